Background: an optimization exercise with open tools, aiming at small area and a short achievable clock period. Do not read the settings as production practice. At most, simulation tests tie the RTL to the original design; equivalence was not proved. The runs stand in the order in which they began. Some may have run side by side, so a run need not build on the results above it, and the first need not be the original design. The series may have gaps, and a smaller design here may also do less where the tests do not look. Only the layout flow was run in runs 2 to 12, 26 and 27; the RTL was not checked for function there. Power figures rest on the tool's default switching activity, not on a simulated workload.

<file path="flow/run.sh">
#!/bin/bash
# synth_recipe.tcl (not shown) runs the flow's synth.tcl, then flattens the netlist and writes it again
# the make line also repeats each setting of config.mk as NAME=value (left out here)
make -C /OpenROAD-flow-scripts/flow DESIGN_CONFIG=/design/flow/config.mk WORK_HOME=/design/flow/orfs CLKGATE_MAP_FILE= SYNTH_SCRIPT=/design/flow/synth_recipe.tcl finish
</file>
<file path="flow/config.mk">
export PLATFORM = sky130hd
export DESIGN_NAME = matriscarpici
export DESIGN_NICKNAME = matriscarpici
export VERILOG_FILES = /design/flow/design.v
export SDC_FILE = /design/flow/constraint.sdc
export NUM_CORES = 4
export LEC_CHECK = 0
export CAP_MARGIN = 20
export CORE_MARGIN = 2
export CORE_UTILIZATION = 40
export SLEW_MARGIN = 20
</file>
<file path="flow/constraint.sdc">
create_clock -name core_clock -period 9.5 [get_ports {clk}]
set_input_delay 1.9000 -clock core_clock [delete_from_list [all_inputs] [get_ports {clk}]]
set_output_delay 1.9000 -clock core_clock [all_outputs]
set_load 0.01 [all_outputs]
</file>
<file path="flow/design.v">
`timescale 1ns / 1ps
module matriscarpici #(parameter M=8)(
    input clk,
    input rst,
    input [M-1:0] matris_veri,
    input matris_gecerli,
    output reg [2*M+1:0] carpim_veri,  
    output reg carpim_gecerli
    );
    reg [M-1:0] A_matrisi [7:0];
    reg [M-1:0] B_matrisi [7:0];
    reg [2*M+1:0] carpim_veri_sonraki;
    reg carpim_gecerli_sonraki;
    reg [4:0] sayac;
    reg [4:0] sayac_sonraki;
    reg [1:0] sayac2;
    reg [1:0] sayac2_sonraki;
    always @* begin
        sayac_sonraki = sayac;
        sayac2_sonraki = sayac2;
        carpim_veri_sonraki = 0;
        carpim_gecerli_sonraki = 0;
        if(matris_gecerli && sayac < 16) begin
            sayac_sonraki = sayac + 1;
        end
        if(sayac == 16) begin  
            sayac2_sonraki = sayac2 + 1;
            case(sayac2)
                2'b00: begin
                    carpim_veri_sonraki = A_matrisi[0]*B_matrisi[0] + A_matrisi[1]*B_matrisi[2] 
                                        + A_matrisi[2]*B_matrisi[4] + A_matrisi[3]*B_matrisi[6];
                    carpim_gecerli_sonraki = 1;
                end
                2'b01: begin
                    carpim_veri_sonraki = A_matrisi[0]*B_matrisi[1] + A_matrisi[1]*B_matrisi[3] 
                                        + A_matrisi[2]*B_matrisi[5] + A_matrisi[3]*B_matrisi[7];
                    carpim_gecerli_sonraki = 1;
                end
                2'b10: begin
                    carpim_veri_sonraki = A_matrisi[4]*B_matrisi[0] + A_matrisi[5]*B_matrisi[2] 
                                        + A_matrisi[6]*B_matrisi[4] + A_matrisi[7]*B_matrisi[6];
                    carpim_gecerli_sonraki = 1;
                end
                2'b11: begin
                    carpim_veri_sonraki = A_matrisi[4]*B_matrisi[1] + A_matrisi[5]*B_matrisi[3] 
                                        + A_matrisi[6]*B_matrisi[5] + A_matrisi[7]*B_matrisi[7];
                    carpim_gecerli_sonraki = 1;
                    sayac_sonraki = 0;
                    sayac2_sonraki = 0;
                end
            endcase
        end
    end
    always @(posedge clk) begin
        if(rst) begin
            sayac <= 0;
            sayac2 <= 0;
            carpim_veri <= 0;
            carpim_gecerli <= 0;
        end
        else begin
            if(matris_gecerli && sayac < 16) begin  
                if(sayac[3] == 0) begin
                    A_matrisi[sayac[2:0]] = matris_veri;
                end
                else begin
                    B_matrisi[sayac[2:0]] = matris_veri;
                end
            end
            sayac <= sayac_sonraki;
            sayac2 <= sayac2_sonraki;
            carpim_veri <= carpim_veri_sonraki;
            carpim_gecerli <= carpim_gecerli_sonraki;
        end
    end
endmodule
</file>
==> impl_metrics.env, run 1 <==
export IMPL_synthTopCellsByArea="fa_1, ha_1, inv_1"
export IMPL_p_leak_uw=0.02233
export IMPL_synth_nets=5752
export IMPL_drt_iter0_markers=1581
export IMPL_finalSetupViolations=0
export IMPL_htreeDepth=4
export IMPL_start_util=0.4036
export IMPL_fillers=10245
export IMPL_whs_ns=0.5088
export IMPL_path_buf_inv=7
export IMPL_yosysUniqueCellTypes=61
export IMPL_slew_violations=0
export IMPL_start_kind="flip-flop"
export IMPL_synth_area_per_cell_um2=9.662
export IMPL_wl_um=120700
export IMPL_cts_setup_buffers=0
export IMPL_finalHoldViolations=0
export IMPL_die_y_um=327.1
export IMPL_drtAntennaViolNets=0
export IMPL_most_common_layout_cells="inv_1, fa_1, and2_1"
export IMPL_grt_pass1_vias=30706
export IMPL_max_stage_delay_ns=0.79
export IMPL_cp_end_kind="flip-flop"
export IMPL_grt_ovfl_total=0
export IMPL_status="complete, no violations"
export IMPL_relSlewSlack=0.2761
export IMPL_nNetsFinal=5676
export IMPL_dp_hpwl_um=101100
export IMPL_hold_class="flip-flop to flip-flop"
export IMPL_fmax_mhz=128.1
export IMPL_die_w_um=327.1
export IMPL_tightest_slew_ns=1.082
export IMPL_track_usage=0.2329
export IMPL_multiInputGateArea_um2=32270
export IMPL_drive_gt1_frac=0.01409
export IMPL_ctsResizeCount=0
export IMPL_syn_area_um2=41770
export IMPL_powerDensity_nw_per_um2=103.8
export IMPL_cts_tree="built"
export IMPL_drc=0
export IMPL_antenna_found_initial=9
export IMPL_grt_max_degree=37
export IMPL_synth_cells=4323
export IMPL_root_buffer="clkbuf_16"
export IMPL_place_gp_congestion=0.9375
export IMPL_cap_viol_max_count=0
export IMPL_vias_per_cell=5.007
export IMPL_fin_skew_ns=0.01866
export IMPL_clock_latency_ns=0.52
export IMPL_cp_arrival_ns=8.16
export IMPL_synth_top_flop_cell="edfxtp_1"
export IMPL_synth_seq_area_share=0.1045
export IMPL_setup_tns_ns=0
export IMPL_num_vias=28274
export IMPL_ios=30
export IMPL_dr_pass1_iters=6
export IMPL_cp_max_fo=16
export IMPL_die_area_um2=107000
export IMPL_clkSinkCount=154
export IMPL_regArea_um2=4364
export IMPL_final_common_cell="inv_1"
export IMPL_criticalPathCategory="flip-flop to flip-flop"
export IMPL_timing_final_crit_share=0.8217
export IMPL_grt_pass1_wl_um=182700
export IMPL_cts_inserted_buffers=17
export IMPL_port_buffers=29
export IMPL_yosys_warnings=1
export IMPL_critPathSlowestCell="edfxtp_1"
export IMPL_cts_hold_buf=0
export IMPL_yosys_register_bits=154
export IMPL_async_flop_share=0
export IMPL_place_inst=5608
export IMPL_critPathTopFamily="adder cells"
export IMPL_cp_cell_sequence="nand2_1 -> fa_1 -> inv_1 -> fa_1 -> inv_1 -> fa_1 -> inv_1 -> fa_1 -> fa_1 -> inv_1 -> fa_1 -> inv_1 -> fa_1 -> inv_1 -> fa_1 -> inv_1 -> ha_1 -> a21o_1 -> a2111oi_1 -> o31ai_1 -> a21o_1 -> a21oi_1 -> xor2_1 -> a221oi_1"
export IMPL_rows=118
export IMPL_synth_top_area_frac=0.4295
export IMPL_yosysTopAreaCell="fa_1"
export IMPL_syn2layout_area_growth_pct=5.284
export IMPL_rsz0062_at_grt="false"
export IMPL_peakVddDrop_uv=222.0
export IMPL_core_area_um2=103500
export IMPL_cp_common_cell="fa_1"
export IMPL_fin_crit_ns=7.807
export IMPL_path_clk_slew_ns=0.07
export IMPL_wl_per_cell_um=21.37
export IMPL_cts_buffer_depth=2
export IMPL_stdcell_count=5647
export IMPL_worstPathRequired_ns=9.85
export IMPL_synth_edf_count=128
## routing by layer
metal | GRT usage | wire, um | vias up
met3 | 0.02253 | 5397 | 228
li1 | - | - | 12433
met2 | 0.4207 | 63530 | 724
met5 | 0 | 0 | -
met1 | 0.2758 | 45080 | 14889
met4 | 0.1170 | 6677 | 0
## synth_stat cells (all sizes together), types with 2 or more instances
cell / count
dfxtp: 26
xnor2: 46
o21a: 6
o41ai: 4
fa: 896
a211o: 2
nor3b: 2
o31ai: 2
o21bai: 5
o22ai: 2
a222oi: 7
a31oi: 5
or3: 2
a211oi: 11
o21ai: 13
or2: 3
a21oi: 43
nand2: 413
a221oi: 10
nor2: 57
a2111oi: 3
o2111ai: 2
a31o: 2
xor2: 18
nor2b: 10
nand2b: 6
a221o: 3
ha: 522
and2: 638
and3: 2
nand3: 10
a22oi: 4
inv: 1227
clkbuf: 141
a21o: 18
nor3: 14
edfxtp: 128
a41oi: 3
or4: 2
## through the flow
step	area (um2)	worst slack, ns	total power [uW]	util
finish	43970	1.693	4566	0.4249
global route	43950	1.351	4882	0.4247
detailed placement	43380	1.804	3836	0.4192
floorplan	41770	2.564	2851	-
CTS	43950	1.778	4579	0.4247
global placement	43380	1.857	3821	0.4192
## cell type report
cell class                      count  area share
Multi-Input combinational cell   2800      0.7338
Inverter                         1227      0.1047
Sequential cell                   154     0.09924
Tap cell                         1380     0.03926
Clock buffer                       18    0.009759
Timing Repair Buffer               47    0.009446
Clock inverter                     13    0.003272
Antenna cell                        8   0.0004552
## tightest hold or removal path, stage by stage (launching register included)
cell and delay (ns):
dfxtp_1 0.34, nand2_1 0.07, a21oi_1 0.06
## kinds of logic after synthesis
logic type               synth area share
adder cells (fa/ha/maj)            0.5858
buffers and inverters              0.1230
AND/OR/NAND/NOR                    0.1464
flip-flops                         0.1045
AO/OA/AOI/OAI                     0.02660
XOR/XNOR                          0.01342
multiplexers                    0.0002397
## final timing paths
kind / startpoint / end / slack, ns / depth (start not counted)
worst min-delay path: sayac[1] / sayac[1] / 0.51 / 2
worst max register to register: B_matrisi[6][0] / carpim_veri[16] / 1.69 / 24
worst max-delay path: B_matrisi[6][0] / carpim_veri[16] / 1.69 / 24
worst min register to register: sayac[1] / sayac[1] / 0.51 / 2
## report_power, final
group	internal, uW	leakage (uW)	switching [uW]
clock	387	0.000278	338
sequential	735	0.00136	18.9
combinational	1240	0.0207	1840
total	2370	0.0223	2200
## flip-flops by register name, summed over array words and instances, names as in the netlist
name,flops
A_matrisi,64
B_matrisi,64
carpim_veri,18
sayac,5
sayac2,2
carpim_gecerli,1
==> run 2, diff against run 1 <==
==> flow/design.v (replaced) <==
`timescale 1ns / 1ps
module matriscarpici #(parameter M=8)(
    input clk,
    input rst,
    input [M-1:0] matris_veri,
    input matris_gecerli,
    output reg [2*M+1:0] carpim_veri,
    output reg carpim_gecerli
    );
    reg [4:0] n;           
    reg [1:0] k;           
    reg [M-1:0] d_r;       
    reg [3:0] i_r;         
    reg t_r;               
    reg [M-1:0] s [0:7];   
    reg [2*M+1:0] f0, g0, f1, g1;  
    wire take = matris_gecerli && !n[4];
    wire shift_a = t_r && (!i_r[3] || i_r[0]);
    wire acc_en = t_r && i_r[3];
    wire first = (i_r[2:1] == 2'd0);
    wire [2*M+1:0] p0 = (first ? {(2*M+2){1'b0}} : f0) + s[0] * d_r;
    wire [2*M+1:0] p1 = (first ? {(2*M+2){1'b0}} : f1) + s[4] * d_r;
    integer j;
    always @(posedge clk) begin
        d_r <= matris_veri;
        i_r <= n[3:0];
        t_r <= take && !rst;
        if (shift_a) begin
            for (j = 0; j < 7; j = j + 1)
                s[j] <= s[j+1];
            s[7] <= d_r;
        end
        if (acc_en) begin
            f0 <= g0;
            g0 <= p0;
            f1 <= g1;
            g1 <= p1;
        end
        if (rst) begin
            n <= 0;
            k <= 0;
            carpim_veri <= 0;
            carpim_gecerli <= 0;
        end else if (n[4]) begin
            k <= k + 1;
            if (k == 2'd3)
                n <= 0;
            carpim_gecerli <= 1;
            carpim_veri <= k[1] ? (k[0] ? g1 : f1) : g0;
        end else begin
            if (take)
                n <= n + 1;
            carpim_veri <= 0;
            carpim_gecerli <= 0;
        end
    end
endmodule
==> run 2 against run 1 <==
- register-to-register slack better by 2.7 ns
- still clean
- sequential cell count increased by 21
- worst hold slack got worse by 0.10 ns
- area after synthesis fell by 74%
- first-iteration DRC count is 70% lower
- core utilization up 2.7 points
- largest cell class unchanged
- critical path type unchanged
- sequential share of layout area increased by 30 points
- synthesized cell count down 78%
- count of clock-buffer cells in the layout increased by 3
- non-clock buffer count fell by 15
- combinational power fell by 74%
- cell area down 72%
==> impl_metrics.env, run 2 <==
export IMPL_synth_top_flop_cell="edfxtp_1"
export IMPL_clock_latency_ns=0.44
export IMPL_yosys_warnings=2
export IMPL_synth_area_per_cell_um2=11.65
export IMPL_worstPathRequired_ns=9.68
export IMPL_yosysTopAreaCell="edfxtp_1"
export IMPL_root_buffer="clkbuf_16"
export IMPL_synth_edf_count=136
export IMPL_cap_viol_max_count=0
export IMPL_cts_buffer_depth=2
export IMPL_synth_cells=942
export IMPL_path_clk_slew_ns=0.08
export IMPL_drc=0
export IMPL_dp_hpwl_um=14930
export IMPL_tightest_slew_ns=1.057
export IMPL_criticalPathCategory="flip-flop to flip-flop"
export IMPL_place_gp_congestion=0.8143
export IMPL_relSlewSlack=0.2950
export IMPL_ctsResizeCount=0
export IMPL_fin_crit_ns=5.093
export IMPL_cp_max_fo=35
export IMPL_nNetsFinal=1161
export IMPL_grt_pass1_vias=6644
export IMPL_start_util=0.4073
export IMPL_yosysUniqueCellTypes=50
export IMPL_setup_tns_ns=0
export IMPL_synthTopCellsByArea="edfxtp_1, fa_1, ha_1"
export IMPL_final_common_cell="inv_1"
export IMPL_wl_um=21640
export IMPL_synth_most_common_cell="inv_1"
export IMPL_most_common_layout_cells="inv_1, edfxtp_1, fa_1"
export IMPL_critPathSlowestCell="or2_2"
export IMPL_grt_max_degree=73
export IMPL_ios=30
export IMPL_cts_setup_buffers=0
export IMPL_cts_tree="built"
export IMPL_vias_per_cell=5.005
export IMPL_antenna_cells=0
export IMPL_wl_per_cell_um=16.37
export IMPL_synth_nets=1135
export IMPL_multiInputGateArea_um2=5408
export IMPL_grt_ovfl_total=0
export IMPL_core_area_um2=26950
export IMPL_finalSetupViolations=0
export IMPL_syn_area_um2=10980
export IMPL_track_usage=0.1616
export IMPL_top_register="s"
export IMPL_num_vias=6616
export IMPL_path_buf_inv=3
export IMPL_drt_iter0_markers=481
export IMPL_async_flop_share=0
export IMPL_status="complete, no violations"
export IMPL_antenna_found_initial=0
export IMPL_largest_register_ffs=64
export IMPL_cp_arrival_ns=5.28
export IMPL_cp_cell_sequence="or2_2 -> nand2_1 -> fa_1 -> inv_1 -> ha_1 -> ha_1 -> inv_1 -> fa_1 -> inv_1 -> ha_1 -> fa_1 -> a211oi_1 -> o21ai_0 -> a2111oi_0 -> nor3_1 -> xor2_1"
export IMPL_fin_skew_ns=0.01657
export IMPL_p_leak_uw=0.005274
export IMPL_port_buffers=29
export IMPL_start_kind="flip-flop"
export IMPL_cts_inserted_buffers=17
export IMPL_cts_hold_buf=0
export IMPL_drtAntennaViolNets=0
export IMPL_yosys_register_bits=175
export IMPL_die_y_um=169.7
export IMPL_synth_common_cells="inv_1, edfxtp_1, fa_1"
export IMPL_dr_pass1_iters=5
export IMPL_regArea_um2=4865
export IMPL_critPathTopFamily="adder cells"
export IMPL_synth_top_area_frac=0.3721
export IMPL_grt_pass1_wl_um=35600
export IMPL_slew_violations=0
export IMPL_die_area_um2=28780
export IMPL_htreeDepth=4
export IMPL_die_w_um=169.7
export IMPL_fmax_mhz=196.4
export IMPL_rows=60
export IMPL_timing_final_crit_share=0.5361
export IMPL_rsz0062_at_grt="false"
export IMPL_hold_class="flip-flop to flip-flop"
export IMPL_fillers=2503
export IMPL_syn2layout_area_growth_pct=10.89
export IMPL_finalHoldViolations=0
export IMPL_cp_end_kind="flip-flop"
export IMPL_max_stage_delay_ns=0.61
export IMPL_whs_ns=0.4092
export IMPL_drive_gt1_frac=0.03568
export IMPL_powerDensity_nw_per_um2=194.8
export IMPL_clkSinkCount=175
export IMPL_peakVddDrop_uv=126.5
export IMPL_synth_seq_area_share=0.4432
-- run 2: cell count changes after synthesis, sizes merged, moves of 10 or more --
| cell | before | now |
|---|---|---|
| a211oi | 11 | 21 |
| ha | 522 | 82 |
| nor2 | 57 | 41 |
| clkbuf | 141 | 19 |
| inv | 1227 | 165 |
| xnor2 | 46 | 16 |
| fa | 896 | 100 |
| a21oi | 43 | 16 |
| mux2i | 1 | 21 |
| and2 | 638 | 93 |
| dfxtp | 26 | 39 |
| xor2 | 18 | 7 |
| nand2 | 413 | 88 |
-- run 2: area by class of cell --
cell class | instances | share of cell area
clock inverter | 11 | 0.007401
tap | 341 | 0.03505
timing repair buffer | 32 | 0.02570
multi-input combinational | 577 | 0.4443
sequential | 175 | 0.3997
inverter | 165 | 0.05088
clock buffer | 21 | 0.03701
-- run 2: final timing paths --
kind               start      to  slack [ns]  cells past startpoint
setup / recovery  i_r[1]  g1[15]        4.41                     16
hold reg to reg     n[1]  i_r[1]        0.41                      0
setup reg to reg  i_r[1]  g1[15]        4.41                     16
hold / removal      n[1]  i_r[1]        0.41                      0
-- run 2: power breakdown --
group	leakage, uW	internal, uW	switching (uW)
clock	0.000256	365	301
combinational	0.00345	337	464
sequential	0.00157	882	22.2
-- run 2: cell families (layout without fill, tap and decap cells) --
| kind of cell | after synthesis | count (layout) | synth area share |
|---|---|---|---|
| simple gates | 262 | 262 | 0.1198 |
| mux | 21 | 21 | 0.01915 |
| compound gates | 89 | 89 | 0.05825 |
| xor+xnor | 23 | 23 | 0.01835 |
| flops | 175 | 175 | 0.4432 |
| fa+ha+maj | 182 | 182 | 0.2758 |
| buf+inv | 190 | 229 | 0.06543 |
-- run 2: worst reg2reg max path, cell delays in order, from the launching register on --
cell and delay, ns:
dfxtp_1 0.33, or2_2 0.61, nand2_1 0.20, fa_1 0.56, inv_1 0.04, ha_1 0.27
ha_1 0.28, inv_1 0.05, fa_1 0.47, inv_1 0.04, ha_1 0.20, fa_1 0.49
a211oi_1 0.34, o21ai_0 0.24, a2111oi_0 0.43, nor3_1 0.13, xor2_1 0.15
-- run 2: routing by layer --
layer  GRT usage  vias up  part of all wire
met5           0        -                 0
met1      0.2295     3344              0.48
met2      0.2525      103              0.47
met3     0.03102       24             0.036
li1            -     3145                 -
met4     0.04794        0             0.015
-- run 2: metrics by stage --
step | utilization | setup slack, ns | std cells | power, uW | instance area (um2)
floorplan | - | 3.935 | 942 | 1556 | 10980
global placement | 0.4316 | 4.542 | 1290 | 1707 | 11630
detailed placement | 0.4316 | 4.446 | 1290 | 1719 | 11630
CTS | 0.4516 | 4.401 | 1322 | 2394 | 12170
global route | 0.4516 | 4.082 | 1322 | 2546 | 12170
finish | 0.4516 | 4.407 | 1322 | 2371 | 12170
==> run 3, diff against run 2 <==
--- a/flow/config.mk
+++ b/flow/config.mk
@@ -8,4 +8,5 @@
 export CAP_MARGIN = 20
 export CORE_MARGIN = 2
 export CORE_UTILIZATION = 40
+export SETUP_SLACK_MARGIN = 5
 export SLEW_MARGIN = 20
==> run 3 against run 2 <==
- still clean
- non-clock buffer count grew 31
- worst hold slack lost 0.0014 ns
- global-route usage grew 0.90 points
- sequential cell count is the same
- wire length grew 5.4%
- die area is the same
- synthesized cell count is the same
- largest power group is now combinational cells
==> impl_metrics.env, run 3 <==
export IMPL_antenna_cells=0
export IMPL_comb_power_share=0.380
export IMPL_grt_pass1_wl_um=37140
export IMPL_worstPathRequired_ns=9.80
export IMPL_drt_iter0_markers=503
export IMPL_final_util=0.4717
export IMPL_syn2layout_area_growth_pct=15.81
export IMPL_synth_top_flop_cell="edfxtp_1"
export IMPL_setup_tns_ns=0
export IMPL_grt_pass1_vias=6749
export IMPL_finalSetupViolations=0
export IMPL_final_common_cell="inv_1"
export IMPL_ios=30
export IMPL_cts_hold_buf=0
export IMPL_synth_compound_area_share=0.05825
export IMPL_seqPwrFrac=0.351
export IMPL_yosys_register_bits=175
export IMPL_core_area_um2=26950
export IMPL_root_buffer="clkbuf_16"
export IMPL_max_stage_delay_ns=0.58
export IMPL_powerDensity_nw_per_um2=201.8
export IMPL_synth_top_family_by_area="adder cells"
export IMPL_worstRegToRegCells=14
export IMPL_yosys_mux_area_fraction=0.01915
export IMPL_tightest_slew_ns=1.011
export IMPL_dr_pass1_iters=5
export IMPL_vias_per_cell=5.003
export IMPL_antenna_found_initial=0
export IMPL_synthTopCellsByArea="edfxtp_1, fa_1, ha_1"
export IMPL_synth_most_common_cell="inv_1"
export IMPL_timing_final_crit_share=0.4664
export IMPL_rsz0062_at_grt="true"
export IMPL_yosysTopAreaCell="edfxtp_1"
export IMPL_start_util=0.4073
export IMPL_grt_max_degree=73
export IMPL_power_switching_uw=891.9
export IMPL_relSlewSlack=0.3262
export IMPL_synth_cells=942
export IMPL_syn_area_um2=10980
export IMPL_critPathSlowestCell="edfxtp_1"
export IMPL_cap_viol_max_count=0
export IMPL_htreeDepth=4
export IMPL_path_clk_slew_ns=0.07
export IMPL_whs_path_depth=0
export IMPL_synth_edf_count=136
export IMPL_cp_max_fo=8
export IMPL_drc=0
export IMPL_synthXorXnorAreaFrac=0.01835
export IMPL_port_buffers=29
export IMPL_cts_buffer_depth=2
export IMPL_yosys_warnings=2
export IMPL_clock_latency_ns=0.45
export IMPL_cp_end_kind="flip-flop"
export IMPL_cp_common_cell="fa_1"
export IMPL_die_area_um2=28780
export IMPL_criticalPathCategory="flip-flop to flip-flop"
export IMPL_slew_violations=0
export IMPL_rows=60
export IMPL_nNetsFinal=1194
export IMPL_drtAntennaViolNets=0
export IMPL_cp_arrival_ns=4.73
export IMPL_cp_cell_sequence="nand2_1 -> fa_1 -> fa_1 -> inv_1 -> fa_1 -> inv_1 -> fa_1 -> inv_1 -> ha_4 -> a21oi_2 -> o211ai_1 -> and3_4 -> or4b_1 -> nand3_1"
export IMPL_drive_gt1_frac=0.1203
export IMPL_most_common_layout_cells="inv_1, edfxtp_1, fa_1"
export IMPL_p_leak_uw=0.005481
export IMPL_yosysUniqueCellTypes=50
export IMPL_cts_inserted_buffers=17
export IMPL_cts_tree="built"
export IMPL_die_y_um=169.7
export IMPL_dpl_worst_slack_ns=4.379
export IMPL_synth_nets=1135
export IMPL_synth_common_cells="inv_1, edfxtp_1, fa_1"
export IMPL_async_flop_share=0
export IMPL_fin_skew_ns=0.01185
export IMPL_fin_ws_ns=5.069
export IMPL_grt_ovfl_total=0
export IMPL_track_usage=0.1706
export IMPL_synth_seq_area_share=0.4432
export IMPL_wl_per_cell_um=16.84
export IMPL_p_sw_frac=0.3477
export IMPL_synth_area_per_cell_um2=11.65
export IMPL_p_int_uw=1673
export IMPL_die_w_um=169.7
export IMPL_wl_um=22820
export IMPL_hold_class="flip-flop to flip-flop"
export IMPL_synth_top_area_frac=0.3721
export IMPL_fmax_mhz=225.7
export IMPL_largest_register_ffs=64
export IMPL_status="complete, no violations"
export IMPL_pwr_share_clk=0.269
export IMPL_synth_fa_ha_area_frac=0.2758
export IMPL_top_register="s"
export IMPL_peakVddDrop_uv=124.1
export IMPL_clkSinkCount=175
export IMPL_place_gp_congestion=0.8089
export IMPL_dp_hpwl_um=15020
export IMPL_finalHoldViolations=0
export IMPL_start_kind="flip-flop"
export IMPL_fin_crit_ns=4.431
export IMPL_synthSimpleGateAreaFrac=0.1198
export IMPL_num_vias=6779
-- run 3: final cells by class --
type,count,area [um2]
timing repair buffer,63,549.3
inverter,165,619.3
multi-input combinational,579,5657
fill,2458,14240
sequential,175,4897
tap,341,426.7
clock inverter,12,95.09
clock buffer,20,467.9
-- run 3: cell families after synthesis --
group	after synthesis
AO/OA/AOI/OAI	89
XOR/XNOR	23
adder cells (fa/ha/maj)	182
buffers and inverters	190
flip-flops	175
multiplexers	21
AND/OR/NAND/NOR	262
-- run 3: final timing paths --
path / start / end / slack, ns
setup / recovery: s[0][3] / g0[16] / 5.07
hold / removal: n[1] / i_r[1] / 0.41
setup reg to reg: s[0][3] / g0[16] / 5.07
hold reg to reg: n[1] / i_r[1] / 0.41
-- run 3: worst max-delay path: cells and delay by family, from the launching register on --
family	cells	cell delay (ns)
fa+ha+maj	5	2.23
flops	1	0.58
compound gates	2	0.33
simple gates	4	1.00
buf+inv	3	0.17
-- run 3: through the flow --
step	instance area, um2	hold slack (ns)	instances	power (uW)
after CTS	12450	0.4097	1345	2482
after floorplan	10980	0.3749	942	1556
final	12710	0.4078	1355	2565
after global placement	11630	0.3892	1290	1706
after global routing	12710	0.4238	1355	2752
after detailed placement	11630	0.3988	1290	1721
-- run 3: power by group through the flow --
stage / clock network [uW] / logic, uW / registers, uW
CTS: 714 / 866 / 902
floorplan: 0 / 649 / 907
detailed placement: 0 / 800 / 921
global route: 741 / 1110 / 902
global placement: 0 / 786 / 920
finish: 691 / 975 / 900
-- run 3: routing by layer --
metal  vias up  global-route usage  wire [um]
met1      3444              0.2441      10850
met5         -                   0          0
met4         0             0.04608        319
met3        23             0.03405        874
li1       3210                   -          -
met2       102              0.2658      10770
-- run 3: what timing repair did --
action,CTS,global route
pin swaps,3,19
gates resized for setup,29,45
setup endpoints to repair,20,16
buffers inserted,21,10
cloned,2,0
==> run 4, diff against run 3 <==
--- a/flow/design.v
+++ b/flow/design.v
@@ -12,14 +12,16 @@
     reg [M-1:0] d_r;       
     reg [3:0] i_r;         
     reg t_r;               
+    reg [2*M-1:0] p0, p1;  
+    reg pv;                
+    reg pf;                
     reg [M-1:0] s [0:7];   
     reg [2*M+1:0] f0, g0, f1, g1;  
     wire take = matris_gecerli && !n[4];
     wire shift_a = t_r && (!i_r[3] || i_r[0]);
-    wire acc_en = t_r && i_r[3];
-    wire first = (i_r[2:1] == 2'd0);
-    wire [2*M+1:0] p0 = (first ? {(2*M+2){1'b0}} : f0) + s[0] * d_r;
-    wire [2*M+1:0] p1 = (first ? {(2*M+2){1'b0}} : f1) + s[4] * d_r;
+    wire [2*M+1:0] sum0 = (pf ? {(2*M+2){1'b0}} : f0) + p0;
+    wire [2*M+1:0] sum1 = (pf ? {(2*M+2){1'b0}} : f1) + p1;
+    wire [2*M+1:0] g0_d = pv ? sum0 : g0;
     integer j;
     always @(posedge clk) begin
         d_r <= matris_veri;
@@ -30,12 +32,16 @@
                 s[j] <= s[j+1];
             s[7] <= d_r;
         end
-        if (acc_en) begin
+        p0 <= s[0] * d_r;
+        p1 <= s[4] * d_r;
+        pv <= t_r && i_r[3];
+        pf <= (i_r[2:1] == 2'd0);
+        if (pv) begin
             f0 <= g0;
-            g0 <= p0;
             f1 <= g1;
-            g1 <= p1;
+            g1 <= sum1;
         end
+        g0 <= g0_d;
         if (rst) begin
             n <= 0;
             k <= 0;
@@ -46,7 +52,7 @@
             if (k == 2'd3)
                 n <= 0;
             carpim_gecerli <= 1;
-            carpim_veri <= k[1] ? (k[0] ? g1 : f1) : g0;
+            carpim_veri <= k[1] ? (k[0] ? g1 : f1) : g0_d;
         end else begin
             if (take)
                 n <= n + 1;
==> run 4 against run 3 <==
- still clean on timing, DRC and antenna
- clock power increased by 33%
- via count rose by 14%
- sequential power increased by 22%
- count of clock-buffer cells in the layout rose by 8
- critical path type unchanged
==> impl_metrics.env, run 4 <==
export IMPL_stdcell_count=1551
export IMPL_grt_pass1_vias=7729
export IMPL_regArea_um2=5389
export IMPL_cts_buffer_depth=3
export IMPL_synth_seq_area_share=0.4415
export IMPL_synth_cells=1074
export IMPL_clock_latency_ns=0.52
export IMPL_cts_tree="built"
export IMPL_final_common_cell="edfxtp_1"
export IMPL_critPathSlowestCell="fa_1"
export IMPL_min_from="i_r[1]"
export IMPL_power_switching_uw=910.8
export IMPL_vias_per_cell=4.962
export IMPL_synth_most_common_cell="edfxtp_1"
export IMPL_place_gp_congestion=0.8130
export IMPL_synth_common_cells="edfxtp_1, inv_1, ha_1"
export IMPL_pwr_share_clk=0.314
export IMPL_start_util=0.4078
export IMPL_finalHoldViolations=0
export IMPL_yosysTopAreaCell="edfxtp_1"
export IMPL_tightest_slew_ns=0.7985
export IMPL_die_w_um=178.3
export IMPL_grt_ovfl_total=0
export IMPL_cap_viol_max_count=0
export IMPL_die_y_um=178.3
export IMPL_die_area_um2=31790
export IMPL_drt_iter0_markers=416
export IMPL_status="complete, no violations"
export IMPL_p_leak_uw=0.005906
export IMPL_cp_end_kind="flip-flop"
export IMPL_synth_edf_count=118
export IMPL_whs_ns=0.3803
export IMPL_p_sw_frac=0.3116
export IMPL_rsz0062_at_grt="true"
export IMPL_relSlewSlack=0.4677
export IMPL_dr_pass1_iters=5
export IMPL_synth_nets=1265
export IMPL_p_int_uw=2012
export IMPL_critPathTopFamily="adder cells"
export IMPL_largest_register_ffs=64
export IMPL_wl_per_cell_um=15.19
export IMPL_hold_class="flip-flop to flip-flop"
export IMPL_drive_gt1_frac=0.1102
export IMPL_nNetsFinal=1335
export IMPL_root_buffer="clkbuf_16"
export IMPL_htreeDepth=1
export IMPL_dpl_worst_slack_ns=4.628
export IMPL_core_area_um2=29800
export IMPL_setup_tns_ns=0
export IMPL_worstPathRequired_ns=9.90
export IMPL_cp_cell_sequence="and2_4 -> fa_2 -> fa_1 -> inv_1 -> fa_1 -> fa_1 -> inv_1 -> ha_4 -> o21a_1 -> o31a_1 -> o211ai_1 -> a21oi_2 -> a2111oi_4 -> a21oi_2 -> xnor2_1"
export IMPL_num_vias=7696
export IMPL_multiInputGateArea_um2=6436
export IMPL_cts_hold_buf=0
export IMPL_peakVddDrop_uv=145.3
export IMPL_port_buffers=29
export IMPL_timing_final_crit_share=0.4566
export IMPL_track_usage=0.1525
export IMPL_ios=30
export IMPL_comb_power_share=0.310
export IMPL_top_register="s"
export IMPL_r2r_start="s[0][1]"
export IMPL_grt_max_degree=65
export IMPL_most_common_layout_cells="edfxtp_1, inv_1, ha_1"
export IMPL_rows=63
export IMPL_cp_max_fo=6
export IMPL_syn_area_um2=12150
export IMPL_synth_area_per_cell_um2=11.31
export IMPL_cp_common_cell="fa_1"
export IMPL_criticalPathCategory="flip-flop to flip-flop"
export IMPL_powerDensity_nw_per_um2=206.8
export IMPL_fin_crit_ns=4.338
export IMPL_cp_arrival_ns=4.74
export IMPL_place_inst=1474
export IMPL_yosys_warnings=2
export IMPL_synth_top_area_frac=0.2916
export IMPL_wl_um=23560
export IMPL_drtAntennaViolNets=0
export IMPL_path_clk_slew_ns=0.06
export IMPL_fmax_mhz=230.5
export IMPL_finalSetupViolations=0
export IMPL_syn2layout_area_growth_pct=16.33
export IMPL_fillers=2712
export IMPL_fin_skew_ns=0.01524
export IMPL_yosysUniqueCellTypes=54
export IMPL_slew_violations=0
export IMPL_start_kind="flip-flop"
export IMPL_antenna_found_initial=0
export IMPL_fin_ws_ns=5.162
export IMPL_dp_hpwl_um=16790
export IMPL_grt_pass1_wl_um=38410
export IMPL_cp_startpoint="s[0][1]"
export IMPL_max_stage_delay_ns=0.54
export IMPL_clkSinkCount=209
export IMPL_async_flop_share=0
export IMPL_cts_inserted_buffers=24
export IMPL_seqPwrFrac=0.376
export IMPL_antenna_cells=0
export IMPL_path_buf_inv=2
export IMPL_yosys_register_bits=209
export IMPL_synth_top_flop_cell="edfxtp_1"
export IMPL_drc=0
export IMPL_synthTopCellsByArea="edfxtp_1, dfxtp_1, fa_1"
==> run 4: cell types whose count changed after synthesis, sizes merged, moves of 10 or more <==
cell,delta
a21oi,+32
and2,+10
dfxtp,+52
edfxtp,-18
fa,-26
ha,+24
inv,-50
mux2,+10
nand2,-33
nand2b,+11
nor2b,+34
o21a,+15
o21ai,+19
xnor2,+20
==> run 4: power by group through the flow <==
stage	clock network, uW	registers [uW]	logic (uW)
after floorplan	0	1100	667
after global placement	0	1130	826
after detailed placement	0	1130	831
after CTS	947	1110	848
after global routing	981	1110	1040
final	917	1100	906
==> run 4: path summary, 6_finish.rpt <==
path,end,slack [ns],depth (start not counted)
worst max-delay path,p0[15],5.16,15
worst min-delay path,pf,0.38,1
worst max register to register,p0[15],5.16,15
worst min register to register,pf,0.38,1
==> run 4: cell families (layout without fill, tap and decap cells) <==
family                     Yosys count  count (layout)  synth area share
and+or+nand+nor                    301             301            0.1327
xor gates and xnor gates            49              49           0.03532
buffers and inverters              139             226           0.04294
muxes                               29              29           0.02492
AOI/OAI and AO/OA                  167             167           0.09154
DFF                                209             209            0.4415
adders and majority gates          180             180            0.2311
==> run 4: repair_timing <==
action,in CTS,in global routing
gates resized for setup,12,26
pin swaps,1,20
endpoints found under the setup margin,6,8
setup buffers,6,28
==> run 4: metrics by stage <==
stage,instance area [um2],util,total power (uW)
6_report,14140,0.4744,2923
4_1_cts,13770,0.4620,2901
2_1_floorplan,12160,-,1763
5_1_grt,14140,0.4744,3128
3_3_place_gp,12900,0.4329,1952
3_5_place_dp,12900,0.4329,1957
==> run 4: final cells by class <==
type | instances | area share
Clock buffer | 28 | 0.04567
Multi-Input combinational cell | 726 | 0.4553
Inverter | 115 | 0.03054
Clock inverter | 15 | 0.01080
Tap cell | 390 | 0.03452
Sequential cell | 209 | 0.3812
Timing Repair Buffer | 68 | 0.04195
==> run 4: per-layer routing <==
layer  share of wire  up-vias  GRT usage
met5               0        -          0
met4           0.029        0    0.05047
met3           0.032       51    0.02003
met2            0.47      103     0.2620
met1            0.47     3722     0.1993
li1                -     3820          -
==> run 4: worst register-to-register path: stages (launching register included) <==
cell	delay, ns
edfxtp_1	0.47
and2_4	0.19
fa_2	0.39
fa_1	0.54
inv_1	0.05
fa_1	0.46
fa_1	0.49
inv_1	0.06
ha_4	0.25
o21a_1	0.17
o31a_1	0.12
o211ai_1	0.30
a21oi_2	0.12
a2111oi_4	0.37
a21oi_2	0.10
xnor2_1	0.13
==> run 5, diff against run 4 <==
--- a/flow/design.v
+++ b/flow/design.v
@@ -12,15 +12,15 @@
     reg [M-1:0] d_r;       
     reg [3:0] i_r;         
     reg t_r;               
-    reg [2*M-1:0] p0, p1;  
+    reg [M+3:0] p0l, p0h, p1l, p1h;  
     reg pv;                
     reg pf;                
     reg [M-1:0] s [0:7];   
     reg [2*M+1:0] f0, g0, f1, g1;  
     wire take = matris_gecerli && !n[4];
     wire shift_a = t_r && (!i_r[3] || i_r[0]);
-    wire [2*M+1:0] sum0 = (pf ? {(2*M+2){1'b0}} : f0) + p0;
-    wire [2*M+1:0] sum1 = (pf ? {(2*M+2){1'b0}} : f1) + p1;
+    wire [2*M+1:0] sum0 = (pf ? {(2*M+2){1'b0}} : f0) + p0l + {p0h, 4'd0};
+    wire [2*M+1:0] sum1 = (pf ? {(2*M+2){1'b0}} : f1) + p1l + {p1h, 4'd0};
     wire [2*M+1:0] g0_d = pv ? sum0 : g0;
     integer j;
     always @(posedge clk) begin
@@ -32,8 +32,10 @@
                 s[j] <= s[j+1];
             s[7] <= d_r;
         end
-        p0 <= s[0] * d_r;
-        p1 <= s[4] * d_r;
+        p0l <= s[0] * d_r[3:0];
+        p0h <= s[0] * d_r[7:4];
+        p1l <= s[4] * d_r[3:0];
+        p1h <= s[4] * d_r[7:4];
         pv <= t_r && i_r[3];
         pf <= (i_r[2:1] == 2'd0);
         if (pv) begin
==> run 5 against run 4 <==
- wire length decreased by 2.5%
- final cell count is 1.8% lower
- highest routed layer unchanged
- synthesized cell count shrank 0.28%
- first-iteration DRC count decreased by 6.3%
- cell area fell by 1.3%
- non-clock buffer count shrank 34
- clock skew rose by 0.0060 ns
==> impl_metrics.env, run 5 <==
export IMPL_dr_pass1_iters=5
export IMPL_root_buffer="clkbuf_16"
export IMPL_rsz0062_at_grt="false"
export IMPL_core_area_um2=30590
export IMPL_p_leak_uw=0.005930
export IMPL_grt_pass1_wl_um=37400
export IMPL_synth_top_area_frac=0.2858
export IMPL_criticalPathCategory="flip-flop to flip-flop"
export IMPL_clock_latency_ns=0.54
export IMPL_power_uw=3040
export IMPL_synth_seq_area_share=0.4585
export IMPL_syn2layout_area_growth_pct=12.48
export IMPL_placed_cell_area_um2=13090
export IMPL_wl_per_cell_um=15.09
export IMPL_antenna_cells=0
export IMPL_setup_tns_ns=0
export IMPL_dpl_worst_slack_ns=5.696
export IMPL_timing_final_crit_share=0.3994
export IMPL_clkSinkCount=225
export IMPL_die_y_um=180.1
export IMPL_critPathSlowestCell="dfxtp_1"
export IMPL_final_util=0.4559
export IMPL_cts_tree="built"
export IMPL_cts_inserted_buffers=26
export IMPL_fillers=2857
export IMPL_track_usage=0.1415
export IMPL_htreeDepth=1
export IMPL_die_w_um=180.1
export IMPL_synth_edf_count=118
export IMPL_fin_ws_ns=5.705
export IMPL_slew_violations=0
export IMPL_synth_nets=1262
export IMPL_status="complete, no violations"
export IMPL_grt_max_degree=75
export IMPL_finalHoldViolations=0
export IMPL_synthXorXnorAreaFrac=0.04379
export IMPL_drtAntennaViolNets=0
export IMPL_dp_hpwl_um=17050
export IMPL_drt_iter0_markers=390
export IMPL_die_area_um2=32420
export IMPL_cts_buffer_depth=3
export IMPL_relSlewSlack=0.3876
export IMPL_synthSimpleGateAreaFrac=0.1285
export IMPL_most_common_layout_cells="edfxtp_1, ha_1, dfxtp_1"
export IMPL_synth_most_common_cell="edfxtp_1"
export IMPL_yosys_warnings=2
export IMPL_place_gp_congestion=0.8271
export IMPL_port_buffers=29
export IMPL_vias_per_cell=4.818
export IMPL_finalSetupViolations=0
export IMPL_final_common_cell="edfxtp_1"
export IMPL_rows=64
export IMPL_grt_pass1_vias=7304
export IMPL_top_register="s"
export IMPL_synth_cells=1071
export IMPL_cp_arrival_ns=4.25
export IMPL_ios=30
export IMPL_syn_area_um2=12400
export IMPL_worstPathRequired_ns=9.95
export IMPL_stdcell_area_um2=13950
export IMPL_path_clk_slew_ns=0.06
export IMPL_cts_setup_buffers=0
export IMPL_drc=0
export IMPL_drive_gt1_frac=0.06477
export IMPL_synth_common_cells="edfxtp_1, ha_1, dfxtp_1"
export IMPL_synth_top_flop_cell="edfxtp_1"
export IMPL_start_util=0.4054
export IMPL_num_vias=7338
export IMPL_cp_end_kind="flip-flop"
export IMPL_cap_viol_max_count=0
export IMPL_hold_class="flip-flop to flip-flop"
export IMPL_cp_cell_sequence="nand2_1 -> fa_1 -> inv_1 -> fa_1 -> ha_1 -> a21o_1 -> a21oi_1 -> o21ai_0 -> or4_1 -> a31o_2 -> a21oi_1 -> xnor2_1"
export IMPL_antenna_found_initial=0
export IMPL_yosys_register_bits=225
export IMPL_fmax_mhz=263.5
export IMPL_yosysUniqueCellTypes=54
export IMPL_cp_max_fo=17
export IMPL_min_from="i_r[1]"
export IMPL_tightest_slew_ns=0.9185
export IMPL_cp_startpoint="d_r[6]"
export IMPL_cts_hold_buf=0
export IMPL_grt_ovfl_total=0
export IMPL_max_stage_delay_ns=0.67
export IMPL_r2r_start="d_r[6]"
export IMPL_ctsResizeCount=0
export IMPL_yosys_mux_area_fraction=0.02714
export IMPL_synth_fa_ha_area_frac=0.2216
export IMPL_yosysTopAreaCell="edfxtp_1"
export IMPL_largest_register_ffs=64
export IMPL_synth_area_per_cell_um2=11.58
export IMPL_start_kind="flip-flop"
export IMPL_powerDensity_nw_per_um2=218.0
export IMPL_nNetsFinal=1298
export IMPL_async_flop_share=0
export IMPL_peakVddDrop_uv=135.4
export IMPL_fin_crit_ns=3.795
export IMPL_synth_compound_area_share=0.07820
export IMPL_synth_top_family_by_area="adder cells"
export IMPL_wl_um=22980
export IMPL_fin_skew_ns=0.02123
export IMPL_synthTopCellsByArea="edfxtp_1, dfxtp_1, ha_1"
run 5: cell types whose count changed in the layout (fill, tap and decap cells not counted), sizes merged, moves of 10 or more:
cell,before,now
buf,37,5
dfxtp,91,107
inv,118,101
xnor2,36,46
o21a,16,6
a21o,9,20
run 5: area by class of cell:
class                           instances  area (um2)  share of cell area
Tap cell                              396       495.5             0.03553
Sequential cell                       225        5689              0.4079
Timing Repair Buffer                   34       327.8             0.02350
Clock inverter                         14       126.4            0.009061
Multi-Input combinational cell        720        6201              0.4446
Inverter                              100       375.4             0.02691
Clock buffer                           34       732.0             0.05248
run 5: metal layers:
| metal | vias up | track usage | wire length, um | share of wire |
|---|---|---|---|---|
| met5 | - | 0 | 0 | 0 |
| met4 | 0 | 0.04129 | 553 | 0.024 |
| met3 | 31 | 0.02082 | 661 | 0.029 |
| met2 | 87 | 0.2354 | 11020 | 0.48 |
| met1 | 3510 | 0.1926 | 10750 | 0.47 |
| li1 | 3710 | - | - | - |
run 5: critical path: cells and delay by family (launching register included):
kind | cells | cell delay (ns)
buf+inv | 1 | 0.06
simple gates | 2 | 0.58
flops | 1 | 0.67
fa+ha+maj | 3 | 1.34
xor+xnor | 1 | 0.13
compound gates | 5 | 0.93
run 5: logic make-up after synthesis:
family / count (synthesis)
and+or+nand+nor: 297
xor gates and xnor gates: 62
DFF: 225
muxes: 32
AOI/OAI and AO/OA: 149
adders and majority gates: 180
buffers and inverters: 126
run 5: report_power, final:
group | leakage, uW | internal, uW | switching, uW
sequential | 0.00198 | 1150 | 62.9
combinational | 0.00353 | 387 | 476
clock | 0.000423 | 574 | 395
total | 0.00593 | 2110 | 934
run 5: stage by stage:
step	hold WS, ns	cells
after global placement	0.3735	1475
after CTS	0.3802	1523
final	0.3752	1523
after global routing	0.3929	1523
after detailed placement	0.3735	1475
after floorplan	0.3627	1071
run 5: final timing paths:
path / slack, ns / endpoint / depth (start not counted)
setup / recovery: 5.71 / p0h[11] / 12
hold / removal: 0.38 / pf / 1
setup reg to reg: 5.71 / p0h[11] / 12
hold reg to reg: 0.38 / pf / 1
==> run 6, diff against run 5 <==
==> flow/flow/run.sh (new file) <==
#!/bin/bash
# Standard layout, unchanged; logs kept in this folder.
bash standard.sh > standard.log 2>&1
==> flow/standard.sh (new file) <==
#!/bin/bash
# synth_recipe.tcl (not shown) runs the flow's synth.tcl, then flattens the netlist and writes it again
# the make line also repeats each setting of config.mk as NAME=value (left out here)
make -C /OpenROAD-flow-scripts/flow DESIGN_CONFIG=/design/flow/config.mk WORK_HOME=/design/flow/orfs CLKGATE_MAP_FILE= SYNTH_SCRIPT=/design/flow/synth_recipe.tcl "${@:-finish}"
removed: flow/run.sh
==> run 6 against run 5 <==
- sequential share of layout area is the same
- critical path depth unchanged
- non-clock buffer count unchanged
- worst hold slack is the same
- core utilization unchanged
- via count unchanged
- register-to-register slack about the same
- largest cell class unchanged
==> impl_metrics.env, run 6 <==
export IMPL_rows=64
export IMPL_most_common_layout_cells="edfxtp_1, ha_1, dfxtp_1"
export IMPL_wl_per_cell_um=15.09
export IMPL_top_register="s"
export IMPL_die_y_um=180.1
export IMPL_setup_tns_ns=0
export IMPL_final_util=0.4559
export IMPL_cp_max_fo=17
export IMPL_die_area_um2=32420
export IMPL_yosysTopAreaCell="edfxtp_1"
export IMPL_synth_cells=1071
export IMPL_stdcell_count=1523
export IMPL_final_common_cell="edfxtp_1"
export IMPL_antenna_cells=0
export IMPL_synthSimpleGateAreaFrac=0.1285
export IMPL_nNetsFinal=1298
export IMPL_drc=0
export IMPL_drtAntennaViolNets=0
export IMPL_num_vias=7338
export IMPL_worstPathRequired_ns=9.95
export IMPL_htreeDepth=1
export IMPL_place_inst=1475
export IMPL_cts_setup_buffers=0
export IMPL_stdcell_area_um2=13950
export IMPL_cp_arrival_ns=4.25
export IMPL_timing_final_crit_share=0.3994
export IMPL_cts_buffer_depth=3
export IMPL_grt_ovfl_total=0
export IMPL_fin_crit_ns=3.795
export IMPL_r2r_start="d_r[6]"
export IMPL_path_buf_inv=1
export IMPL_clock_latency_ns=0.54
export IMPL_async_flop_share=0
export IMPL_port_buffers=29
export IMPL_track_usage=0.1415
export IMPL_synth_common_cells="edfxtp_1, ha_1, dfxtp_1"
export IMPL_synthTopCellsByArea="edfxtp_1, dfxtp_1, ha_1"
export IMPL_powerDensity_nw_per_um2=218.0
export IMPL_synth_most_common_cell="edfxtp_1"
export IMPL_clkSinkCount=225
export IMPL_rrSetupSlack_ns=5.71
export IMPL_largest_register_ffs=64
export IMPL_grt_max_degree=75
export IMPL_worstRegToRegCells=12
export IMPL_path_clk_slew_ns=0.06
export IMPL_root_buffer="clkbuf_16"
export IMPL_synth_area_per_cell_um2=11.58
export IMPL_ctsResizeCount=0
export IMPL_drive_gt1_frac=0.06477
export IMPL_synth_seq_area_share=0.4585
export IMPL_critPathTopFamily="adder cells"
export IMPL_vias_per_cell=4.818
export IMPL_finalSetupViolations=0
export IMPL_fin_ws_ns=5.705
export IMPL_core_area_um2=30590
export IMPL_worst_path_stages=12
export IMPL_yosys_mux_area_fraction=0.02714
export IMPL_finalHoldViolations=0
export IMPL_antenna_found_initial=0
export IMPL_start_util=0.4054
export IMPL_yosysUniqueCellTypes=54
export IMPL_max_stage_delay_ns=0.67
export IMPL_drt_iter0_markers=390
export IMPL_dr_pass1_iters=5
export IMPL_cp_startpoint="d_r[6]"
export IMPL_syn2layout_area_growth_pct=12.48
export IMPL_r2r_end="p0h[11]"
export IMPL_synth_edf_count=118
export IMPL_place_gp_congestion=0.8271
export IMPL_hold_class="flip-flop to flip-flop"
export IMPL_placed_cell_area_um2=13090
export IMPL_yosys_warnings=2
export IMPL_wl_um=22980
export IMPL_grt_pass1_vias=7304
export IMPL_synth_fa_ha_area_frac=0.2216
export IMPL_grt_pass1_wl_um=37400
export IMPL_yosys_register_bits=225
export IMPL_cts_tree="built"
export IMPL_synth_top_flop_cell="edfxtp_1"
export IMPL_synth_top_area_frac=0.2858
export IMPL_tightest_slew_ns=0.9185
export IMPL_status="complete, no violations"
export IMPL_rsz0062_at_grt="false"
export IMPL_critPathSlowestCell="dfxtp_1"
export IMPL_cap_viol_max_count=0
export IMPL_fmax_mhz=263.5
export IMPL_slew_violations=0
export IMPL_synth_nets=1262
export IMPL_syn_area_um2=12400
export IMPL_dp_hpwl_um=17050
export IMPL_cts_inserted_buffers=26
export IMPL_cts_hold_buf=0
export IMPL_ios=30
export IMPL_die_w_um=180.1
export IMPL_relSlewSlack=0.3876
export IMPL_start_kind="flip-flop"
export IMPL_synth_compound_area_share=0.07820
export IMPL_crit_end="p0h[11]"
export IMPL_cp_cell_sequence="nand2_1 -> fa_1 -> inv_1 -> fa_1 -> ha_1 -> a21o_1 -> a21oi_1 -> o21ai_0 -> or4_1 -> a31o_2 -> a21oi_1 -> xnor2_1"
export IMPL_criticalPathCategory="flip-flop to flip-flop"
export IMPL_cp_end_kind="flip-flop"
export IMPL_synthXorXnorAreaFrac=0.04379
export IMPL_p_leak_uw=0.005930
export IMPL_dpl_worst_slack_ns=5.696
export IMPL_synth_top_family_by_area="adder cells"
export IMPL_fin_skew_ns=0.02123
export IMPL_peakVddDrop_uv=135.4
## run 6: cell counts in the layout (fill, tap and decap cells not counted)
No cell type changed its count.
## run 6: worst min-delay path by stage
stage,from,end,slack (ns),cells after the start
finish,i_r[1],pf,0.38,1
global route,i_r[2],pf,0.39,1
CTS,i_r[1],pf,0.38,1
detailed placement,i_r[1],pf,0.37,1
global placement,i_r[1],pf,0.37,1
floorplan,i_r[1],pf,0.36,1
## run 6: cells by family (layout without fill, tap and decap cells)
group | after synthesis | after routing
buffers and inverters | 126 | 182
XOR/XNOR | 62 | 62
flip-flops | 225 | 225
adder cells (fa/ha/maj) | 180 | 180
AO/OA/AOI/OAI | 149 | 149
AND/OR/NAND/NOR | 297 | 297
multiplexers | 32 | 32
## run 6: metal layers
metal	vias to the layer above	part of all wire	track usage
met5	-	0	0
met4	0	0.024	0.04129
met3	31	0.029	0.02082
met2	87	0.48	0.2354
met1	3510	0.47	0.1926
li1	3710	-	-
## run 6: per-stage QoR
step           hold slack, ns  total power [uW]
2_1_floorplan          0.3627              1892
3_3_place_gp           0.3735              2097
3_5_place_dp           0.3735              2105
4_1_cts                0.3802              3087
5_1_grt                0.3929              3243
6_report               0.3752              3040
## run 6: cell type report
| type | count | area, um2 |
|---|---|---|
| clock buffer | 34 | 732.0 |
| clock inverter | 14 | 126.4 |
| fill | 2857 | 16640 |
| inverter | 100 | 375.4 |
| multi-input combinational | 720 | 6201 |
| sequential | 225 | 5689 |
| tap | 396 | 495.5 |
| timing repair buffer | 34 | 327.8 |
## run 6: power by group
group | internal [uW] | switching (uW) | leakage, uW
sequential | 1150 | 62.9 | 0.00198
combinational | 387 | 476 | 0.00353
clock | 574 | 395 | 0.000423
total | 2110 | 934 | 0.00593
==> run 7, diff against run 6 <==
==> flow/flow/run.sh (replaced) <==
#!/bin/bash
# Standard layout with extra ORFS make settings from flow/make_args.txt
# (repair-timing margin and similar); the full make output goes to standard.log.
args=$(cat flow/make_args.txt)
bash standard.sh $args finish > standard.log 2>&1
==> flow/flow/make_args.txt (new file) <==
SETUP_SLACK_MARGIN=6.0
==> run 7 against run 6 <==
- still clean
- synthesized cell count unchanged
- setup slack better by 0.32 ns
- cell area up 3.0%
- sequential power about the same
- first-iteration DRC count down 3.1%
- die area unchanged
- clock skew up 0.0049 ns
- final cell count up 1.8%
- non-clock buffer count up 30
- critical path depth up 1
- critical endpoint is now p1l[11]
- largest cell class unchanged
- largest power group unchanged
==> impl_metrics.env, run 7 <==
export IMPL_status="complete, no violations"
export IMPL_most_common_layout_cells="edfxtp_1, ha_1, dfxtp_1"
export IMPL_clkSinkCount=225
export IMPL_synth_cells=1071
export IMPL_relSlewSlack=0.3773
export IMPL_synthTopCellsByArea="edfxtp_1, dfxtp_1, ha_1"
export IMPL_cp_max_fo=6
export IMPL_synth_common_cells="edfxtp_1, ha_1, dfxtp_1"
export IMPL_cts_tree="built"
export IMPL_drive_gt1_frac=0.1177
export IMPL_setup_tns_ns=0
export IMPL_path_buf_inv=2
export IMPL_num_vias=7543
export IMPL_critPathSlowestCell="edfxtp_1"
export IMPL_synth_compound_area_share=0.07820
export IMPL_powerDensity_nw_per_um2=215.0
export IMPL_ios=30
export IMPL_finalSetupViolations=0
export IMPL_multiInputGateArea_um2=6372
export IMPL_p_leak_uw=0.006098
export IMPL_regArea_um2=5709
export IMPL_synth_top_flop_cell="edfxtp_1"
export IMPL_worstPathRequired_ns=9.95
export IMPL_syn2layout_area_growth_pct=15.90
export IMPL_fillers=2809
export IMPL_synth_top_family_by_area="adder cells"
export IMPL_grt_pass1_vias=7400
export IMPL_cap_viol_max_count=0
export IMPL_drtAntennaViolNets=0
export IMPL_die_w_um=180.1
export IMPL_largest_register_ffs=64
export IMPL_nNetsFinal=1327
export IMPL_final_common_cell="edfxtp_1"
export IMPL_yosys_mux_area_fraction=0.02714
export IMPL_port_buffers=29
export IMPL_place_gp_congestion=0.8322
export IMPL_dp_hpwl_um=17250
export IMPL_grt_pass1_wl_um=38470
export IMPL_wl_um=24090
export IMPL_yosys_warnings=2
export IMPL_whs_ns=0.3786
export IMPL_synth_seq_area_share=0.4585
export IMPL_synth_most_common_cell="edfxtp_1"
export IMPL_top_register="s"
export IMPL_synth_top_area_frac=0.2858
export IMPL_p_int_uw=2144
export IMPL_start_util=0.4054
export IMPL_dr_pass1_iters=4
export IMPL_track_usage=0.1461
export IMPL_slew_violations=0
export IMPL_grt_ovfl_total=0
export IMPL_criticalPathCategory="flip-flop to flip-flop"
export IMPL_synth_nets=1262
export IMPL_core_area_um2=30590
export IMPL_hold_class="flip-flop to flip-flop"
export IMPL_cts_inserted_buffers=25
export IMPL_seqPwrFrac=0.390
export IMPL_vias_per_cell=4.863
export IMPL_root_buffer="clkbuf_16"
export IMPL_critPathTopFamily="adder cells"
export IMPL_max_stage_delay_ns=0.54
export IMPL_async_flop_share=0
export IMPL_pwr_share_clk=0.315
export IMPL_fmax_mhz=287.8
export IMPL_fin_crit_ns=3.475
export IMPL_timing_final_crit_share=0.3658
export IMPL_finalHoldViolations=0
export IMPL_yosysUniqueCellTypes=54
export IMPL_fin_skew_ns=0.02613
export IMPL_antenna_found_initial=0
export IMPL_cp_cell_sequence="buf_6 -> nand2_4 -> fa_1 -> inv_1 -> fa_1 -> ha_1 -> a21o_1 -> a21oi_2 -> o21ai_2 -> or4_4 -> a41o_1 -> a21oi_2 -> xnor2_1"
export IMPL_cts_hold_buf=0
export IMPL_cp_end_kind="flip-flop"
export IMPL_wl_per_cell_um=15.53
export IMPL_cts_buffer_depth=3
export IMPL_power_switching_uw=946.8
export IMPL_drt_iter0_markers=378
export IMPL_comb_power_share=0.295
export IMPL_syn_area_um2=12400
export IMPL_path_clk_slew_ns=0.06
export IMPL_synth_fa_ha_area_frac=0.2216
export IMPL_synthSimpleGateAreaFrac=0.1285
export IMPL_die_y_um=180.1
export IMPL_rows=64
export IMPL_htreeDepth=1
export IMPL_synthXorXnorAreaFrac=0.04379
export IMPL_rsz0062_at_grt="true"
export IMPL_yosys_register_bits=225
export IMPL_antenna_cells=0
export IMPL_drc=0
export IMPL_synth_edf_count=118
export IMPL_grt_max_degree=65
export IMPL_tightest_slew_ns=0.9340
export IMPL_yosysTopAreaCell="edfxtp_1"
export IMPL_cp_arrival_ns=3.92
export IMPL_clock_latency_ns=0.54
export IMPL_die_area_um2=32420
export IMPL_start_kind="flip-flop"
export IMPL_synth_area_per_cell_um2=11.58
export IMPL_peakVddDrop_uv=113.8
export IMPL_p_sw_frac=0.3063
==> run 7: cell counts after synthesis <==
No cell type changed its count.
==> run 7: per-stage QoR <==
| stage | power (uW) | worst slack, ns | instances | cell area (um2) | utilization |
|---|---|---|---|---|---|
| final | 3090 | 6.025 | 1551 | 14370 | 0.4698 |
| after global routing | 3291 | 5.863 | 1551 | 14370 | 0.4698 |
| after CTS | 3109 | 5.881 | 1538 | 14110 | 0.4614 |
| after detailed placement | 2104 | 5.706 | 1475 | 13090 | 0.4279 |
| after global placement | 2096 | 5.773 | 1475 | 13090 | 0.4279 |
| after floorplan | 1892 | 6.018 | 1071 | 12410 | - |
==> run 7: layer usage <==
layer,part of all wire,vias to the layer above,wire (um),global-route usage
met5,0,-,0,0
met4,0.021,0,503,0.03548
met2,0.49,93,11800,0.2472
met1,0.46,3639,11000,0.1997
met3,0.033,38,784,0.01940
li1,-,3773,-,-
==> run 7: layout make-up <==
| cell class | instances | share of cell area |
|---|---|---|
| flip-flops and latches | 225 | 0.3973 |
| clock inverters | 13 | 0.01106 |
| clock buffers | 33 | 0.04701 |
| repair buffers | 64 | 0.04066 |
| inverters | 100 | 0.02612 |
| well taps | 396 | 0.03448 |
| multi-input cells | 720 | 0.4434 |
==> run 7: cells by family (layout without fill, tap and decap cells) <==
family	after synthesis	after routing
xor gates and xnor gates	62	62
DFF	225	225
and+or+nand+nor	297	297
muxes	32	32
buffers and inverters	126	210
adders and majority gates	180	180
AOI/OAI and AO/OA	149	149
==> run 7: timing repair <==
item	CTS	global route
pin swaps	3	25
resized for setup	18	42
cloned	0	0
endpoints found under the setup margin	11	11
setup buffers	17	13
==> run 7: power by group through the flow <==
stage | sequential [uW] | combinational [uW] | clock [uW]
3_5_place_dp | 1230 | 870 | 0
3_3_place_gp | 1230 | 865 | 0
5_1_grt | 1220 | 1030 | 1040
2_1_floorplan | 1200 | 687 | 0
4_1_cts | 1210 | 895 | 1000
6_report | 1210 | 911 | 973
==> run 7: worst paths after layout <==
check	start	to	slack, ns	cells past startpoint
worst min-delay path	i_r[1]	pf	0.38	1
worst max-delay path	s[4][2]	p1l[11]	6.03	13
worst max register to register	s[4][2]	p1l[11]	6.03	13
worst min register to register	i_r[1]	pf	0.38	1
==> run 8, diff against run 7 <==
==> flow/flow/make_args.txt (replaced) <==
SETUP_SLACK_MARGIN=6.5
==> run 8 against run 7 <==
- final cell count rose by 3.4%
- sequential power hardly changed
- largest power group unchanged
- critical path depth stayed put
- non-clock buffer count grew 50
- critical path type unchanged
- fmax is 3.3% higher
- clock skew fell by 0.0085 ns
- via count up 4.1%
- cell area is 7.1% higher
- setup slack better by 0.11 ns
- critical endpoint unchanged
- synthesized cell count is the same
- clock power shrank 1%
==> impl_metrics.env, run 8 <==
export IMPL_drc=0
export IMPL_drtAntennaViolNets=0
export IMPL_path_clk_slew_ns=0.06
export IMPL_status="complete, no violations"
export IMPL_rows=64
export IMPL_die_y_um=180.1
export IMPL_clock_latency_ns=0.54
export IMPL_yosysTopAreaCell="edfxtp_1"
export IMPL_cp_startpoint="s[4][1]"
export IMPL_hold_class="flip-flop to flip-flop"
export IMPL_drive_gt1_frac=0.2626
export IMPL_ios=30
export IMPL_synth_most_common_cell="edfxtp_1"
export IMPL_synth_area_per_cell_um2=11.58
export IMPL_r2r_start="s[4][1]"
export IMPL_fin_skew_ns=0.01758
export IMPL_syn_area_um2=12400
export IMPL_synth_top_area_frac=0.2858
export IMPL_htreeDepth=1
export IMPL_core_area_um2=30590
export IMPL_drt_iter0_markers=298
export IMPL_synthTopCellsByArea="edfxtp_1, dfxtp_1, ha_1"
export IMPL_wl_per_cell_um=15.75
export IMPL_nNetsFinal=1378
export IMPL_fin_crit_ns=3.365
export IMPL_grt_max_degree=65
export IMPL_cap_viol_max_count=0
export IMPL_num_vias=7853
export IMPL_wl_um=25250
export IMPL_fillers=2738
export IMPL_powerDensity_nw_per_um2=218.1
export IMPL_vias_per_cell=4.899
export IMPL_antenna_cells=0
export IMPL_yosys_register_bits=225
export IMPL_final_common_cell="edfxtp_1"
export IMPL_start_kind="flip-flop"
export IMPL_grt_ovfl_total=0
export IMPL_start_util=0.4054
export IMPL_timing_final_crit_share=0.3542
export IMPL_cts_tree="built"
export IMPL_cp_arrival_ns=3.83
export IMPL_peakVddDrop_uv=166.0
export IMPL_grt_pass1_vias=7844
export IMPL_antenna_found_initial=0
export IMPL_dr_pass1_iters=4
export IMPL_slew_violations=0
export IMPL_synth_top_flop_cell="edfxtp_1"
export IMPL_track_usage=0.1526
export IMPL_synth_seq_area_share=0.4585
export IMPL_cp_end_kind="flip-flop"
export IMPL_cts_inserted_buffers=26
export IMPL_yosys_warnings=2
export IMPL_cp_max_fo=6
export IMPL_worstPathRequired_ns=9.96
export IMPL_synth_nets=1262
export IMPL_min_from="i_r[1]"
export IMPL_most_common_layout_cells="edfxtp_1, dfxtp_1, and2_1, inv_1, ha_1"
export IMPL_top_register="s"
export IMPL_tightest_slew_ns=0.8331
export IMPL_relSlewSlack=0.4446
export IMPL_cts_hold_buf=0
export IMPL_whs_ns=0.3691
export IMPL_finalSetupViolations=0
export IMPL_grt_pass1_wl_um=40230
export IMPL_criticalPathCategory="flip-flop to flip-flop"
export IMPL_dp_hpwl_um=17020
export IMPL_root_buffer="clkbuf_16"
export IMPL_syn2layout_area_growth_pct=24.15
export IMPL_fmax_mhz=297.2
export IMPL_synth_common_cells="edfxtp_1, ha_1, dfxtp_1"
export IMPL_async_flop_share=0
export IMPL_p_leak_uw=0.006568
export IMPL_yosysUniqueCellTypes=54
export IMPL_finalHoldViolations=0
export IMPL_place_gp_congestion=0.7979
export IMPL_die_area_um2=32420
export IMPL_port_buffers=29
export IMPL_synth_cells=1071
export IMPL_setup_tns_ns=0
export IMPL_synth_edf_count=118
export IMPL_die_w_um=180.1
export IMPL_rsz0062_at_grt="true"
export IMPL_largest_register_ffs=64
export IMPL_cts_buffer_depth=3
export IMPL_clkSinkCount=225
[run 8: cell families (layout without fill, tap and decap cells)]
kind of cell               count (synthesis)  after routing  synth area share
adders and majority gates                180            180            0.2216
muxes                                     32             32           0.02714
DFF                                      225            225            0.4585
xor gates and xnor gates                  62             62           0.04379
AOI/OAI and AO/OA                        149            149           0.07820
buffers and inverters                    126            262           0.04228
and+or+nand+nor                          297            297            0.1285
[run 8: per-stage QoR]
step | std cells | cell area (um2) | total power (uW) | setup WS, ns | utilization
6_report | 1603 | 15390 | 3357 | 6.135 | 0.5032
5_1_grt | 1603 | 15390 | 3564 | 5.997 | 0.5032
4_1_cts | 1578 | 14930 | 3249 | 6.163 | 0.4880
3_5_place_dp | 1475 | 13230 | 2114 | 5.893 | 0.4326
3_3_place_gp | 1475 | 13230 | 2104 | 5.922 | 0.4326
2_1_floorplan | 1071 | 12600 | 1913 | 6.267 | -
[run 8: final timing paths]
kind              to  slack [ns]  cells after the start
max          p1l[11]        6.14                     13
min               pf        0.37                      1
max reg2reg  p1l[11]        6.14                     13
min reg2reg       pf        0.37                      1
[run 8: what timing repair did]
item | CTS | global route
pin swaps | 51 | 71
buffers inserted | 54 | 25
endpoints found under the setup margin | 61 | 54
resized for setup | 166 | 87
gates cloned | 1 | 0
[run 8: final cells by class]
cell class                 instances  area, um2  area share
clock inverter                    12      108.9    0.007071
tap                              396      495.5     0.03219
clock buffer                      36      729.5     0.04739
multi-input combinational        720       7034      0.4570
timing repair buffer             114      937.1     0.06088
sequential                       225       5713      0.3711
inverter                         100      375.4     0.02438
[run 8: layer usage]
layer,track usage,vias up,share of wire
met4,0.04710,0,0.026
met1,0.2020,3842,0.45
met2,0.2604,105,0.49
li1,-,3866,-
met5,0,-,0
met3,0.02102,40,0.034
[run 8: power by group]
group	internal (uW)	total, uW	switching, uW
logic	590	1190	598
registers	1150	1200	59.5
clock network	568	963	396
[run 8: critical path, stage by stage, from the launching register on]
cell	delay (ns)
edfxtp_1	0.39
buf_6	0.15
nand2_1	0.07
fa_1	0.51
inv_1	0.05
fa_1	0.48
ha_1	0.34
a21o_1	0.19
a21oi_4	0.15
o21ai_2	0.09
or4_4	0.42
a41o_1	0.22
a21oi_2	0.13
xnor2_1	0.11
==> run 9, diff against run 8 <==
==> flow/flow/make_args.txt (replaced) <==
SETUP_SLACK_MARGIN=6.0
--- a/flow/config.mk
+++ b/flow/config.mk
@@ -5,6 +5,7 @@
 export SDC_FILE = /design/flow/constraint.sdc
 export NUM_CORES = 4
 export LEC_CHECK = 0
+export ABC_CLOCK_PERIOD_IN_PS = 2500
 export CAP_MARGIN = 20
 export CORE_MARGIN = 2
 export CORE_UTILIZATION = 40
==> run 9 against run 8 <==
- global-route usage is 0.65 points lower
- wire length is 4.6% lower
- critical path type unchanged
- setup slack worse by 0.11 ns
- non-clock buffer count is 50 lower
- largest cell class unchanged
- die area stayed put
- still clean
- final cell count is 3.2% lower
- clock skew is 0.0085 ns higher
- largest power group unchanged
- combinational power is 23% lower
- area after synthesis stayed put
==> impl_metrics.env, run 9 <==
export IMPL_num_vias=7543
export IMPL_synth_top_area_frac=0.2858
export IMPL_cp_arrival_ns=3.92
export IMPL_cts_inserted_buffers=25
export IMPL_yosys_register_bits=225
export IMPL_cap_viol_max_count=0
export IMPL_root_buffer="clkbuf_16"
export IMPL_dpl_worst_slack_ns=5.706
export IMPL_timing_final_crit_share=0.3658
export IMPL_nNetsFinal=1327
export IMPL_setup_tns_ns=0
export IMPL_synth_most_common_cell="edfxtp_1"
export IMPL_wl_per_cell_um=15.53
export IMPL_start_util=0.4054
export IMPL_peakVddDrop_uv=113.8
export IMPL_cp_end_kind="flip-flop"
export IMPL_dp_hpwl_um=17250
export IMPL_die_w_um=180.1
export IMPL_rsz0062_at_grt="true"
export IMPL_yosysTopAreaCell="edfxtp_1"
export IMPL_final_common_cell="edfxtp_1"
export IMPL_die_y_um=180.1
export IMPL_synth_nets=1262
export IMPL_relSlewSlack=0.3773
export IMPL_cp_max_fo=6
export IMPL_multiInputGateArea_um2=6372
export IMPL_async_flop_share=0
export IMPL_p_leak_uw=0.006098
export IMPL_powerDensity_nw_per_um2=215.0
export IMPL_place_gp_congestion=0.8322
export IMPL_drive_gt1_frac=0.1177
export IMPL_cts_hold_buf=0
export IMPL_drtAntennaViolNets=0
export IMPL_fin_skew_ns=0.02613
export IMPL_synth_area_per_cell_um2=11.58
export IMPL_yosysUniqueCellTypes=54
export IMPL_cts_buffer_depth=3
export IMPL_vias_per_cell=4.863
export IMPL_tightest_slew_ns=0.9340
export IMPL_power_uw=3090
export IMPL_drc=0
export IMPL_path_clk_slew_ns=0.06
export IMPL_synth_cells=1071
export IMPL_grt_pass1_vias=7400
export IMPL_grt_ovfl_total=0
export IMPL_clkSinkCount=225
export IMPL_core_area_um2=30590
export IMPL_place_inst=1475
export IMPL_hold_class="flip-flop to flip-flop"
export IMPL_fillers=2809
export IMPL_fmax_mhz=287.8
export IMPL_synth_seq_area_share=0.4585
export IMPL_synth_edf_count=118
export IMPL_yosys_warnings=2
export IMPL_grt_max_degree=65
export IMPL_finalSetupViolations=0
export IMPL_antenna_found_initial=0
export IMPL_track_usage=0.1461
export IMPL_htreeDepth=1
export IMPL_stdcell_count=1551
export IMPL_start_kind="flip-flop"
export IMPL_syn2layout_area_growth_pct=15.90
export IMPL_largest_register_ffs=64
export IMPL_top_register="s"
export IMPL_wl_um=24090
export IMPL_ios=30
export IMPL_regArea_um2=5709
export IMPL_criticalPathCategory="flip-flop to flip-flop"
export IMPL_fin_crit_ns=3.475
export IMPL_most_common_layout_cells="edfxtp_1, ha_1, dfxtp_1"
export IMPL_slew_violations=0
export IMPL_drt_iter0_markers=378
export IMPL_synthTopCellsByArea="edfxtp_1, dfxtp_1, ha_1"
export IMPL_synth_common_cells="edfxtp_1, ha_1, dfxtp_1"
export IMPL_fin_ws_ns=6.025
export IMPL_worstPathRequired_ns=9.95
export IMPL_port_buffers=29
export IMPL_whs_ns=0.3786
export IMPL_antenna_cells=0
export IMPL_dr_pass1_iters=4
export IMPL_finalHoldViolations=0
export IMPL_clock_latency_ns=0.54
export IMPL_syn_area_um2=12400
export IMPL_cts_tree="built"
export IMPL_die_area_um2=32420
export IMPL_rows=64
export IMPL_grt_pass1_wl_um=38470
export IMPL_status="complete, no violations"
export IMPL_synth_top_flop_cell="edfxtp_1"
## run 9: power by group
part / total, uW / switching (uW) / internal, uW / leakage, uW
registers: 1210 / 60.8 / 1150 / 0.00198
clock network: 973 / 388 / 585 / 0.000405
logic: 911 / 498 / 413 / 0.00372
## run 9: path summary, 6_finish.rpt
check	from	to	slack [ns]	cells past startpoint
setup / recovery	s[4][2]	p1l[11]	6.03	13
hold / removal	i_r[1]	pf	0.38	1
setup reg to reg	s[4][2]	p1l[11]	6.03	13
hold reg to reg	i_r[1]	pf	0.38	1
## run 9: final cells by class
cell class                 count  share of cell area
sequential                   225              0.3973
timing repair buffer          64             0.04066
multi-input combinational    720              0.4434
inverter                     100             0.02612
tap                          396             0.03448
clock buffer                  33             0.04701
clock inverter                13             0.01106
## run 9: kinds of logic (layout without fill, tap and decap cells)
kind of cell | after synthesis | after routing | synth area share
adders and majority gates | 180 | 180 | 0.2216
muxes | 32 | 32 | 0.02714
and+or+nand+nor | 297 | 297 | 0.1285
AOI/OAI and AO/OA | 149 | 149 | 0.07820
xor gates and xnor gates | 62 | 62 | 0.04379
buffers and inverters | 126 | 210 | 0.04228
DFF | 225 | 225 | 0.4585
## run 9: worst max-delay path, cell delays in order (launching register included)
cell and delay (ns):
edfxtp_1 0.54, buf_6 0.16, nand2_4 0.04, fa_1 0.48, inv_1 0.05, fa_1 0.47
ha_1 0.30, a21o_1 0.17, a21oi_2 0.17, o21ai_2 0.09, or4_4 0.48, a41o_1 0.21
a21oi_2 0.13, xnor2_1 0.12
## run 9: timing repair
| item | 4_1_cts | 5_1_grt |
|---|---|---|
| endpoints found under the setup margin | 11 | 11 |
| pin swaps | 3 | 25 |
| resized for setup | 18 | 42 |
| buffers inserted | 17 | 13 |
## run 9: layer usage
metal	up-vias	track usage	part of all wire
met1	3639	0.1997	0.46
met2	93	0.2472	0.49
li1	3773	-	-
met3	38	0.01940	0.033
met4	0	0.03548	0.021
met5	-	0	0
## run 9: stage by stage
step	area, um2	util
after floorplan	12410	-
after global placement	13090	0.4279
final	14370	0.4698
after global routing	14370	0.4698
after CTS	14110	0.4614
after detailed placement	13090	0.4279
==> run 10, diff against run 9 <==
==> flow/flow/make_args.txt (replaced) <==
SETUP_SLACK_MARGIN=6.5
==> run 10 against run 9 <==
- still clean
- total power increased by 8.6%
- core utilization is 3.3 points higher
- sequential cell count unchanged
- combinational power is 31% higher
- first-iteration DRC count down 21%
- sequential share of layout area fell by 2.6 points
- critical path type unchanged
- highest routed layer unchanged
==> impl_metrics.env, run 10 <==
export IMPL_status="complete, no violations"
export IMPL_rsz0062_at_grt="true"
export IMPL_antenna_found_initial=0
export IMPL_syn2layout_area_growth_pct=24.15
export IMPL_grt_pass1_wl_um=40230
export IMPL_hold_class="flip-flop to flip-flop"
export IMPL_p_int_uw=2303
export IMPL_grt_ovfl_total=0
export IMPL_start_kind="flip-flop"
export IMPL_synth_cells=1071
export IMPL_wl_per_cell_um=15.75
export IMPL_p_sw_frac=0.3139
export IMPL_dr_pass1_iters=4
export IMPL_die_area_um2=32420
export IMPL_vias_per_cell=4.899
export IMPL_wl_um=25250
export IMPL_rrSetupSlack_ns=6.14
export IMPL_holdPathEnd="pf"
export IMPL_start_util=0.4054
export IMPL_power_switching_uw=1053
export IMPL_top_register="s"
export IMPL_fmax_mhz=297.2
export IMPL_grt_pass1_vias=7844
export IMPL_place_inst=1475
export IMPL_grt_max_degree=65
export IMPL_ios=30
export IMPL_num_vias=7853
export IMPL_finalHoldViolations=0
export IMPL_slew_violations=0
export IMPL_fillers=2738
export IMPL_seqPwrFrac=0.359
export IMPL_synth_top_area_frac=0.2858
export IMPL_placed_cell_area_um2=13230
export IMPL_die_w_um=180.1
export IMPL_cp_max_fo=6
export IMPL_yosysUniqueCellTypes=54
export IMPL_finalSetupViolations=0
export IMPL_power_uw=3357
export IMPL_criticalPathCategory="flip-flop to flip-flop"
export IMPL_cts_buffer_depth=3
export IMPL_async_flop_share=0
export IMPL_stdcell_area_um2=15390
export IMPL_synth_nets=1262
export IMPL_die_y_um=180.1
export IMPL_drc=0
export IMPL_cts_tree="built"
export IMPL_clock_latency_ns=0.54
export IMPL_most_common_layout_cells="edfxtp_1, dfxtp_1, and2_1, inv_1, ha_1"
export IMPL_track_usage=0.1526
export IMPL_synthTopCellsByArea="edfxtp_1, dfxtp_1, ha_1"
export IMPL_place_gp_congestion=0.7979
export IMPL_worstRegToRegCells=13
export IMPL_fin_crit_ns=3.365
export IMPL_clkSinkCount=225
export IMPL_rows=64
export IMPL_synth_area_per_cell_um2=11.58
export IMPL_root_buffer="clkbuf_16"
export IMPL_powerDensity_nw_per_um2=218.1
export IMPL_r2r_end="p1l[11]"
export IMPL_synth_edf_count=118
export IMPL_r2r_start="s[4][1]"
export IMPL_htreeDepth=1
export IMPL_core_area_um2=30590
export IMPL_setup_tns_ns=0
export IMPL_yosys_register_bits=225
export IMPL_cp_arrival_ns=3.83
export IMPL_syn_area_um2=12400
export IMPL_cts_inserted_buffers=26
export IMPL_final_common_cell="edfxtp_1"
export IMPL_largest_register_ffs=64
export IMPL_comb_power_share=0.354
export IMPL_yosys_warnings=2
export IMPL_drt_iter0_markers=298
export IMPL_synth_common_cells="edfxtp_1, ha_1, dfxtp_1"
export IMPL_peakVddDrop_uv=166.0
export IMPL_pwr_share_clk=0.287
export IMPL_min_from="i_r[1]"
export IMPL_cp_end_kind="flip-flop"
export IMPL_synth_seq_area_share=0.4585
export IMPL_yosysTopAreaCell="edfxtp_1"
export IMPL_drive_gt1_frac=0.2626
export IMPL_drtAntennaViolNets=0
export IMPL_port_buffers=29
export IMPL_p_leak_uw=0.006568
export IMPL_antenna_cells=0
export IMPL_path_clk_slew_ns=0.06
export IMPL_worstPathRequired_ns=9.96
export IMPL_fin_skew_ns=0.01758
export IMPL_stdcell_count=1603
export IMPL_synth_top_flop_cell="edfxtp_1"
export IMPL_whs_path_depth=1
export IMPL_nNetsFinal=1378
export IMPL_synth_most_common_cell="edfxtp_1"
export IMPL_tightest_slew_ns=0.8331
export IMPL_timing_final_crit_share=0.3542
export IMPL_relSlewSlack=0.4446
export IMPL_cap_viol_max_count=0
export IMPL_dp_hpwl_um=17020
==> run 10: cell counts after synthesis <==
No cell type changed its count.
==> run 10: layout make-up <==
| type | instances | area [um2] | area share |
|---|---|---|---|
| Inverter | 100 | 375.4 | 0.02438 |
| Tap cell | 396 | 495.5 | 0.03219 |
| Clock inverter | 12 | 108.9 | 0.007071 |
| Timing Repair Buffer | 114 | 937.1 | 0.06088 |
| Clock buffer | 36 | 729.5 | 0.04739 |
| Multi-Input combinational cell | 720 | 7034 | 0.4570 |
| Sequential cell | 225 | 5713 | 0.3711 |
==> run 10: worst max-delay path, stage by stage (launching register included) <==
cell      delay (ns)
edfxtp_1        0.39
buf_6           0.15
nand2_1         0.07
fa_1            0.51
inv_1           0.05
fa_1            0.48
ha_1            0.34
a21o_1          0.19
a21oi_4         0.15
o21ai_2         0.09
or4_4           0.42
a41o_1          0.22
a21oi_2         0.13
xnor2_1         0.11
==> run 10: worst max-delay path by stage <==
stage | from | end | cells past startpoint
2_1_floorplan | s[0][2] | p0h[11] | 12
3_3_place_gp | rst | carpim_veri[14] | 5
3_5_place_dp | rst | carpim_veri[16] | 4
4_1_cts | s[0][4] | p0h[11] | 12
5_1_grt | s[4][2] | p1l[11] | 13
6_report | s[4][1] | p1l[11] | 13
==> run 10: power groups by stage <==
stage	Combinational [uW]	Sequential [uW]	Clock, uW
2_1_floorplan	708	1210	0
3_3_place_gp	872	1230	0
3_5_place_dp	879	1230	0
4_1_cts	1060	1210	984
5_1_grt	1320	1220	1030
6_report	1190	1200	963
==> run 10: kinds of logic after synthesis <==
| family | count (synthesis) | share of synthesized area |
|---|---|---|
| adder cells (fa/ha/maj) | 180 | 0.2216 |
| AND/OR/NAND/NOR | 297 | 0.1285 |
| flip-flops | 225 | 0.4585 |
| multiplexers | 32 | 0.02714 |
| XOR/XNOR | 62 | 0.04379 |
| buffers and inverters | 126 | 0.04228 |
| AO/OA/AOI/OAI | 149 | 0.07820 |
==> run 10: what timing repair did <==
action | 4_1_cts | 5_1_grt
buffers inserted | 54 | 25
gates cloned | 1 | 0
hold buffers | 0 | 0
resized for setup | 166 | 87
pin swaps | 51 | 71
setup endpoints to repair | 61 | 54
hold endpoints to repair | 0 | 0
==> run 10: stage by stage <==
stage	hold WS (ns)	util	setup slack (ns)
6_report	0.3691	0.5032	6.135
5_1_grt	0.3899	0.5032	5.997
4_1_cts	0.3716	0.4880	6.163
3_5_place_dp	0.3653	0.4326	5.893
3_3_place_gp	0.3578	0.4326	5.922
2_1_floorplan	0.3553	-	6.267
==> run 10: layer usage <==
| metal | up-vias | track usage | part of all wire |
|---|---|---|---|
| met5 | - | 0 | 0 |
| met4 | 0 | 0.04710 | 0.026 |
| met2 | 105 | 0.2604 | 0.49 |
| met3 | 40 | 0.02102 | 0.034 |
| met1 | 3842 | 0.2020 | 0.45 |
| li1 | 3866 | - | - |
==> run 11, diff against run 10 <==
==> flow/design.v (replaced) <==
`timescale 1ns / 1ps
module matriscarpici #(parameter M=8)(
    input clk,
    input rst,
    input [M-1:0] matris_veri,
    input matris_gecerli,
    output reg [2*M+1:0] carpim_veri,
    output reg carpim_gecerli
    );
    reg [4:0] n;           
    reg [1:0] k;           
    reg [M-1:0] d0_r, d1_r;  
    reg [3:0] i_r;         
    reg t_r;               
    reg [M+3:0] p0l, p0h, p1l, p1h;  
    reg pv;                
    reg [M-1:0] s [0:7];   
    reg [2*M+1:0] f0, g0, f1, g1;  
    wire take = matris_gecerli && !n[4];
    wire shift_a = t_r && (!i_r[3] || i_r[0]);
    wire clr = !n[4] && !n[3];
    wire [2*M+1:0] sum0 = f0 + p0l + {p0h, 4'd0};
    wire [2*M+1:0] sum1 = f1 + p1l + {p1h, 4'd0};
    wire out_sum = !rst && n[4] && !k[1] && pv;
    wire [2*M+1:0] out_held = (rst || !n[4]) ? {(2*M+2){1'b0}} :
                              k[1] ? (k[0] ? g1 : f1) : g0;
    integer j;
    always @(posedge clk) begin
        d0_r <= matris_veri;
        d1_r <= matris_veri;
        i_r <= n[3:0];
        t_r <= take && !rst;
        if (shift_a) begin
            for (j = 0; j < 7; j = j + 1)
                s[j] <= s[j+1];
            s[7] <= d0_r;
        end
        p0l <= s[0] * d0_r[3:0];
        p0h <= s[0] * d0_r[7:4];
        p1l <= s[4] * d1_r[3:0];
        p1h <= s[4] * d1_r[7:4];
        pv <= t_r && i_r[3];
        if (clr) begin
            f0 <= 0;
            g0 <= 0;
            f1 <= 0;
            g1 <= 0;
        end else if (pv) begin
            f0 <= g0;
            g0 <= sum0;
            f1 <= g1;
            g1 <= sum1;
        end
        carpim_veri <= out_sum ? sum0 : out_held;
        carpim_gecerli <= !rst && n[4];
        if (rst) begin
            n <= 0;
            k <= 0;
        end else if (n[4]) begin
            k <= k + 1;
            if (k == 2'd3)
                n <= 0;
        end else if (take) begin
            n <= n + 1;
        end
    end
endmodule
==> flow/flow/make_args.txt (replaced) <==
SETUP_SLACK_MARGIN=6.8
--- a/flow/config.mk
+++ b/flow/config.mk
@@ -5,7 +5,6 @@
 export SDC_FILE = /design/flow/constraint.sdc
 export NUM_CORES = 4
 export LEC_CHECK = 0
-export ABC_CLOCK_PERIOD_IN_PS = 2500
 export CAP_MARGIN = 20
 export CORE_MARGIN = 2
 export CORE_UTILIZATION = 40
==> run 11 against run 10 <==
- final cell count up 5.8%
- clock skew shrank 0.0022 ns
- cell area increased by 1.5%
- sequential cell count fell by 3
- count of clock-buffer cells in the layout down 3
- non-clock buffer count shrank 14
- sequential power down 7%
- critical path type unchanged
- area after synthesis grew 0.93%
- still clean on timing, DRC and antenna
==> impl_metrics.env, run 11 <==
export IMPL_final_common_cell="dfxtp_1"
export IMPL_drt_iter0_markers=461
export IMPL_drc=0
export IMPL_port_buffers=29
export IMPL_die_y_um=180.9
export IMPL_cts_hold_buf=0
export IMPL_p_leak_uw=0.006463
export IMPL_status="complete, no violations"
export IMPL_r2r_start="s[4][2]"
export IMPL_place_gp_congestion=0.7976
export IMPL_powerDensity_nw_per_um2=207.9
export IMPL_timing_final_crit_share=0.3522
export IMPL_synth_seq_area_share=0.4063
export IMPL_synth_top_flop_cell="dfxtp_1"
export IMPL_cts_tree="built"
export IMPL_antenna_found_initial=0
export IMPL_rows=64
export IMPL_fin_crit_ns=3.345
export IMPL_yosysTopAreaCell="dfxtp_1"
export IMPL_setup_tns_ns=0
export IMPL_place_inst=1583
export IMPL_cp_max_fo=4
export IMPL_ios=30
export IMPL_antenna_cells=0
export IMPL_wl_um=27520
export IMPL_async_flop_share=0
export IMPL_syn_area_um2=12510
export IMPL_grt_pass1_wl_um=44220
export IMPL_worstPathRequired_ns=9.93
export IMPL_cp_startpoint="s[4][2]"
export IMPL_dr_pass1_iters=5
export IMPL_most_common_layout_cells="dfxtp_1, nor2_1, inv_1"
export IMPL_criticalPathCategory="flip-flop to flip-flop"
export IMPL_synth_top_area_frac=0.2527
export IMPL_num_vias=8479
export IMPL_synth_nets=1380
export IMPL_top_register="s"
export IMPL_dp_hpwl_um=18370
export IMPL_min_from="s[6][3]"
export IMPL_tightest_slew_ns=0.9170
export IMPL_start_kind="flip-flop"
export IMPL_path_clk_slew_ns=0.06
export IMPL_stdcell_count=1696
export IMPL_die_w_um=180.9
export IMPL_drive_gt1_frac=0.2315
export IMPL_clock_latency_ns=0.54
export IMPL_grt_max_degree=65
export IMPL_synthTopCellsByArea="dfxtp_1, edfxtp_1, ha_1"
export IMPL_die_area_um2=32720
export IMPL_yosys_warnings=2
export IMPL_grt_pass1_vias=8349
export IMPL_synth_common_cells="dfxtp_1, ha_1, inv_1"
export IMPL_core_area_um2=30670
export IMPL_track_usage=0.1672
export IMPL_finalHoldViolations=0
export IMPL_synth_area_per_cell_um2=10.53
export IMPL_root_buffer="clkbuf_16"
export IMPL_slew_violations=0
export IMPL_synth_most_common_cell="dfxtp_1"
export IMPL_wl_per_cell_um=16.23
export IMPL_htreeDepth=1
export IMPL_peakVddDrop_uv=135.0
export IMPL_start_util=0.4080
export IMPL_hold_class="flip-flop to flip-flop"
export IMPL_synth_edf_count=64
export IMPL_largest_register_ffs=64
export IMPL_clkSinkCount=222
export IMPL_fin_skew_ns=0.01538
export IMPL_syn2layout_area_growth_pct=24.82
export IMPL_relSlewSlack=0.3887
export IMPL_nNetsFinal=1472
export IMPL_cap_viol_max_count=0
export IMPL_vias_per_cell=4.999
export IMPL_yosysUniqueCellTypes=59
export IMPL_cp_arrival_ns=3.78
export IMPL_cts_inserted_buffers=25
export IMPL_finalSetupViolations=0
export IMPL_rsz0062_at_grt="true"
export IMPL_yosys_register_bits=222
export IMPL_cp_end_kind="flip-flop"
export IMPL_grt_ovfl_total=0
export IMPL_fmax_mhz=298.9
export IMPL_drtAntennaViolNets=0
export IMPL_synth_cells=1189
export IMPL_cts_buffer_depth=3
==> run 11: cell count changes after synthesis, moves of 7 or more <==
cell / change
nor2_1: +53
nor2b_1: -28
mux2_2: -7
a21oi_1: +10
xnor2_1: -12
clkbuf_1: +9
o21ai_0: +12
mux2i_1: +44
edfxtp_1: -54
xor2_1: +8
dfxtp_1: +51
==> run 11: final cells by class <==
type	instances	area, um2
Tap cell	396	495.5
Timing Repair Buffer	100	892.1
Multi-Input combinational cell	826	7744
Clock inverter	13	240.2
Sequential cell	222	5134
Inverter	106	400.4
Fill cell	2741	15050
Clock buffer	33	715.7
==> run 11: critical path, cell delays in order (launching register included) <==
cell	delay (ns)
edfxtp_1	0.38
buf_6	0.13
nand2_4	0.04
fa_1	0.50
inv_1	0.05
fa_1	0.47
ha_1	0.30
a21o_1	0.18
a21oi_4	0.15
nor2b_1	0.06
o21a_1	0.20
o41ai_4	0.23
or4b_1	0.46
o311ai_1	0.09
==> run 11: report_power, final <==
group	internal (uW)	leakage, uW	switching (uW)
Combinational	503	0.00410	541
Sequential	1050	0.00190	54.1
Clock	696	0.000457	403
Total	2250	0.00646	998
==> run 11: layer usage <==
| metal | track usage | up-vias | wire [um] |
|---|---|---|---|
| met5 | 0 | - | 0 |
| met4 | 0.04097 | 0 | 652 |
| met3 | 0.02117 | 41 | 743 |
| met2 | 0.2695 | 124 | 12530 |
| met1 | 0.2385 | 4076 | 13600 |
| li1 | - | 4238 | - |
==> run 11: kinds of logic (layout without fill, tap and decap cells) <==
group / after synthesis / after routing / share of synthesized area
mux: 69 / 69 / 0.05579
compound gates: 195 / 195 / 0.1034
flops: 222 / 222 / 0.4063
fa+ha+maj: 180 / 180 / 0.2196
buf+inv: 141 / 252 / 0.04249
simple gates: 324 / 324 / 0.1319
xor+xnor: 58 / 58 / 0.04059
==> run 11: final timing paths <==
check	to	depth (start not counted)	slack, ns
max reg2reg	p1h[11]	13	6.15
min	s[5][3]	0	0.41
max	p1h[11]	13	6.15
min reg2reg	s[5][3]	0	0.41
==> run 11: repair_timing <==
| action | CTS | global route |
|---|---|---|
| setup endpoints to repair | 72 | 68 |
| gates cloned | 1 | 0 |
| setup buffers | 52 | 14 |
| pin swaps | 56 | 54 |
| resized for setup | 159 | 77 |
==> run 11: through the flow <==
stage / power (uW) / area (um2) / worst slack [ns] / util / hold WS, ns
after floorplan: 1751 / 12830 / 6.127 / - / 0.3909
after global placement: 1915 / 13470 / 5.973 / 0.4391 / 0.4017
after detailed placement: 1919 / 13470 / 5.852 / 0.4391 / 0.4045
after CTS: 3145 / 15120 / 6.179 / 0.4930 / 0.4125
after global routing: 3430 / 15620 / 6.031 / 0.5093 / 0.4202
final: 3248 / 15620 / 6.155 / 0.5093 / 0.4134
==> run 12, diff against run 11 <==
==> flow/flow/make_args.txt (replaced) <==
SETUP_SLACK_MARGIN=6.5
==> run 12 against run 11 <==
- area after synthesis unchanged
- die area unchanged
- fmax about the same
- global-route usage down 0.49 points
- setup slack worse by 0.0012 ns
- critical endpoint unchanged
- largest cell class unchanged
- highest routed layer is now met5
==> impl_metrics.env, run 12 <==
export IMPL_status="complete, no violations"
export IMPL_worstRegToRegCells=12
export IMPL_finalSetupViolations=0
export IMPL_start_kind="flip-flop"
export IMPL_slew_violations=0
export IMPL_yosys_warnings=2
export IMPL_drt_iter0_markers=301
export IMPL_tightest_slew_ns=0.8636
export IMPL_die_y_um=180.9
export IMPL_cp_max_fo=3
export IMPL_holdPathEnd="s[4][6]"
export IMPL_antenna_cells=0
export IMPL_die_area_um2=32720
export IMPL_fmax_mhz=298.8
export IMPL_cts_buffer_depth=3
export IMPL_antenna_found_initial=1
export IMPL_rsz0062_at_grt="true"
export IMPL_drtAntennaViolNets=0
export IMPL_criticalPathCategory="flip-flop to flip-flop"
export IMPL_root_buffer="clkbuf_16"
export IMPL_track_usage=0.1623
export IMPL_wl_um=27050
export IMPL_fillers=2823
export IMPL_whs_ns=0.4178
export IMPL_cts_inserted_buffers=25
export IMPL_rrSetupSlack_ns=6.15
export IMPL_grt_max_degree=65
export IMPL_port_buffers=29
export IMPL_relSlewSlack=0.4243
export IMPL_cp_arrival_ns=3.77
export IMPL_synth_nets=1380
export IMPL_syn_area_um2=12510
export IMPL_top_register="s"
export IMPL_synth_most_common_cell="dfxtp_1"
export IMPL_regArea_um2=5117
export IMPL_grt_pass1_wl_um=43170
export IMPL_synth_common_cells="dfxtp_1, ha_1, inv_1"
export IMPL_cts_tree="built"
export IMPL_clkSinkCount=222
export IMPL_synth_seq_area_share=0.4063
export IMPL_synth_cells=1189
export IMPL_fin_skew_ns=0.01808
export IMPL_cp_end_kind="flip-flop"
export IMPL_fin_crit_ns=3.347
export IMPL_nNetsFinal=1467
export IMPL_core_area_um2=30670
export IMPL_drc=0
export IMPL_yosys_register_bits=222
export IMPL_synth_area_per_cell_um2=10.53
export IMPL_cap_viol_max_count=0
export IMPL_largest_register_ffs=64
export IMPL_start_util=0.4080
export IMPL_ios=30
export IMPL_die_w_um=180.9
export IMPL_r2r_end="p1h[11]"
export IMPL_synthTopCellsByArea="dfxtp_1, edfxtp_1, ha_1"
export IMPL_place_gp_congestion=0.8055
export IMPL_stdcell_area_um2=14890
export IMPL_multiInputGateArea_um2=7343
export IMPL_wl_per_cell_um=16.00
export IMPL_htreeDepth=1
export IMPL_dp_hpwl_um=18530
export IMPL_hold_class="flip-flop to flip-flop"
export IMPL_r2r_start="s[4][2]"
export IMPL_vias_per_cell=4.988
export IMPL_drive_gt1_frac=0.1807
export IMPL_synth_edf_count=64
export IMPL_grt_pass1_vias=8212
export IMPL_grt_ovfl_total=0
export IMPL_timing_final_crit_share=0.3523
export IMPL_async_flop_share=0
export IMPL_most_common_layout_cells="dfxtp_1, ha_1, and2_1"
export IMPL_yosysUniqueCellTypes=59
export IMPL_placed_cell_area_um2=13400
export IMPL_rows=64
export IMPL_synth_top_area_frac=0.2527
export IMPL_peakVddDrop_uv=159.3
export IMPL_yosysTopAreaCell="dfxtp_1"
export IMPL_syn2layout_area_growth_pct=18.95
export IMPL_num_vias=8434
export IMPL_cts_hold_buf=0
export IMPL_path_clk_slew_ns=0.06
export IMPL_p_leak_uw=0.006251
export IMPL_final_common_cell="dfxtp_1"
export IMPL_dr_pass1_iters=5
export IMPL_whs_path_depth=0
export IMPL_finalHoldViolations=0
export IMPL_worstPathRequired_ns=9.92
export IMPL_synth_top_flop_cell="dfxtp_1"
export IMPL_cp_startpoint="s[4][2]"
export IMPL_final_util=0.4854
export IMPL_clock_latency_ns=0.53
export IMPL_setup_tns_ns=0
export IMPL_min_from="s[5][6]"
export IMPL_powerDensity_nw_per_um2=195.9
==> run 12: changes by cell type in the layout (fill, tap and decap cells not counted), moves of 7 or more <==
cell	before	now
buf_6	26	9
ha_4	20	10
ha_1	87	101
dfxtp_1	133	146
a21oi_1	43	50
dfxtp_2	18	5
==> run 12: what timing repair did <==
action	4_1_cts	5_1_grt
endpoints found under the hold margin	0	0
endpoints found under the setup margin	42	45
resized for setup	93	56
pin swaps	39	30
buffers inserted	48	14
==> run 12: critical path, stage by stage (launching register included) <==
cell	delay [ns]
edfxtp_1	0.45
nand2_2	0.09
fa_1	0.51
inv_1	0.05
fa_1	0.47
ha_1	0.30
a21o_1	0.19
a21oi_4	0.15
nor2b_1	0.06
o21a_1	0.22
o41ai_4	0.23
or4b_1	0.46
o311ai_1	0.09
==> run 12: cell type report <==
class                      count  share of cell area
tap                          396             0.03329
timing repair buffer          95             0.05026
multi-input combinational    826              0.4933
clock buffer                  31             0.04631
inverter                     106             0.02673
sequential                   222              0.3438
clock inverter                15            0.006304
==> run 12: cell families (layout without fill, tap and decap cells) <==
kind of cell,after synthesis,count (layout),synth area share
AOI/OAI and AO/OA,195,195,0.1034
xor gates and xnor gates,58,58,0.04059
adders and majority gates,180,180,0.2196
buffers and inverters,141,247,0.04249
DFF,222,222,0.4063
muxes,69,69,0.05579
and+or+nand+nor,324,324,0.1319
==> run 12: power breakdown <==
part	leakage [uW]	internal [uW]	switching, uW	total, uW
combinational	0.00397	425	477	901
sequential	0.00190	1050	57.0	1110
clock	0.000378	517	389	907
==> run 12: through the flow <==
step                total power [uW]  std cells  worst slack (ns)
finish                          2916       1691             6.153
detailed placement              1917       1583             5.869
CTS                             2880       1677             6.177
global route                    3092       1691             6.029
global placement                1908       1583             5.967
floorplan                       1741       1189             6.109
==> run 12: worst max path at each step <==
stage | slack [ns] | cells past startpoint | to
global placement | 5.97 | 12 | p1h[11]
detailed placement | 5.87 | 12 | p1h[11]
CTS | 6.18 | 12 | p1h[11]
floorplan | 6.11 | 13 | p1h[11]
global route | 6.03 | 12 | p1h[11]
finish | 6.15 | 12 | p1h[11]
==> run 12: metal layers <==
metal  wire [um]  global-route usage  vias up
met5          13                   0        -
met4         561             0.04774        2
met3         744             0.02298       40
met2       12030              0.2484      109
met1       13700              0.2382     4048
li1            -                   -     4235
==> run 13, diff against run 12 <==
--- a/flow/design.v
+++ b/flow/design.v
@@ -10,6 +10,7 @@
     reg [4:0] n;           
     reg [1:0] k;           
     reg [M-1:0] d0_r, d1_r;  
+    reg [M+1:0] t_r3;      
     reg [3:0] i_r;         
     reg t_r;               
     reg [M+3:0] p0l, p0h, p1l, p1h;  
@@ -19,6 +20,17 @@
     wire take = matris_gecerli && !n[4];
     wire shift_a = t_r && (!i_r[3] || i_r[0]);
     wire clr = !n[4] && !n[3];
+    wire [M+1:0] r0 [0:3];
+    wire [M+1:0] r1 [0:3];
+    genvar q;
+    generate
+        for (q = 0; q < 4; q = q + 1) begin : rows
+            wire [1:0] a0 = s[0][2*q+1:2*q];
+            wire [1:0] a1 = s[4][2*q+1:2*q];
+            assign r0[q] = a0[1] ? (a0[0] ? t_r3 : {1'b0, d0_r, 1'b0}) : (a0[0] ? {2'b00, d0_r} : {(M+2){1'b0}});
+            assign r1[q] = a1[1] ? (a1[0] ? t_r3 : {1'b0, d1_r, 1'b0}) : (a1[0] ? {2'b00, d1_r} : {(M+2){1'b0}});
+        end
+    endgenerate
     wire [2*M+1:0] sum0 = f0 + p0l + {p0h, 4'd0};
     wire [2*M+1:0] sum1 = f1 + p1l + {p1h, 4'd0};
     wire out_sum = !rst && n[4] && !k[1] && pv;
@@ -28,6 +40,7 @@
     always @(posedge clk) begin
         d0_r <= matris_veri;
         d1_r <= matris_veri;
+        t_r3 <= {2'b00, matris_veri} + {1'b0, matris_veri, 1'b0};
         i_r <= n[3:0];
         t_r <= take && !rst;
         if (shift_a) begin
@@ -35,10 +48,10 @@
                 s[j] <= s[j+1];
             s[7] <= d0_r;
         end
-        p0l <= s[0] * d0_r[3:0];
-        p0h <= s[0] * d0_r[7:4];
-        p1l <= s[4] * d1_r[3:0];
-        p1h <= s[4] * d1_r[7:4];
+        p0l <= r0[0] + {r0[1], 2'b00};
+        p0h <= r0[2] + {r0[3], 2'b00};
+        p1l <= r1[0] + {r1[1], 2'b00};
+        p1h <= r1[2] + {r1[3], 2'b00};
         pv <= t_r && i_r[3];
         if (clr) begin
             f0 <= 0;
==> flow/flow/make_args.txt (replaced) <==
SETUP_SLACK_MARGIN=7.0
==> run 13 against run 12 <==
- largest cell class unchanged
- final cell count decreased by 4.3%
- non-clock buffer count decreased by 2
- core utilization increased by 1.1 points
- cell area increased by 2.0%
- total power increased by 3.0%
- synthesized cell count decreased by 3.2%
- wire length increased by 7.4%
- first-iteration DRC count increased by 39%
==> impl_metrics.env, run 13 <==
export IMPL_fmax_mhz=350.5
export IMPL_num_vias=8653
export IMPL_dr_pass1_iters=4
export IMPL_peakVddDrop_uv=133.0
export IMPL_cp_max_fo=1
export IMPL_htreeDepth=1
export IMPL_drtAntennaViolNets=0
export IMPL_grt_pass1_wl_um=45660
export IMPL_placed_cell_area_um2=13100
export IMPL_final_util=0.4965
export IMPL_whs_ns=0.4168
export IMPL_stdcell_area_um2=15190
export IMPL_wl_um=29060
export IMPL_synth_most_common_cell="dfxtp_1"
export IMPL_fin_crit_ns=2.853
export IMPL_cts_buffer_depth=3
export IMPL_async_flop_share=0
export IMPL_antenna_found_initial=0
export IMPL_yosys_register_bits=231
export IMPL_place_gp_congestion=0.7866
export IMPL_drive_gt1_frac=0.3017
export IMPL_synth_nets=1276
export IMPL_rows=64
export IMPL_synth_common_cells="dfxtp_1, ha_1, nor2_1"
export IMPL_die_y_um=180.1
export IMPL_cp_arrival_ns=0.95
export IMPL_most_common_layout_cells="dfxtp_1, nor2_1, mux2i_1"
export IMPL_yosysUniqueCellTypes=76
export IMPL_stdcell_count=1619
export IMPL_top_register="s"
export IMPL_root_buffer="clkbuf_16"
export IMPL_r2r_start="s[0][0]"
export IMPL_synth_seq_area_share=0.4242
export IMPL_wl_per_cell_um=17.95
export IMPL_grt_max_degree=65
export IMPL_powerDensity_nw_per_um2=197.7
export IMPL_drt_iter0_markers=417
export IMPL_start_util=0.4057
export IMPL_cp_cell_sequence="buf_2"
export IMPL_dp_hpwl_um=19000
export IMPL_setup_tns_ns=0
export IMPL_antenna_cells=0
export IMPL_cts_tree="built"
export IMPL_core_area_um2=30590
export IMPL_p_leak_uw=0.005868
export IMPL_tightest_slew_ns=0.9713
export IMPL_cap_viol_max_count=0
export IMPL_nNetsFinal=1330
export IMPL_synth_top_area_frac=0.2694
export IMPL_grt_pass1_vias=8482
export IMPL_clkSinkCount=231
export IMPL_whs_path_depth=0
export IMPL_cp_end_kind="output port"
export IMPL_rrSetupSlack_ns=6.69
export IMPL_finalSetupViolations=0
export IMPL_timing_final_crit_share=0.3003
export IMPL_worstPathRequired_ns=7.60
export IMPL_critPathSlowestCell="dfxtp_1"
export IMPL_yosys_warnings=2
export IMPL_r2r_end="p0l[10]"
export IMPL_max_stage_delay_ns=0.30
export IMPL_track_usage=0.1728
export IMPL_status="complete, no violations"
export IMPL_final_common_cell="dfxtp_1"
export IMPL_rsz0062_at_grt="true"
export IMPL_largest_register_ffs=64
export IMPL_criticalPathCategory="flip-flop to output port"
export IMPL_min_from="n[0]"
export IMPL_vias_per_cell=5.345
export IMPL_cts_inserted_buffers=24
export IMPL_syn_area_um2=12410
export IMPL_fin_skew_ns=0.02204
export IMPL_grt_ovfl_total=0
export IMPL_ios=30
export IMPL_die_area_um2=32450
export IMPL_worst_path_stages=1
export IMPL_synth_edf_count=64
export IMPL_synth_area_per_cell_um2=10.78
export IMPL_syn2layout_area_growth_pct=22.37
export IMPL_relSlewSlack=0.3518
export IMPL_start_kind="flip-flop"
export IMPL_worstRegToRegCells=10
export IMPL_synth_top_flop_cell="dfxtp_1"
export IMPL_slew_violations=0
export IMPL_hold_class="flip-flop to flip-flop"
export IMPL_path_clk_slew_ns=0.06
export IMPL_port_buffers=29
export IMPL_finalHoldViolations=0
export IMPL_path_buf_inv=1
export IMPL_synthTopCellsByArea="dfxtp_1, edfxtp_1, ha_1"
export IMPL_drc=0
export IMPL_yosysTopAreaCell="dfxtp_1"
export IMPL_die_w_um=180.1
export IMPL_clock_latency_ns=0.53
export IMPL_holdPathEnd="i_r[0]"
export IMPL_place_inst=1515
export IMPL_synth_cells=1151
export IMPL_critPathTopFamily="flip-flops"
## run 13: report_power, final
part	switching [uW]	internal [uW]	total [uW]
combinational	417	409	825
sequential	74.7	1080	1160
clock	399	621	1020
## run 13: worst max-delay path by stage
stage	start	slack (ns)	end
detailed placement	matris_veri[1]	5.64	t_r3[7]
CTS	carpim_veri[0]	6.62	carpim_veri[0]
floorplan	matris_veri[1]	6.40	t_r3[8]
global placement	matris_veri[1]	5.68	t_r3[7]
global route	s[0][0]	6.59	p0l[10]
finish	carpim_veri[0]	6.65	carpim_veri[0]
## run 13: metal layers
metal	global-route usage	vias to the layer above	part of all wire
met2	0.2880	152	0.46
met5	0	-	0
met1	0.2361	4166	0.48
li1	-	4290	-
met4	0.04839	0	0.028
met3	0.02264	45	0.034
## run 13: repair_timing
| action | 4_1_cts | 5_1_grt |
|---|---|---|
| gates resized for setup | 178 | 104 |
| setup buffers | 43 | 17 |
| pin swaps | 47 | 62 |
| endpoints found under the setup margin | 83 | 70 |
| hold buffers | 0 | 0 |
## run 13: area by class of cell
cell class                      instances  area (um2)
Multi-Input combinational cell        823        7617
Fill cell                            2773       15400
Tap cell                              396       495.5
Clock inverter                         12       153.9
Sequential cell                       231        5300
Timing Repair Buffer                   93       770.7
Clock buffer                           32       724.4
Inverter                               32       125.1
## run 13: worst reg2reg max path, cell delays in order (launching register included)
cell and delay (ns):
edfxtp_1 0.53, mux2_4 0.35, a22o_1 0.18, ha_2 0.19
fa_2 0.40, a21o_1 0.17, a21oi_2 0.18, o21bai_1 0.13
a2111oi_2 0.30, nor3_1 0.09, xor2_1 0.16
## run 13: cell families after synthesis
| kind of cell | count (synthesis) | synth area share |
|---|---|---|
| compound gates | 259 | 0.1549 |
| fa+ha+maj | 114 | 0.1288 |
| buf+inv | 97 | 0.03166 |
| simple gates | 254 | 0.1017 |
| xor+xnor | 60 | 0.04234 |
| flops | 231 | 0.4242 |
| mux | 136 | 0.1163 |
## run 13: metrics by stage
stage	worst slack [ns]	power (uW)
3_3_place_gp	5.676	1813
6_report	6.647	3003
4_1_cts	6.618	2902
2_1_floorplan	6.398	1672
3_5_place_dp	5.644	1820
5_1_grt	6.589	3152
==> run 14, diff against run 13 <==
==> flow/flow/make_args.txt (replaced) <==
SETUP_SLACK_MARGIN=6.5
==> run 14 against run 13 <==
- sequential share of layout area up 2.7 points
- fmax down 3.9%
- clock power down 8%
- synthesized cell count unchanged
- final cell count down 1.9%
- global-route usage down 0.77 points
- combinational power down 21%
- die area unchanged
- area after synthesis unchanged
- wire length down 5.2%
- register-to-register slack worse by 0.12 ns
==> impl_metrics.env, run 14 <==
export IMPL_status="complete, no violations"
export IMPL_ios=30
export IMPL_holdPathEnd="s[5][2]"
export IMPL_worstRegToRegCells=10
export IMPL_grt_ovfl_total=0
export IMPL_tightest_slew_ns=0.9117
export IMPL_stdcell_area_um2=14020
export IMPL_die_area_um2=32450
export IMPL_cts_tree="built"
export IMPL_whs_ns=0.4177
export IMPL_cap_viol_max_count=0
export IMPL_yosysUniqueCellTypes=76
export IMPL_multiInputGateArea_um2=6877
export IMPL_path_clk_slew_ns=0.06
export IMPL_most_common_layout_cells="dfxtp_1, nor2_1, ha_1"
export IMPL_top_register="s"
export IMPL_vias_per_cell=5.324
export IMPL_rsz0062_at_grt="true"
export IMPL_placed_cell_area_um2=13020
export IMPL_yosys_warnings=2
export IMPL_synth_area_per_cell_um2=10.78
export IMPL_start_kind="flip-flop"
export IMPL_critPathSlowestCell="dfxtp_1"
export IMPL_drive_gt1_frac=0.1770
export IMPL_die_y_um=180.1
export IMPL_peakVddDrop_uv=121.7
export IMPL_grt_pass1_wl_um=44020
export IMPL_synthTopCellsByArea="dfxtp_1, edfxtp_1, ha_1"
export IMPL_yosys_register_bits=231
export IMPL_powerDensity_nw_per_um2=196.5
export IMPL_fin_crit_ns=2.970
export IMPL_finalHoldViolations=0
export IMPL_track_usage=0.1651
export IMPL_rrSetupSlack_ns=6.57
export IMPL_drc=0
export IMPL_rows=64
export IMPL_regArea_um2=5275
export IMPL_relSlewSlack=0.3916
export IMPL_start_util=0.4057
export IMPL_power_uw=2756
export IMPL_finalSetupViolations=0
export IMPL_synth_most_common_cell="dfxtp_1"
export IMPL_grt_max_degree=67
export IMPL_cts_inserted_buffers=25
export IMPL_cts_buffer_depth=3
export IMPL_whs_path_depth=0
export IMPL_criticalPathCategory="flip-flop to output port"
export IMPL_final_util=0.4584
export IMPL_dp_hpwl_um=18830
export IMPL_wl_um=27550
export IMPL_synth_cells=1151
export IMPL_fillers=2857
export IMPL_place_gp_congestion=0.8287
export IMPL_path_buf_inv=1
export IMPL_root_buffer="clkbuf_16"
export IMPL_synth_common_cells="dfxtp_1, ha_1, nor2_1"
export IMPL_cp_max_fo=1
export IMPL_setup_tns_ns=0
export IMPL_yosysTopAreaCell="dfxtp_1"
export IMPL_antenna_cells=0
export IMPL_cp_arrival_ns=1.07
export IMPL_worstPathRequired_ns=7.60
export IMPL_r2r_start="s[4][0]"
export IMPL_cp_end_kind="output port"
export IMPL_fin_skew_ns=0.01448
export IMPL_async_flop_share=0
export IMPL_syn_area_um2=12410
export IMPL_synth_nets=1276
export IMPL_largest_register_ffs=64
export IMPL_synth_edf_count=64
export IMPL_drtAntennaViolNets=0
export IMPL_core_area_um2=30590
export IMPL_cp_cell_sequence="clkdlybuf4s15_1"
export IMPL_final_common_cell="dfxtp_1"
export IMPL_r2r_end="p1l[10]"
export IMPL_clkSinkCount=231
export IMPL_fmax_mhz=336.7
export IMPL_synth_top_flop_cell="dfxtp_1"
export IMPL_syn2layout_area_growth_pct=12.99
export IMPL_nNetsFinal=1299
export IMPL_min_from="s[6][2]"
export IMPL_num_vias=8455
export IMPL_dr_pass1_iters=5
export IMPL_die_w_um=180.1
export IMPL_grt_pass1_vias=8109
export IMPL_timing_final_crit_share=0.3126
export IMPL_drt_iter0_markers=454
export IMPL_port_buffers=29
export IMPL_synth_seq_area_share=0.4242
export IMPL_max_stage_delay_ns=0.31
export IMPL_slew_violations=0
export IMPL_hold_class="flip-flop to flip-flop"
export IMPL_cts_hold_buf=0
export IMPL_wl_per_cell_um=17.35
export IMPL_clock_latency_ns=0.53
export IMPL_critPathTopFamily="flip-flops"
export IMPL_synth_top_area_frac=0.2694
export IMPL_htreeDepth=1
export IMPL_antenna_found_initial=0
export IMPL_p_leak_uw=0.005550
## run 14: cell counts after synthesis
Identical to the previous run, type by type.
## run 14: what timing repair did
action / in CTS / in global routing
pin swaps: 2 / 9
endpoints found under the setup margin: 38 / 31
resized for setup: 57 / 41
setup buffers: 11 / 17
## run 14: how the worst max path moves through the flow
stage / startpoint / cells past startpoint / end
2_1_floorplan: matris_veri[1] / 7 / t_r3[8]
3_3_place_gp: matris_veri[1] / 10 / t_r3[7]
3_5_place_dp: matris_veri[1] / 8 / t_r3[8]
4_1_cts: matris_veri[2] / 8 / t_r3[8]
5_1_grt: s[4][0] / 10 / p1l[10]
6_report: carpim_veri[10] / 1 / carpim_veri[10]
## run 14: cell type report
| cell class | instances | share of cell area |
|---|---|---|
| repair buffers | 61 | 0.03186 |
| inverters | 32 | 0.008834 |
| multi-input cells | 823 | 0.4904 |
| clock buffers | 34 | 0.05068 |
| well taps | 396 | 0.03534 |
| flip-flops and latches | 231 | 0.3762 |
| clock inverters | 11 | 0.006692 |
## run 14: power by group
| group | switching [uW] | internal (uW) |
|---|---|---|
| Clock | 390 | 553 |
| Combinational | 350 | 302 |
| Sequential | 77.7 | 1080 |
## run 14: through the flow
step | worst slack [ns] | instances
6_report | 6.530 | 1588
5_1_grt | 6.421 | 1588
4_1_cts | 6.427 | 1571
3_5_place_dp | 5.621 | 1515
3_3_place_gp | 5.689 | 1515
2_1_floorplan | 6.398 | 1151
## run 14: per-layer routing
layer / track usage / part of all wire
met1: 0.2355 / 0.50
met2: 0.2630 / 0.44
met3: 0.02122 / 0.035
met4: 0.04742 / 0.027
met5: 0 / 0
## run 14: kinds of logic after synthesis
logic type      count (synthesis)  share of synthesized area
buf+inv                        97                    0.03166
compound gates                259                     0.1549
xor+xnor                       60                    0.04234
fa+ha+maj                     114                     0.1288
simple gates                  254                     0.1017
flops                         231                     0.4242
mux                           136                     0.1163
## run 14: worst reg2reg max path, cell delays in order (launching register included)
cell and delay, ns:
edfxtp_1 0.46, nor2b_1 0.27, a22o_1 0.29, ha_1 0.24
fa_1 0.41, a21o_1 0.19, a21oi_2 0.18, o21bai_1 0.10
a2111oi_0 0.41, nor3_1 0.12, xor2_1 0.15
==> run 15, diff against run 14 <==
--- a/flow/config.mk
+++ b/flow/config.mk
@@ -7,6 +7,8 @@
 export LEC_CHECK = 0
 export CAP_MARGIN = 20
 export CORE_MARGIN = 2
-export CORE_UTILIZATION = 40
+export CORE_UTILIZATION = 65
+export CTS_CLUSTER_DIAMETER = 150
+export CTS_CLUSTER_SIZE = 30
 export SETUP_SLACK_MARGIN = 5
 export SLEW_MARGIN = 20
==> run 15 against run 14 <==
- sequential power hardly changed
- combinational power is 2% lower
- total power fell by 16%
- core utilization rose by 26 points
- final cell count fell by 12%
- die area fell by 38%
- critical path type unchanged
- largest cell class unchanged
==> impl_metrics.env, run 15 <==
export IMPL_status="complete, no violations"
export IMPL_async_flop_share=0
export IMPL_slew_violations=0
export IMPL_drc=0
export IMPL_peakVddDrop_uv=146.1
export IMPL_critPathTopFamily="flip-flops"
export IMPL_rows=50
export IMPL_nNetsFinal=1292
export IMPL_synth_common_cells="dfxtp_1, ha_1, nor2_1"
export IMPL_clock_latency_ns=0.47
export IMPL_tightest_slew_ns=0.8255
export IMPL_num_vias=8412
export IMPL_grt_ovfl_total=0
export IMPL_antenna_found_initial=0
export IMPL_ios=30
export IMPL_synth_top_area_frac=0.2694
export IMPL_fmax_mhz=337.1
export IMPL_htreeDepth=1
export IMPL_grt_max_degree=67
export IMPL_die_w_um=142.2
export IMPL_drive_gt1_frac=0.1479
export IMPL_path_clk_slew_ns=0.11
export IMPL_cts_tree="built"
export IMPL_die_y_um=142.2
export IMPL_start_util=0.6635
export IMPL_rsz0062_at_grt="true"
export IMPL_use_met3=0.02591
export IMPL_yosysUniqueCellTypes=76
export IMPL_die_area_um2=20220
export IMPL_critPathSlowestCell="dfxtp_1"
export IMPL_powerDensity_nw_per_um2=172.5
export IMPL_clkSinkCount=231
export IMPL_criticalPathCategory="flip-flop to output port"
export IMPL_place_gp_congestion=0.8565
export IMPL_synth_edf_count=64
export IMPL_max_stage_delay_ns=0.33
export IMPL_grt_use_met2=0.4048
export IMPL_cp_max_fo=1
export IMPL_grt_pass1_vias=7794
export IMPL_yosys_warnings=2
export IMPL_path_buf_inv=1
export IMPL_synth_cells=1151
export IMPL_dr_pass1_iters=4
export IMPL_power_uw=2306
export IMPL_top_register="s"
export IMPL_cts_inserted_buffers=11
export IMPL_cp_end_kind="output port"
export IMPL_cp_arrival_ns=1.07
export IMPL_most_common_layout_cells="dfxtp_1, ha_1, nor2_1"
export IMPL_setup_tns_ns=0
export IMPL_synth_nets=1276
export IMPL_track_usage=0.2462
export IMPL_largest_register_ffs=64
export IMPL_core_area_um2=18710
export IMPL_synth_top_flop_cell="dfxtp_1"
export IMPL_timing_final_crit_share=0.3122
export IMPL_fin_skew_ns=0.01626
export IMPL_synthTopCellsByArea="dfxtp_1, edfxtp_1, ha_1"
export IMPL_cap_viol_max_count=0
export IMPL_drt_iter0_markers=477
export IMPL_synth_most_common_cell="dfxtp_1"
export IMPL_syn_area_um2=12410
export IMPL_cp_cell_sequence="dlygate4sd2_1"
export IMPL_cts_hold_buf=0
export IMPL_port_buffers=29
export IMPL_fin_crit_ns=2.966
export IMPL_yosys_register_bits=231
export IMPL_grt_use_met1=0.3541
export IMPL_relSlewSlack=0.4497
export IMPL_synth_area_per_cell_um2=10.78
export IMPL_p_leak_uw=0.005334
export IMPL_drtAntennaViolNets=0
export IMPL_yosysTopAreaCell="dfxtp_1"
export IMPL_busiest_layer="met2"
export IMPL_wl_um=25160
export IMPL_finalSetupViolations=0
export IMPL_grt_pass1_wl_um=40060
export IMPL_final_common_cell="dfxtp_1"
export IMPL_finalHoldViolations=0
export IMPL_root_buffer="clkbuf_16"
export IMPL_start_kind="flip-flop"
export IMPL_hold_class="flip-flop to flip-flop"
export IMPL_worstPathRequired_ns=7.60
export IMPL_syn2layout_area_growth_pct=7.723
export IMPL_cts_buffer_depth=3
export IMPL_antenna_cells=0
export IMPL_synth_seq_area_share=0.4242
export IMPL_vias_per_cell=5.991
export IMPL_wl_per_cell_um=17.92
export IMPL_dp_hpwl_um=17650
export IMPL_rrSetupSlack_ns=6.59
==> run 15: cell counts after synthesis <==
No cell type changed its count.
==> run 15: repair_timing <==
item	CTS	global route
setup buffers	20	15
resized for setup	36	31
setup endpoints to repair	38	21
pin swaps	3	1
==> run 15: kinds of logic after synthesis <==
kind of cell               share of synthesized area
AOI/OAI and AO/OA                             0.1549
xor gates and xnor gates                     0.04234
adders and majority gates                     0.1288
buffers and inverters                        0.03166
DFF                                           0.4242
muxes                                         0.1163
and+or+nand+nor                               0.1017
==> run 15: layout make-up <==
cell class	instances	area, um2
Timing Repair Buffer	68	531.8
Clock buffer	15	290.3
Clock inverter	1	11.26
Tap cell	234	292.8
Sequential cell	231	5273
Fill cell	1417	5336
Multi-Input combinational cell	823	6849
Inverter	32	121.4
==> run 15: path summary, 6_finish.rpt <==
check	from	end	cells past startpoint
worst max register to register	s[4][5]	p1h[10]	10
worst max-delay path	carpim_veri[5]	carpim_veri[5]	1
worst min register to register	s[2][4]	s[1][4]	0
worst min-delay path	s[2][4]	s[1][4]	0
==> run 15: per-stage QoR <==
| stage | hold slack, ns | worst slack, ns | cell area, um2 | std cells | util |
|---|---|---|---|---|---|
| detailed placement | 0.4045 | 5.637 | 12820 | 1353 | 0.6852 |
| CTS | 0.4289 | 6.501 | 13250 | 1389 | 0.7084 |
| finish | 0.4269 | 6.534 | 13370 | 1404 | 0.7147 |
| floorplan | 0.3909 | 6.398 | 12460 | 1151 | - |
| global route | 0.4326 | 6.410 | 13370 | 1404 | 0.7147 |
| global placement | 0.4000 | 5.692 | 12820 | 1353 | 0.6852 |
==> run 15: power breakdown <==
| part | leakage (uW) | total (uW) | switching, uW | internal [uW] |
|---|---|---|---|---|
| Clock | 0.000146 | 513 | 293 | 220 |
| Sequential | 0.00197 | 1150 | 70.7 | 1080 |
| Combinational | 0.00322 | 641 | 341 | 299 |
==> run 15: layer usage <==
layer / vias up / routed length [um]
li1: 4198 / -
met1: 3982 / 12330
met2: 191 / 11240
met3: 41 / 992
met4: 0 / 597
met5: - / 0
==> run 16, diff against run 15 <==
--- a/flow/design.v
+++ b/flow/design.v
@@ -9,7 +9,7 @@
     );
     reg [4:0] n;           
     reg [1:0] k;           
-    reg [M-1:0] d0_r, d1_r;  
+    reg [M-1:0] d_r;       
     reg [M+1:0] t_r3;      
     reg [3:0] i_r;         
     reg t_r;               
@@ -27,41 +27,42 @@
         for (q = 0; q < 4; q = q + 1) begin : rows
             wire [1:0] a0 = s[0][2*q+1:2*q];
             wire [1:0] a1 = s[4][2*q+1:2*q];
-            assign r0[q] = a0[1] ? (a0[0] ? t_r3 : {1'b0, d0_r, 1'b0}) : (a0[0] ? {2'b00, d0_r} : {(M+2){1'b0}});
-            assign r1[q] = a1[1] ? (a1[0] ? t_r3 : {1'b0, d1_r, 1'b0}) : (a1[0] ? {2'b00, d1_r} : {(M+2){1'b0}});
+            assign r0[q] = a0[1] ? (a0[0] ? t_r3 : {1'b0, d_r, 1'b0}) : (a0[0] ? {2'b00, d_r} : {(M+2){1'b0}});
+            assign r1[q] = a1[1] ? (a1[0] ? t_r3 : {1'b0, d_r, 1'b0}) : (a1[0] ? {2'b00, d_r} : {(M+2){1'b0}});
         end
     endgenerate
     wire [2*M+1:0] sum0 = f0 + p0l + {p0h, 4'd0};
     wire [2*M+1:0] sum1 = f1 + p1l + {p1h, 4'd0};
     wire out_sum = !rst && n[4] && !k[1] && pv;
     wire [2*M+1:0] out_held = (rst || !n[4]) ? {(2*M+2){1'b0}} :
-                              k[1] ? (k[0] ? g1 : f1) : g0;
+                              k[1] ? f1 : g0;
     integer j;
     always @(posedge clk) begin
-        d0_r <= matris_veri;
-        d1_r <= matris_veri;
+        d_r <= matris_veri;
         t_r3 <= {2'b00, matris_veri} + {1'b0, matris_veri, 1'b0};
         i_r <= n[3:0];
         t_r <= take && !rst;
         if (shift_a) begin
             for (j = 0; j < 7; j = j + 1)
                 s[j] <= s[j+1];
-            s[7] <= d0_r;
+            s[7] <= d_r;
         end
         p0l <= r0[0] + {r0[1], 2'b00};
         p0h <= r0[2] + {r0[3], 2'b00};
         p1l <= r1[0] + {r1[1], 2'b00};
         p1h <= r1[2] + {r1[3], 2'b00};
         pv <= t_r && i_r[3];
+        if (clr || pv) begin
+            f0 <= g0;
+            f1 <= g1;
+        end else if (n[4] && k == 2'd2) begin
+            f1 <= g1;            
+        end
         if (clr) begin
-            f0 <= 0;
             g0 <= 0;
-            f1 <= 0;
             g1 <= 0;
         end else if (pv) begin
-            f0 <= g0;
             g0 <= sum0;
-            f1 <= g1;
             g1 <= sum1;
         end
         carpim_veri <= out_sum ? sum0 : out_held;
==> flow/flow/make_args.txt (replaced) <==
SETUP_SLACK_MARGIN=6.3
==> run 16 against run 15 <==
- via count down 1.4%
- cell area down 2.0%
- register-to-register slack worse by 0.20 ns
- first-iteration DRC count up 5.9%
- fmax down 4.6%
==> impl_metrics.env, run 16 <==
export IMPL_status="complete, no violations"
export IMPL_clock_latency_ns=0.47
export IMPL_place_gp_congestion=0.8821
export IMPL_wl_per_cell_um=19.45
export IMPL_fillers=1318
export IMPL_most_common_layout_cells="dfxtp_1, edfxtp_1, ha_1"
export IMPL_track_usage=0.2640
export IMPL_rows=49
export IMPL_clkSinkCount=231
export IMPL_dp_hpwl_um=18070
export IMPL_hold_class="flip-flop to flip-flop"
export IMPL_rrSetupSlack_ns=6.39
export IMPL_nNetsFinal=1225
export IMPL_drc=0
export IMPL_worstPathRequired_ns=9.86
export IMPL_wl_um=25910
export IMPL_rsz0062_at_grt="true"
export IMPL_synth_seq_area_share=0.4666
export IMPL_die_y_um=140.2
export IMPL_async_flop_share=0
export IMPL_timing_final_crit_share=0.3272
export IMPL_fin_skew_ns=0.01913
export IMPL_start_kind="flip-flop"
export IMPL_die_area_um2=19650
export IMPL_tightest_slew_ns=0.8911
export IMPL_yosysUniqueCellTypes=71
export IMPL_cp_arrival_ns=3.47
export IMPL_drt_iter0_markers=505
export IMPL_synth_top_flop_cell="dfxtp_1"
export IMPL_syn_area_um2=12060
export IMPL_ios=30
export IMPL_synth_cells=1065
export IMPL_synth_edf_count=100
export IMPL_grt_pass1_wl_um=41370
export IMPL_drtAntennaViolNets=0
export IMPL_relSlewSlack=0.4053
export IMPL_fin_ws_ns=6.392
export IMPL_num_vias=8292
export IMPL_die_w_um=140.2
export IMPL_cts_tree="built"
export IMPL_yosys_register_bits=231
export IMPL_fmax_mhz=321.7
export IMPL_yosys_warnings=2
export IMPL_setup_tns_ns=0
export IMPL_port_buffers=29
export IMPL_synth_nets=1191
export IMPL_finalHoldViolations=0
export IMPL_p_leak_uw=0.005525
export IMPL_vias_per_cell=6.225
export IMPL_synth_common_cells="dfxtp_1, edfxtp_1, ha_1"
export IMPL_grt_ovfl_total=0
export IMPL_antenna_found_initial=0
export IMPL_root_buffer="clkbuf_16"
export IMPL_start_util=0.6666
export IMPL_synthTopCellsByArea="edfxtp_1, dfxtp_1, ha_1"
export IMPL_criticalPathCategory="flip-flop to flip-flop"
export IMPL_cap_viol_max_count=0
export IMPL_final_common_cell="dfxtp_1"
export IMPL_grt_pass1_vias=7850
export IMPL_cts_buffer_depth=3
export IMPL_slew_violations=0
export IMPL_dpl_worst_slack_ns=5.702
export IMPL_finalSetupViolations=0
export IMPL_yosysTopAreaCell="edfxtp_1"
export IMPL_synth_area_per_cell_um2=11.32
export IMPL_antenna_cells=0
export IMPL_fin_crit_ns=3.108
export IMPL_peakVddDrop_uv=163.0
export IMPL_syn2layout_area_growth_pct=8.625
export IMPL_cts_inserted_buffers=11
export IMPL_cp_end_kind="flip-flop"
export IMPL_largest_register_ffs=64
export IMPL_drive_gt1_frac=0.1296
export IMPL_dr_pass1_iters=5
export IMPL_synth_most_common_cell="dfxtp_1"
export IMPL_grt_max_degree=65
export IMPL_powerDensity_nw_per_um2=181.6
export IMPL_top_register="s"
export IMPL_htreeDepth=1
export IMPL_synth_top_area_frac=0.2491
export IMPL_path_clk_slew_ns=0.11
export IMPL_cp_max_fo=7
export IMPL_cts_hold_buf=0
export IMPL_core_area_um2=18090
-- run 16: cell types whose count changed after synthesis, sizes merged, moves of 10 or more --
cell    delta
buf       -10
dfxtp     -36
edfxtp    +36
mux2i     -43
nor2      -18
o21ai     +15
-- run 16: cell families (layout without fill, tap and decap cells) --
kind of cell,count (synthesis),count (layout),share of synthesized area
buf+inv,93,131,0.02948
xor+xnor,58,58,0.04214
simple gates,222,222,0.08999
fa+ha+maj,115,115,0.1337
compound gates,262,262,0.1624
mux,84,84,0.07566
flops,231,231,0.4666
-- run 16: repair_timing --
item,in CTS,in global routing
pin swaps,3,0
setup endpoints to repair,24,7
buffers inserted,8,34
gates resized for setup,24,8
-- run 16: worst paths after layout --
| check | cells after the start | startpoint | endpoint |
|---|---|---|---|
| setup / recovery | 10 | s[0][0] | p0l[10] |
| hold / removal | 0 | s[5][2] | s[4][2] |
| setup reg to reg | 10 | s[0][0] | p0l[10] |
| hold reg to reg | 0 | s[5][2] | s[4][2] |
-- run 16: metrics by stage --
stage / power (uW) / instance area, um2 / hold slack [ns] / std cells / util
after floorplan: 1703 / 12070 / 0.3909 / 1065 / -
final: 2378 / 13100 / 0.4154 / 1332 / 0.7240
after detailed placement: 1857 / 12480 / 0.4045 / 1273 / 0.6898
after global routing: 2501 / 13100 / 0.4175 / 1332 / 0.7240
after CTS: 2375 / 12830 / 0.4110 / 1298 / 0.7093
after global placement: 1848 / 12480 / 0.4000 / 1273 / 0.6898
-- run 16: power by group --
group	internal, uW	switching [uW]	total [uW]
Clock	222	298	520
Combinational	313	367	681
Sequential	1100	74.4	1180
-- run 16: cell type report --
class	count	area, um2	area share
clock inverters	1	11.26	0.0008599
repair buffers	74	600.6	0.04586
inverters	40	150.1	0.01147
well taps	229	286.5	0.02188
multi-input cells	741	6125	0.4677
flip-flops and latches	231	5628	0.4298
clock buffers	16	294.0	0.02245
-- run 16: per-layer routing --
metal  up-vias  routed length (um)  global-route usage
met2       233               12510              0.4502
met5         -                   0                   0
met1      4034               11530              0.3689
met3        41                1411             0.02701
met4         0                 460             0.05795
li1       3984                   -                   -
-- run 16: worst max-delay path: stages, from the launching register on --
cell and delay [ns]:
edfxtp_1 0.47, nor2b_1 0.26, a22o_1 0.27, ha_1 0.22, fa_1 0.42, a21o_1 0.20
a21oi_1 0.26, o21bai_1 0.14, a2111oi_1 0.48, nor3_1 0.13, xor2_1 0.15
==> run 17, diff against run 16 <==
==> flow/flow/make_args.txt (replaced) <==
SETUP_SLACK_MARGIN=6.5
--- a/flow/config.mk
+++ b/flow/config.mk
@@ -5,6 +5,7 @@
 export SDC_FILE = /design/flow/constraint.sdc
 export NUM_CORES = 4
 export LEC_CHECK = 0
+export ABC_AREA = 1
 export CAP_MARGIN = 20
 export CORE_MARGIN = 2
 export CORE_UTILIZATION = 65
==> run 17 against run 16 <==
- sequential share of layout area up 0.63 points
- highest routed layer unchanged
- critical endpoint is now carpim_veri[10]
- clock power about the same
- combinational power down 3%
- via count up 12%
- count of clock-buffer cells in the layout unchanged
- sequential power about the same
- non-clock buffer count down 43
==> impl_metrics.env, run 17 <==
export IMPL_p_int_uw=1554
export IMPL_port_buffers=29
export IMPL_seqPwrFrac=0.494
export IMPL_synth_nets=1514
export IMPL_antenna_cells=0
export IMPL_pwr_share_clk=0.223
export IMPL_clock_latency_ns=0.48
export IMPL_holdPathEnd="i_r[0]"
export IMPL_syn2layout_area_growth_pct=6.470
export IMPL_cts_setup_buffers=0
export IMPL_final_common_cell="nand2_1"
export IMPL_cap_viol_max_count=0
export IMPL_max_stage_delay_ns=0.35
export IMPL_cp_max_fo=1
export IMPL_wl_um=26870
export IMPL_synth_common_cells="nand2_1, inv_1, dfxtp_1"
export IMPL_synth_cells=1388
export IMPL_critPathTopFamily="flip-flops"
export IMPL_die_w_um=140.6
export IMPL_vias_per_cell=5.655
export IMPL_yosys_warnings=2
export IMPL_rrSetupSlack_ns=6.79
export IMPL_cts_inserted_buffers=11
export IMPL_yosysUniqueCellTypes=43
export IMPL_grt_max_degree=65
export IMPL_rsz0062_at_grt="false"
export IMPL_finalSetupViolations=0
export IMPL_dp_hpwl_um=20130
export IMPL_clkSinkCount=231
export IMPL_largest_register_ffs=64
export IMPL_peakVddDrop_uv=155.8
export IMPL_timing_final_crit_share=0.3127
export IMPL_cts_tree="built"
export IMPL_slew_violations=0
export IMPL_cp_cell_sequence="clkdlybuf4s15_1"
export IMPL_tightest_slew_ns=0.8036
export IMPL_die_y_um=140.6
export IMPL_cp_end_kind="output port"
export IMPL_nNetsFinal=1530
export IMPL_p_sw_frac=0.3334
export IMPL_synth_edf_count=100
export IMPL_path_buf_inv=1
export IMPL_synth_top_flop_cell="dfxtp_1"
export IMPL_wl_per_cell_um=16.41
export IMPL_critPathSlowestCell="dfxtp_1"
export IMPL_powerDensity_nw_per_um2=180.6
export IMPL_synth_most_common_cell="nand2_1"
export IMPL_place_gp_congestion=0.9122
export IMPL_grt_pass1_wl_um=43410
export IMPL_setup_tns_ns=0
export IMPL_track_usage=0.2756
export IMPL_drt_iter0_markers=1008
export IMPL_drive_gt1_frac=0.03977
export IMPL_r2r_start="s[0][4]"
export IMPL_whs_path_depth=0
export IMPL_whs_ns=0.3892
export IMPL_synth_seq_area_share=0.4640
export IMPL_synthTopCellsByArea="edfxtp_1, dfxtp_1, ha_1"
export IMPL_rows=49
export IMPL_finalHoldViolations=0
export IMPL_relSlewSlack=0.4643
export IMPL_start_util=0.6681
export IMPL_fillers=1461
export IMPL_worstRegToRegCells=9
export IMPL_fin_crit_ns=2.971
export IMPL_path_clk_slew_ns=0.11
export IMPL_criticalPathCategory="flip-flop to output port"
export IMPL_root_buffer="clkbuf_16"
export IMPL_yosysTopAreaCell="edfxtp_1"
export IMPL_drc=0
export IMPL_cts_buffer_depth=3
export IMPL_num_vias=9258
export IMPL_drtAntennaViolNets=0
export IMPL_power_switching_uw=777.3
export IMPL_core_area_um2=18150
export IMPL_cp_arrival_ns=1.07
export IMPL_min_from="n[0]"
export IMPL_hold_class="flip-flop to flip-flop"
export IMPL_placed_cell_area_um2=12610
export IMPL_fin_skew_ns=0.01825
export IMPL_ios=30
export IMPL_start_kind="flip-flop"
export IMPL_stdcell_area_um2=12910
export IMPL_antenna_found_initial=0
export IMPL_status="complete, no violations"
export IMPL_yosys_register_bits=231
export IMPL_comb_power_share=0.284
export IMPL_die_area_um2=19760
export IMPL_worstPathRequired_ns=7.60
export IMPL_cts_hold_buf=0
export IMPL_grt_pass1_vias=8542
export IMPL_syn_area_um2=12120
export IMPL_p_leak_uw=0.006098
export IMPL_dr_pass1_iters=6
export IMPL_async_flop_share=0
export IMPL_grt_ovfl_total=0
export IMPL_synth_area_per_cell_um2=8.735
export IMPL_synth_top_area_frac=0.2477
export IMPL_final_util=0.7113
export IMPL_r2r_end="p0h[8]"
export IMPL_most_common_layout_cells="nand2_1, inv_1, o21ai_0, dfxtp_1, a21oi_1"
export IMPL_worst_path_stages=1
export IMPL_top_register="s"
export IMPL_power_uw=2331
export IMPL_htreeDepth=1
export IMPL_fmax_mhz=336.6
[run 17: power by group through the flow]
stage,Combinational (uW),Sequential (uW),Clock [uW]
2_1_floorplan,507,1150,0
3_3_place_gp,641,1170,0
3_5_place_dp,648,1170,0
4_1_cts,655,1150,536
5_1_grt,755,1160,568
6_report,661,1150,520
[run 17: how the worst max path moves through the flow]
stage                    startpoint              end  slack [ns]
floorplan            matris_veri[0]          t_r3[7]        6.51
global placement     matris_veri[1]          t_r3[7]        5.84
detailed placement   matris_veri[1]          t_r3[7]        5.83
CTS                  carpim_veri[2]   carpim_veri[2]        6.45
global route         carpim_veri[3]   carpim_veri[3]        6.50
finish              carpim_veri[10]  carpim_veri[10]        6.53
[run 17: cell type report]
cell class                 count  area, um2  area share
timing repair buffer          31      265.3     0.02055
inverter                     189      711.9     0.05515
tap                          229      286.5     0.02220
multi-input combinational    940       5710      0.4424
sequential                   231       5629      0.4361
clock inverter                 1      11.26   0.0008723
clock buffer                  16      294.0     0.02278
[run 17: cells by family (layout without fill, tap and decap cells)]
| family | count (synthesis) | in the layout | synth area share |
|---|---|---|---|
| AOI/OAI and AO/OA | 295 | 295 | 0.1304 |
| DFF | 231 | 231 | 0.4640 |
| buffers and inverters | 217 | 237 | 0.07028 |
| and+or+nand+nor | 487 | 487 | 0.1713 |
| xor gates and xnor gates | 43 | 43 | 0.03106 |
| adders and majority gates | 115 | 115 | 0.1329 |
[run 17: metrics by stage]
step	setup slack, ns	std cells
6_report	6.529	1637
5_1_grt	6.500	1637
4_1_cts	6.448	1637
3_5_place_dp	5.831	1620
3_3_place_gp	5.841	1620
2_1_floorplan	6.512	1388
[run 17: timing repair]
item / 4_1_cts / 5_1_grt
gates resized for setup: 39 / 19
pin swaps: 0 / 0
cloned: 0 / 0
endpoints found under the setup margin: 21 / 20
[run 17: layer usage]
layer | global-route usage | up-vias | wire [um]
met4 | 0.06947 | 0 | 590
met2 | 0.4505 | 320 | 12430
met3 | 0.03057 | 41 | 2000
met1 | 0.3981 | 4235 | 11840
li1 | - | 4662 | -
met5 | 0 | - | 0
==> run 18, diff against run 17 <==
--- a/flow/config.mk
+++ b/flow/config.mk
@@ -5,7 +5,6 @@
 export SDC_FILE = /design/flow/constraint.sdc
 export NUM_CORES = 4
 export LEC_CHECK = 0
-export ABC_AREA = 1
 export CAP_MARGIN = 20
 export CORE_MARGIN = 2
 export CORE_UTILIZATION = 65
==> run 18 against run 17 <==
- highest routed layer unchanged
- global-route usage down 0.60 points
- wire length shrank 2.5%
- cell area up 1.7%
- final cell count fell by 19%
- clock power barely moved
- sequential power hardly changed
- critical path type unchanged
- count of clock-buffer cells in the layout is the same
- setup slack worse by 0.0099 ns
- via count is 11% lower
- non-clock buffer count grew 31
- largest cell class unchanged
- area after synthesis shrank 0.57%
==> impl_metrics.env, run 18 <==
export IMPL_vias_per_cell=6.240
export IMPL_synth_edf_count=100
export IMPL_fin_crit_ns=2.981
export IMPL_yosysTopAreaCell="edfxtp_1"
export IMPL_syn_area_um2=12060
export IMPL_stdcell_area_um2=13130
export IMPL_dp_hpwl_um=18090
export IMPL_num_vias=8237
export IMPL_place_inst=1274
export IMPL_grt_use_met1=0.3808
export IMPL_yosys_register_bits=231
export IMPL_grt_ovfl_total=0
export IMPL_powerDensity_nw_per_um2=182.9
export IMPL_path_buf_inv=1
export IMPL_final_common_cell="dfxtp_1"
export IMPL_cts_buffer_depth=3
export IMPL_cp_end_kind="output port"
export IMPL_hold_class="flip-flop to flip-flop"
export IMPL_critPathTopFamily="flip-flops"
export IMPL_critPathSlowestCell="dfxtp_1"
export IMPL_max_stage_delay_ns=0.37
export IMPL_die_y_um=140.2
export IMPL_synth_top_flop_cell="dfxtp_1"
export IMPL_worstRegToRegCells=10
export IMPL_nNetsFinal=1213
export IMPL_status="complete, no violations"
export IMPL_wl_um=26210
export IMPL_async_flop_share=0
export IMPL_criticalPathCategory="flip-flop to output port"
export IMPL_path_clk_slew_ns=0.11
export IMPL_rsz0062_at_grt="true"
export IMPL_finalSetupViolations=0
export IMPL_synth_most_common_cell="dfxtp_1"
export IMPL_drive_gt1_frac=0.1494
export IMPL_drc=0
export IMPL_cp_arrival_ns=1.08
export IMPL_min_from="s[3][3]"
export IMPL_whs_path_depth=0
export IMPL_drt_iter0_markers=653
export IMPL_start_util=0.6666
export IMPL_port_buffers=29
export IMPL_htreeDepth=1
export IMPL_finalHoldViolations=0
export IMPL_r2r_start="s[4][5]"
export IMPL_yosys_warnings=2
export IMPL_peakVddDrop_uv=154.6
export IMPL_slew_violations=0
export IMPL_tightest_slew_ns=0.9288
export IMPL_stdcell_count=1320
export IMPL_synth_top_area_frac=0.2491
export IMPL_synth_cells=1065
export IMPL_grt_use_met2=0.4536
export IMPL_power_uw=2402
export IMPL_die_w_um=140.2
export IMPL_clkSinkCount=231
export IMPL_cap_viol_max_count=0
export IMPL_die_area_um2=19650
export IMPL_root_buffer="clkbuf_16"
export IMPL_placed_cell_area_um2=12520
export IMPL_place_gp_congestion=0.9158
export IMPL_clock_latency_ns=0.48
export IMPL_start_kind="flip-flop"
export IMPL_worstPathRequired_ns=7.60
export IMPL_use_met3=0.03726
export IMPL_r2r_end="p1h[10]"
export IMPL_antenna_found_initial=0
export IMPL_grt_max_degree=65
export IMPL_timing_final_crit_share=0.3137
export IMPL_synth_nets=1191
export IMPL_top_register="s"
export IMPL_fin_skew_ns=0.01830
export IMPL_p_leak_uw=0.005441
export IMPL_track_usage=0.2695
export IMPL_dr_pass1_iters=5
export IMPL_drtAntennaViolNets=0
export IMPL_wl_per_cell_um=19.85
export IMPL_synth_common_cells="dfxtp_1, edfxtp_1, ha_1"
export IMPL_relSlewSlack=0.3793
export IMPL_fmax_mhz=335.5
export IMPL_cp_cell_sequence="clkdlybuf4s15_1"
export IMPL_core_area_um2=18090
export IMPL_syn2layout_area_growth_pct=8.925
export IMPL_yosysUniqueCellTypes=71
export IMPL_synth_area_per_cell_um2=11.32
export IMPL_antenna_cells=0
export IMPL_grt_pass1_wl_um=42170
export IMPL_cts_inserted_buffers=11
export IMPL_fillers=1320
export IMPL_most_common_layout_cells="dfxtp_1, edfxtp_1, ha_1"
export IMPL_setup_tns_ns=0
export IMPL_ios=30
export IMPL_synth_seq_area_share=0.4666
export IMPL_rrSetupSlack_ns=6.56
export IMPL_holdPathEnd="s[2][3]"
export IMPL_cts_tree="built"
export IMPL_largest_register_ffs=64
export IMPL_synthTopCellsByArea="edfxtp_1, dfxtp_1, ha_1"
export IMPL_cp_max_fo=1
export IMPL_grt_pass1_vias=7915
export IMPL_busiest_layer="met2"
export IMPL_rows=49
[run 18: cell types whose count changed after synthesis, moves of 18 or more]
cell and delta:
a21o_1 +18, clkbuf_1 +31, nor2b_1 +20, mux2i_1 +27, a22o_1 +53, o21ai_0 -85
xnor2_1 +23, inv_1 -135, mux2_2 +57, nand3_1 -68, a21oi_1 -62, nand2_1 -263
[run 18: layout make-up]
class	instances	area, um2	area share
flip-flops and latches	231	5629	0.4287
clock inverters	1	11.26	0.0008576
clock buffers	16	294.0	0.02239
repair buffers	62	504.2	0.03840
inverters	40	150.1	0.01143
well taps	229	286.5	0.02182
multi-input cells	741	6256	0.4764
[run 18: cells by family after synthesis]
group / Yosys count / synth area share
buf+inv: 93 / 0.02948
simple gates: 222 / 0.08999
mux: 84 / 0.07566
compound gates: 262 / 0.1624
xor+xnor: 58 / 0.04214
flops: 231 / 0.4666
fa+ha+maj: 115 / 0.1337
[run 18: metal layers]
metal  vias to the layer above  share of wire
met5                         -              0
li1                       3963              -
met2                       211           0.49
met3                        33          0.049
met4                         0          0.014
met1                      4030           0.45
[run 18: power by group]
group	switching, uW	internal [uW]
registers	73.1	1100
logic	376	326
clock network	302	222
[run 18: repair_timing]
item	in CTS	in global routing
hold buffers	0	0
setup endpoints to repair	36	35
hold endpoints to repair	0	0
setup buffers	20	9
resized for setup	37	46
pin swaps	0	13
[run 18: worst max path at each step]
stage / from / end / slack [ns] / cells after the start
2_1_floorplan: matris_veri[1] / t_r3[8] / 6.33 / 7
3_3_place_gp: matris_veri[2] / t_r3[8] / 5.65 / 8
3_5_place_dp: matris_veri[1] / t_r3[8] / 5.61 / 8
4_1_cts: matris_veri[2] / t_r3[8] / 6.38 / 8
5_1_grt: s[4][5] / p1h[10] / 6.37 / 10
6_report: carpim_veri[11] / carpim_veri[11] / 6.52 / 1
[run 18: per-stage QoR]
| stage | setup WS [ns] | util | hold slack (ns) |
|---|---|---|---|
| 6_report | 6.519 | 0.7260 | 0.4166 |
| 3_5_place_dp | 5.614 | 0.6923 | 0.4038 |
| 4_1_cts | 6.376 | 0.7173 | 0.4250 |
| 3_3_place_gp | 5.649 | 0.6923 | 0.4009 |
| 5_1_grt | 6.370 | 0.7260 | 0.4376 |
| 2_1_floorplan | 6.334 | - | 0.3909 |
==> run 19, diff against run 18 <==
--- a/flow/design.v
+++ b/flow/design.v
@@ -11,14 +11,15 @@
     reg [1:0] k;           
     reg [M-1:0] d_r;       
     reg [M+1:0] t_r3;      
-    reg [3:0] i_r;         
     reg t_r;               
     reg [M+3:0] p0l, p0h, p1l, p1h;  
     reg pv;                
     reg [M-1:0] s [0:7];   
     reg [2*M+1:0] f0, g0, f1, g1;  
     wire take = matris_gecerli && !n[4];
-    wire shift_a = t_r && (!i_r[3] || i_r[0]);
+    wire a_r = t_r && (n[4:3] == 2'b00 || n == 5'd8);   
+    wire b_r = t_r && !a_r;                              
+    wire shift_a = a_r || (b_r && !n[0]);                
     wire clr = !n[4] && !n[3];
     wire [M+1:0] r0 [0:3];
     wire [M+1:0] r1 [0:3];
@@ -40,7 +41,6 @@
     always @(posedge clk) begin
         d_r <= matris_veri;
         t_r3 <= {2'b00, matris_veri} + {1'b0, matris_veri, 1'b0};
-        i_r <= n[3:0];
         t_r <= take && !rst;
         if (shift_a) begin
             for (j = 0; j < 7; j = j + 1)
@@ -51,7 +51,7 @@
         p0h <= r0[2] + {r0[3], 2'b00};
         p1l <= r1[0] + {r1[1], 2'b00};
         p1h <= r1[2] + {r1[3], 2'b00};
-        pv <= t_r && i_r[3];
+        pv <= b_r;
         if (clr || pv) begin
             f0 <= g0;
             f1 <= g1;
--- a/flow/config.mk
+++ b/flow/config.mk
@@ -5,6 +5,7 @@
 export SDC_FILE = /design/flow/constraint.sdc
 export NUM_CORES = 4
 export LEC_CHECK = 0
+export ABC_AREA = 1
 export CAP_MARGIN = 20
 export CORE_MARGIN = 2
 export CORE_UTILIZATION = 65
==> run 19 against run 18 <==
- critical endpoint is now carpim_veri[2]
- total power fell by 3.3%
- core utilization fell by 1.3 points
- still clean on timing, DRC and antenna
- count of clock-buffer cells in the layout fell by 1
- area after synthesis rose by 0.37%
- global-route usage rose by 1.0 points
- setup slack improved by 0.0075 ns
- combinational power fell by 5.7%
- sequential share of layout area rose by 0.48 points
- final cell count rose by 24%
- wire length rose by 3.4%
- sequential power fell by 3%
- register-to-register slack improved by 0.13 ns
==> impl_metrics.env, run 19 <==
export IMPL_cp_cell_sequence="clkdlybuf4s15_1"
export IMPL_wl_um=27100
export IMPL_synth_most_common_cell="nand2_1"
export IMPL_timing_final_crit_share=0.3130
export IMPL_num_vias=9387
export IMPL_start_util=0.6690
export IMPL_worstPathRequired_ns=7.60
export IMPL_largest_register_ffs=64
export IMPL_drc=0
export IMPL_yosys_register_bits=229
export IMPL_yosysUniqueCellTypes=41
export IMPL_antenna_cells=0
export IMPL_synthTopCellsByArea="edfxtp_1, dfxtp_1, ha_1"
export IMPL_async_flop_share=0
export IMPL_top_register="s"
export IMPL_nNetsFinal=1532
export IMPL_fmax_mhz=336.3
export IMPL_synth_common_cells="nand2_1, inv_1, o21ai_0"
export IMPL_antenna_found_initial=0
export IMPL_r2r_start="s[0][4]"
export IMPL_track_usage=0.2796
export IMPL_whs_path_depth=0
export IMPL_drt_iter0_markers=1039
export IMPL_root_buffer="clkbuf_16"
export IMPL_finalSetupViolations=0
export IMPL_place_gp_congestion=0.9062
export IMPL_grt_ovfl_total=0
export IMPL_start_kind="flip-flop"
export IMPL_r2r_end="p0h[10]"
export IMPL_clock_latency_ns=0.48
export IMPL_cts_inserted_buffers=11
export IMPL_htreeDepth=1
export IMPL_cap_viol_max_count=0
export IMPL_rrSetupSlack_ns=6.69
export IMPL_dpl_worst_slack_ns=5.796
export IMPL_critPathTopFamily="flip-flops"
export IMPL_fin_ws_ns=6.527
export IMPL_rsz0062_at_grt="true"
export IMPL_yosysTopAreaCell="edfxtp_1"
export IMPL_cp_arrival_ns=1.07
export IMPL_whs_ns=0.4124
export IMPL_setup_tns_ns=0
export IMPL_crit_end="carpim_veri[2]"
export IMPL_stdcell_count=1637
export IMPL_max_stage_delay_ns=0.36
export IMPL_p_leak_uw=0.006093
export IMPL_cp_max_fo=1
export IMPL_criticalPathCategory="flip-flop to output port"
export IMPL_yosys_warnings=2
export IMPL_synth_cells=1388
export IMPL_dr_pass1_iters=6
export IMPL_powerDensity_nw_per_um2=180.2
export IMPL_syn2layout_area_growth_pct=6.525
export IMPL_worst_path_stages=1
export IMPL_place_inst=1621
export IMPL_syn_area_um2=12100
export IMPL_wl_per_cell_um=16.56
export IMPL_slew_violations=0
export IMPL_drive_gt1_frac=0.03622
export IMPL_worstRegToRegCells=10
export IMPL_relSlewSlack=0.4331
export IMPL_finalHoldViolations=0
export IMPL_cts_tree="built"
export IMPL_synth_edf_count=100
export IMPL_core_area_um2=18090
export IMPL_clkSinkCount=229
export IMPL_cts_buffer_depth=3
export IMPL_ios=30
export IMPL_status="complete, no violations"
export IMPL_vias_per_cell=5.734
export IMPL_synth_top_area_frac=0.2482
export IMPL_most_common_layout_cells="nand2_1, inv_1, o21ai_0"
export IMPL_die_w_um=140.4
export IMPL_grt_max_degree=65
export IMPL_path_clk_slew_ns=0.12
export IMPL_synth_top_flop_cell="dfxtp_1"
export IMPL_tightest_slew_ns=0.8483
export IMPL_cp_end_kind="output port"
export IMPL_cts_setup_buffers=0
export IMPL_drtAntennaViolNets=0
export IMPL_grt_pass1_vias=8736
export IMPL_port_buffers=29
export IMPL_dp_hpwl_um=20080
export IMPL_synth_nets=1515
export IMPL_path_buf_inv=1
export IMPL_fin_crit_ns=2.973
export IMPL_synth_area_per_cell_um2=8.718
export IMPL_fin_skew_ns=0.01681
export IMPL_die_area_um2=19720
export IMPL_grt_pass1_wl_um=43820
export IMPL_cp_startpoint="carpim_veri[2]"
export IMPL_rows=49
export IMPL_synth_seq_area_share=0.4616
export IMPL_peakVddDrop_uv=152.5
export IMPL_hold_class="flip-flop to flip-flop"
export IMPL_critPathSlowestCell="dfxtp_2"
export IMPL_die_y_um=140.4
export IMPL_final_common_cell="nand2_1"
[run 19: layer usage]
| metal | global-route usage | share of wire | vias up |
|---|---|---|---|
| li1 | - | - | 4668 |
| met1 | 0.3967 | 0.44 | 4328 |
| met2 | 0.4569 | 0.46 | 332 |
| met3 | 0.03419 | 0.075 | 59 |
| met4 | 0.07921 | 0.026 | 0 |
| met5 | 0 | 0 | - |
[run 19: where the power goes]
group / total, uW / internal, uW / switching, uW
combinational: 663 / 233 / 430
sequential: 1140 / 1090 / 48.3
clock: 521 / 220 / 301
[run 19: metrics by stage]
stage	total power, uW	cell area (um2)	utilization
final	2323	12890	0.7127
after global routing	2469	12890	0.7127
after CTS	2330	12890	0.7128
after detailed placement	1810	12580	0.6955
after global placement	1808	12580	0.6955
after floorplan	1645	12120	-
[run 19: kinds of logic (layout without fill, tap and decap cells)]
logic type | count (synthesis) | in the layout | share of synthesized area
XOR/XNOR | 42 | 42 | 0.03040
AND/OR/NAND/NOR | 487 | 487 | 0.1715
adder cells (fa/ha/maj) | 116 | 116 | 0.1342
AO/OA/AOI/OAI | 295 | 295 | 0.1307
flip-flops | 229 | 229 | 0.4616
buffers and inverters | 219 | 239 | 0.07155
[run 19: area by class of cell]
type / count / area [um2]
multi-input combinational: 940 / 5705
sequential: 229 / 5588
fill: 1438 / 5196
inverter: 191 / 721.9
clock buffer: 15 / 290.3
tap: 229 / 286.5
timing repair buffer: 32 / 281.5
clock inverter: 1 / 16.27
[run 19: what timing repair did]
item / in CTS / in global routing
gates resized for setup: 34 / 21
setup endpoints to repair: 21 / 19
hold buffers: 0 / 0
[run 19: worst min-delay path by stage]
stage,from,to,slack (ns)
2_1_floorplan,s[1][0],s[0][0],0.40
3_3_place_gp,s[7][1],s[6][1],0.40
3_5_place_dp,s[2][2],s[1][2],0.40
4_1_cts,s[3][4],s[2][4],0.42
5_1_grt,s[5][4],s[4][4],0.42
6_report,s[3][4],s[2][4],0.41
==> run 20, diff against run 19 <==
--- a/flow/config.mk
+++ b/flow/config.mk
@@ -9,7 +9,8 @@
 export CAP_MARGIN = 20
 export CORE_MARGIN = 2
 export CORE_UTILIZATION = 65
-export CTS_CLUSTER_DIAMETER = 150
-export CTS_CLUSTER_SIZE = 30
+export CTS_BUF_LIST = sky130_fd_sc_hd__clkbuf_8
+export CTS_CLUSTER_DIAMETER = 100
+export CTS_CLUSTER_SIZE = 16
 export SETUP_SLACK_MARGIN = 5
 export SLEW_MARGIN = 20
==> run 20 against run 19 <==
- critical path type unchanged
- highest routed layer unchanged
- wire length rose by 0.65%
- synthesized cell count did not move
- combinational power about the same
- sequential power barely moved
- largest power group unchanged
- core utilization about the same
- count of clock-buffer cells in the layout increased by 4
- critical path depth did not move
==> impl_metrics.env, run 20 <==
export IMPL_place_gp_congestion=0.9062
export IMPL_stdcell_count=1653
export IMPL_htreeDepth=1
export IMPL_timing_final_crit_share=0.3137
export IMPL_fmax_mhz=335.5
export IMPL_cts_hold_buf=0
export IMPL_top_layer_used="met4"
export IMPL_core_area_um2=18090
export IMPL_yosys_register_bits=229
export IMPL_powerDensity_nw_per_um2=179.0
export IMPL_grt_ovfl_total=0
export IMPL_fin_crit_ns=2.980
export IMPL_async_flop_share=0
export IMPL_place_inst=1621
export IMPL_synth_cells=1388
export IMPL_die_w_um=140.4
export IMPL_criticalPathCategory="flip-flop to output port"
export IMPL_path_buf_inv=1
export IMPL_cts_inserted_buffers=18
export IMPL_final_common_cell="nand2_1"
export IMPL_peakVddDrop_uv=151.6
export IMPL_drt_iter0_markers=925
export IMPL_wl_per_cell_um=16.50
export IMPL_syn_area_um2=12100
export IMPL_max_stage_delay_ns=0.34
export IMPL_multiInputGateArea_um2=5702
export IMPL_synth_top_flop_cell="dfxtp_1"
export IMPL_yosysTopAreaCell="edfxtp_1"
export IMPL_grt_pass1_vias=8781
export IMPL_path_clk_slew_ns=0.12
export IMPL_cp_end_kind="output port"
export IMPL_grt_max_degree=65
export IMPL_dr_pass1_iters=6
export IMPL_finalHoldViolations=0
export IMPL_comb_power_share=0.287
export IMPL_p_int_uw=1514
export IMPL_port_buffers=29
export IMPL_vias_per_cell=5.713
export IMPL_synth_area_per_cell_um2=8.718
export IMPL_slew_violations=0
export IMPL_critPathSlowestCell="dfxtp_2"
export IMPL_synth_seq_area_share=0.4616
export IMPL_synth_top_area_frac=0.2482
export IMPL_pwr_share_clk=0.219
export IMPL_clock_latency_ns=0.54
export IMPL_power_switching_uw=793.8
export IMPL_met3_length_um=2003
export IMPL_root_buffer="clkbuf_8"
export IMPL_largest_register_ffs=64
export IMPL_synth_common_cells="nand2_1, inv_1, o21ai_0"
export IMPL_wl_um=27280
export IMPL_drtAntennaViolNets=0
export IMPL_fillers=1436
export IMPL_die_area_um2=19720
export IMPL_rsz0062_at_grt="false"
export IMPL_stdcell_area_um2=12890
export IMPL_tightest_slew_ns=0.8643
export IMPL_cts_buffer_depth=3
export IMPL_whs_ns=0.3971
export IMPL_rows=49
export IMPL_fin_ws_ns=6.520
export IMPL_track_usage=0.2793
export IMPL_cts_setup_buffers=0
export IMPL_critPathTopFamily="flip-flops"
export IMPL_die_y_um=140.4
export IMPL_status="complete, no violations"
export IMPL_nNetsFinal=1539
export IMPL_seqPwrFrac=0.494
export IMPL_setup_tns_ns=0
export IMPL_regArea_um2=5603
export IMPL_dpl_worst_slack_ns=5.796
export IMPL_relSlewSlack=0.4224
export IMPL_cap_viol_max_count=0
export IMPL_fin_skew_ns=0.02889
export IMPL_cts_tree="built"
export IMPL_antenna_cells=0
export IMPL_synth_nets=1515
export IMPL_placed_cell_area_um2=12580
export IMPL_drive_gt1_frac=0.05829
export IMPL_num_vias=9443
export IMPL_cp_arrival_ns=1.08
export IMPL_synthTopCellsByArea="edfxtp_1, dfxtp_1, ha_1"
export IMPL_ios=30
export IMPL_synth_edf_count=100
export IMPL_met1Wirelength_um=12120
export IMPL_finalSetupViolations=0
export IMPL_grt_pass1_wl_um=43740
export IMPL_p_sw_frac=0.3440
export IMPL_antenna_found_initial=0
export IMPL_start_util=0.6690
export IMPL_yosys_warnings=2
export IMPL_top_register="s"
export IMPL_most_common_layout_cells="nand2_1, inv_1, o21ai_0"
export IMPL_dp_hpwl_um=20080
export IMPL_clkSinkCount=229
export IMPL_synth_most_common_cell="nand2_1"
export IMPL_p_leak_uw=0.006164
export IMPL_syn2layout_area_growth_pct=6.535
export IMPL_yosysUniqueCellTypes=41
export IMPL_cp_max_fo=1
export IMPL_hold_class="flip-flop to flip-flop"
export IMPL_start_kind="flip-flop"
export IMPL_worstPathRequired_ns=7.60
export IMPL_cp_cell_sequence="clkdlybuf4s15_2"
export IMPL_drc=0
export IMPL_wl_met2_um=12320
==> run 20: changes by cell type in the layout (fill, tap and decap cells not counted), moves of 2 or more <==
| cell | change |
|---|---|
| dlygate4sd2_1 | -4 |
| clkbuf_2 | -2 |
| dfxtp_1 | -12 |
| clkbuf_16 | -11 |
| dfxtp_2 | +12 |
| clkdlybuf4s15_2 | +5 |
| inv_1 | +12 |
| buf_2 | +10 |
| clkbuf_1 | -4 |
| clkbuf_8 | +19 |
| clkdlybuf4s15_1 | -11 |
==> run 20: timing repair <==
item | CTS | global route
endpoints found under the setup margin | 21 | 14
resized for setup | 72 | 18
cloned | 0 | 0
==> run 20: cell type report <==
class | instances | share of cell area
timing repair buffer | 32 | 0.01980
sequential | 229 | 0.4346
tap | 229 | 0.02223
inverter | 191 | 0.05600
clock buffer | 19 | 0.02029
multi-input combinational | 940 | 0.4423
clock inverter | 13 | 0.004756
==> run 20: power by group through the flow <==
stage | clock, uW | sequential [uW] | combinational (uW)
2_1_floorplan | 0 | 1140 | 507
3_3_place_gp | 0 | 1160 | 645
3_5_place_dp | 0 | 1160 | 647
4_1_cts | 517 | 1140 | 653
5_1_grt | 551 | 1150 | 755
6_report | 506 | 1140 | 663
==> run 20: kinds of logic (layout without fill, tap and decap cells) <==
family                   after synthesis  in the layout  synth area share
AO/OA/AOI/OAI                        295            295            0.1307
adder cells (fa/ha/maj)              116            116            0.1342
flip-flops                           229            229            0.4616
AND/OR/NAND/NOR                      487            487            0.1715
XOR/XNOR                              42             42           0.03040
buffers and inverters                219            255           0.07155
==> run 20: final timing paths <==
kind                            cells after the start  slack, ns             from               to
worst max register to register                     10       6.69          s[0][4]          p0h[10]
worst min register to register                      0       0.40          s[2][2]          s[1][2]
worst max-delay path                                1       6.52  carpim_veri[10]  carpim_veri[10]
worst min-delay path                                0       0.40          s[2][2]          s[1][2]
==> run 20: metrics by stage <==
stage	power, uW	util
2_1_floorplan	1645	-
3_3_place_gp	1808	0.6955
3_5_place_dp	1810	0.6955
4_1_cts	2311	0.7129
5_1_grt	2451	0.7128
6_report	2307	0.7128
==> run 20: per-layer routing <==
layer	track usage	vias to the layer above
li1	-	4683
met1	0.3932	4348
met2	0.4469	353
met3	0.04034	59
met4	0.09623	0
met5	0	-
==> run 21, diff against run 20 <==
==> flow/flow/make_args.txt (replaced) <==
SETUP_SLACK_MARGIN=6.9
--- a/flow/config.mk
+++ b/flow/config.mk
@@ -9,8 +9,7 @@
 export CAP_MARGIN = 20
 export CORE_MARGIN = 2
 export CORE_UTILIZATION = 65
-export CTS_BUF_LIST = sky130_fd_sc_hd__clkbuf_8
-export CTS_CLUSTER_DIAMETER = 100
-export CTS_CLUSTER_SIZE = 16
+export CTS_CLUSTER_DIAMETER = 150
+export CTS_CLUSTER_SIZE = 30
 export SETUP_SLACK_MARGIN = 5
 export SLEW_MARGIN = 20
==> run 21 against run 20 <==
- sequential power barely moved
- total power rose by 1.5%
- count of clock-buffer cells in the layout fell by 3
- global-route usage rose by 0.67 points
- die area did not move
- non-clock buffer count rose by 25
- fmax rose by 4.1%
- largest cell class unchanged
- combinational power rose by 2%
- largest power group unchanged
- highest routed layer unchanged
- critical path depth did not move
- via count rose by 0.34%
- sequential share of layout area fell by 0.96 points
- still clean on timing, DRC and antenna
- register-to-register slack improved by 0.33 ns
==> impl_metrics.env, run 21 <==
export IMPL_status="complete, no violations"
export IMPL_die_y_um=140.4
export IMPL_cap_viol_max_count=0
export IMPL_htreeDepth=1
export IMPL_track_usage=0.2860
export IMPL_ios=30
export IMPL_busiest_layer="met2"
export IMPL_whs_path_depth=0
export IMPL_cp_max_fo=1
export IMPL_synth_top_flop_cell="dfxtp_1"
export IMPL_start_kind="flip-flop"
export IMPL_use_met3=0.04274
export IMPL_stdcell_count=1663
export IMPL_max_stage_delay_ns=0.38
export IMPL_synth_seq_area_share=0.4616
export IMPL_synth_edf_count=100
export IMPL_r2r_start="d_r[1]"
export IMPL_fin_crit_ns=2.864
export IMPL_place_inst=1619
export IMPL_drc=0
export IMPL_cts_tree="built"
export IMPL_wl_per_cell_um=16.83
export IMPL_drive_gt1_frac=0.08787
export IMPL_cp_arrival_ns=0.96
export IMPL_cp_cell_sequence="buf_6"
export IMPL_criticalPathCategory="flip-flop to output port"
export IMPL_timing_final_crit_share=0.3015
export IMPL_path_clk_slew_ns=0.12
export IMPL_synth_area_per_cell_um2=8.718
export IMPL_worstPathRequired_ns=7.60
export IMPL_fin_ws_ns=6.636
export IMPL_r2r_end="p1l[9]"
export IMPL_dp_hpwl_um=20230
export IMPL_yosysTopAreaCell="edfxtp_1"
export IMPL_most_common_layout_cells="nand2_1, inv_1, o21ai_0"
export IMPL_finalSetupViolations=0
export IMPL_placed_cell_area_um2=12610
export IMPL_synth_cells=1388
export IMPL_powerDensity_nw_per_um2=177.4
export IMPL_min_from="s[3][6]"
export IMPL_rows=49
export IMPL_yosys_register_bits=229
export IMPL_nNetsFinal=1557
export IMPL_dpl_worst_slack_ns=5.765
export IMPL_worstRegToRegCells=10
export IMPL_synth_top_area_frac=0.2482
export IMPL_cts_inserted_buffers=11
export IMPL_port_buffers=29
export IMPL_fin_skew_ns=0.02542
export IMPL_grt_use_met1=0.3966
export IMPL_start_util=0.6690
export IMPL_die_w_um=140.4
export IMPL_place_gp_congestion=0.9144
export IMPL_grt_max_degree=65
export IMPL_syn_area_um2=12100
export IMPL_dr_pass1_iters=7
export IMPL_async_flop_share=0
export IMPL_path_buf_inv=1
export IMPL_grt_pass1_wl_um=44950
export IMPL_wl_um=27980
export IMPL_setup_tns_ns=0
export IMPL_p_leak_uw=0.006226
export IMPL_num_vias=9475
export IMPL_rsz0062_at_grt="true"
export IMPL_synth_most_common_cell="nand2_1"
export IMPL_core_area_um2=18090
export IMPL_largest_register_ffs=64
export IMPL_antenna_found_initial=0
export IMPL_antenna_cells=0
export IMPL_grt_pass1_vias=8805
export IMPL_grt_use_met2=0.4791
export IMPL_yosysUniqueCellTypes=41
export IMPL_top_register="s"
export IMPL_holdPathEnd="s[2][6]"
export IMPL_rrSetupSlack_ns=7.02
export IMPL_peakVddDrop_uv=171.8
export IMPL_synthTopCellsByArea="edfxtp_1, dfxtp_1, ha_1"
export IMPL_slew_violations=0
export IMPL_final_common_cell="nand2_1"
export IMPL_vias_per_cell=5.698
export IMPL_critPathSlowestCell="dfxtp_2"
export IMPL_cts_buffer_depth=3
export IMPL_critPathTopFamily="flip-flops"
export IMPL_drtAntennaViolNets=0
export IMPL_fmax_mhz=349.1
export IMPL_clkSinkCount=229
export IMPL_syn2layout_area_growth_pct=9.079
export IMPL_drt_iter0_markers=1026
export IMPL_synth_nets=1515
export IMPL_cp_end_kind="output port"
export IMPL_whs_ns=0.4100
export IMPL_finalHoldViolations=0
export IMPL_grt_ovfl_total=0
export IMPL_synth_common_cells="nand2_1, inv_1, o21ai_0"
export IMPL_clock_latency_ns=0.49
export IMPL_stdcell_area_um2=13200
export IMPL_yosys_warnings=2
export IMPL_die_area_um2=19720
export IMPL_relSlewSlack=0.4535
export IMPL_tightest_slew_ns=0.8178
export IMPL_hold_class="flip-flop to flip-flop"
export IMPL_root_buffer="clkbuf_16"
-- run 21: cell count changes in the layout (fill, tap and decap cells not counted), sizes merged --
cell	delta
clkbuf	-2
clkdlybuf4s15	-6
buf	+36
clkinvlp	+1
dlymetal6s2s	-3
clkdlybuf4s50	-4
dlygate4sd2	+1
inv	-13
-- run 21: layer usage --
metal  up-vias  routed length (um)  share of wire
li1       4721                   -              -
met4         0                 470          0.017
met2       327               13170           0.47
met5         -                   0              0
met3        36                2015          0.072
met1      4391               12330           0.44
-- run 21: cell families (layout without fill, tap and decap cells) --
| kind of cell | after synthesis | in the layout | synth area share |
|---|---|---|---|
| AO/OA/AOI/OAI | 295 | 295 | 0.1307 |
| buffers and inverters | 219 | 265 | 0.07155 |
| adder cells (fa/ha/maj) | 116 | 116 | 0.1342 |
| XOR/XNOR | 42 | 42 | 0.03040 |
| flip-flops | 229 | 229 | 0.4616 |
| AND/OR/NAND/NOR | 487 | 487 | 0.1715 |
-- run 21: worst max-delay path by stage --
| stage | depth (start not counted) | to | startpoint |
|---|---|---|---|
| after floorplan | 8 | t_r3[7] | matris_veri[0] |
| after global placement | 9 | t_r3[7] | matris_veri[1] |
| after detailed placement | 9 | t_r3[7] | matris_veri[1] |
| after CTS | 1 | carpim_veri[1] | carpim_veri[1] |
| after global routing | 1 | carpim_veri[1] | carpim_veri[1] |
| final | 1 | carpim_veri[1] | carpim_veri[1] |
-- run 21: stage by stage --
stage	total power (uW)	utilization
6_report	2341	0.7298
5_1_grt	2491	0.7298
4_1_cts	2339	0.7211
3_5_place_dp	1818	0.6975
3_3_place_gp	1812	0.6975
2_1_floorplan	1647	-
-- run 21: area by class of cell --
type,count,area [um2]
inverter,191,728.2
tap,229,286.5
fill,1432,4887
clock inverter,1,16.27
sequential,229,5610
timing repair buffer,57,490.5
multi-input combinational,940,5773
clock buffer,16,294.0
-- run 21: worst register-to-register path: cells and delay by family, from the launching register on --
family / cells / cell delay, ns
compound gates: 1 / 0.42
xor+xnor: 1 / 0.25
fa+ha+maj: 1 / 0.31
buf+inv: 1 / 0.30
flops: 1 / 0.58
simple gates: 6 / 0.52
-- run 21: what timing repair did --
action                                  4_1_cts  5_1_grt
cloned                                        0        0
setup buffers                                 7       20
pin swaps                                    10        8
endpoints found under the setup margin       51       44
hold buffers                                  0        0
hold endpoints to repair                      0        0
gates resized for setup                     141       16
-- run 21: report_power, final --
group | leakage [uW] | internal [uW] | total, uW | switching (uW)
logic | 0.00396 | 240 | 676 | 436
registers | 0.00212 | 1090 | 1140 | 46.5
clock network | 0.000148 | 222 | 528 | 306
total | 0.00623 | 1550 | 2340 | 788
==> run 22, diff against run 21 <==
==> flow/flow/make_args.txt (replaced) <==
SETUP_SLACK_MARGIN=7.1
==> run 22 against run 21 <==
- highest routed layer unchanged
- register-to-register slack better by 0.08 ns
- largest power group unchanged
- critical path type unchanged
- clock skew fell by 0.013 ns
- cell area increased by 3.9%
- count of clock-buffer cells in the layout fell by 1
==> impl_metrics.env, run 22 <==
export IMPL_drc=0
export IMPL_setup_tns_ns=0
export IMPL_dp_hpwl_um=20340
export IMPL_root_buffer="clkbuf_16"
export IMPL_tightest_slew_ns=0.6433
export IMPL_use_met3=0.03590
export IMPL_synth_cells=1388
export IMPL_cts_buffer_depth=3
export IMPL_cp_max_fo=1
export IMPL_num_vias=9813
export IMPL_synth_nets=1515
export IMPL_synthTopCellsByArea="edfxtp_1, dfxtp_1, ha_1"
export IMPL_rsz0062_at_grt="true"
export IMPL_rrSetupSlack_ns=7.10
export IMPL_antenna_found_initial=0
export IMPL_cp_end_kind="output port"
export IMPL_powerDensity_nw_per_um2=174.2
export IMPL_largest_register_ffs=64
export IMPL_hold_class="flip-flop to flip-flop"
export IMPL_track_usage=0.2877
export IMPL_cts_hold_buf=0
export IMPL_slew_violations=0
export IMPL_synth_common_cells="nand2_1, inv_1, o21ai_0"
export IMPL_yosysUniqueCellTypes=41
export IMPL_final_common_cell="nand2_1"
export IMPL_syn_area_um2=12100
export IMPL_start_kind="flip-flop"
export IMPL_start_util=0.6690
export IMPL_synth_seq_area_share=0.4616
export IMPL_status="complete, no violations"
export IMPL_syn2layout_area_growth_pct=13.36
export IMPL_cap_viol_max_count=0
export IMPL_path_clk_slew_ns=0.11
export IMPL_path_buf_inv=1
export IMPL_busiest_layer="met2"
export IMPL_finalHoldViolations=0
export IMPL_cts_tree="built"
export IMPL_critPathSlowestCell="dfxtp_2"
export IMPL_top_register="s"
export IMPL_grt_pass1_vias=8980
export IMPL_criticalPathCategory="flip-flop to output port"
export IMPL_grt_use_met1=0.4030
export IMPL_async_flop_share=0
export IMPL_most_common_layout_cells="nand2_1, inv_1, o21ai_0"
export IMPL_grt_use_met2=0.4791
export IMPL_timing_final_crit_share=0.3004
export IMPL_die_area_um2=19720
export IMPL_cts_inserted_buffers=11
export IMPL_max_stage_delay_ns=0.37
export IMPL_clkSinkCount=229
export IMPL_ios=30
export IMPL_cp_arrival_ns=0.95
export IMPL_cp_startpoint="carpim_veri[0]"
export IMPL_r2r_end="p0h[10]"
export IMPL_worstPathRequired_ns=7.60
export IMPL_core_area_um2=18090
export IMPL_synth_area_per_cell_um2=8.718
export IMPL_min_from="s[2][3]"
export IMPL_synth_top_area_frac=0.2482
export IMPL_fin_skew_ns=0.01211
export IMPL_rows=49
export IMPL_antenna_cells=0
export IMPL_nNetsFinal=1581
export IMPL_fmax_mhz=350.4
export IMPL_grt_max_degree=65
export IMPL_drt_iter0_markers=1333
export IMPL_relSlewSlack=0.5711
export IMPL_vias_per_cell=5.820
export IMPL_stdcell_count=1686
export IMPL_clock_latency_ns=0.48
export IMPL_worstRegToRegCells=7
export IMPL_synth_most_common_cell="nand2_1"
export IMPL_wl_per_cell_um=17.19
export IMPL_drtAntennaViolNets=0
export IMPL_synth_edf_count=100
export IMPL_htreeDepth=1
export IMPL_drive_gt1_frac=0.1462
export IMPL_p_leak_uw=0.006355
export IMPL_whs_path_depth=0
export IMPL_synth_top_flop_cell="dfxtp_1"
export IMPL_yosys_register_bits=229
export IMPL_place_inst=1619
export IMPL_place_gp_congestion=0.9210
export IMPL_yosys_warnings=2
export IMPL_die_w_um=140.4
export IMPL_grt_ovfl_total=0
export IMPL_cp_cell_sequence="buf_6"
export IMPL_wl_um=28990
export IMPL_port_buffers=29
export IMPL_peakVddDrop_uv=162.7
export IMPL_finalSetupViolations=0
export IMPL_critPathTopFamily="flip-flops"
export IMPL_holdPathEnd="s[1][3]"
export IMPL_r2r_start="d_r[7]"
export IMPL_die_y_um=140.4
export IMPL_grt_pass1_wl_um=45330
export IMPL_yosysTopAreaCell="edfxtp_1"
export IMPL_dr_pass1_iters=5
export IMPL_fin_crit_ns=2.854
run 22: cell counts after synthesis:
Identical to the previous run, type by type.
run 22: worst max path at each step:
| stage | to | slack [ns] | cells after the start |
|---|---|---|---|
| after floorplan | t_r3[7] | 6.51 | 8 |
| after global placement | t_r3[7] | 5.85 | 9 |
| after detailed placement | t_r3[7] | 5.80 | 9 |
| after CTS | carpim_veri[0] | 6.64 | 1 |
| after global routing | carpim_veri[0] | 6.62 | 1 |
| final | carpim_veri[0] | 6.65 | 1 |
run 22: kinds of logic after synthesis:
logic type / Yosys count / synth area share
DFF: 229 / 0.4616
adders and majority gates: 116 / 0.1342
xor gates and xnor gates: 42 / 0.03040
AOI/OAI and AO/OA: 295 / 0.1307
and+or+nand+nor: 487 / 0.1715
buffers and inverters: 219 / 0.07155
run 22: area by class of cell:
class | count | area, um2
well taps | 229 | 286.5
clock buffers | 15 | 290.3
fillers | 1328 | 4369
repair buffers | 81 | 713.2
multi-input cells | 940 | 6005
inverters | 191 | 780.7
clock inverters | 1 | 16.27
flip-flops and latches | 229 | 5625
run 22: through the flow:
step | total power (uW) | setup WS [ns] | instance area, um2 | util | hold slack [ns]
floorplan | 1651 | 6.513 | 12240 | - | 0.4003
global placement | 1816 | 5.851 | 12680 | 0.7010 | 0.4002
detailed placement | 1826 | 5.801 | 12680 | 0.7010 | 0.4045
CTS | 2347 | 6.643 | 13300 | 0.7351 | 0.4304
global route | 2522 | 6.624 | 13720 | 0.7584 | 0.4369
finish | 2390 | 6.646 | 13720 | 0.7584 | 0.4299
run 22: routing by layer:
| metal | wire length (um) | share of wire | vias to the layer above |
|---|---|---|---|
| met4 | 558 | 0.019 | 0 |
| met2 | 13710 | 0.47 | 395 |
| met1 | 12720 | 0.44 | 4583 |
| met3 | 2000 | 0.069 | 67 |
| met5 | 0 | 0 | - |
| li1 | - | - | 4768 |
run 22: where the power goes:
group          internal, uW  switching (uW)
sequential             1090            50.7
clock                   220             296
combinational           270             463
total                  1580             809
run 22: repair_timing:
action,CTS,global route
pin swaps,16,10
buffers inserted,24,27
setup endpoints to repair,148,120
resized for setup,183,65
==> run 23, diff against run 22 <==
==> flow/flow/make_args.txt (replaced) <==
SETUP_SLACK_MARGIN=6.7
==> run 23 against run 22 <==
- still clean
- sequential share of layout area grew 1.8 points
- combinational power shrank 7.6%
- die area did not move
- area after synthesis is the same
- non-clock buffer count fell by 32
- critical path depth did not move
- fmax decreased by 0.41%
- setup slack worse by 0.012 ns
- cell area fell by 4.5%
- sequential cell count stayed put
- critical path type unchanged
- highest routed layer unchanged
==> impl_metrics.env, run 23 <==
export IMPL_synth_top_flop_cell="dfxtp_1"
export IMPL_r2r_end="p0h[10]"
export IMPL_track_usage=0.2821
export IMPL_synth_area_per_cell_um2=8.718
export IMPL_p_int_uw=1550
export IMPL_final_common_cell="nand2_1"
export IMPL_fin_crit_ns=2.866
export IMPL_grt_pass1_wl_um=44160
export IMPL_die_y_um=140.4
export IMPL_core_area_um2=18090
export IMPL_comb_power_share=0.290
export IMPL_synth_common_cells="nand2_1, inv_1, o21ai_0"
export IMPL_worst_path_stages=1
export IMPL_cap_viol_max_count=0
export IMPL_root_buffer="clkbuf_16"
export IMPL_synth_nets=1515
export IMPL_drc=0
export IMPL_tightest_slew_ns=0.8651
export IMPL_met1Wirelength_um=12320
export IMPL_criticalPathCategory="flip-flop to output port"
export IMPL_largest_register_ffs=64
export IMPL_cp_cell_sequence="buf_6"
export IMPL_yosys_warnings=2
export IMPL_setup_tns_ns=0
export IMPL_top_layer_used="met4"
export IMPL_relSlewSlack=0.4219
export IMPL_num_vias=9467
export IMPL_yosysUniqueCellTypes=41
export IMPL_synth_most_common_cell="nand2_1"
export IMPL_holdPathEnd="s[2][5]"
export IMPL_wl_met2_um=12490
export IMPL_grt_max_degree=65
export IMPL_clkSinkCount=229
export IMPL_rsz0062_at_grt="true"
export IMPL_final_util=0.7245
export IMPL_start_util=0.6690
export IMPL_fmax_mhz=348.9
export IMPL_stdcell_area_um2=13100
export IMPL_nNetsFinal=1549
export IMPL_synth_top_area_frac=0.2482
export IMPL_drive_gt1_frac=0.07293
export IMPL_critPathTopFamily="flip-flops"
export IMPL_grt_pass1_vias=8660
export IMPL_seqPwrFrac=0.489
export IMPL_place_gp_congestion=0.9291
export IMPL_slew_violations=0
export IMPL_path_clk_slew_ns=0.11
export IMPL_synth_seq_area_share=0.4616
export IMPL_antenna_cells=0
export IMPL_worstPathRequired_ns=7.60
export IMPL_dp_hpwl_um=20260
export IMPL_async_flop_share=0
export IMPL_powerDensity_nw_per_um2=178.4
export IMPL_cp_end_kind="output port"
export IMPL_cts_hold_buf=0
export IMPL_met3_length_um=1961
export IMPL_cts_inserted_buffers=11
export IMPL_synth_cells=1388
export IMPL_min_from="s[3][5]"
export IMPL_finalSetupViolations=0
export IMPL_worstRegToRegCells=10
export IMPL_rows=49
export IMPL_hold_class="flip-flop to flip-flop"
export IMPL_most_common_layout_cells="nand2_1, inv_1, o21ai_0"
export IMPL_path_buf_inv=1
export IMPL_p_sw_frac=0.3368
export IMPL_grt_ovfl_total=0
export IMPL_power_uw=2337
export IMPL_cts_buffer_depth=3
export IMPL_wl_per_cell_um=16.77
export IMPL_top_register="s"
export IMPL_peakVddDrop_uv=154.5
export IMPL_start_kind="flip-flop"
export IMPL_ios=30
export IMPL_placed_cell_area_um2=12580
export IMPL_yosys_register_bits=229
export IMPL_max_stage_delay_ns=0.38
export IMPL_rrSetupSlack_ns=6.90
export IMPL_syn_area_um2=12100
export IMPL_wl_um=27750
export IMPL_synthTopCellsByArea="edfxtp_1, dfxtp_1, ha_1"
export IMPL_power_switching_uw=787.2
export IMPL_timing_final_crit_share=0.3017
export IMPL_synth_edf_count=100
export IMPL_yosysTopAreaCell="edfxtp_1"
export IMPL_pwr_share_clk=0.222
export IMPL_cp_arrival_ns=0.97
export IMPL_p_leak_uw=0.006199
export IMPL_cp_max_fo=1
export IMPL_finalHoldViolations=0
export IMPL_dr_pass1_iters=7
export IMPL_drt_iter0_markers=969
export IMPL_r2r_start="s[0][4]"
export IMPL_syn2layout_area_growth_pct=8.283
export IMPL_place_inst=1619
export IMPL_port_buffers=29
export IMPL_die_w_um=140.4
export IMPL_fin_skew_ns=0.02221
export IMPL_clock_latency_ns=0.48
export IMPL_cts_tree="built"
export IMPL_status="complete, no violations"
export IMPL_antenna_found_initial=0
export IMPL_drtAntennaViolNets=0
export IMPL_critPathSlowestCell="dfxtp_2"
export IMPL_htreeDepth=1
export IMPL_vias_per_cell=5.720
export IMPL_whs_path_depth=0
export IMPL_stdcell_count=1655
export IMPL_die_area_um2=19720
run 23: cell counts after synthesis:
No cell type changed its count.
run 23: layer usage:
| layer | global-route usage | vias to the layer above |
|---|---|---|
| met2 | 0.4538 | 351 |
| met3 | 0.03897 | 71 |
| met4 | 0.09250 | 0 |
| met5 | 0 | - |
| met1 | 0.3976 | 4349 |
| li1 | - | 4696 |
run 23: power by group through the flow:
stage	clock, uW	sequential, uW	combinational [uW]
after CTS	527	1150	662
final	518	1140	677
after global placement	0	1170	646
after floorplan	0	1140	507
after detailed placement	0	1170	654
after global routing	557	1150	774
run 23: area by class of cell:
type | instances | area, um2
Fill cell | 1424 | 4984
Tap cell | 229 | 286.5
Clock buffer | 16 | 294.0
Timing Repair Buffer | 49 | 434.2
Sequential cell | 229 | 5608
Multi-Input combinational cell | 940 | 5739
Clock inverter | 1 | 16.27
Inverter | 191 | 724.4
run 23: how the worst max path moves through the flow:
| stage | startpoint | endpoint |
|---|---|---|
| 3_5_place_dp | matris_veri[1] | t_r3[7] |
| 3_3_place_gp | matris_veri[1] | t_r3[7] |
| 5_1_grt | carpim_veri[0] | carpim_veri[0] |
| 2_1_floorplan | matris_veri[0] | t_r3[7] |
| 4_1_cts | carpim_veri[0] | carpim_veri[0] |
| 6_report | carpim_veri[0] | carpim_veri[0] |
run 23: cell families after synthesis:
kind of cell,synth area share
compound gates,0.1307
fa+ha+maj,0.1342
buf+inv,0.07155
xor+xnor,0.03040
flops,0.4616
simple gates,0.1715
run 23: stage by stage:
| stage | hold WS, ns | setup slack [ns] |
|---|---|---|
| floorplan | 0.4003 | 6.512 |
| global placement | 0.4008 | 5.844 |
| detailed placement | 0.4045 | 5.793 |
| CTS | 0.4179 | 6.633 |
| global route | 0.4229 | 6.618 |
| finish | 0.4168 | 6.634 |
run 23: what timing repair did:
item,4_1_cts,5_1_grt
pin swaps,5,3
setup endpoints to repair,44,32
hold endpoints to repair,0,0
setup buffers,6,13
gates resized for setup,127,14
==> run 24, diff against run 23 <==
--- a/flow/config.mk
+++ b/flow/config.mk
@@ -8,7 +8,7 @@
 export ABC_AREA = 1
 export CAP_MARGIN = 20
 export CORE_MARGIN = 2
-export CORE_UTILIZATION = 65
+export CORE_UTILIZATION = 75
 export CTS_CLUSTER_DIAMETER = 150
 export CTS_CLUSTER_SIZE = 30
 export SETUP_SLACK_MARGIN = 5
==> run 24 against run 23 <==
- global-route usage is 6.9 points higher
- critical endpoint is now carpim_veri[3]
- largest power group unchanged
- count of clock-buffer cells in the layout unchanged
- synthesized cell count stayed put
- largest cell class unchanged
- core utilization up 11 points
- critical path depth stayed put
- die area decreased by 13%
==> impl_metrics.env, run 24 <==
export IMPL_status="complete, no violations"
export IMPL_fmax_mhz=350.8
export IMPL_slew_violations=0
export IMPL_rows=46
export IMPL_whs_path_depth=0
export IMPL_drive_gt1_frac=0.07950
export IMPL_nNetsFinal=1557
export IMPL_setup_tns_ns=0
export IMPL_yosys_warnings=2
export IMPL_cap_viol_max_count=0
export IMPL_relSlewSlack=0.4195
export IMPL_top_register="s"
export IMPL_peakVddDrop_uv=170.3
export IMPL_drt_iter0_markers=1297
export IMPL_synth_compound_area_share=0.1307
export IMPL_r2r_start="d_r[4]"
export IMPL_tightest_slew_ns=0.8686
export IMPL_path_buf_inv=1
export IMPL_root_buffer="clkbuf_16"
export IMPL_vias_per_cell=6.001
export IMPL_synthXorXnorAreaFrac=0.03040
export IMPL_synth_top_area_frac=0.2482
export IMPL_cts_tree="built"
export IMPL_synth_top_flop_cell="dfxtp_1"
export IMPL_grt_pass1_wl_um=46730
export IMPL_worstPathRequired_ns=7.60
export IMPL_most_common_layout_cells="nand2_1, inv_1, o21ai_0"
export IMPL_die_w_um=131.0
export IMPL_drtAntennaViolNets=0
export IMPL_rrSetupSlack_ns=6.76
export IMPL_synth_fa_ha_area_frac=0.1342
export IMPL_syn2layout_area_growth_pct=8.810
export IMPL_die_y_um=131.0
export IMPL_async_flop_share=0
export IMPL_cts_inserted_buffers=11
export IMPL_yosys_mux_area_fraction=0
export IMPL_synth_common_cells="nand2_1, inv_1, o21ai_0"
export IMPL_syn_area_um2=12100
export IMPL_drc=0
export IMPL_ios=30
export IMPL_cts_hold_buf=0
export IMPL_powerDensity_nw_per_um2=179.5
export IMPL_synth_most_common_cell="nand2_1"
export IMPL_grt_max_degree=65
export IMPL_fin_crit_ns=2.851
export IMPL_grt_pass1_vias=9286
export IMPL_rsz0062_at_grt="true"
export IMPL_yosysUniqueCellTypes=41
export IMPL_start_kind="flip-flop"
export IMPL_finalHoldViolations=0
export IMPL_cp_end_kind="output port"
export IMPL_synth_seq_area_share=0.4616
export IMPL_cp_max_fo=1
export IMPL_grt_ovfl_total=0
export IMPL_critPathTopFamily="flip-flops"
export IMPL_place_gp_congestion=0.9265
export IMPL_antenna_found_initial=0
export IMPL_holdPathEnd="s[1][4]"
export IMPL_htreeDepth=1
export IMPL_die_area_um2=17170
export IMPL_cts_buffer_depth=3
export IMPL_wl_per_cell_um=18.00
export IMPL_antenna_cells=0
export IMPL_clock_latency_ns=0.48
export IMPL_synthSimpleGateAreaFrac=0.1715
export IMPL_criticalPathCategory="flip-flop to output port"
export IMPL_finalSetupViolations=0
export IMPL_synth_top_family_by_area="simple AND/OR/NAND/NOR gates"
export IMPL_p_leak_uw=0.006241
export IMPL_largest_register_ffs=64
export IMPL_fin_ws_ns=6.649
export IMPL_yosysTopAreaCell="edfxtp_1"
export IMPL_yosys_register_bits=229
export IMPL_num_vias=9901
export IMPL_worstRegToRegCells=11
export IMPL_fin_skew_ns=0.02046
export IMPL_timing_final_crit_share=0.3001
export IMPL_track_usage=0.3506
export IMPL_r2r_end="p0h[11]"
export IMPL_dp_hpwl_um=20770
export IMPL_final_util=0.8319
export IMPL_critPathSlowestCell="dfxtp_2"
export IMPL_path_clk_slew_ns=0.12
export IMPL_synthTopCellsByArea="edfxtp_1, dfxtp_1, ha_1"
export IMPL_cp_cell_sequence="buf_6"
export IMPL_synth_area_per_cell_um2=8.718
export IMPL_start_util=0.7645
export IMPL_hold_class="flip-flop to flip-flop"
export IMPL_synth_cells=1388
export IMPL_dpl_worst_slack_ns=5.721
export IMPL_wl_um=29710
export IMPL_max_stage_delay_ns=0.37
export IMPL_clkSinkCount=229
export IMPL_port_buffers=29
export IMPL_synth_nets=1515
export IMPL_core_area_um2=15830
export IMPL_final_common_cell="nand2_1"
export IMPL_whs_ns=0.4085
export IMPL_min_from="s[2][4]"
export IMPL_cp_arrival_ns=0.95
export IMPL_dr_pass1_iters=6
export IMPL_synth_edf_count=100
## run 24: metal layers
metal,routed length [um],part of all wire,global-route usage,vias up
li1,-,-,-,4715
met1,12020,0.40,0.4741,4552
met2,13800,0.46,0.5693,538
met3,2794,0.094,0.06352,96
met4,1091,0.037,0.1302,0
met5,0,0,0,-
## run 24: how the worst max path moves through the flow
stage	start	to	slack [ns]	depth (start not counted)
CTS	matris_veri[3]	t_r3[7]	6.65	8
global route	carpim_veri[1]	carpim_veri[1]	6.63	1
finish	carpim_veri[3]	carpim_veri[3]	6.65	1
floorplan	matris_veri[0]	t_r3[7]	6.51	8
global placement	matris_veri[1]	t_r3[7]	5.85	9
detailed placement	matris_veri[1]	t_r3[7]	5.72	9
## run 24: power breakdown
group	total, uW	leakage, uW	internal, uW	switching [uW]
Clock	527	0.000148	222	305
Combinational	692	0.00398	240	452
Sequential	1140	0.00212	1090	53.6
Total	2360	0.00624	1550	810
## run 24: cell families (layout without fill, tap and decap cells)
group	Yosys count	in the layout
AND/OR/NAND/NOR	487	488
AO/OA/AOI/OAI	295	295
flip-flops	229	229
buffers and inverters	219	264
adder cells (fa/ha/maj)	116	116
XOR/XNOR	42	42
## run 24: per-stage QoR
stage | cells | area (um2) | power, uW
2_1_floorplan | 1388 | 12140 | 1645
3_3_place_gp | 1606 | 12560 | 1799
3_5_place_dp | 1606 | 12560 | 1822
4_1_cts | 1632 | 13010 | 2338
5_1_grt | 1650 | 13170 | 2498
6_report | 1650 | 13170 | 2364
## run 24: repair_timing
| action | CTS | global route |
|---|---|---|
| pin swaps | 6 | 5 |
| gates resized for setup | 126 | 19 |
| endpoints found under the setup margin | 40 | 40 |
| setup buffers | 8 | 18 |
| cloned | 1 | 0 |
## run 24: cell type report
class,count,area (um2)
Fill cell,1001,2661
Clock inverter,1,16.27
Clock buffer,16,294.0
Multi-Input combinational cell,941,5763
Tap cell,216,270.3
Sequential cell,229,5608
Inverter,191,728.2
Timing Repair Buffer,56,486.7
==> run 25, diff against run 24 <==
==> flow/flow/make_args.txt (replaced) <==
SETUP_SLACK_MARGIN=6.8
--- a/flow/config.mk
+++ b/flow/config.mk
@@ -8,7 +8,7 @@
 export ABC_AREA = 1
 export CAP_MARGIN = 20
 export CORE_MARGIN = 2
-export CORE_UTILIZATION = 75
+export CORE_UTILIZATION = 65
 export CTS_CLUSTER_DIAMETER = 150
 export CTS_CLUSTER_SIZE = 30
 export SETUP_SLACK_MARGIN = 5
==> run 25 against run 24 <==
- clock skew up 0.0017 ns
- total power fell by 0.84%
- die area is 15% higher
- worst hold slack improved by 0.0033 ns
- critical path depth unchanged
- sequential cell count did not move
- wire length fell by 4.6%
==> impl_metrics.env, run 25 <==
export IMPL_setup_tns_ns=0
export IMPL_yosys_register_bits=229
export IMPL_fin_ws_ns=6.644
export IMPL_cts_buffer_depth=3
export IMPL_p_int_uw=1553
export IMPL_worstPathRequired_ns=7.60
export IMPL_num_vias=9461
export IMPL_syn_area_um2=12100
export IMPL_criticalPathCategory="flip-flop to output port"
export IMPL_cp_cell_sequence="buf_6"
export IMPL_drt_iter0_markers=991
export IMPL_path_buf_inv=1
export IMPL_path_clk_slew_ns=0.12
export IMPL_top_register="s"
export IMPL_track_usage=0.2872
export IMPL_syn2layout_area_growth_pct=8.613
export IMPL_core_area_um2=18090
export IMPL_pwr_share_clk=0.225
export IMPL_holdPathEnd="s[5][4]"
export IMPL_relSlewSlack=0.4317
export IMPL_ios=30
export IMPL_port_buffers=29
export IMPL_seqPwrFrac=0.486
export IMPL_r2r_start="s[4][3]"
export IMPL_max_stage_delay_ns=0.38
export IMPL_cts_hold_buf=0
export IMPL_yosysTopAreaCell="edfxtp_1"
export IMPL_rsz0062_at_grt="true"
export IMPL_yosys_warnings=2
export IMPL_power_switching_uw=791.1
export IMPL_place_gp_congestion=0.9058
export IMPL_finalSetupViolations=0
export IMPL_dpl_worst_slack_ns=5.776
export IMPL_final_common_cell="nand2_1"
export IMPL_start_util=0.6690
export IMPL_use_met3=0.03487
export IMPL_most_common_layout_cells="nand2_1, inv_1, o21ai_0"
export IMPL_cp_max_fo=1
export IMPL_grt_ovfl_total=0
export IMPL_tightest_slew_ns=0.8504
export IMPL_synth_most_common_cell="nand2_1"
export IMPL_status="complete, no violations"
export IMPL_cap_viol_max_count=0
export IMPL_root_buffer="clkbuf_16"
export IMPL_comb_power_share=0.289
export IMPL_p_sw_frac=0.3375
export IMPL_rrSetupSlack_ns=7.04
export IMPL_synth_seq_area_share=0.4616
export IMPL_critPathTopFamily="flip-flops"
export IMPL_cp_arrival_ns=0.96
export IMPL_clkSinkCount=229
export IMPL_die_w_um=140.4
export IMPL_async_flop_share=0
export IMPL_cts_inserted_buffers=11
export IMPL_timing_final_crit_share=0.3006
export IMPL_busiest_layer="met2"
export IMPL_dp_hpwl_um=20560
export IMPL_die_area_um2=19720
export IMPL_grt_use_met1=0.4018
export IMPL_synth_edf_count=100
export IMPL_synth_top_flop_cell="dfxtp_1"
export IMPL_synth_nets=1515
export IMPL_critPathSlowestCell="dfxtp_2"
export IMPL_antenna_found_initial=0
export IMPL_powerDensity_nw_per_um2=178.3
export IMPL_peakVddDrop_uv=135.2
export IMPL_fmax_mhz=350.1
export IMPL_nNetsFinal=1552
export IMPL_dr_pass1_iters=6
export IMPL_start_kind="flip-flop"
export IMPL_whs_ns=0.4118
export IMPL_die_y_um=140.4
export IMPL_cp_end_kind="output port"
export IMPL_clock_latency_ns=0.48
export IMPL_grt_use_met2=0.4791
export IMPL_fin_skew_ns=0.02218
export IMPL_htreeDepth=1
export IMPL_wl_per_cell_um=17.10
export IMPL_drc=0
export IMPL_drive_gt1_frac=0.08118
export IMPL_vias_per_cell=5.706
export IMPL_hold_class="flip-flop to flip-flop"
export IMPL_p_leak_uw=0.006209
export IMPL_largest_register_ffs=64
export IMPL_finalHoldViolations=0
export IMPL_r2r_end="p1l[11]"
export IMPL_synth_common_cells="nand2_1, inv_1, o21ai_0"
export IMPL_synth_cells=1388
export IMPL_fin_crit_ns=2.856
export IMPL_worstRegToRegCells=12
export IMPL_synth_top_area_frac=0.2482
export IMPL_drtAntennaViolNets=0
export IMPL_grt_max_degree=65
export IMPL_wl_um=28350
export IMPL_cp_startpoint="carpim_veri[1]"
export IMPL_cts_tree="built"
export IMPL_synthTopCellsByArea="edfxtp_1, dfxtp_1, ha_1"
export IMPL_yosysUniqueCellTypes=41
export IMPL_whs_path_depth=0
export IMPL_min_from="s[6][4]"
export IMPL_slew_violations=0
export IMPL_stdcell_area_um2=13140
export IMPL_synth_area_per_cell_um2=8.718
export IMPL_antenna_cells=0
export IMPL_grt_pass1_vias=8756
export IMPL_grt_pass1_wl_um=44950
export IMPL_placed_cell_area_um2=12600
export IMPL_rows=49
-- run 25: cell counts after synthesis --
No cell type changed its count.
-- run 25: layer usage --
metal  part of all wire  up-vias
met5                  0        -
met4              0.020        0
met3              0.064       44
met2               0.48      317
met1               0.44     4403
li1                   -     4697
-- run 25: worst reg2reg max path: cells and delay by family (launching register included) --
| kind | cells | cell delay [ns] |
|---|---|---|
| AOI/OAI and AO/OA | 1 | 0.40 |
| adders and majority gates | 1 | 0.32 |
| buffers and inverters | 1 | 0.22 |
| DFF | 1 | 0.46 |
| and+or+nand+nor | 9 | 0.92 |
-- run 25: worst max-delay path by stage --
stage                           endpoint  slack (ns)  cells past startpoint
after CTS                 carpim_veri[1]        6.64                      1
after global routing      carpim_veri[5]        6.63                      1
after global placement           t_r3[7]        5.85                      9
after detailed placement         t_r3[7]        5.78                      9
final                     carpim_veri[1]        6.64                      1
after floorplan                  t_r3[7]        6.51                      8
-- run 25: cell type report --
cell class	count	area, um2
tap	229	286.5
clock buffer	16	294.0
inverter	191	721.9
multi-input combinational	940	5741
fill	1429	4943
clock inverter	1	16.27
timing repair buffer	52	469.2
sequential	229	5614
-- run 25: logic make-up (layout without fill, tap and decap cells) --
| family | after synthesis | in the layout | synth area share |
|---|---|---|---|
| AND/OR/NAND/NOR | 487 | 487 | 0.1715 |
| AO/OA/AOI/OAI | 295 | 295 | 0.1307 |
| flip-flops | 229 | 229 | 0.4616 |
| buffers and inverters | 219 | 260 | 0.07155 |
| adder cells (fa/ha/maj) | 116 | 116 | 0.1342 |
| XOR/XNOR | 42 | 42 | 0.03040 |
-- run 25: power groups by stage --
stage               sequential, uW  clock, uW  combinational [uW]
detailed placement            1160          0                 653
finish                        1140        528                 677
floorplan                     1140          0                 508
CTS                           1140        534                 663
global route                  1150        564                 772
global placement              1160          0                 644
-- run 25: what timing repair did --
item / in CTS / in global routing
buffers inserted: 9 / 13
resized for setup: 140 / 12
pin swaps: 9 / 8
setup endpoints to repair: 48 / 29
-- run 25: metrics by stage --
| step | utilization | cells | power, uW |
|---|---|---|---|
| after floorplan | - | 1388 | 1647 |
| after global placement | 0.6969 | 1619 | 1808 |
| after detailed placement | 0.6969 | 1619 | 1818 |
| after CTS | 0.7208 | 1645 | 2338 |
| after global routing | 0.7267 | 1658 | 2482 |
| final | 0.7267 | 1658 | 2344 |
==> run 26, diff against run 25 <==
--- a/flow/design.v
+++ b/flow/design.v
@@ -12,7 +12,7 @@
     reg [M-1:0] d_r;       
     reg [M+1:0] t_r3;      
     reg t_r;               
-    reg [M+3:0] p0l, p0h, p1l, p1h;  
+    reg [2*M-1:0] p0, p1;  
     reg pv;                
     reg [M-1:0] s [0:7];   
     reg [2*M+1:0] f0, g0, f1, g1;  
@@ -32,8 +32,8 @@
             assign r1[q] = a1[1] ? (a1[0] ? t_r3 : {1'b0, d_r, 1'b0}) : (a1[0] ? {2'b00, d_r} : {(M+2){1'b0}});
         end
     endgenerate
-    wire [2*M+1:0] sum0 = f0 + p0l + {p0h, 4'd0};
-    wire [2*M+1:0] sum1 = f1 + p1l + {p1h, 4'd0};
+    wire [2*M+1:0] sum0 = f0 + p0;
+    wire [2*M+1:0] sum1 = f1 + p1;
     wire out_sum = !rst && n[4] && !k[1] && pv;
     wire [2*M+1:0] out_held = (rst || !n[4]) ? {(2*M+2){1'b0}} :
                               k[1] ? f1 : g0;
@@ -47,10 +47,8 @@
                 s[j] <= s[j+1];
             s[7] <= d_r;
         end
-        p0l <= r0[0] + {r0[1], 2'b00};
-        p0h <= r0[2] + {r0[3], 2'b00};
-        p1l <= r1[0] + {r1[1], 2'b00};
-        p1h <= r1[2] + {r1[3], 2'b00};
+        p0 <= r0[0] + {r0[1], 2'b00} + {r0[2], 4'b0000} + {r0[3], 6'b000000};
+        p1 <= r1[0] + {r1[1], 2'b00} + {r1[2], 4'b0000} + {r1[3], 6'b000000};
         pv <= b_r;
         if (clr || pv) begin
             f0 <= g0;
==> flow/flow/make_args.txt (replaced) <==
SETUP_SLACK_MARGIN=6.7
==> run 26 against run 25 <==
- highest routed layer unchanged
- still clean
- via count up 4.5%
- critical endpoint is now p0[9]
- die area down 3.4%
- register-to-register slack lost 0.80 ns
- largest power group unchanged
- largest cell class unchanged
==> impl_metrics.env, run 26 <==
export IMPL_status="complete, no violations"
export IMPL_max_stage_delay_ns=0.49
export IMPL_worst_path_stages=13
export IMPL_grt_pass1_vias=9310
export IMPL_r2r_start="s[0][2]"
export IMPL_criticalPathCategory="flip-flop to flip-flop"
export IMPL_hold_class="flip-flop to flip-flop"
export IMPL_clkSinkCount=213
export IMPL_cap_viol_max_count=0
export IMPL_syn2layout_area_growth_pct=19.96
export IMPL_largest_register_ffs=64
export IMPL_fin_ws_ns=6.242
export IMPL_synthXorXnorAreaFrac=0.02775
export IMPL_num_vias=9884
export IMPL_whs_ns=0.3865
export IMPL_yosys_mux_area_fraction=0
export IMPL_synth_top_area_frac=0.2572
export IMPL_cts_tree="built"
export IMPL_top_register="s"
export IMPL_slew_violations=0
export IMPL_place_gp_congestion=0.9160
export IMPL_async_flop_share=0
export IMPL_worstRegToRegCells=13
export IMPL_final_common_cell="nand2_1"
export IMPL_powerDensity_nw_per_um2=175.9
export IMPL_relSlewSlack=0.4329
export IMPL_cp_end_kind="flip-flop"
export IMPL_cp_max_fo=5
export IMPL_cts_inserted_buffers=11
export IMPL_worstPathRequired_ns=9.89
export IMPL_rows=49
export IMPL_drt_iter0_markers=1059
export IMPL_timing_final_crit_share=0.3430
export IMPL_synth_area_per_cell_um2=8.740
export IMPL_start_kind="flip-flop"
export IMPL_wl_um=30990
export IMPL_dp_hpwl_um=20890
export IMPL_synth_edf_count=100
export IMPL_cts_buffer_depth=3
export IMPL_cts_hold_buf=0
export IMPL_power_uw=2463
export IMPL_grt_pass1_wl_um=47750
export IMPL_drive_gt1_frac=0.2226
export IMPL_port_buffers=29
export IMPL_drtAntennaViolNets=0
export IMPL_most_common_layout_cells="nand2_1, inv_1, edfxtp_1"
export IMPL_ios=30
export IMPL_wl_per_cell_um=18.54
export IMPL_root_buffer="clkbuf_16"
export IMPL_place_inst=1560
export IMPL_synth_cells=1336
export IMPL_peakVddDrop_uv=184.5
export IMPL_path_clk_slew_ns=0.12
export IMPL_finalSetupViolations=0
export IMPL_antenna_found_initial=0
export IMPL_cp_cell_sequence="buf_6 -> buf_4 -> o21ai_0 -> a22oi_2 -> fa_1 -> inv_1 -> fa_2 -> ha_4 -> inv_4 -> o21bai_4 -> a21oi_2 -> o21bai_1 -> xor2_1"
export IMPL_critPathSlowestCell="edfxtp_1"
export IMPL_yosysTopAreaCell="edfxtp_1"
export IMPL_min_from="s[7][3]"
export IMPL_dpl_worst_slack_ns=5.579
export IMPL_die_y_um=138.0
export IMPL_die_area_um2=19050
export IMPL_core_area_um2=17780
export IMPL_stdcell_count=1671
export IMPL_grt_ovfl_total=0
export IMPL_synthTopCellsByArea="edfxtp_1, dfxtp_1, ha_1"
export IMPL_rsz0062_at_grt="true"
export IMPL_fmax_mhz=306.9
export IMPL_synth_top_flop_cell="dfxtp_1"
export IMPL_synth_top_family_by_area="simple AND/OR/NAND/NOR gates"
export IMPL_cp_startpoint="s[0][2]"
export IMPL_yosys_warnings=2
export IMPL_fin_crit_ns=3.258
export IMPL_synth_common_cells="nand2_1, inv_1, o21ai_0"
export IMPL_r2r_end="p0[9]"
export IMPL_nNetsFinal=1569
export IMPL_crit_end="p0[9]"
export IMPL_cp_arrival_ns=3.65
export IMPL_antenna_cells=0
export IMPL_synth_compound_area_share=0.1404
export IMPL_tightest_slew_ns=0.8506
export IMPL_path_buf_inv=4
export IMPL_rrSetupSlack_ns=6.24
export IMPL_vias_per_cell=5.915
export IMPL_die_w_um=138.0
export IMPL_fin_skew_ns=0.03917
export IMPL_yosys_register_bits=213
export IMPL_synth_fa_ha_area_frac=0.1472
export IMPL_drc=0
export IMPL_yosysUniqueCellTypes=41
export IMPL_critPathTopFamily="adder cells"
export IMPL_grt_max_degree=65
export IMPL_setup_tns_ns=0
export IMPL_synth_most_common_cell="nand2_1"
export IMPL_synthSimpleGateAreaFrac=0.1647
export IMPL_synth_seq_area_share=0.4509
export IMPL_syn_area_um2=11680
export IMPL_htreeDepth=1
export IMPL_p_leak_uw=0.006266
export IMPL_dr_pass1_iters=6
export IMPL_finalHoldViolations=0
export IMPL_start_util=0.6567
export IMPL_track_usage=0.3104
export IMPL_clock_latency_ns=0.48
export IMPL_synth_nets=1467
run 26: timing repair:
action / 4_1_cts / 5_1_grt
pin swaps: 30 / 50
endpoints found under the setup margin: 65 / 59
buffers inserted: 56 / 37
gates resized for setup: 210 / 102
cloned: 1 / 0
run 26: per-layer routing:
metal | vias to the layer above | GRT usage | wire length [um]
met2 | 473 | 0.4950 | 14300
met1 | 4616 | 0.4436 | 13080
met5 | - | 0 | 0
met3 | 90 | 0.05300 | 2760
met4 | 0 | 0.08593 | 846
li1 | 4705 | - | -
run 26: layout make-up:
cell class | count | area (um2)
multi-input cells | 911 | 6294
repair buffers | 125 | 1091
flip-flops and latches | 213 | 5319
inverters | 176 | 693.2
well taps | 229 | 286.5
clock buffers | 16 | 294.0
clock inverters | 1 | 30.03
fillers | 1208 | 3772
run 26: worst min path at each step:
stage | cells after the start | endpoint
floorplan | 0 | s[0][0]
global placement | 0 | s[1][5]
detailed placement | 0 | s[0][7]
CTS | 0 | s[6][3]
global route | 0 | s[6][3]
finish | 0 | s[6][3]
run 26: cells by family after synthesis:
group	Yosys count
xor+xnor	37
compound gates	293
simple gates	461
fa+ha+maj	120
buf+inv	212
flops	213
run 26: report_power, final:
group | internal (uW) | switching (uW) | total [uW]
logic | 354 | 501 | 855
registers | 1030 | 55.8 | 1090
clock network | 225 | 296 | 521
total | 1610 | 853 | 2460
run 26: metrics by stage:
step                        util  area (um2)
after floorplan                -       12050
after global placement    0.6968       12390
after detailed placement  0.6968       12390
after CTS                 0.7554       13430
after global routing      0.7878       14010
final                     0.7878       14010
run 26: worst reg2reg max path: stages, from the launching register on:
cell	delay (ns)
edfxtp_1	0.49
buf_6	0.18
buf_4	0.13
o21ai_0	0.23
a22oi_2	0.11
fa_1	0.42
inv_1	0.09
fa_2	0.47
ha_4	0.31
inv_4	0.05
o21bai_4	0.18
a21oi_2	0.08
o21bai_1	0.17
xor2_1	0.25
==> run 27, diff against run 26 <==
==> flow/flow/make_args.txt (replaced) <==
SETUP_SLACK_MARGIN=6.5
==> run 27 against run 26 <==
- still clean on timing, DRC and antenna
- sequential share of layout area grew 0.064 points
- combinational power grew 4.8%
- clock power about the same
- clock skew shrank 0.0043 ns
- synthesized cell count stayed put
- die area is the same
- non-clock buffer count is 10 lower
- first-iteration DRC count grew 5.9%
- final cell count fell by 0.60%
- largest cell class unchanged
- largest power group unchanged
==> impl_metrics.env, run 27 <==
export IMPL_max_stage_delay_ns=0.55
export IMPL_drtAntennaViolNets=0
export IMPL_status="complete, no violations"
export IMPL_drt_iter0_markers=1122
export IMPL_port_buffers=29
export IMPL_relSlewSlack=0.4404
export IMPL_antenna_found_initial=0
export IMPL_fmax_mhz=307.3
export IMPL_synth_most_common_cell="nand2_1"
export IMPL_grt_ovfl_total=0
export IMPL_die_w_um=138.0
export IMPL_worstPathRequired_ns=9.86
export IMPL_worst_path_stages=14
export IMPL_rrSetupSlack_ns=6.25
export IMPL_synth_common_cells="nand2_1, inv_1, o21ai_0"
export IMPL_finalSetupViolations=0
export IMPL_powerDensity_nw_per_um2=179.7
export IMPL_grt_pass1_wl_um=48540
export IMPL_wl_per_cell_um=18.69
export IMPL_synth_top_flop_cell="dfxtp_1"
export IMPL_drc=0
export IMPL_yosysUniqueCellTypes=41
export IMPL_peakVddDrop_uv=186.7
export IMPL_synth_nets=1467
export IMPL_synth_edf_count=100
export IMPL_cp_cell_sequence="buf_6 -> o21ai_4 -> o21ai_2 -> fa_1 -> inv_2 -> fa_1 -> inv_2 -> ha_4 -> nand2_2 -> nor3_2 -> nand2_1 -> nand2_2 -> a21oi_1 -> xor2_1"
export IMPL_async_flop_share=0
export IMPL_tightest_slew_ns=0.8394
export IMPL_start_util=0.6567
export IMPL_ios=30
export IMPL_core_area_um2=17780
export IMPL_clock_latency_ns=0.48
export IMPL_fin_skew_ns=0.03485
export IMPL_vias_per_cell=5.927
export IMPL_track_usage=0.3146
export IMPL_r2r_end="p0[15]"
export IMPL_rsz0062_at_grt="true"
export IMPL_synth_seq_area_share=0.4509
export IMPL_rows=49
export IMPL_stdcell_count=1661
export IMPL_hold_class="flip-flop to flip-flop"
export IMPL_nNetsFinal=1559
export IMPL_start_kind="flip-flop"
export IMPL_largest_register_ffs=64
export IMPL_fillers=1209
export IMPL_final_common_cell="nand2_1"
export IMPL_yosys_register_bits=213
export IMPL_antenna_cells=0
export IMPL_cts_tree="built"
export IMPL_most_common_layout_cells="nand2_1, inv_1, dfxtp_1, edfxtp_1"
export IMPL_cts_hold_buf=0
export IMPL_cts_inserted_buffers=11
export IMPL_dr_pass1_iters=5
export IMPL_yosysTopAreaCell="edfxtp_1"
export IMPL_drive_gt1_frac=0.1878
export IMPL_synth_cells=1336
export IMPL_worstRegToRegCells=14
export IMPL_die_area_um2=19050
export IMPL_dp_hpwl_um=20610
export IMPL_crit_end="p0[15]"
export IMPL_cts_buffer_depth=3
export IMPL_top_register="s"
export IMPL_syn_area_um2=11680
export IMPL_clkSinkCount=213
export IMPL_cap_viol_max_count=0
export IMPL_num_vias=9844
export IMPL_grt_max_degree=65
export IMPL_place_gp_congestion=0.9444
export IMPL_synthTopCellsByArea="edfxtp_1, dfxtp_1, ha_1"
export IMPL_finalHoldViolations=0
export IMPL_cp_arrival_ns=3.62
export IMPL_place_inst=1560
export IMPL_synth_area_per_cell_um2=8.740
export IMPL_setup_tns_ns=0
export IMPL_timing_final_crit_share=0.3426
export IMPL_cp_end_kind="flip-flop"
export IMPL_grt_pass1_vias=9293
export IMPL_criticalPathCategory="flip-flop to flip-flop"
export IMPL_synth_top_area_frac=0.2572
export IMPL_path_clk_slew_ns=0.11
export IMPL_root_buffer="clkbuf_16"
export IMPL_p_leak_uw=0.006228
export IMPL_wl_um=31040
export IMPL_fin_crit_ns=3.254
export IMPL_r2r_start="s[0][2]"
export IMPL_cp_startpoint="s[0][2]"
export IMPL_path_buf_inv=3
export IMPL_critPathTopFamily="adder cells"
export IMPL_yosys_warnings=2
export IMPL_htreeDepth=1
export IMPL_cp_max_fo=6
export IMPL_die_y_um=138.0
export IMPL_critPathSlowestCell="fa_1"
export IMPL_syn2layout_area_growth_pct=19.31
export IMPL_slew_violations=0
## run 27: cell counts after synthesis
No cell type changed its count.
## run 27: cells by family (layout without fill, tap and decap cells)
family,Yosys count,after routing,synth area share
xor+xnor,37,37,0.02775
flops,213,213,0.4509
compound gates,293,293,0.1404
simple gates,461,461,0.1647
buf+inv,212,308,0.06901
fa+ha+maj,120,120,0.1472
## run 27: worst min-delay path by stage
| stage | start | to | slack, ns | depth (start not counted) |
|---|---|---|---|---|
| final | s[2][6] | s[1][6] | 0.42 | 0 |
| after global routing | s[5][6] | s[4][6] | 0.43 | 0 |
| after CTS | s[2][6] | s[1][6] | 0.42 | 0 |
| after detailed placement | s[2][6] | s[1][6] | 0.40 | 0 |
| after global placement | s[3][7] | s[2][7] | 0.40 | 0 |
| after floorplan | s[1][0] | s[0][0] | 0.40 | 0 |
## run 27: power breakdown
group          internal (uW)  switching (uW)  total, uW
clock                    225             294        519
combinational            380             516        896
sequential              1030            56.8       1090
## run 27: final cells by class
type | instances | area, um2 | share of cell area
Multi-Input combinational cell | 911 | 6329 | 0.4543
Sequential cell | 213 | 5299 | 0.3804
Timing Repair Buffer | 115 | 1003 | 0.07203
Inverter | 176 | 689.4 | 0.04949
Clock buffer | 16 | 294.0 | 0.02111
Tap cell | 229 | 286.5 | 0.02057
Clock inverter | 1 | 30.03 | 0.002156
## run 27: what timing repair did
action / in CTS / in global routing
gates resized for setup: 163 / 98
pin swaps: 70 / 57
buffers inserted: 63 / 20
setup endpoints to repair: 63 / 44
cloned: 1 / 0
## run 27: worst register-to-register path: stages, from the launching register on
cell and delay (ns):
edfxtp_1 0.53, buf_6 0.20, o21ai_4 0.15, o21ai_2 0.08
fa_1 0.54, inv_2 0.05, fa_1 0.55, inv_2 0.05
ha_4 0.31, nand2_2 0.08, nor3_2 0.14, nand2_1 0.10
nand2_2 0.12, a21oi_1 0.09, xor2_1 0.14
## run 27: per-layer routing
layer,wire length (um),up-vias,global-route usage
met1,13200,4616,0.4551
li1,-,4682,-
met2,14380,467,0.5060
met3,2581,79,0.04399
met5,0,-,0
met4,882,0,0.08056
## run 27: metrics by stage
| stage | util | hold slack [ns] | cell area, um2 | power (uW) | worst slack (ns) |
|---|---|---|---|---|---|
| 6_report | 0.7835 | 0.4156 | 13930 | 2503 | 6.246 |
| 5_1_grt | 0.7835 | 0.4347 | 13930 | 2633 | 6.177 |
| 4_1_cts | 0.7585 | 0.4227 | 13490 | 2399 | 6.356 |
| 2_1_floorplan | - | 0.4003 | 11890 | 1583 | 6.472 |
| 3_3_place_gp | 0.6897 | 0.4009 | 12260 | 1736 | 5.680 |
| 3_5_place_dp | 0.6897 | 0.4045 | 12260 | 1753 | 5.584 |
==> run 28, diff against run 27 <==
--- a/flow/design.v
+++ b/flow/design.v
@@ -8,11 +8,10 @@
     output reg carpim_gecerli
     );
     reg [4:0] n;           
-    reg [1:0] k;           
     reg [M-1:0] d_r;       
     reg [M+1:0] t_r3;      
     reg t_r;               
-    reg [2*M-1:0] p0, p1;  
+    reg [M+3:0] p0l, p0h, p1l, p1h;  
     reg pv;                
     reg [M-1:0] s [0:7];   
     reg [2*M+1:0] f0, g0, f1, g1;  
@@ -32,11 +31,11 @@
             assign r1[q] = a1[1] ? (a1[0] ? t_r3 : {1'b0, d_r, 1'b0}) : (a1[0] ? {2'b00, d_r} : {(M+2){1'b0}});
         end
     endgenerate
-    wire [2*M+1:0] sum0 = f0 + p0;
-    wire [2*M+1:0] sum1 = f1 + p1;
-    wire out_sum = !rst && n[4] && !k[1] && pv;
+    wire [2*M+1:0] sum0 = f0 + p0l + {p0h, 4'd0};
+    wire [2*M+1:0] sum1 = f1 + p1l + {p1h, 4'd0};
+    wire out_sum = !rst && n[4] && !n[1] && pv;
     wire [2*M+1:0] out_held = (rst || !n[4]) ? {(2*M+2){1'b0}} :
-                              k[1] ? f1 : g0;
+                              n[1] ? f1 : g0;
     integer j;
     always @(posedge clk) begin
         d_r <= matris_veri;
@@ -47,13 +46,15 @@
                 s[j] <= s[j+1];
             s[7] <= d_r;
         end
-        p0 <= r0[0] + {r0[1], 2'b00} + {r0[2], 4'b0000} + {r0[3], 6'b000000};
-        p1 <= r1[0] + {r1[1], 2'b00} + {r1[2], 4'b0000} + {r1[3], 6'b000000};
+        p0l <= r0[0] + {r0[1], 2'b00};
+        p0h <= r0[2] + {r0[3], 2'b00};
+        p1l <= r1[0] + {r1[1], 2'b00};
+        p1h <= r1[2] + {r1[3], 2'b00};
         pv <= b_r;
         if (clr || pv) begin
             f0 <= g0;
             f1 <= g1;
-        end else if (n[4] && k == 2'd2) begin
+        end else if (n[4] && n[1:0] == 2'd2) begin
             f1 <= g1;            
         end
         if (clr) begin
@@ -65,15 +66,9 @@
         end
         carpim_veri <= out_sum ? sum0 : out_held;
         carpim_gecerli <= !rst && n[4];
-        if (rst) begin
+        if (rst || n == 5'd19)
             n <= 0;
-            k <= 0;
-        end else if (n[4]) begin
-            k <= k + 1;
-            if (k == 2'd3)
-                n <= 0;
-        end else if (take) begin
+        else if (n[4] || take)
             n <= n + 1;
-        end
     end
 endmodule
==> flow/flow/make_args.txt (replaced) <==
SETUP_SLACK_MARGIN=6.8
==> run 28 against run 27 <==
- still clean
- count of clock-buffer cells in the layout is 2 lower
- final cell count decreased by 1.5%
- via count down 4.0%
- critical endpoint is now carpim_veri[8]
==> impl_metrics.env, run 28 <==
export IMPL_syn_area_um2=11970
export IMPL_synth_area_per_cell_um2=8.689
export IMPL_rsz0062_at_grt="true"
export IMPL_grt_pass1_vias=8918
export IMPL_die_w_um=139.7
export IMPL_drtAntennaViolNets=0
export IMPL_r2r_end="p1l[11]"
export IMPL_synth_cells=1378
export IMPL_powerDensity_nw_per_um2=179.3
export IMPL_clock_latency_ns=0.48
export IMPL_largest_register_ffs=64
export IMPL_cts_buffer_depth=3
export IMPL_grt_pass1_wl_um=44960
export IMPL_critPathTopFamily="flip-flops"
export IMPL_synthTopCellsByArea="edfxtp_1, dfxtp_1, ha_1"
export IMPL_timing_final_crit_share=0.2999
export IMPL_peakVddDrop_uv=157.1
export IMPL_p_leak_uw=0.006060
export IMPL_most_common_layout_cells="nand2_1, inv_1, o21ai_0"
export IMPL_power_uw=2321
export IMPL_cp_cell_sequence="buf_6"
export IMPL_htreeDepth=1
export IMPL_synth_edf_count=100
export IMPL_rows=49
export IMPL_synth_seq_area_share=0.4631
export IMPL_synth_top_flop_cell="dfxtp_1"
export IMPL_max_stage_delay_ns=0.37
export IMPL_dpl_worst_slack_ns=5.804
export IMPL_antenna_found_initial=0
export IMPL_min_from="s[7][0]"
export IMPL_whs_path_depth=0
export IMPL_yosys_mux_area_fraction=0
export IMPL_criticalPathCategory="flip-flop to output port"
export IMPL_fmax_mhz=350.9
export IMPL_synthSimpleGateAreaFrac=0.1751
export IMPL_nNetsFinal=1531
export IMPL_synth_compound_area_share=0.1261
export IMPL_synth_nets=1504
export IMPL_fillers=1422
export IMPL_cp_arrival_ns=0.95
export IMPL_start_util=0.6643
export IMPL_r2r_start="d_r[1]"
export IMPL_stdcell_area_um2=12950
export IMPL_wl_per_cell_um=17.21
export IMPL_syn2layout_area_growth_pct=8.119
export IMPL_path_buf_inv=1
export IMPL_yosys_register_bits=227
export IMPL_final_common_cell="nand2_1"
export IMPL_num_vias=9448
export IMPL_fin_crit_ns=2.849
export IMPL_start_kind="flip-flop"
export IMPL_worst_path_stages=1
export IMPL_top_register="s"
export IMPL_core_area_um2=18020
export IMPL_worstRegToRegCells=11
export IMPL_track_usage=0.2884
export IMPL_dr_pass1_iters=7
export IMPL_path_clk_slew_ns=0.11
export IMPL_rrSetupSlack_ns=6.99
export IMPL_synth_top_area_frac=0.2508
export IMPL_drt_iter0_markers=1134
export IMPL_status="complete, no violations"
export IMPL_cp_max_fo=1
export IMPL_finalHoldViolations=0
export IMPL_synth_fa_ha_area_frac=0.1346
export IMPL_synthXorXnorAreaFrac=0.03511
export IMPL_cts_inserted_buffers=11
export IMPL_tightest_slew_ns=1.007
export IMPL_cts_tree="built"
export IMPL_placed_cell_area_um2=12510
export IMPL_fin_ws_ns=6.651
export IMPL_ios=30
export IMPL_wl_um=28160
export IMPL_grt_max_degree=65
export IMPL_worstPathRequired_ns=7.60
export IMPL_async_flop_share=0
export IMPL_drive_gt1_frac=0.07107
export IMPL_synth_common_cells="nand2_1, inv_1, o21ai_0"
export IMPL_hold_class="flip-flop to flip-flop"
export IMPL_antenna_cells=0
export IMPL_root_buffer="clkbuf_16"
export IMPL_critPathSlowestCell="dfxtp_2"
export IMPL_clkSinkCount=227
export IMPL_die_area_um2=19520
export IMPL_die_y_um=139.7
export IMPL_yosysUniqueCellTypes=39
export IMPL_vias_per_cell=5.775
export IMPL_slew_violations=0
export IMPL_yosys_warnings=2
export IMPL_cp_end_kind="output port"
export IMPL_relSlewSlack=0.3276
export IMPL_fin_skew_ns=0.01443
export IMPL_grt_ovfl_total=0
export IMPL_synth_top_family_by_area="simple AND/OR/NAND/NOR gates"
export IMPL_place_gp_congestion=0.9201
export IMPL_dp_hpwl_um=20520
export IMPL_whs_ns=0.4272
export IMPL_synth_most_common_cell="nand2_1"
export IMPL_drc=0
export IMPL_crit_end="carpim_veri[8]"
export IMPL_yosysTopAreaCell="edfxtp_1"
export IMPL_cap_viol_max_count=0
export IMPL_cp_startpoint="carpim_veri[8]"
export IMPL_setup_tns_ns=0
export IMPL_port_buffers=29
export IMPL_finalSetupViolations=0
## run 28: layout make-up
class | count | area (um2) | area share
sequential | 227 | 5567 | 0.4300
clock inverter | 1 | 16.27 | 0.001256
timing repair buffer | 42 | 376.6 | 0.02909
tap | 229 | 286.5 | 0.02213
inverter | 178 | 678.2 | 0.05238
multi-input combinational | 945 | 5736 | 0.4430
clock buffer | 14 | 286.5 | 0.02213
## run 28: worst min path at each step
stage                   end  slack (ns)
CTS                 s[4][1]        0.43
finish              s[6][0]        0.43
detailed placement  s[1][6]        0.40
global placement    s[4][0]        0.40
global route        s[2][6]        0.43
floorplan           s[0][0]        0.40
## run 28: timing repair
action                                 CTS  global route
setup endpoints to repair              151           103
buffers inserted                         7             5
pin swaps                                6             3
hold buffers                             0             0
cloned                                   0             0
endpoints found under the hold margin    0             0
resized for setup                      130            14
## run 28: per-stage QoR
stage	utilization	cells
2_1_floorplan	-	1378
3_3_place_gp	0.6943	1609
3_5_place_dp	0.6943	1609
4_1_cts	0.7141	1631
5_1_grt	0.7182	1636
6_report	0.7182	1636
## run 28: report_power, final
part / switching (uW) / internal, uW / total (uW)
Combinational: 434 / 235 / 669
Clock: 296 / 219 / 515
Sequential: 54.4 / 1080 / 1140
Total: 785 / 1540 / 2320
## run 28: cells by family after synthesis
group                    count (synthesis)
buffers and inverters                  206
XOR/XNOR                                48
flip-flops                             227
AND/OR/NAND/NOR                        495
adder cells (fa/ha/maj)                115
AO/OA/AOI/OAI                          287
## run 28: routing by layer
layer,GRT usage,share of wire,vias up
met5,0,0,-
met4,0.08211,0.027,0
met3,0.03889,0.075,55
met2,0.4706,0.46,363
met1,0.4069,0.43,4383
li1,-,-,4647
==> run 29, diff against run 28 <==
==> flow/flow/make_args.txt (replaced) <==
SETUP_SLACK_MARGIN=6.7
==> run 29 against run 28 <==
- still clean
- die area unchanged
- first-iteration DRC count up 3.3%
- total power about the same
- combinational power down 1%
- clock power up 2%
- sequential cell count unchanged
- critical path depth unchanged
- sequential power about the same
- cell area down 0.17%
- area after synthesis unchanged
- synthesized cell count unchanged
- largest cell class unchanged
==> impl_metrics.env, run 29 <==
export IMPL_cp_max_fo=1
export IMPL_top_register="s"
export IMPL_clkSinkCount=227
export IMPL_grt_max_degree=65
export IMPL_r2r_end="p1l[11]"
export IMPL_cp_startpoint="carpim_veri[9]"
export IMPL_track_usage=0.2803
export IMPL_crit_end="carpim_veri[9]"
export IMPL_setup_tns_ns=0
export IMPL_root_buffer="clkbuf_16"
export IMPL_yosys_register_bits=227
export IMPL_synth_seq_area_share=0.4631
export IMPL_critPathSlowestCell="dfxtp_2"
export IMPL_powerDensity_nw_per_um2=179.7
export IMPL_core_area_um2=18020
export IMPL_rsz0062_at_grt="true"
export IMPL_tightest_slew_ns=0.9893
export IMPL_yosys_warnings=2
export IMPL_drive_gt1_frac=0.06671
export IMPL_yosysUniqueCellTypes=39
export IMPL_synth_common_cells="nand2_1, inv_1, o21ai_0"
export IMPL_start_util=0.6643
export IMPL_peakVddDrop_uv=171.1
export IMPL_multiInputGateArea_um2=5718
export IMPL_htreeDepth=1
export IMPL_cts_hold_buf=0
export IMPL_die_area_um2=19520
export IMPL_r2r_start="d_r[2]"
export IMPL_worst_path_stages=1
export IMPL_criticalPathCategory="flip-flop to output port"
export IMPL_worstRegToRegCells=12
export IMPL_slew_violations=0
export IMPL_most_common_layout_cells="nand2_1, inv_1, o21ai_0"
export IMPL_status="complete, no violations"
export IMPL_start_kind="flip-flop"
export IMPL_syn2layout_area_growth_pct=7.931
export IMPL_synth_edf_count=100
export IMPL_ios=30
export IMPL_finalHoldViolations=0
export IMPL_rrSetupSlack_ns=6.96
export IMPL_nNetsFinal=1531
export IMPL_timing_final_crit_share=0.3003
export IMPL_cap_viol_max_count=0
export IMPL_synth_area_per_cell_um2=8.689
export IMPL_dr_pass1_iters=5
export IMPL_dpl_worst_slack_ns=5.831
export IMPL_drc=0
export IMPL_synth_cells=1378
export IMPL_grt_pass1_vias=8642
export IMPL_fin_ws_ns=6.647
export IMPL_max_stage_delay_ns=0.37
export IMPL_antenna_found_initial=0
export IMPL_syn_area_um2=11970
export IMPL_wl_um=27270
export IMPL_place_gp_congestion=0.9185
export IMPL_async_flop_share=0
export IMPL_fin_skew_ns=0.02010
export IMPL_synthTopCellsByArea="edfxtp_1, dfxtp_1, ha_1"
export IMPL_yosysTopAreaCell="edfxtp_1"
export IMPL_finalSetupViolations=0
export IMPL_antenna_cells=0
export IMPL_critPathTopFamily="flip-flops"
export IMPL_worstPathRequired_ns=7.60
export IMPL_final_common_cell="nand2_1"
export IMPL_cp_end_kind="output port"
export IMPL_synth_most_common_cell="nand2_1"
export IMPL_p_leak_uw=0.006069
export IMPL_die_w_um=139.7
export IMPL_regArea_um2=5568
export IMPL_clock_latency_ns=0.48
export IMPL_port_buffers=29
export IMPL_rows=49
export IMPL_synth_top_area_frac=0.2508
export IMPL_drtAntennaViolNets=0
export IMPL_cts_tree="built"
export IMPL_hold_class="flip-flop to flip-flop"
export IMPL_cts_buffer_depth=3
export IMPL_num_vias=9347
export IMPL_dp_hpwl_um=19980
export IMPL_final_util=0.7170
export IMPL_largest_register_ffs=64
export IMPL_vias_per_cell=5.706
export IMPL_synth_top_flop_cell="dfxtp_1"
export IMPL_fillers=1427
export IMPL_grt_ovfl_total=0
export IMPL_cp_cell_sequence="buf_6"
export IMPL_relSlewSlack=0.3395
export IMPL_fmax_mhz=350.5
export IMPL_synth_nets=1504
export IMPL_path_buf_inv=1
export IMPL_die_y_um=139.7
export IMPL_cts_inserted_buffers=11
export IMPL_path_clk_slew_ns=0.12
export IMPL_min_from="s[5][5]"
export IMPL_fin_crit_ns=2.853
export IMPL_grt_pass1_wl_um=43940
export IMPL_drt_iter0_markers=1171
export IMPL_wl_per_cell_um=16.65
export IMPL_cp_arrival_ns=0.95
## run 29: cell count changes in the layout (fill, tap and decap cells not counted), moves of 2 or more
cell	previous run	this run
a21oi_1	108	110
clkbuf_1	3	5
clkbuf_4	3	0
buf_4	10	12
clkbuf_2	0	3
a21oi_2	3	1
clkinvlp_4	2	0
## run 29: cell families (layout without fill, tap and decap cells)
logic type,after synthesis,after routing,synth area share
adder cells (fa/ha/maj),115,115,0.1346
buffers and inverters,206,237,0.06594
flip-flops,227,227,0.4631
AO/OA/AOI/OAI,287,287,0.1261
AND/OR/NAND/NOR,495,495,0.1751
XOR/XNOR,48,48,0.03511
## run 29: cell type report
cell class              instances  area share
clock buffers                  16     0.02275
inverters                     178     0.05189
flip-flops and latches        227      0.4308
multi-input cells             945      0.4424
repair buffers                 42     0.02866
clock inverters                 1    0.001259
well taps                     229     0.02217
## run 29: routing by layer
layer  vias up  part of all wire  track usage  wire [um]
met4         0             0.030      0.09211        810
met5         -                 0            0          0
met2       349              0.46       0.4475      12500
li1       4644                 -            -          -
met3        50             0.066      0.03028       1811
met1      4304              0.45       0.4035      12150
## run 29: worst reg2reg max path, stage by stage (launching register included)
cell and delay, ns:
dfxtp_1 0.70, inv_1 0.35, o21ai_0 0.30, ha_1 0.32
nand3_1 0.10, nand3_1 0.11, nand2_1 0.08, nand2_1 0.07
nand3_1 0.10, nand3_1 0.10, nand2_1 0.07, nand2_1 0.05
nand2_1 0.12
## run 29: per-stage QoR
step | total power, uW | hold WS, ns | area [um2] | std cells
2_1_floorplan | 1633 | 0.4003 | 12020 | 1378
3_3_place_gp | 1798 | 0.4006 | 12490 | 1609
3_5_place_dp | 1807 | 0.4045 | 12490 | 1609
4_1_cts | 2325 | 0.4204 | 12870 | 1632
5_1_grt | 2462 | 0.4285 | 12920 | 1638
6_report | 2322 | 0.4173 | 12920 | 1638
## run 29: report_power, final
group | internal, uW | switching, uW
Sequential | 1080 | 54.2
Clock | 222 | 301
Combinational | 234 | 429
Total | 1540 | 784
## run 29: what timing repair did
action	in CTS	in global routing
setup buffers	6	6
gates cloned	0	0
gates resized for setup	121	15
pin swaps	4	7
endpoints found under the setup margin	85	114
## run 29: how the worst min path moves through the flow
stage / end / slack [ns] / cells past startpoint
6_report: s[4][5] / 0.42 / 0
2_1_floorplan: s[0][0] / 0.40 / 0
4_1_cts: s[4][5] / 0.42 / 0
5_1_grt: s[6][5] / 0.43 / 0
3_3_place_gp: s[2][4] / 0.40 / 0
3_5_place_dp: s[1][2] / 0.40 / 0
==> run 30, diff against run 29 <==
--- a/flow/config.mk
+++ b/flow/config.mk
@@ -11,5 +11,6 @@
 export CORE_UTILIZATION = 65
 export CTS_CLUSTER_DIAMETER = 150
 export CTS_CLUSTER_SIZE = 30
+export PLACE_DENSITY = 0.85
 export SETUP_SLACK_MARGIN = 5
 export SLEW_MARGIN = 20
==> run 30 against run 29 <==
- sequential share of layout area hardly changed
- area after synthesis stayed put
- clock power is 1% lower
- critical path depth stayed put
- first-iteration DRC count is 2.6% higher
- synthesized cell count stayed put
- clock skew is 0.0012 ns lower
- core utilization hardly changed
- worst hold slack better by 0.0037 ns
- via count is 2.3% higher
- sequential power hardly changed
- critical path type unchanged
- critical endpoint is now carpim_veri[7]
==> impl_metrics.env, run 30 <==
export IMPL_synth_top_area_frac=0.2508
export IMPL_clkSinkCount=227
export IMPL_vias_per_cell=5.833
export IMPL_synthSimpleGateAreaFrac=0.1751
export IMPL_finalHoldViolations=0
export IMPL_syn_area_um2=11970
export IMPL_placed_cell_area_um2=12490
export IMPL_rsz0062_at_grt="true"
export IMPL_synth_fa_ha_area_frac=0.1346
export IMPL_yosys_register_bits=227
export IMPL_multiInputGateArea_um2=5715
export IMPL_synth_compound_area_share=0.1261
export IMPL_hold_class="flip-flop to flip-flop"
export IMPL_wl_per_cell_um=16.87
export IMPL_rrSetupSlack_ns=6.87
export IMPL_critPathSlowestCell="dfxtp_2"
export IMPL_min_from="s[2][5]"
export IMPL_num_vias=9566
export IMPL_die_area_um2=19520
export IMPL_r2r_start="n[1]"
export IMPL_track_usage=0.2808
export IMPL_drt_iter0_markers=1202
export IMPL_max_stage_delay_ns=0.35
export IMPL_tightest_slew_ns=0.8976
export IMPL_synth_area_per_cell_um2=8.689
export IMPL_path_clk_slew_ns=0.12
export IMPL_worst_path_stages=1
export IMPL_antenna_cells=0
export IMPL_place_gp_congestion=0.9042
export IMPL_powerDensity_nw_per_um2=179.8
export IMPL_drive_gt1_frac=0.06733
export IMPL_htreeDepth=1
export IMPL_synth_common_cells="nand2_1, inv_1, o21ai_0"
export IMPL_dr_pass1_iters=7
export IMPL_root_buffer="clkbuf_16"
export IMPL_yosys_warnings=2
export IMPL_synthTopCellsByArea="edfxtp_1, dfxtp_1, ha_1"
export IMPL_critPathTopFamily="flip-flops"
export IMPL_relSlewSlack=0.4008
export IMPL_drc=0
export IMPL_clock_latency_ns=0.47
export IMPL_cp_cell_sequence="buf_6"
export IMPL_nNetsFinal=1534
export IMPL_async_flop_share=0
export IMPL_ios=30
export IMPL_grt_ovfl_total=0
export IMPL_synth_most_common_cell="nand2_1"
export IMPL_syn2layout_area_growth_pct=7.952
export IMPL_stdcell_area_um2=12930
export IMPL_core_area_um2=18020
export IMPL_final_common_cell="nand2_1"
export IMPL_grt_pass1_wl_um=44330
export IMPL_r2r_end="s[5][6]"
export IMPL_path_buf_inv=1
export IMPL_cts_buffer_depth=3
export IMPL_grt_max_degree=65
export IMPL_regArea_um2=5564
export IMPL_port_buffers=29
export IMPL_cp_max_fo=1
export IMPL_fin_crit_ns=2.831
export IMPL_cts_tree="built"
export IMPL_synth_top_flop_cell="dfxtp_1"
export IMPL_synth_top_family_by_area="simple AND/OR/NAND/NOR gates"
export IMPL_rows=49
export IMPL_status="complete, no violations"
export IMPL_start_kind="flip-flop"
export IMPL_p_leak_uw=0.006082
export IMPL_timing_final_crit_share=0.2980
export IMPL_yosys_mux_area_fraction=0
export IMPL_peakVddDrop_uv=124.9
export IMPL_most_common_layout_cells="nand2_1, inv_1, o21ai_0"
export IMPL_finalSetupViolations=0
export IMPL_die_w_um=139.7
export IMPL_synth_seq_area_share=0.4631
export IMPL_cp_end_kind="output port"
export IMPL_wl_um=27670
export IMPL_criticalPathCategory="flip-flop to output port"
export IMPL_worstPathRequired_ns=7.60
export IMPL_cp_arrival_ns=0.93
export IMPL_cts_inserted_buffers=11
export IMPL_fmax_mhz=353.2
export IMPL_crit_end="carpim_veri[7]"
export IMPL_setup_tns_ns=0
export IMPL_synth_nets=1504
export IMPL_start_util=0.6643
export IMPL_antenna_found_initial=0
export IMPL_slew_violations=0
export IMPL_cap_viol_max_count=0
export IMPL_fillers=1334
export IMPL_largest_register_ffs=64
export IMPL_synth_edf_count=100
export IMPL_yosysUniqueCellTypes=39
export IMPL_grt_pass1_vias=8959
export IMPL_fin_skew_ns=0.01888
export IMPL_die_y_um=139.7
export IMPL_dp_hpwl_um=19750
export IMPL_drtAntennaViolNets=0
export IMPL_cp_startpoint="carpim_veri[7]"
export IMPL_synth_cells=1378
export IMPL_yosysTopAreaCell="edfxtp_1"
export IMPL_top_register="s"
export IMPL_synthXorXnorAreaFrac=0.03511
export IMPL_worstRegToRegCells=5
run 30: kinds of logic (layout without fill, tap and decap cells):
kind of cell	after synthesis	after routing
and+or+nand+nor	495	495
AOI/OAI and AO/OA	287	287
DFF	227	227
buffers and inverters	206	239
adders and majority gates	115	115
xor gates and xnor gates	48	48
run 30: through the flow:
| stage | setup slack [ns] | hold WS (ns) | total power (uW) | util | cells |
|---|---|---|---|---|---|
| 5_1_grt | 6.646 | 0.4277 | 2455 | 0.7171 | 1640 |
| 6_report | 6.669 | 0.4210 | 2325 | 0.7171 | 1640 |
| 2_1_floorplan | 6.512 | 0.4003 | 1633 | - | 1378 |
| 3_3_place_gp | 5.855 | 0.4005 | 1780 | 0.6927 | 1609 |
| 3_5_place_dp | 5.790 | 0.4045 | 1804 | 0.6927 | 1609 |
| 4_1_cts | 6.655 | 0.4225 | 2313 | 0.7144 | 1635 |
run 30: worst min path at each step:
stage	slack, ns	to	cells past startpoint
5_1_grt	0.43	s[4][6]	0
2_1_floorplan	0.40	s[0][0]	0
3_3_place_gp	0.40	s[2][2]	0
4_1_cts	0.42	s[1][5]	0
3_5_place_dp	0.40	s[0][2]	0
6_report	0.42	s[1][5]	0
run 30: where the power goes:
group / total (uW) / switching (uW) / internal [uW]
Sequential: 1140 / 54.4 / 1080
Clock: 517 / 297 / 220
Combinational: 671 / 436 / 234
run 30: layer usage:
layer  global-route usage  wire length [um]  part of all wire  vias up
met5                    0                 0                 0        -
met4              0.08263               748             0.027        0
met3              0.02925              2263             0.082       75
met2               0.4709             13190              0.48      449
met1               0.3898             11470              0.41     4401
li1                     -                 -                 -     4641
run 30: area by class of cell:
| cell class | instances | share of cell area |
|---|---|---|
| sequential | 227 | 0.4305 |
| clock buffer | 15 | 0.02246 |
| tap | 229 | 0.02217 |
| clock inverter | 1 | 0.001258 |
| multi-input combinational | 945 | 0.4422 |
| inverter | 178 | 0.05188 |
| timing repair buffer | 45 | 0.02962 |
run 30: repair_timing:
item,4_1_cts,5_1_grt
buffers inserted,10,5
gates resized for setup,120,12
setup endpoints to repair,51,47
pin swaps,4,1
hold buffers,0,0
==> run 31, diff against run 30 <==
--- a/flow/config.mk
+++ b/flow/config.mk
@@ -8,7 +8,7 @@
 export ABC_AREA = 1
 export CAP_MARGIN = 20
 export CORE_MARGIN = 2
-export CORE_UTILIZATION = 65
+export CORE_UTILIZATION = 75
 export CTS_CLUSTER_DIAMETER = 150
 export CTS_CLUSTER_SIZE = 30
 export PLACE_DENSITY = 0.85
==> run 31 against run 30 <==
- still clean
- wire length up 4.2%
- synthesized cell count unchanged
- first-iteration DRC count up 5.9%
- die area down 13%
- total power up 0.22%
- critical path type unchanged
- critical endpoint is now carpim_veri[2]
==> impl_metrics.env, run 31 <==
export IMPL_final_common_cell="nand2_1"
export IMPL_num_vias=9721
export IMPL_tightest_slew_ns=1.023
export IMPL_worstPathRequired_ns=7.60
export IMPL_drc=0
export IMPL_drtAntennaViolNets=0
export IMPL_fmax_mhz=352.4
export IMPL_cts_tree="built"
export IMPL_synth_common_cells="nand2_1, inv_1, o21ai_0"
export IMPL_antenna_cells=0
export IMPL_cap_viol_max_count=0
export IMPL_synthTopCellsByArea="edfxtp_1, dfxtp_1, ha_1"
export IMPL_clkSinkCount=227
export IMPL_yosysTopAreaCell="edfxtp_1"
export IMPL_cp_cell_sequence="buf_6"
export IMPL_die_area_um2=16990
export IMPL_die_w_um=130.4
export IMPL_antenna_found_initial=0
export IMPL_wl_per_cell_um=17.73
export IMPL_yosysUniqueCellTypes=39
export IMPL_root_buffer="clkbuf_16"
export IMPL_critPathSlowestCell="dfxtp_2"
export IMPL_pwr_share_clk=0.220
export IMPL_cp_end_kind="output port"
export IMPL_cp_arrival_ns=0.94
export IMPL_seqPwrFrac=0.490
export IMPL_comb_power_share=0.290
export IMPL_cp_max_fo=1
export IMPL_synth_top_area_frac=0.2508
export IMPL_nNetsFinal=1532
export IMPL_grt_ovfl_total=0
export IMPL_setup_tns_ns=0
export IMPL_dr_pass1_iters=6
export IMPL_cts_inserted_buffers=11
export IMPL_drive_gt1_frac=0.06738
export IMPL_drt_iter0_markers=1273
export IMPL_core_area_um2=15770
export IMPL_ios=30
export IMPL_critPathTopFamily="flip-flops"
export IMPL_powerDensity_nw_per_um2=180.3
export IMPL_cts_hold_buf=0
export IMPL_syn2layout_area_growth_pct=7.889
export IMPL_finalSetupViolations=0
export IMPL_grt_pass1_vias=8920
export IMPL_start_util=0.7593
export IMPL_synth_nets=1504
export IMPL_fin_crit_ns=2.838
export IMPL_synth_most_common_cell="nand2_1"
export IMPL_dp_hpwl_um=20200
export IMPL_place_gp_congestion=0.9260
export IMPL_status="complete, no violations"
export IMPL_p_int_uw=1538
export IMPL_power_switching_uw=791.4
export IMPL_yosys_warnings=2
export IMPL_synth_edf_count=100
export IMPL_wl_um=28830
export IMPL_path_clk_slew_ns=0.12
export IMPL_vias_per_cell=5.978
export IMPL_timing_final_crit_share=0.2987
export IMPL_cts_buffer_depth=3
export IMPL_most_common_layout_cells="nand2_1, inv_1, o21ai_0"
export IMPL_slew_violations=0
export IMPL_htreeDepth=1
export IMPL_finalHoldViolations=0
export IMPL_synth_area_per_cell_um2=8.689
export IMPL_start_kind="flip-flop"
export IMPL_synth_seq_area_share=0.4631
export IMPL_whs_path_depth=0
export IMPL_p_leak_uw=0.006073
export IMPL_rsz0062_at_grt="true"
export IMPL_fin_skew_ns=0.02664
export IMPL_criticalPathCategory="flip-flop to output port"
export IMPL_worst_path_stages=1
export IMPL_synth_cells=1378
export IMPL_relSlewSlack=0.3169
export IMPL_final_util=0.8192
export IMPL_hold_class="flip-flop to flip-flop"
export IMPL_worstRegToRegCells=12
export IMPL_grt_max_degree=65
export IMPL_port_buffers=29
export IMPL_yosys_register_bits=227
export IMPL_path_buf_inv=1
export IMPL_max_stage_delay_ns=0.37
export IMPL_grt_pass1_wl_um=44450
export IMPL_track_usage=0.3352
export IMPL_fillers=1062
export IMPL_async_flop_share=0
export IMPL_syn_area_um2=11970
export IMPL_top_register="s"
export IMPL_peakVddDrop_uv=182.0
export IMPL_synth_top_flop_cell="dfxtp_1"
export IMPL_clock_latency_ns=0.47
export IMPL_largest_register_ffs=64
export IMPL_die_y_um=130.4
export IMPL_p_sw_frac=0.3397
export IMPL_rows=46
run 31: cell families (layout without fill, tap and decap cells):
| family | after synthesis | in the layout | share of synthesized area |
|---|---|---|---|
| buf+inv | 206 | 238 | 0.06594 |
| simple gates | 495 | 495 | 0.1751 |
| flops | 227 | 227 | 0.4631 |
| compound gates | 287 | 287 | 0.1261 |
| xor+xnor | 48 | 48 | 0.03511 |
| fa+ha+maj | 115 | 115 | 0.1346 |
run 31: what timing repair did:
action,in CTS,in global routing
setup endpoints to repair,67,118
pin swaps,4,2
gates resized for setup,120,16
setup buffers,7,6
run 31: final cells by class:
class / instances / area (um2) / area share
Clock buffer: 16 / 294.0 / 0.02276
Clock inverter: 1 / 16.27 / 0.001259
Inverter: 178 / 674.4 / 0.05220
Multi-Input combinational cell: 945 / 5729 / 0.4435
Sequential cell: 227 / 5565 / 0.4308
Tap cell: 216 / 270.3 / 0.02092
Timing Repair Buffer: 43 / 369.1 / 0.02857
run 31: worst paths after layout:
check,start,end,slack (ns)
worst min register to register,s[3][1],s[2][1],0.41
worst max register to register,d_r[3],p1l[11],6.81
worst min-delay path,s[3][1],s[2][1],0.41
worst max-delay path,carpim_veri[2],carpim_veri[2],6.66
run 31: per-stage QoR:
step / hold WS (ns) / instances / area [um2] / power (uW) / worst slack, ns
after detailed placement: 0.4045 / 1596 / 12470 / 1806 / 5.816
after floorplan: 0.4003 / 1378 / 12020 / 1633 / 6.512
after global routing: 0.4224 / 1626 / 12920 / 2451 / 6.629
final: 0.4092 / 1626 / 12920 / 2330 / 6.662
after global placement: 0.4004 / 1596 / 12470 / 1788 / 5.859
after CTS: 0.4138 / 1620 / 12840 / 2311 / 6.639
run 31: power groups by stage:
stage               Clock, uW  Combinational, uW  Sequential, uW
finish                    512                675            1140
global route              544                758            1150
CTS                       516                654            1140
detailed placement          0                644            1160
global placement            0                628            1160
floorplan                   0                502            1130
run 31: routing by layer:
metal  up-vias  track usage  wire, um
met5         -            0         0
met2       527       0.5482     13390
li1       4660            -         -
met4         0       0.1227      1164
met3       115      0.05904      2737
met1      4419       0.4539     11540

-- static timing again, ports no longer ideal --
In the flow no input, the clock included, has a driving cell. The finished layouts below were timed again as built, in two steps. Step 1, drivers: a clkbuf_16 drives clk and a buf_2 each remaining input, both assumed. Step 2 also shifts input and output timing later by t, the mid clock arrival at the registers, as if the neighbouring blocks saw the same clock. Slacks: no drivers / after step 1 / after step 2; pairs: no drivers / after step 1.
| run | t, ns | slack for setup (ns) | worst slew at a driven data input, ns |
|---|---|---|---|
| run 1 | 0.567 | 1.693 / 1.693 / 1.693 | 0.06 |
| run 2 | 0.484 | 4.407 / 4.407 / 4.407 | 0.03 |
| run 3 | 0.490 | 5.069 / 5.069 / 5.069 | 0.03 |
| run 4 | 0.562 | 5.162 / 5.162 / 5.162 | 0.07 |
| run 5 | 0.576 | 5.705 / 5.705 / 5.705 | 0.03 |
| run 6 | 0.576 | 5.705 / 5.705 / 5.705 | 0.03 |
| run 7 | 0.572 | 6.025 / 6.025 / 5.878 | 0.03 |
| run 8 | 0.575 | 6.135 / 6.135 / 6.064 | 0.03 |
| run 9 | 0.572 | 6.025 / 6.025 / 5.878 | 0.03 |
| run 10 | 0.575 | 6.135 / 6.135 / 6.064 | 0.03 |
| run 11 | 0.579 | 6.155 / 6.155 / 6.155 | 0.04 |
| run 12 | 0.568 | 6.153 / 6.153 / 6.153 | 0.03 |
| run 13 | 0.570 | 6.647 / 6.597 / 6.212 | 0.05 |
| run 14 | 0.570 | 6.530 / 6.484 / 6.045 | 0.03 |
| run 15 | 0.510 | 6.534 / 6.490 / 6.051 | 0.03 |
| run 16 | 0.510 | 6.392 / 6.392 / 5.942 | 0.03 |
| run 17 | 0.516 | 6.529 / 6.480 / 6.088 | 0.03 |
| run 18 | 0.514 | 6.519 / 6.475 / 6.091 | 0.03 |
| run 19 | 0.514 | 6.527 / 6.482 / 6.038 | 0.04 |
| run 20 | 0.561 | 6.520 / 6.478 / 6.039 | 0.03 |
| run 21 | 0.524 | 6.636 / 6.590 / 6.318 | 0.05 |
| run 22 | 0.517 | 6.646 / 6.599 / 6.343 | 0.05 |
| run 23 | 0.518 | 6.634 / 6.586 / 6.240 | 0.04 |
| run 24 | 0.516 | 6.649 / 6.603 / 6.204 | 0.04 |
| run 25 | 0.513 | 6.644 / 6.596 / 6.277 | 0.06 |
| run 26 | 0.510 | 6.242 / 6.242 / 6.216 | 0.06 |
| run 27 | 0.511 | 6.246 / 6.246 / 6.061 | 0.03 |
| run 28 | 0.516 | 6.651 / 6.605 / 6.373 | 0.03 |
| run 29 | 0.512 | 6.647 / 6.602 / 6.301 | 0.03 |
| run 30 | 0.506 | 6.669 / 6.625 / 6.323 | 0.04 |
| run 31 | 0.504 | 6.662 / 6.616 / 6.315 | 0.03 |
After both steps every run listed still meets setup and hold. The setup slack of run 19, which loses most, moves by -0.045 ns with the drivers and by -0.489 ns with both steps.
